What follows belongs to an exercise in optimizing a design on an open flow for small area and a short achievable clock period; a production flow would make more cautious choices. RTL that was checked went through simulation tests only; none was proved equivalent to the original. Runs are listed by start time; runs that overlapped did not see each other's results, and the first one shown may already differ from the original design. The series may have gaps, and a smaller design here may also do less where the tests do not look. Only the layout flow was run in runs 1 to 10, 12, 14 and 18; the RTL was not checked for function there. Power is estimated from default activity; no workload was simulated.

===== flow/run.sh =====
#!/bin/bash
# synth_recipe.tcl (not shown) runs the flow's synth.tcl, then flattens the netlist and writes it again
# the make line also repeats each setting of config.mk as NAME=value (left out here)
make -C /OpenROAD-flow-scripts/flow DESIGN_CONFIG=/design/flow/config.mk WORK_HOME=/design/flow/orfs CLKGATE_MAP_FILE= SYNTH_SCRIPT=/design/flow/synth_recipe.tcl finish

===== flow/config.mk =====
export PLATFORM = sky130hd
export DESIGN_NAME = tinyalu
export DESIGN_NICKNAME = tinyalu
export VERILOG_FILES = /design/flow/design.v
export SDC_FILE = /design/flow/constraint.sdc
export NUM_CORES = 4
export LEC_CHECK = 0
export CAP_MARGIN = 20
export CORE_MARGIN = 2
export CORE_UTILIZATION = 40
export SLEW_MARGIN = 20

===== flow/constraint.sdc =====
create_clock -name core_clock -period 4.2 [get_ports {clk}]
set_input_delay 0.8400 -clock core_clock [delete_from_list [all_inputs] [get_ports {clk}]]
set_output_delay 0.8400 -clock core_clock [all_outputs]
set_load 0.01 [all_outputs]

===== flow/design.v =====
typedef enum logic [2:0] {OP_AND=3'h3, OP_ADD=3'h2, OP_XOR=3'h4, OP_MULT=3'h1, OP_NULL=3'h0} opcode;
`timescale 1 ns / 1 ps
module tinyalu (
	input  [7:0]  A,
	input  [7:0]  B,
	input  [2:0]  op,
	input         clk,
	input         reset_n,
	input         start,
	output        done,
	output [15:0] result
);
wire is_mult = (op == OP_MULT);
wire is_add  = (op == OP_ADD);
wire is_and  = (op == OP_AND);
wire is_xor  = (op == OP_XOR);
reg  [8:0] r_q;
reg        d_q;
wire       r_add = reset_n & is_add;
wire       r_and = reset_n & is_and;
wire       r_xor = reset_n & is_xor;
wire [8:0] sum   = A + B;
wire [8:0] r_d   = ({9{r_add}} & sum) | ({9{r_and}} & {1'b0, A & B}) | ({9{r_xor}} & {1'b0, A ^ B});
always @(posedge clk) begin
	if (!reset_n || is_add || is_and || is_xor)
		r_q <= r_d;
	d_q <= reset_n & start & (is_add | is_and | is_xor);
end
wire        en_m = start & is_mult;
reg  [7:0]  a_q, b_q;
reg  [15-1:0] s_q;
reg  [14-1:0] c_q;
reg  [15:0] m2_q, m_q;
reg  [2:0]  p_q;
reg         v_q;
reg         ci_q;
	wire pp0_0 = a_q[0] & b_q[0];
	wire pp0_1 = a_q[0] & b_q[1];
	wire pp0_2 = a_q[0] & b_q[2];
	wire pp0_3 = a_q[0] & b_q[3];
	wire pp0_4 = a_q[0] & b_q[4];
	wire pp0_5 = a_q[0] & b_q[5];
	wire pp0_6 = a_q[0] & b_q[6];
	wire pp0_7 = a_q[0] & b_q[7];
	wire pp1_0 = a_q[1] & b_q[0];
	wire pp1_1 = a_q[1] & b_q[1];
	wire pp1_2 = a_q[1] & b_q[2];
	wire pp1_3 = a_q[1] & b_q[3];
	wire pp1_4 = a_q[1] & b_q[4];
	wire pp1_5 = a_q[1] & b_q[5];
	wire pp1_6 = a_q[1] & b_q[6];
	wire pp1_7 = a_q[1] & b_q[7];
	wire pp2_0 = a_q[2] & b_q[0];
	wire pp2_1 = a_q[2] & b_q[1];
	wire pp2_2 = a_q[2] & b_q[2];
	wire pp2_3 = a_q[2] & b_q[3];
	wire pp2_4 = a_q[2] & b_q[4];
	wire pp2_5 = a_q[2] & b_q[5];
	wire pp2_6 = a_q[2] & b_q[6];
	wire pp2_7 = a_q[2] & b_q[7];
	wire pp3_0 = a_q[3] & b_q[0];
	wire pp3_1 = a_q[3] & b_q[1];
	wire pp3_2 = a_q[3] & b_q[2];
	wire pp3_3 = a_q[3] & b_q[3];
	wire pp3_4 = a_q[3] & b_q[4];
	wire pp3_5 = a_q[3] & b_q[5];
	wire pp3_6 = a_q[3] & b_q[6];
	wire pp3_7 = a_q[3] & b_q[7];
	wire pp4_0 = a_q[4] & b_q[0];
	wire pp4_1 = a_q[4] & b_q[1];
	wire pp4_2 = a_q[4] & b_q[2];
	wire pp4_3 = a_q[4] & b_q[3];
	wire pp4_4 = a_q[4] & b_q[4];
	wire pp4_5 = a_q[4] & b_q[5];
	wire pp4_6 = a_q[4] & b_q[6];
	wire pp4_7 = a_q[4] & b_q[7];
	wire pp5_0 = a_q[5] & b_q[0];
	wire pp5_1 = a_q[5] & b_q[1];
	wire pp5_2 = a_q[5] & b_q[2];
	wire pp5_3 = a_q[5] & b_q[3];
	wire pp5_4 = a_q[5] & b_q[4];
	wire pp5_5 = a_q[5] & b_q[5];
	wire pp5_6 = a_q[5] & b_q[6];
	wire pp5_7 = a_q[5] & b_q[7];
	wire pp6_0 = a_q[6] & b_q[0];
	wire pp6_1 = a_q[6] & b_q[1];
	wire pp6_2 = a_q[6] & b_q[2];
	wire pp6_3 = a_q[6] & b_q[3];
	wire pp6_4 = a_q[6] & b_q[4];
	wire pp6_5 = a_q[6] & b_q[5];
	wire pp6_6 = a_q[6] & b_q[6];
	wire pp6_7 = a_q[6] & b_q[7];
	wire pp7_0 = a_q[7] & b_q[0];
	wire pp7_1 = a_q[7] & b_q[1];
	wire pp7_2 = a_q[7] & b_q[2];
	wire pp7_3 = a_q[7] & b_q[3];
	wire pp7_4 = a_q[7] & b_q[4];
	wire pp7_5 = a_q[7] & b_q[5];
	wire pp7_6 = a_q[7] & b_q[6];
	wire pp7_7 = a_q[7] & b_q[7];
	wire hs1 = pp0_6 ^ pp1_5;
	wire hc2 = pp0_6 & pp1_5;
	wire fs3 = pp0_7 ^ pp1_6 ^ pp2_5;
	wire fc4 = (pp0_7 & pp1_6) | (pp0_7 & pp2_5) | (pp1_6 & pp2_5);
	wire hs5 = pp3_4 ^ pp4_3;
	wire hc6 = pp3_4 & pp4_3;
	wire fs7 = pp1_7 ^ pp2_6 ^ pp3_5;
	wire fc8 = (pp1_7 & pp2_6) | (pp1_7 & pp3_5) | (pp2_6 & pp3_5);
	wire hs9 = pp4_4 ^ pp5_3;
	wire hc10 = pp4_4 & pp5_3;
	wire fs11 = pp2_7 ^ pp3_6 ^ pp4_5;
	wire fc12 = (pp2_7 & pp3_6) | (pp2_7 & pp4_5) | (pp3_6 & pp4_5);
	wire hs13 = pp0_4 ^ pp1_3;
	wire hc14 = pp0_4 & pp1_3;
	wire fs15 = pp0_5 ^ pp1_4 ^ pp2_3;
	wire fc16 = (pp0_5 & pp1_4) | (pp0_5 & pp2_3) | (pp1_4 & pp2_3);
	wire hs17 = pp3_2 ^ pp4_1;
	wire hc18 = pp3_2 & pp4_1;
	wire fs19 = hs1 ^ pp2_4 ^ pp3_3;
	wire fc20 = (hs1 & pp2_4) | (hs1 & pp3_3) | (pp2_4 & pp3_3);
	wire fs21 = pp4_2 ^ pp5_1 ^ pp6_0;
	wire fc22 = (pp4_2 & pp5_1) | (pp4_2 & pp6_0) | (pp5_1 & pp6_0);
	wire fs23 = fs3 ^ hs5 ^ pp5_2;
	wire fc24 = (fs3 & hs5) | (fs3 & pp5_2) | (hs5 & pp5_2);
	wire fs25 = pp6_1 ^ pp7_0 ^ hc2;
	wire fc26 = (pp6_1 & pp7_0) | (pp6_1 & hc2) | (pp7_0 & hc2);
	wire fs27 = fs7 ^ hs9 ^ pp6_2;
	wire fc28 = (fs7 & hs9) | (fs7 & pp6_2) | (hs9 & pp6_2);
	wire fs29 = pp7_1 ^ fc4 ^ hc6;
	wire fc30 = (pp7_1 & fc4) | (pp7_1 & hc6) | (fc4 & hc6);
	wire fs31 = fs11 ^ pp5_4 ^ pp6_3;
	wire fc32 = (fs11 & pp5_4) | (fs11 & pp6_3) | (pp5_4 & pp6_3);
	wire fs33 = pp7_2 ^ fc8 ^ hc10;
	wire fc34 = (pp7_2 & fc8) | (pp7_2 & hc10) | (fc8 & hc10);
	wire fs35 = pp3_7 ^ pp4_6 ^ pp5_5;
	wire fc36 = (pp3_7 & pp4_6) | (pp3_7 & pp5_5) | (pp4_6 & pp5_5);
	wire fs37 = pp6_4 ^ pp7_3 ^ fc12;
	wire fc38 = (pp6_4 & pp7_3) | (pp6_4 & fc12) | (pp7_3 & fc12);
	wire fs39 = pp4_7 ^ pp5_6 ^ pp6_5;
	wire fc40 = (pp4_7 & pp5_6) | (pp4_7 & pp6_5) | (pp5_6 & pp6_5);
	wire hs41 = pp0_3 ^ pp1_2;
	wire hc42 = pp0_3 & pp1_2;
	wire fs43 = hs13 ^ pp2_2 ^ pp3_1;
	wire fc44 = (hs13 & pp2_2) | (hs13 & pp3_1) | (pp2_2 & pp3_1);
	wire fs45 = fs15 ^ hs17 ^ pp5_0;
	wire fc46 = (fs15 & hs17) | (fs15 & pp5_0) | (hs17 & pp5_0);
	wire fs47 = fs19 ^ fs21 ^ fc16;
	wire fc48 = (fs19 & fs21) | (fs19 & fc16) | (fs21 & fc16);
	wire fs49 = fs23 ^ fs25 ^ fc20;
	wire fc50 = (fs23 & fs25) | (fs23 & fc20) | (fs25 & fc20);
	wire fs51 = fs27 ^ fs29 ^ fc24;
	wire fc52 = (fs27 & fs29) | (fs27 & fc24) | (fs29 & fc24);
	wire fs53 = fs31 ^ fs33 ^ fc28;
	wire fc54 = (fs31 & fs33) | (fs31 & fc28) | (fs33 & fc28);
	wire fs55 = fs35 ^ fs37 ^ fc32;
	wire fc56 = (fs35 & fs37) | (fs35 & fc32) | (fs37 & fc32);
	wire fs57 = fs39 ^ pp7_4 ^ fc36;
	wire fc58 = (fs39 & pp7_4) | (fs39 & fc36) | (pp7_4 & fc36);
	wire fs59 = pp5_7 ^ pp6_6 ^ pp7_5;
	wire fc60 = (pp5_7 & pp6_6) | (pp5_7 & pp7_5) | (pp6_6 & pp7_5);
	wire hs61 = pp0_2 ^ pp1_1;
	wire hc62 = pp0_2 & pp1_1;
	wire fs63 = hs41 ^ pp2_1 ^ pp3_0;
	wire fc64 = (hs41 & pp2_1) | (hs41 & pp3_0) | (pp2_1 & pp3_0);
	wire fs65 = fs43 ^ pp4_0 ^ hc42;
	wire fc66 = (fs43 & pp4_0) | (fs43 & hc42) | (pp4_0 & hc42);
	wire fs67 = fs45 ^ hc14 ^ fc44;
	wire fc68 = (fs45 & hc14) | (fs45 & fc44) | (hc14 & fc44);
	wire fs69 = fs47 ^ hc18 ^ fc46;
	wire fc70 = (fs47 & hc18) | (fs47 & fc46) | (hc18 & fc46);
	wire fs71 = fs49 ^ fc22 ^ fc48;
	wire fc72 = (fs49 & fc22) | (fs49 & fc48) | (fc22 & fc48);
	wire fs73 = fs51 ^ fc26 ^ fc50;
	wire fc74 = (fs51 & fc26) | (fs51 & fc50) | (fc26 & fc50);
	wire fs75 = fs53 ^ fc30 ^ fc52;
	wire fc76 = (fs53 & fc30) | (fs53 & fc52) | (fc30 & fc52);
	wire fs77 = fs55 ^ fc34 ^ fc54;
	wire fc78 = (fs55 & fc34) | (fs55 & fc54) | (fc34 & fc54);
	wire fs79 = fs57 ^ fc38 ^ fc56;
	wire fc80 = (fs57 & fc38) | (fs57 & fc56) | (fc38 & fc56);
	wire fs81 = fs59 ^ fc40 ^ fc58;
	wire fc82 = (fs59 & fc40) | (fs59 & fc58) | (fc40 & fc58);
	wire fs83 = pp6_7 ^ pp7_6 ^ fc60;
	wire fc84 = (pp6_7 & pp7_6) | (pp6_7 & fc60) | (pp7_6 & fc60);
	wire [15-1:0] s_d = {pp7_7, fs83, fs81, fs79, fs77, fs75, fs73, fs71, fs69, fs67, fs65, fs63, hs61, pp0_1, pp0_0};
	wire [14-1:0] c_d = {fc84, fc82, fc80, fc78, fc76, fc74, fc72, fc70, fc68, fc66, fc64, hc62, pp2_0, pp1_0};
	wire ci_d = 1'b0;
	wire [15:0] prod = s_q + ({c_q, 1'b0} << (1 - 1)) + ({15'd0, ci_q} << 1);
always @(posedge clk) begin
	if (en_m) begin
		a_q  <= A;
		b_q  <= B;
		s_q  <= s_d;
		c_q  <= c_d;
		ci_q <= ci_d;
		m2_q <= prod;
		m_q  <= m2_q;
	end
end
always @(posedge clk) begin
	if (!reset_n) begin
		p_q <= 3'd0;
		v_q <= 1'b0;
	end else if (en_m) begin
		p_q <= {p_q[1] & p_q[0], p_q[1] ^ p_q[0], ~p_q[0] & ~p_q[2]};
		v_q <= v_q | (p_q == 3'd3);
	end
end
wire sel_m = is_mult & v_q;
assign done   = is_mult ? p_q[2] : d_q;
assign result = ({16{sel_m}} & m_q) | ({16{~is_mult}} & {7'd0, r_q});
endmodule

==> results of run 1 <==
==> report_power, final <==
group	switching, mW	internal, mW	leakage, nW
clock	0.322	0.490	0.145
combinational	0.139	0.117	1.50
sequential	0.0164	1.03	0.867
total	0.477	1.63	2.51
==> registers in the layout (all words and copies together) (netlist names) <==
signal  cells
m2_q       16
m_q        16
s_q        15
c_q        14
r_q         9
a_q         8
b_q         8
p_q         3
d_q         1
v_q         1
==> metrics by stage <==
stage | utilization (%) | cell area [µm²]
6_report | 47.8 | 6280
5_1_grt | 47.8 | 6280
4_1_cts | 47.8 | 6280
3_5_place_dp | 45.4 | 5960
3_3_place_gp | 45.4 | 5960
2_1_floorplan | - | 5340
==> path summary, 6_finish.rpt <==
kind | startpoint | endpoint | depth (start not counted)
min reg2reg | m2_q[7] | m_q[7] | 0
min | m2_q[7] | m_q[7] | 0
max reg2reg | a_q[2] | s_q[9] | 7
max | op[0] | result[0] | 6
==> final cells by class <==
cell class	instances	area, µm²
well taps	176	220
flip-flops and latches	91	2680
repair buffers	41	428
fillers	1211	6860
multi-input cells	307	2480
inverters	40	150
clock buffers	14	297
clock inverters	2	15.0
==> cell families (layout without fill, tap and decap cells) <==
| logic type | after synthesis | in the layout | synth area share [%] |
|---|---|---|---|
| XOR/XNOR | 11 | 11 | 1.81 |
| multiplexers | 1 | 1 | 0.211 |
| flip-flops | 91 | 91 | 50.3 |
| adder cells (fa/ha/maj) | 67 | 67 | 20.9 |
| AO/OA/AOI/OAI | 77 | 77 | 9.45 |
| AND/OR/NAND/NOR | 151 | 151 | 14.2 |
| buffers and inverters | 45 | 97 | 3.19 |
==> metal layers <==
layer	wire [µm]	vias to the layer above
li1	-	1653
met1	4730	1601
met2	4580	75
met3	323	20
met4	229	0
met5	0	-
==> placed cells by master (no fill, tap or decap), drive strengths merged, types with 14 or more instances in the layout <==
master | Yosys | layout
ha | 30 | 30
nand2 | 62 | 62
and2 | 41 | 41
clkbuf | 4 | 14
clkdlybuf4s50 | 0 | 38
a21oi | 24 | 24
fa | 37 | 37
edfxtp | 86 | 86
inv | 40 | 40
o21ai | 21 | 21
==> impl_metrics.csv, run 1 <==
group,metric,value,unit
status,status,"no timing/DRC/antenna violations",
clock_network,cts_buffers,9,
global_routing,met1_usage,19.8,%
cells_and_area,final_cells,671,
timing,fin_crit_sh,83.5,%
yosys,syn_avg_cell_area,12.0,µm²
floorplan,coreArea,0.0131,mm²
floorplan,die-area,0.0143,mm²
placed_design,place_ws,0.676,ns
routing,first_iter_violations,210,
critical_path,cp-end-kind,"output port",
global_routing,gr-usage-all-layers,14.9,%
timing,tightest_slew,0.618,ns
critical_path,crit_top_cell,"clkdlybuf4s50_1",
timing,whs,0.416,ns
global_routing,grt_max_degree,30,
timing,max_slew_margin,58.7,%
timing,setup_slack,0.694,ns
yosys,synthFlopType,"edfxtp_1",
critical_path,regToRegSetupSlack,1.03,ns
critical_path,cp_cell_sequence,"clkdlybuf4s50_1 > nor3b_2 > buf_4 > nand3_1 > nand2_1 > clkdlybuf4s50_1",
pwr,pwr_density_cell,336,mW/mm²
yosys,synth_commonest_cells,"edfxtp_1 (86), nand2_1 (62), and2_1 (41)",
critical_path,critPathSlowestCell,"clkdlybuf4s50_1",
clock_network,cts.clk_slew.worst_paths,0.06,ns
global_routing,grt_pass1_vias,3424,
timing,fin_worst_skew,0.0117,ns
routing,wl_per_cell,14.7,µm
pwr,power,2.11,mW
critical_path,slowest_delay,0.61,ns
global_routing,grt_overflow,0,
timing,finalSetupTns,0,ns
clock_network,cts-hold-fix-buffers,0,
worst_hold_path,hold_path.class,"reg2reg",
pwr,leakage,2.51,nW
floorplan,die_h,120,µm
floorplan,fp.dieW,120,µm
yosys,synth.cell_area,0.00534,mm²
routing,vias_per_cell,4.99,
clock_network,cts.path.max_buffers,2,
clock_network,cts-htree-levels,3,
clock_network,postCtsSetupBuffers,0,
yosys,syn-instance-count,443,
cells_and_area,syn2layout_area_growth,17.6,%
timing,fmax,285,MHz
placed_design,port-buffer-count,38,
critical_path,critical_path.top_delay_family,"buffers and inverters",
yosys,syn_nets,532,
yosys,synth.top_cell.area_share,48.4,%
yosys,synth-edff-count,86,
cells_and_area,diodes,0,
global_routing,grt_use_met3,2.76,%
timing,finalHoldViolCount,0,
run,cap_violations,0,
yosys,yosys_warnings,1,
yosys,synthMostInstantiatedCell,"edfxtp_1",
clock_network,cts.sinks,91,
yosys,synth-seq-cells,91,
yosys,yosysUniqueCellTypes,48,
yosys,synth_area_leaders,"edfxtp_1 (48%), fa_1 (14%), ha_1 (7.0%)",
critical_path,worstPathArrival,2.67,ns
pwr,vdd_drop_max,0.194,mV
routing,drc,0,
cells_and_area,finalNetCount,579,
critical_path,path_buf_inv,3,
placed_design,gp_congestion,0.852,
global_routing,grt.busiest_layer,"met2",
floorplan,initial_core_util,40.6,%
yosys,synth_async_sr_flop_share,0,%
clock_network,cts_root_buffer,"clkbuf_16",
global_routing,use_met2,24.1,%
routing,drt_wl_total,9860,µm
clock_network,cts_resized,0,
critical_path,critPathKind,"in2out",
global_routing,antenna_found_initial,0,
timing,setup_viol,0,
critical_path,crit_required,3.36,ns
critical_path,cp_max_fo,18,
timing,period_needed,3.51,ns
timing,rsz0062_at_grt,"false",
clock_network,cts_tree,"yes",
cells_and_area,drive_above_1_share,5.66,%
routing,drtAntennaViolNets,0,
placed_design,dp.cells,655,
clock_network,clock_latency,0.34,ns
yosys,synth_top_area_cell,"edfxtp_1",
routing,num_vias,3349,
critical_path,cp-start-kind,"input port",
yosys,yosysSeqAreaShare,50.3,%
routing,dr.pass1.iters,4,
floorplan,rows,42,
placed_design,post-dp-hpwl,7590,µm
floorplan,ios,39,
global_routing,grt_pass1_wl,16600,µm
timing,slew_violations,0,
==> run 2, diff against run 1 <==
--- a/flow/config.mk
+++ b/flow/config.mk
@@ -7,2 +7,3 @@
 export LEC_CHECK = 0
+export ABC_CLOCK_PERIOD_IN_PS = 3600
 export CAP_MARGIN = 20
@@ -10,2 +11,3 @@
 export CORE_UTILIZATION = 40
+export SETUP_SLACK_MARGIN = 1.6
 export SLEW_MARGIN = 20
==> run 2 against run 1 <==
Compared with the run above:
- via count is 2.1% higher
- die area is the same
- sequential power about the same
- sequential share of layout area down 1.7 points
- critical endpoint is now s_q[9]
- largest power group unchanged
- highest routed layer unchanged
==> impl_metrics.csv, run 2 <==
group,metric,value,unit
status,status,"no timing/DRC/antenna violations",
yosys,syn-instance-count,443,
timing,fin_crit_sh,70.0,%
timing,tightest_slew,0.615,ns
worst_hold_path,hp-start,"m2_q[8]",
floorplan,rows,42,
critical_path,cp-end-kind,"register",
cells_and_area,finalNetCount,598,
cells_and_area,mostFrequentLayoutCells,"edfxtp_1 (86), nand2_1 (54), and2_1 (37), inv_1 (36), fa_1 (29)",
clock_network,cts.sinks,91,
timing,fmax,340,MHz
yosys,synth_async_sr_flop_share,0,%
pwr,power,2.10,mW
pwr,leakage,2.66,nW
routing,first_iter_violations,228,
floorplan,coreArea,0.0131,mm²
critical_path,cp-start-kind,"register",
clock_network,cts_buffers,9,
critical_path,r2r_cells,7,
critical_path,worstPathArrival,3.02,ns
yosys,yosysSeqAreaShare,50.3,%
pwr,pwr_density_cell,321,mW/mm²
yosys,synth_top_area_cell,"edfxtp_1",
timing,setup_viol,0,
pwr,vdd_drop_max,0.207,mV
routing,dr.pass1.iters,4,
routing,drc,0,
yosys,syn_nets,532,
worst_hold_path,hold_end,"m_q[8]",
critical_path,r2r-end,"s_q[9]",
global_routing,grt_pass1_wl,17500,µm
timing,rsz0062_at_grt,"true",
critical_path,cp_max_fo,4,
critical_path,regToRegStartpoint,"a_q[2]",
yosys,yosys_warnings,1,
routing,wl_per_cell,15.0,µm
timing,slew_violations,0,
floorplan,die_h,120,µm
cells_and_area,layout.cells.most_common,"edfxtp_1",
timing,period_needed,2.94,ns
yosys,synth-seq-cells,91,
global_routing,grt_max_degree,30,
cells_and_area,diodes,0,
yosys,synth.cell_area,0.00534,mm²
critical_path,critPathKind,"reg2reg",
worst_hold_path,hold_path_depth,0,
global_routing,gr-usage-all-layers,15.8,%
yosys,yosysUniqueCellTypes,48,
timing,finalHoldViolCount,0,
clock_network,clock_latency,0.34,ns
yosys,synth.top_cell.area_share,48.4,%
placed_design,post-dp-hpwl,7650,µm
clock_network,cts.clk_slew.worst_paths,0.06,ns
yosys,syn_avg_cell_area,12.0,µm²
clock_network,cts.path.max_buffers,2,
clock_network,cts-htree-levels,3,
yosys,synth_commonest_cells,"edfxtp_1 (86), nand2_1 (62), and2_1 (41)",
floorplan,ios,39,
routing,num_vias,3420,
timing,finalSetupTns,0,ns
routing,drtAntennaViolNets,0,
global_routing,grt_pass1_vias,3549,
timing,max_slew_margin,58.9,%
run,cap_violations,0,
yosys,synth_area_leaders,"edfxtp_1 (48%), fa_1 (14%), ha_1 (7.0%)",
yosys,synthFlopType,"edfxtp_1",
timing,fin_worst_skew,0.00615,ns
yosys,synth-edff-count,86,
floorplan,die-area,0.0143,mm²
clock_network,cts_root_buffer,"clkbuf_16",
global_routing,grt_overflow,0,
cells_and_area,syn2layout_area_growth,22.6,%
cells_and_area,top_regs,"m2_q (16), m_q (16), s_q (15)",
placed_design,port-buffer-count,38,
placed_design,gp_congestion,0.839,
routing,vias_per_cell,4.96,
global_routing,antenna_found_initial,0,
clock_network,cts_tree,"yes",
cells_and_area,fillers,1189,
yosys,synthMostInstantiatedCell,"edfxtp_1",
cells_and_area,drive_above_1_share,19.8,%
critical_path,crit_required,4.27,ns
routing,drt_wl_total,10400,µm
floorplan,initial_core_util,40.6,%
floorplan,fp.dieW,120,µm
worst_hold_path,hold_path.class,"reg2reg",
critical_path,regToRegSetupSlack,1.26,ns
==> run 2: worst max path at each step <==
stage | startpoint | to | slack, ns
finish | a_q[2] | s_q[9] | 1.26
global route | b_q[5] | s_q[9] | 1.20
CTS | a_q[3] | s_q[9] | 1.27
detailed placement | op[0] | result[8] | 0.66
global placement | op[0] | result[2] | 0.73
floorplan | a_q[4] | s_q[9] | 1.37
==> run 2: metrics by stage <==
step	instances	hold WS (ns)	cell area (µm²)	worst slack [ns]	util (%)
after floorplan	443	0.400	5370	1.37	-
after global placement	655	0.400	5990	0.730	45.6
after detailed placement	655	0.405	5990	0.664	45.6
after CTS	690	0.419	6390	1.27	48.6
after global routing	690	0.422	6540	1.20	49.8
final	690	0.419	6540	1.26	49.8
==> run 2: layout make-up <==
class	instances	area, µm²	share of cell area, %
Sequential cell	91	2680	41.0
Clock buffer	9	225	3.44
Timing Repair Buffer	60	574	8.78
Clock inverter	7	68.8	1.05
Inverter	40	154	2.35
Multi-Input combinational cell	307	2620	40.0
Tap cell	176	220	3.37
==> run 2: what timing repair did <==
action | 4_1_cts | 5_1_grt
cloned | 3 | 0
gates resized for setup | 98 | 43
hold buffers | 0 | 0
pin swaps | 16 | 12
setup endpoints to repair | 109 | 29
buffers inserted | 16 | 0
endpoints found under the hold margin | 0 | 0
==> run 2: layer usage <==
metal | routed length [µm] | track usage, %
met1 | 4740 | 21.1
met2 | 4950 | 25.6
met3 | 423 | 2.95
met4 | 257 | 6.69
met5 | 0 | 0
==> run 2: logic make-up (layout without fill, tap and decap cells) <==
group | after synthesis | in the layout | share of synthesized area (%)
buf+inv | 45 | 116 | 3.19
flops | 91 | 91 | 50.3
xor+xnor | 11 | 11 | 1.81
fa+ha+maj | 67 | 67 | 20.9
mux | 1 | 1 | 0.211
simple gates | 151 | 151 | 14.2
compound gates | 77 | 77 | 9.45
==> run 2: power by group <==
part | total [mW] | internal [mW] | switching [mW]
combinational | 0.277 | 0.128 | 0.149
sequential | 1.04 | 1.03 | 0.0150
clock | 0.784 | 0.458 | 0.326
==> run 2: worst max-delay path, cell delays in order (launching register included) <==
cell and delay (ns):
edfxtp_1 0.50, and2_4 0.19, fa_1 0.48, inv_1 0.05, fa_1 0.49, inv_1 0.05, fa_1 0.49, fa_1 0.41
==> run 3, diff against run 2 <==
--- a/flow/config.mk
+++ b/flow/config.mk
@@ -7,3 +7,3 @@
 export LEC_CHECK = 0
-export ABC_CLOCK_PERIOD_IN_PS = 3600
+export ABC_CLOCK_PERIOD_IN_PS = 4000
 export CAP_MARGIN = 20
@@ -11,3 +11,3 @@
 export CORE_UTILIZATION = 40
-export SETUP_SLACK_MARGIN = 1.6
+export SETUP_SLACK_MARGIN = 1.2
 export SLEW_MARGIN = 20
==> run 3 against run 2 <==
Compared with the run above:
- worst hold slack lost 0.0010 ns
- die area is the same
- sequential cell count is the same
- final cell count shrank 0.58%
- largest cell class unchanged
- largest power group unchanged
- highest routed layer unchanged
==> impl_metrics.csv, run 3 <==
group,metric,value,unit
status,status,"no timing/DRC/antenna violations",
pwr,vdd_drop_max,0.184,mV
global_routing,grt_pass1_wl,17200,µm
floorplan,die-area,0.0143,mm²
critical_path,critPathKind,"reg2reg",
critical_path,worstPathArrival,3.19,ns
yosys,synth_area_leaders,"edfxtp_1 (48%), fa_1 (14%), ha_1 (7.0%)",
critical_path,cp_cell_sequence,"buf_6 > and2_4 > fa_2 > inv_2 > fa_1 > inv_2 > fa_2 > fa_1",
worst_hold_path,hold_path.class,"reg2reg",
pwr,pwr_density_cell,352,mW/mm²
placed_design,dp.cells,655,
timing,max_slew_margin,55.4,%
yosys,synth_xor_xnor_area_share,1.81,%
yosys,synth-seq-cells,91,
floorplan,initial_core_util,40.6,%
worst_hold_path,hold_path_depth,0,
yosys,syn_nets,532,
global_routing,grt_overflow,0,
worst_hold_path,hp-start,"m2_q[13]",
clock_network,cts.clk_slew.worst_paths,0.07,ns
yosys,synth.cell_area,0.00534,mm²
global_routing,antenna_found_initial,0,
cells_and_area,finalNetCount,594,
critical_path,r2r-end,"s_q[9]",
yosys,yosysUniqueCellTypes,48,
critical_path,cp-end-kind,"register",
placed_design,place_area,0.00597,mm²
critical_path,crit_required,4.28,ns
floorplan,rows,42,
yosys,syn-instance-count,443,
critical_path,crit_path_start,"a_q[2]",
pwr,leakage,2.68,nW
cells_and_area,top_regs,"m2_q (16), m_q (16), s_q (15)",
clock_network,cts.path.max_buffers,2,
yosys,yosysSeqAreaShare,50.3,%
timing,finalHoldViolCount,0,
clock_network,cts_tree,"yes",
yosys,synth_commonest_cells,"edfxtp_1 (86), nand2_1 (62), and2_1 (41)",
critical_path,critPathSlowestCell,"fa_2",
cells_and_area,final_cells,686,
clock_network,cts_root_buffer,"clkbuf_16",
yosys,synth_async_sr_flop_share,0,%
yosys,syn_avg_cell_area,12.0,µm²
cells_and_area,syn2layout_area_growth,21.3,%
yosys,muxShareOfSynthArea,0.211,%
global_routing,grt_max_degree,29,
floorplan,die_h,120,µm
routing,dr.pass1.iters,5,
critical_path,regToRegSetupSlack,1.08,ns
routing,drc,0,
cells_and_area,drive_above_1_share,11.4,%
clock_network,cts.sinks,91,
timing,fmax,321,MHz
cells_and_area,mostFrequentLayoutCells,"edfxtp_1 (86), nand2_1 (60), and2_1 (40), inv_1 (35), fa_1 (34)",
worst_hold_path,hold_end,"m_q[13]",
timing,whs,0.417,ns
clock_network,cts-htree-levels,3,
routing,vias_per_cell,5.01,
timing,setup_viol,0,
clock_network,clock_latency,0.34,ns
yosys,yosys_warnings,1,
timing,period_needed,3.12,ns
clock_network,cts_buffers,9,
floorplan,ios,39,
routing,wl_per_cell,14.9,µm
yosys,synth-edff-count,86,
critical_path,cp-start-kind,"register",
yosys,synth_top_area_cell,"edfxtp_1",
timing,rsz0062_at_grt,"true",
timing,fin_crit_sh,74.2,%
global_routing,gr-usage-all-layers,15.5,%
critical_path,regToRegStartpoint,"a_q[2]",
yosys,synth.top_cell.area_share,48.4,%
critical_path,cp_max_fo,6,
floorplan,fp.dieW,120,µm
cells_and_area,diodes,0,
cells_and_area,layout.cells.most_common,"edfxtp_1",
run,cap_violations,0,
yosys,synthFlopType,"edfxtp_1",
placed_design,post-dp-hpwl,7550,µm
timing,finalSetupTns,0,ns
floorplan,coreArea,0.0131,mm²
global_routing,grt_pass1_vias,3487,
yosys,synth_top_family_by_area,"adder cells",
routing,first_iter_violations,260,
clock_network,cts-hold-fix-buffers,0,
timing,fin_worst_skew,0.00997,ns
yosys,synthAdderAreaFrac,20.9,%
timing,tightest_slew,0.668,ns
routing,drtAntennaViolNets,0,
cells_and_area,finalInstanceArea,0.00647,mm²
placed_design,gp_congestion,0.846,
critical_path,r2r_cells,8,
routing,drt_wl_total,10200,µm
yosys,synthMostInstantiatedCell,"edfxtp_1",
routing,num_vias,3439,
pwr,power,2.28,mW
critical_path,slowest_delay,0.54,ns
yosys,synth_compound_area_share,9.45,%
yosys,yosys.area_share.simple,14.2,%
placed_design,port-buffer-count,38,
timing,slew_violations,0,
==> run 3: cell types whose count changed in the layout (fill, tap and decap cells not counted), sizes merged <==
cell           delta
clkdlybuf4s50     +4
dlymetal6s2s      -1
bufinv            +3
clkdlybuf4s15     -1
dlygate4sd2      +16
buf              -22
clkinv            -3
==> run 3: critical path: cells and delay by family (launching register included) <==
| kind | cells | cell delay (ns) |
|---|---|---|
| simple gates | 1 | 0.13 |
| fa+ha+maj | 4 | 1.98 |
| buf+inv | 3 | 0.25 |
| flops | 1 | 0.50 |
==> run 3: worst max-delay path by stage <==
stage                      endpoint  depth (start not counted)
after floorplan              s_q[9]                          7
after detailed placement  result[1]                          6
final                        s_q[9]                          8
after global placement    result[2]                          6
after global routing         s_q[9]                          8
after CTS                 result[1]                          7
==> run 3: kinds of logic after synthesis <==
| group | count (synthesis) |
|---|---|
| and+or+nand+nor | 151 |
| DFF | 91 |
| AOI/OAI and AO/OA | 77 |
| adders and majority gates | 67 |
| buffers and inverters | 45 |
| xor gates and xnor gates | 11 |
| muxes | 1 |
==> run 3: through the flow <==
step / util, % / setup slack [ns]
6_report: 49.3 / 1.08
3_5_place_dp: 45.4 / 0.708
5_1_grt: 49.3 / 0.965
3_3_place_gp: 45.4 / 0.760
4_1_cts: 48.9 / 1.05
2_1_floorplan: - / 1.20
==> run 3: layout make-up <==
type	instances	area (µm²)
fillers	1173	6660
flip-flops and latches	91	2680
multi-input cells	307	2520
repair buffers	56	531
clock buffers	9	225
well taps	176	220
inverters	40	154
clock inverters	7	140
==> run 3: where the power goes <==
part           internal [mW]  switching (mW)
logic                  0.119           0.143
registers               1.03          0.0178
clock network          0.640           0.334
==> run 3: routing by layer <==
layer / up-vias / global-route usage, % / part of all wire, %
li1: 1681 / - / -
met1: 1665 / 21.4 / 47
met2: 76 / 24.5 / 47
met3: 17 / 2.23 / 3.0
met4: 0 / 7.06 / 2.2
met5: - / 0 / 0
==> run 3: what timing repair did <==
| action | CTS | global route |
|---|---|---|
| pin swaps | 12 | 8 |
| setup buffers | 10 | 4 |
| gates resized for setup | 34 | 8 |
| endpoints found under the setup margin | 23 | 13 |
| cloned | 1 | 0 |
==> run 4, diff against run 3 <==
==> flow/flow/run.sh (new file) <==
#!/bin/bash
# Standard layout, except: ports buffered with buf_1, and full adders left to ABC
# (no extract_fa into sky130 fa/ha cells).
export BUFFER_PORTS_ARGS="-buffer_cell sky130_fd_sc_hd__buf_1"
export ADDER_MAP_FILE=
bash standard.sh > standard.log 2>&1
==> flow/standard.sh (new file) <==
#!/bin/bash
# synth_recipe.tcl (not shown) runs the flow's synth.tcl, then flattens the netlist and writes it again
# the make line also repeats each setting of config.mk as NAME=value (left out here)
make -C /OpenROAD-flow-scripts/flow DESIGN_CONFIG=/design/flow/config.mk WORK_HOME=/design/flow/orfs CLKGATE_MAP_FILE= SYNTH_SCRIPT=/design/flow/synth_recipe.tcl "${@:-finish}"
--- a/flow/config.mk
+++ b/flow/config.mk
@@ -7,3 +7,3 @@
 export LEC_CHECK = 0
-export ABC_CLOCK_PERIOD_IN_PS = 4000
+export ABC_CLOCK_PERIOD_IN_PS = 2600
 export CAP_MARGIN = 20
@@ -11,3 +11,3 @@
 export CORE_UTILIZATION = 40
-export SETUP_SLACK_MARGIN = 1.2
+export SETUP_SLACK_MARGIN = 1.6
 export SLEW_MARGIN = 20
removed: flow/run.sh
==> run 4 against run 3 <==
Compared with the run above:
- still clean on timing, DRC and antenna
- clock-buffer cell count is 2 higher
- critical path depth grew 2
- via count up 20%
- sequential cell count unchanged
- clock power down 19%
- final cell count is 17% higher
- non-clock buffer count is 15 higher
- wire length up 18%
- sequential share of layout area is 1.0 points lower
- global-route usage up 0.22 points
- final area grew 2.5%
- largest cell class is now multi-input combinational cells
- largest power group unchanged
- highest routed layer unchanged
==> impl_metrics.csv, run 4 <==
group,metric,value,unit
clock_network,cts-htree-levels,3,
yosys,yosys_warnings,1,
critical_path,critPathKind,"in2reg",
routing,vias_per_cell,5.15,
cells_and_area,final_cells,804,
critical_path,worstPathArrival,3.04,ns
yosys,syn_avg_cell_area,9.88,µm²
critical_path,slowest_delay,0.34,ns
yosys,synth.top_cell.area_share,46.7,%
global_routing,grt_max_degree,42,
yosys,synthFlopType,"edfxtp_1",
global_routing,gr-usage-all-layers,15.8,%
routing,drt_wl_total,12000,µm
timing,tightest_slew,0.845,ns
cells_and_area,fin_util,49.5,%
routing,first_iter_violations,424,
timing,period_needed,2.97,ns
floorplan,initial_core_util,41.3,%
yosys,synthMostInstantiatedCell,"nand2_1",
pwr,leakage,2.34,nW
pwr,power,2.16,mW
critical_path,cp-end-kind,"register",
cells_and_area,syn2layout_area_growth,19.9,%
routing,drtAntennaViolNets,0,
yosys,synth-edff-count,86,
global_routing,grt_pass1_wl,18200,µm
critical_path,crit_required,4.27,ns
timing,finalSetupTns,0,ns
pwr,pwr_density_cell,325,mW/mm²
floorplan,ios,39,
cells_and_area,finalNetCount,645,
run,cap_violations,0,
yosys,syn_nets,582,
timing,slew_violations,0,
cells_and_area,drive_above_1_share,15.4,%
yosys,synth_async_sr_flop_share,0,%
floorplan,coreArea,0.0134,mm²
timing,fin_worst_skew,0.00889,ns
placed_design,port-buffer-count,38,
critical_path,crit_top_cell,"maj3_2",
cells_and_area,layout.cells.most_common,"nand2_1",
floorplan,rows,42,
routing,dr.pass1.iters,4,
worst_hold_path,hold_path.class,"reg2reg",
timing,setup_viol,0,
clock_network,cts_buffers,9,
critical_path,cp-start-kind,"input port",
pwr,vdd_drop_max,0.187,mV
routing,drc,0,
clock_network,cts_tree,"yes",
cells_and_area,top_regs,"m2_q (16), m_q (16), s_q (15)",
global_routing,antenna_found_initial,0,
yosys,syn-instance-count,560,
cells_and_area,mostFrequentLayoutCells,"nand2_1 (106), edfxtp_1 (86), xnor2_1 (69), xor2_1 (37), nor2_1 (29)",
floorplan,die_h,122,µm
critical_path,critPathSlowestCell,"maj3_2",
status,status,"no timing/DRC/antenna violations",
critical_path,cp_max_fo,3,
timing,fmax,337,MHz
routing,wl_per_cell,14.9,µm
timing,finalHoldViolCount,0,
yosys,synth.cell_area,0.00553,mm²
yosys,synth_commonest_cells,"nand2_1 (109), edfxtp_1 (86), xnor2_1 (69)",
clock_network,clock_latency,0.34,ns
routing,num_vias,4137,
cells_and_area,finalInstanceArea,0.00664,mm²
yosys,yosysUniqueCellTypes,44,
global_routing,grt_overflow,0,
floorplan,fp.dieW,122,µm
timing,max_slew_margin,43.3,%
timing,fin_crit_sh,70.7,%
placed_design,place_area,0.00587,mm²
critical_path,cp_cell_sequence,"buf_8 > and2_4 > maj3_2 > maj3_2 > maj3_2 > maj3_2 > maj3_2 > o21bai_4 > nor2b_1 > o32ai_1",
placed_design,dp.cells,754,
yosys,yosysSeqAreaShare,48.5,%
cells_and_area,diodes,0,
global_routing,grt_pass1_vias,3727,
clock_network,cts.path.max_buffers,2,
placed_design,gp_congestion,0.820,
timing,rsz0062_at_grt,"true",
yosys,synth-seq-cells,91,
yosys,synth_top_area_cell,"edfxtp_1",
yosys,synth_area_leaders,"edfxtp_1 (47%), xnor2_1 (11%), nand2_1 (7.4%)",
floorplan,die-area,0.0148,mm²
clock_network,cts.sinks,91,
clock_network,cts.clk_slew.worst_paths,0.07,ns
clock_network,cts_root_buffer,"clkbuf_16",
placed_design,post-dp-hpwl,7990,µm
## run 4: per-layer routing
metal / vias to the layer above / global-route usage (%) / routed length (µm)
met5: - / 0 / 0
met4: 0 / 4.53 / 126
met3: 9 / 2.72 / 498
met2: 77 / 26.2 / 5810
met1: 1960 / 21.3 / 5560
li1: 2091 / - / -
## run 4: report_power, final
group | switching, mW | internal, mW
logic | 0.178 | 0.145
clock network | 0.346 | 0.444
registers | 0.0232 | 1.02
## run 4: cell families after synthesis
| family | count (synthesis) | synth area share (%) |
|---|---|---|
| buffers and inverters | 32 | 2.17 |
| AOI/OAI and AO/OA | 92 | 10.3 |
| DFF | 91 | 48.5 |
| adders and majority gates | 27 | 5.00 |
| and+or+nand+nor | 212 | 17.3 |
| xor gates and xnor gates | 106 | 16.8 |
## run 4: repair_timing
| action | 4_1_cts | 5_1_grt |
|---|---|---|
| hold buffers | 0 | 0 |
| setup endpoints to repair | 24 | 71 |
| pin swaps | 10 | 21 |
| cloned | 1 | 3 |
| resized for setup | 17 | 45 |
| setup buffers | 6 | 24 |
## run 4: cell type report
type | instances | area, µm²
repair buffers | 71 | 499
multi-input cells | 439 | 2890
repair inverters | 1 | 5.00
clock inverters | 5 | 42.5
well taps | 176 | 220
clock buffers | 11 | 254
flip-flops and latches | 91 | 2680
inverters | 10 | 41.3
fillers | 1236 | 6760
## run 4: path summary, 6_finish.rpt
path	start	slack, ns	endpoint	cells after the start
setup / recovery	A[0]	1.23	r_q[7]	10
hold reg to reg	s_q[0]	0.41	m2_q[0]	0
hold / removal	s_q[0]	0.41	m2_q[0]	0
setup reg to reg	s_q[1]	1.66	m2_q[14]	9
## run 4: per-stage QoR
step	hold WS, ns	setup WS, ns
after floorplan	0.400	0.999
after global placement	0.402	0.798
after detailed placement	0.405	0.737
after CTS	0.414	1.14
after global routing	0.418	1.15
final	0.411	1.23
## run 4: worst max-delay path: cells and delay by family
family / cells / cell delay (ns)
AO/OA/AOI/OAI: 2 / 0.22
adder cells (fa/ha/maj): 5 / 1.60
buffers and inverters: 1 / 0.10
AND/OR/NAND/NOR: 2 / 0.29
==> run 5, diff against run 4 <==
==> flow/run.sh (new file) <==
#!/bin/bash
# synth_recipe.tcl (not shown) runs the flow's synth.tcl, then flattens the netlist and writes it again
# the make line also repeats each setting of config.mk as NAME=value (left out here)
make -C /OpenROAD-flow-scripts/flow DESIGN_CONFIG=/design/flow/config.mk WORK_HOME=/design/flow/orfs CLKGATE_MAP_FILE= SYNTH_SCRIPT=/design/flow/synth_recipe.tcl finish
--- a/flow/config.mk
+++ b/flow/config.mk
@@ -7,3 +7,3 @@
 export LEC_CHECK = 0
-export ABC_CLOCK_PERIOD_IN_PS = 2600
+export ABC_CLOCK_PERIOD_IN_PS = 3000
 export CAP_MARGIN = 20
@@ -11,3 +11,4 @@
 export CORE_UTILIZATION = 40
-export SETUP_SLACK_MARGIN = 1.6
+export CTS_BUF_LIST = sky130_fd_sc_hd__clkbuf_8
+export SETUP_SLACK_MARGIN = 1.2
 export SLEW_MARGIN = 20
removed: flow/flow/run.sh
removed: flow/standard.sh
==> run 5 against run 4 <==
Compared with the run above:
- still clean
- combinational power is 19% lower
- sequential power hardly changed
- wire length is 15% lower
- non-clock buffer count is 13 lower
- clock skew is 0.0051 ns higher
- worst hold slack better by 0.013 ns
- critical path type is now reg2reg
- largest cell class is now registers
- largest power group unchanged
==> impl_metrics.csv, run 5 <==
group,metric,value,unit
status,status,"no timing/DRC/antenna violations",
yosys,yosysUniqueCellTypes,48,
yosys,synth_async_sr_flop_share,0,%
yosys,synth_commonest_cells,"edfxtp_1 (86), nand2_1 (62), and2_1 (41)",
routing,first_iter_violations,232,
yosys,synth-edff-count,86,
timing,fin_worst_skew,0.0140,ns
critical_path,critical_path.top_delay_family,"adder cells",
critical_path,cp-start-kind,"register",
yosys,synth.top_cell.area_share,48.4,%
critical_path,crit_required,4.29,ns
floorplan,coreArea,0.0131,mm²
timing,period_needed,3.14,ns
global_routing,gr-usage-all-layers,15.5,%
routing,wl_per_cell,14.9,µm
pwr,p_comb_share,12.8,%
timing,max_slew_margin,54.9,%
routing,dr.pass1.iters,4,
clock_network,cts.sinks,91,
placed_design,dp.cells,655,
routing,drt_wl_total,10200,µm
pwr,swShare,22.4,%
routing,drc,0,
clock_network,cts_root_buffer,"clkbuf_8",
cells_and_area,finalNetCount,596,
timing,fmax,318,MHz
clock_network,clock_latency,0.36,ns
floorplan,fp.dieW,120,µm
clock_network,cts_tree,"yes",
clock_network,cts_buffers,9,
cells_and_area,fillers,1184,
placed_design,port-buffer-count,38,
timing,finalHoldViolCount,0,
cells_and_area,drive_above_1_share,12.3,%
yosys,synthFlopType,"edfxtp_1",
floorplan,die_h,120,µm
placed_design,place_ws,0.708,ns
critical_path,critPathKind,"reg2reg",
clock_network,cts-hold-fix-buffers,0,
timing,fin_crit_sh,74.8,%
cells_and_area,final_cells,688,
pwr,vdd_drop_max,0.142,mV
pwr,leakage,2.64,nW
timing,setup_slack,1.06,ns
pwr,internal_power,1.60,mW
pwr,pwr_density_cell,322,mW/mm²
timing,tightest_slew,0.675,ns
cells_and_area,diodes,0,
critical_path,regToRegStartpoint,"a_q[2]",
critical_path,cp_max_fo,6,
yosys,synth.cell_area,0.00534,mm²
timing,slew_violations,0,
worst_hold_path,hp-start,"m2_q[15]",
floorplan,rows,42,
yosys,synth-seq-cells,91,
floorplan,die-area,0.0143,mm²
cells_and_area,seq_area,0.00268,mm²
critical_path,path_depth,8,
critical_path,r2r_cells,8,
yosys,synth_area_leaders,"edfxtp_1 (48%), fa_1 (14%), ha_1 (7.0%)",
placed_design,place_area,0.00597,mm²
cells_and_area,layout.cells.most_common,"edfxtp_1",
yosys,synthMostInstantiatedCell,"edfxtp_1",
global_routing,grt_max_degree,29,
clock_network,cts.path.max_buffers,2,
clock_network,cts.clk_slew.worst_paths,0.09,ns
pwr,clkPwrFrac,36.6,%
timing,setup_viol,0,
worst_hold_path,hold_path.class,"reg2reg",
timing,rsz0062_at_grt,"true",
placed_design,gp_congestion,0.846,
routing,num_vias,3430,
global_routing,grt_pass1_wl,17200,µm
yosys,yosysSeqAreaShare,50.3,%
yosys,syn_avg_cell_area,12.0,µm²
timing,whs,0.423,ns
cells_and_area,finalInstanceArea,0.00639,mm²
routing,vias_per_cell,4.99,
pwr,seq_power_share,50.6,%
routing,drtAntennaViolNets,0,
critical_path,cp-end-kind,"register",
global_routing,antenna_found_initial,0,
critical_path,crit_path_start,"a_q[2]",
global_routing,grt_pass1_vias,3453,
critical_path,slowest_delay,0.56,ns
yosys,syn-instance-count,443,
worst_hold_path,hold_path_depth,0,
placed_design,post-dp-hpwl,7550,µm
critical_path,worstPathArrival,3.24,ns
cells_and_area,mostFrequentLayoutCells,"edfxtp_1 (86), nand2_1 (59), and2_1 (40), inv_1 (34), fa_1 (33)",
critical_path,cp_cell_sequence,"buf_4 > and2_4 > fa_2 > inv_2 > fa_1 > inv_2 > fa_2 > fa_1",
critical_path,critPathSlowestCell,"fa_2",
pwr,net-switching-power,0.460,mW
clock_network,cts-htree-levels,3,
cells_and_area,syn2layout_area_growth,19.7,%
global_routing,grt_overflow,0,
cells_and_area,top_regs,"m2_q (16), m_q (16), s_q (15)",
yosys,syn_nets,532,
critical_path,path_buf_inv,3,
yosys,synth_top_area_cell,"edfxtp_1",
cells_and_area,multi_input_area,0.00253,mm²
floorplan,ios,39,
yosys,yosys_warnings,1,
floorplan,initial_core_util,40.6,%
timing,finalSetupTns,0,ns
run,cap_violations,0,
run 5: cell types whose count changed after synthesis, moves of 7 or more:
| cell | previous run | this run |
|---|---|---|
| and2_1 | 15 | 41 |
| maj3_1 | 22 | 0 |
| o21ai_1 | 12 | 1 |
| nor2_1 | 30 | 11 |
| clkbuf_1 | 22 | 4 |
| xnor2_1 | 69 | 7 |
| ha_1 | 0 | 30 |
| nor3_1 | 13 | 6 |
| xor2_1 | 37 | 4 |
| nand2_1 | 109 | 62 |
| inv_1 | 10 | 40 |
| fa_1 | 0 | 37 |
run 5: power groups by stage:
stage                     logic [mW]  registers, mW  clock network [mW]
after floorplan                0.164           1.05                   0
after global placement         0.248           1.06                   0
after detailed placement       0.256           1.06                   0
after CTS                      0.262           1.04               0.775
after global routing           0.306           1.04               0.807
final                          0.263           1.04               0.753
run 5: logic make-up after synthesis:
logic type / synth area share (%)
xor+xnor: 1.81
buf+inv: 3.19
flops: 50.3
mux: 0.211
simple gates: 14.2
fa+ha+maj: 20.9
compound gates: 9.45
run 5: repair_timing:
| action | 4_1_cts | 5_1_grt |
|---|---|---|
| setup buffers | 12 | 4 |
| endpoints found under the setup margin | 24 | 12 |
| resized for setup | 33 | 11 |
| pin swaps | 13 | 10 |
| gates cloned | 1 | 0 |
run 5: layer usage:
| layer | vias to the layer above | GRT usage [%] | wire [µm] |
|---|---|---|---|
| li1 | 1683 | - | - |
| met1 | 1669 | 21.5 | 4850 |
| met2 | 67 | 24.7 | 4870 |
| met3 | 11 | 2.52 | 375 |
| met4 | 0 | 5.74 | 125 |
| met5 | - | 0 | 0 |
run 5: worst paths after layout:
| check | end | slack (ns) |
|---|---|---|
| max | s_q[9] | 1.06 |
| min | m_q[15] | 0.42 |
| max reg2reg | s_q[9] | 1.06 |
| min reg2reg | m_q[15] | 0.42 |
run 5: final cells by class:
type	instances	area share [%]
clock buffer	9	1.94
clock inverter	7	2.19
inverter	40	2.41
multi-input combinational	307	39.5
sequential	91	42.0
tap	176	3.45
timing repair buffer	58	8.48
run 5: worst register-to-register path, stage by stage, from the launching register on:
cell and delay (ns):
edfxtp_1 0.50, buf_4 0.19, and2_4 0.13, fa_2 0.56
inv_2 0.04, fa_1 0.48, inv_2 0.04, fa_2 0.53
fa_1 0.41
run 5: metrics by stage:
| step | util [%] | power [mW] |
|---|---|---|
| 6_report | 48.6 | 2.06 |
| 5_1_grt | 48.6 | 2.16 |
| 4_1_cts | 48.2 | 2.08 |
| 3_5_place_dp | 45.4 | 1.32 |
| 3_3_place_gp | 45.4 | 1.31 |
| 2_1_floorplan | - | 1.22 |
==> run 6, diff against run 5 <==
==> flow/flow/run.sh (new file) <==
#!/bin/bash
# Standard layout, except: ports buffered with buf_1, and full adders left to ABC
# (no extract_fa into sky130 fa/ha cells).
export BUFFER_PORTS_ARGS="-buffer_cell sky130_fd_sc_hd__buf_1"
export ADDER_MAP_FILE=
bash standard.sh > standard.log 2>&1
==> flow/standard.sh (new file) <==
#!/bin/bash
# synth_recipe.tcl (not shown) runs the flow's synth.tcl, then flattens the netlist and writes it again
# the make line also repeats each setting of config.mk as NAME=value (left out here)
make -C /OpenROAD-flow-scripts/flow DESIGN_CONFIG=/design/flow/config.mk WORK_HOME=/design/flow/orfs CLKGATE_MAP_FILE= SYNTH_SCRIPT=/design/flow/synth_recipe.tcl "${@:-finish}"
--- a/flow/config.mk
+++ b/flow/config.mk
@@ -7,3 +7,3 @@
 export LEC_CHECK = 0
-export ABC_CLOCK_PERIOD_IN_PS = 3000
+export ABC_CLOCK_PERIOD_IN_PS = 2000
 export CAP_MARGIN = 20
@@ -12,3 +12,3 @@
 export CTS_BUF_LIST = sky130_fd_sc_hd__clkbuf_8
-export SETUP_SLACK_MARGIN = 1.2
+export SETUP_SLACK_MARGIN = 1.7
 export SLEW_MARGIN = 20
removed: flow/run.sh
==> run 6 against run 5 <==
Compared with the run above:
- still clean
- first-iteration DRC count rose by 27%
- clock-buffer cell count rose by 1
- wire length is 18% higher
- synthesized area increased by 3.7%
- register-to-register slack better by 0.57 ns
- largest cell class is now multi-input combinational cells
- highest routed layer unchanged
==> impl_metrics.csv, run 6 <==
group,metric,value,unit
routing,first_iter_violations,295,
pwr,p_comb_share,17.8,%
routing,drt_wl_total,12100,µm
global_routing,grt_pass1_vias,3868,
worst_hold_path,hold_path.class,"reg2reg",
timing,rsz0062_at_grt,"true",
yosys,synth_top_area_cell,"edfxtp_1",
routing,dr.pass1.iters,4,
pwr,pwr_density_cell,283,mW/mm²
floorplan,die-area,0.0148,mm²
timing,setup_slack,1.23,ns
pwr,vdd_drop_max,0.129,mV
placed_design,place_area,0.00587,mm²
routing,vias_per_cell,5.16,
floorplan,coreArea,0.0134,mm²
cells_and_area,finalInstanceArea,0.00681,mm²
global_routing,gr-usage-all-layers,16.3,%
yosys,syn_nets,582,
yosys,synth.cell_area,0.00553,mm²
timing,fin_worst_skew,0.0110,ns
timing,tightest_slew,0.845,ns
cells_and_area,drive_above_1_share,23.1,%
placed_design,place_ws,0.720,ns
yosys,synth.top_cell.area_share,46.7,%
placed_design,port-buffer-count,38,
yosys,synth_commonest_cells,"nand2_1 (109), edfxtp_1 (86), xnor2_1 (69)",
pwr,internal_power,1.41,mW
clock_network,cts.clk_slew.worst_paths,0.09,ns
clock_network,cts-hold-fix-buffers,0,
floorplan,rows,42,
global_routing,grt_max_degree,42,
yosys,syn_avg_cell_area,9.88,µm²
yosys,yosysSeqAreaShare,48.5,%
timing,finalSetupTns,0,ns
routing,highest_layer,"met4",
clock_network,cts_tree,"yes",
run,cap_violations,0,
timing,fin_crit_sh,70.6,%
placed_design,post-dp-hpwl,7960,µm
critical_path,crit_required,4.30,ns
cells_and_area,layout.cells.most_common,"nand2_1",
yosys,yosysUniqueCellTypes,44,
yosys,synthFlopType,"edfxtp_1",
pwr,net-switching-power,0.518,mW
yosys,synth_area_leaders,"edfxtp_1 (47%), xnor2_1 (11%), nand2_1 (7.4%)",
critical_path,worstPathArrival,3.07,ns
clock_network,cts-htree-levels,3,
critical_path,cp-end-kind,"register",
cells_and_area,mostFrequentLayoutCells,"nand2_1 (103), edfxtp_1 (86), xnor2_1 (67), buf_4 (47), xor2_1 (35)",
routing,route.met2.wl,5780,µm
routing,num_vias,4236,
floorplan,initial_core_util,41.3,%
pwr,seq_power_share,54.1,%
yosys,synth-seq-cells,91,
global_routing,grt_pass1_wl,19000,µm
cells_and_area,top_regs,"m2_q (16), m_q (16), s_q (15)",
pwr,leakage,2.43,nW
timing,period_needed,2.97,ns
yosys,yosys_warnings,1,
yosys,synth-edff-count,86,
floorplan,fp.dieW,122,µm
routing,drtAntennaViolNets,0,
timing,fmax,337,MHz
clock_network,cts.path.max_buffers,2,
critical_path,critPathKind,"in2reg",
routing,drc,0,
clock_network,cts_buffers,9,
cells_and_area,fillers,1218,
routing,met3_length,482,µm
pwr,clkPwrFrac,28.1,%
floorplan,die_h,122,µm
routing,drt-met1-wl,5660,µm
yosys,synthMostInstantiatedCell,"nand2_1",
yosys,synth_async_sr_flop_share,0,%
timing,whs,0.423,ns
cells_and_area,finalNetCount,662,
clock_network,cts.sinks,91,
timing,setup_viol,0,
status,status,"no timing/DRC/antenna violations",
clock_network,clock_latency,0.36,ns
yosys,syn-instance-count,560,
critical_path,cp_max_fo,3,
global_routing,antenna_found_initial,0,
clock_network,cts_root_buffer,"clkbuf_8",
timing,finalHoldViolCount,0,
cells_and_area,syn2layout_area_growth,23.1,%
pwr,swShare,26.9,%
timing,slew_violations,0,
global_routing,grt_overflow,0,
timing,max_slew_margin,43.4,%
placed_design,gp_congestion,0.820,
floorplan,ios,39,
critical_path,cp-start-kind,"input port",
routing,wl_per_cell,14.7,µm
cells_and_area,diodes,0,
==> run 6: cell types whose count changed after synthesis, moves of 7 or more <==
cell and change:
inv_1 -30, xnor2_1 +62, ha_1 -30, maj3_1 +22
xor2_1 +33, and2_1 -26, nand2_1 +47, fa_1 -37
clkbuf_1 +18, o21ai_1 +11, nor3_1 +7, nor2_1 +19
==> run 6: area by class of cell <==
cell class              count  area (µm²)  area share, %
repair buffers             87         633           9.29
inverters                  10        41.3          0.606
clock buffers              10         138           2.02
clock inverters             6        40.0          0.588
flip-flops and latches     91        2680           39.4
well taps                 176         220           3.23
repair inverters            1        5.00         0.0735
multi-input cells         440        3050           44.8
==> run 6: critical path, stage by stage <==
cell	delay, ns
buf_8	0.09
and2_4	0.15
maj3_2	0.30
maj3_2	0.31
maj3_2	0.32
maj3_2	0.31
maj3_2	0.34
o21bai_4	0.15
nor2b_4	0.16
o32ai_2	0.08
==> run 6: routing by layer <==
metal | vias up | global-route usage (%)
met3 | 12 | 2.53
li1 | 2133 | -
met4 | 0 | 5.17
met1 | 1994 | 22.2
met5 | - | 0
met2 | 97 | 26.9
==> run 6: through the flow <==
stage | instances | power, mW | utilization (%)
finish | 821 | 1.93 | 50.8
global route | 821 | 2.02 | 50.8
CTS | 794 | 1.92 | 48.2
detailed placement | 754 | 1.36 | 43.8
global placement | 754 | 1.35 | 43.8
floorplan | 560 | 1.28 | -
==> run 6: kinds of logic after synthesis <==
group,synth area share (%)
XOR/XNOR,16.8
AO/OA/AOI/OAI,10.3
AND/OR/NAND/NOR,17.3
flip-flops,48.5
buffers and inverters,2.17
adder cells (fa/ha/maj),5.00
==> run 6: power by group through the flow <==
| stage | clock network, mW | registers [mW] | logic [mW] |
|---|---|---|---|
| final | 0.542 | 1.04 | 0.343 |
| after global routing | 0.592 | 1.04 | 0.380 |
| after CTS | 0.558 | 1.04 | 0.318 |
| after detailed placement | 0 | 1.07 | 0.289 |
| after global placement | 0 | 1.07 | 0.280 |
| after floorplan | 0 | 1.05 | 0.233 |
==> run 6: repair_timing <==
| action | in CTS | in global routing |
|---|---|---|
| setup buffers | 21 | 26 |
| setup endpoints to repair | 68 | 70 |
| gates resized for setup | 66 | 29 |
| pin swaps | 35 | 32 |
| gates cloned | 3 | 1 |
==> run 6: path summary, 6_finish.rpt <==
check	start	to	slack, ns	cells past startpoint
setup reg to reg	c_q[0]	m2_q[14]	1.63	9
hold / removal	m2_q[11]	m_q[11]	0.42	0
hold reg to reg	m2_q[11]	m_q[11]	0.42	0
setup / recovery	A[0]	r_q[7]	1.23	10
==> run 7, diff against run 6 <==
--- a/flow/config.mk
+++ b/flow/config.mk
@@ -7,3 +7,3 @@
 export LEC_CHECK = 0
-export ABC_CLOCK_PERIOD_IN_PS = 2000
+export ABC_CLOCK_PERIOD_IN_PS = 2200
 export CAP_MARGIN = 20
@@ -12,3 +12,3 @@
 export CTS_BUF_LIST = sky130_fd_sc_hd__clkbuf_8
-export SETUP_SLACK_MARGIN = 1.7
+export SETUP_SLACK_MARGIN = 1.6
 export SLEW_MARGIN = 20
==> run 7 against run 6 <==
Compared with the run above:
- worst setup slack improved by 0.035 ns
- critical path type unchanged
- synthesized area did not move
- clock power rose by 11%
- worst hold slack got worse by 0.0097 ns
- combinational power fell by 6%
- sequential power barely moved
- final area fell by 3.7%
- register-to-register slack improved by 0.03 ns
- synthesized cell count did not move
- sequential share of layout area rose by 1.5 points
- largest power group unchanged
- power rose by 2.2%
- final cell count fell by 1.8%
==> impl_metrics.csv, run 7 <==
group,metric,value,unit
status,status,"no timing/DRC/antenna violations",
routing,vias_per_cell,5.19,
floorplan,coreArea,0.0134,mm²
pwr,clkPwrFrac,30.5,%
clock_network,cts.clk_slew.worst_paths,0.10,ns
cells_and_area,syn2layout_area_growth,18.5,%
timing,rsz0062_at_grt,"true",
yosys,synth-edff-count,86,
clock_network,clock_latency,0.37,ns
clock_network,cts_tree,"yes",
cells_and_area,top_regs,"m2_q (16), m_q (16), s_q (15)",
floorplan,rows,42,
yosys,yosys_warnings,1,
placed_design,port-buffer-count,38,
floorplan,fp.dieW,122,µm
yosys,synthFlopType,"edfxtp_1",
placed_design,dp.cells,754,
global_routing,antenna_found_initial,0,
critical_path,slowest_delay,0.34,ns
critical_path,cp_cell_sequence,"buf_8 > and2_4 > maj3_2 > maj3_2 > maj3_2 > maj3_2 > maj3_2 > o21bai_4 > nor2b_1 > o32ai_1",
routing,num_vias,4182,
cells_and_area,finalNetCount,647,
timing,period_needed,2.93,ns
critical_path,cp_max_fo,3,
clock_network,cts.path.max_buffers,2,
placed_design,post-dp-hpwl,7990,µm
critical_path,worstPathArrival,3.04,ns
clock_network,cts-htree-levels,3,
pwr,seq_power_share,53.1,%
clock_network,cts-hold-fix-buffers,0,
pwr,leakage,2.31,nW
floorplan,die-area,0.0148,mm²
yosys,syn_avg_cell_area,9.88,µm²
critical_path,crit_top_cell,"maj3_2",
yosys,yosysUniqueCellTypes,44,
yosys,synth_async_sr_flop_share,0,%
worst_hold_path,hold_path.class,"reg2reg",
yosys,synth-seq-cells,91,
yosys,synth_area_leaders,"edfxtp_1 (47%), xnor2_1 (11%), nand2_1 (7.4%)",
floorplan,initial_core_util,41.3,%
timing,fmax,341,MHz
yosys,yosysSeqAreaShare,48.5,%
critical_path,critPathKind,"in2reg",
cells_and_area,final_cells,806,
pwr,net-switching-power,0.522,mW
critical_path,cp-start-kind,"input port",
yosys,synth.top_cell.area_share,46.7,%
floorplan,die_h,122,µm
yosys,synthMostInstantiatedCell,"nand2_1",
yosys,syn-instance-count,560,
routing,drc,0,
routing,drt_wl_total,12000,µm
routing,wl_per_cell,14.9,µm
global_routing,grt_max_degree,42,
yosys,synth.cell_area,0.00553,mm²
routing,dr.pass1.iters,5,
clock_network,cts_buffers,9,
pwr,power,1.97,mW
global_routing,grt_pass1_wl,18200,µm
routing,drtAntennaViolNets,0,
timing,tightest_slew,0.820,ns
pwr,swShare,26.5,%
timing,finalHoldViolCount,0,
clock_network,cts_root_buffer,"clkbuf_8",
timing,slew_violations,0,
cells_and_area,fin_util,49.0,%
timing,setup_viol,0,
pwr,p_comb_share,16.4,%
timing,fin_worst_skew,0.0130,ns
critical_path,cp-end-kind,"register",
cells_and_area,diodes,0,
routing,first_iter_violations,403,
cells_and_area,layout.cells.most_common,"nand2_1",
pwr,internal_power,1.45,mW
cells_and_area,mostFrequentLayoutCells,"nand2_1 (106), edfxtp_1 (86), xnor2_1 (69), xor2_1 (37)",
timing,fin_crit_sh,69.8,%
yosys,synth_commonest_cells,"nand2_1 (109), edfxtp_1 (86), xnor2_1 (69)",
global_routing,grt_overflow,0,
critical_path,crit_required,4.31,ns
placed_design,gp_congestion,0.820,
pwr,pwr_density_cell,300,mW/mm²
global_routing,gr-usage-all-layers,15.8,%
yosys,synth_top_area_cell,"edfxtp_1",
global_routing,grt_pass1_vias,3758,
clock_network,cts.sinks,91,
timing,finalSetupTns,0,ns
floorplan,ios,39,
run,cap_violations,0,
pwr,vdd_drop_max,0.126,mV
critical_path,critPathSlowestCell,"maj3_2",
cells_and_area,drive_above_1_share,15.9,%
yosys,syn_nets,582,
timing,max_slew_margin,45.0,%
## run 7: final timing paths
| path | start | end | slack (ns) | depth (start not counted) |
|---|---|---|---|---|
| setup / recovery | A[0] | r_q[7] | 1.27 | 10 |
| hold / removal | m2_q[11] | m_q[11] | 0.41 | 0 |
| setup reg to reg | s_q[3] | m2_q[14] | 1.66 | 9 |
| hold reg to reg | m2_q[11] | m_q[11] | 0.41 | 0 |
## run 7: power groups by stage
| stage | Combinational, mW | Clock, mW | Sequential (mW) |
|---|---|---|---|
| finish | 0.324 | 0.600 | 1.05 |
| detailed placement | 0.288 | 0 | 1.07 |
| global placement | 0.279 | 0 | 1.07 |
| CTS | 0.300 | 0.619 | 1.05 |
| global route | 0.361 | 0.652 | 1.05 |
| floorplan | 0.233 | 0 | 1.05 |
## run 7: logic make-up (layout without fill, tap and decap cells)
logic type	count (synthesis)	after routing	share of synthesized area, %
flip-flops	91	91	48.5
XOR/XNOR	106	106	16.8
adder cells (fa/ha/maj)	27	27	5.00
AND/OR/NAND/NOR	212	214	17.3
AO/OA/AOI/OAI	92	92	10.3
buffers and inverters	32	100	2.17
## run 7: final cells by class
| type | instances | area (µm²) |
|---|---|---|
| clock buffer | 9 | 124 |
| timing repair buffer | 73 | 514 |
| timing repair inverter | 1 | 5.00 |
| tap | 176 | 220 |
| clock inverter | 7 | 76.3 |
| multi-input combinational | 439 | 2900 |
| sequential | 91 | 2680 |
| fill | 1254 | 6840 |
| inverter | 10 | 41.3 |
## run 7: per-stage QoR
stage               cell area [µm²]  hold WS, ns  setup WS [ns]
detailed placement             5870        0.405          0.737
global placement               5870        0.402          0.798
CTS                            6210        0.415           1.17
global route                   6560        0.421           1.20
floorplan                      5570        0.400          0.999
finish                         6560        0.413           1.27
## run 7: worst max-delay path: cells and delay by family
family          cells  cell delay [ns]
fa+ha+maj           5             1.60
simple gates        2             0.29
compound gates      2             0.22
buf+inv             1             0.10
## run 7: repair_timing
action / CTS / global route
pin swaps: 10 / 23
endpoints found under the hold margin: 0 / 0
resized for setup: 17 / 47
gates cloned: 1 / 3
buffers inserted: 6 / 26
setup endpoints to repair: 24 / 70
## run 7: routing by layer
metal / global-route usage [%] / part of all wire (%)
met1: 21.1 / 46
met2: 26.4 / 48
met3: 2.76 / 4.3
met4: 4.67 / 1.4
met5: 0 / 0
==> run 8, diff against run 7 <==
--- a/flow/config.mk
+++ b/flow/config.mk
@@ -7,3 +7,3 @@
 export LEC_CHECK = 0
-export ABC_CLOCK_PERIOD_IN_PS = 2200
+export ABC_CLOCK_PERIOD_IN_PS = 1200
 export CAP_MARGIN = 20
@@ -12,3 +12,3 @@
 export CTS_BUF_LIST = sky130_fd_sc_hd__clkbuf_8
-export SETUP_SLACK_MARGIN = 1.6
+export SETUP_SLACK_MARGIN = 1.7
 export SLEW_MARGIN = 20
==> run 8 against run 7 <==
Compared with the run above:
- still clean
- sequential share of layout area shrank 1.5 points
- maximum frequency shrank 1.2%
- synthesized area is the same
- critical path type unchanged
==> impl_metrics.csv, run 8 <==
group,metric,value,unit
critical_path,worstPathArrival,3.07,ns
yosys,syn_avg_cell_area,9.88,µm²
floorplan,ios,39,
clock_network,cts.clk_slew.worst_paths,0.09,ns
yosys,synth_top_area_cell,"edfxtp_1",
worst_hold_path,hold_path.class,"reg2reg",
routing,dr.pass1.iters,4,
yosys,synth.top_cell.area_share,46.7,%
cells_and_area,seq_area,0.00268,mm²
critical_path,crit_required,4.30,ns
placed_design,port-buffer-count,38,
global_routing,grt_max_degree,42,
critical_path,cp_max_fo,3,
cells_and_area,syn2layout_area_growth,23.1,%
placed_design,place_area,0.00587,mm²
yosys,yosysUniqueCellTypes,44,
floorplan,fp.dieW,122,µm
clock_network,clock_latency,0.36,ns
yosys,yosysSeqAreaShare,48.5,%
yosys,syn-instance-count,560,
cells_and_area,drive_above_1_share,23.1,%
floorplan,die_h,122,µm
floorplan,rows,42,
timing,setup_viol,0,
yosys,yosys_warnings,1,
yosys,synth.cell_area,0.00553,mm²
global_routing,gr-usage-all-layers,16.3,%
cells_and_area,finalNetCount,662,
routing,drtAntennaViolNets,0,
routing,first_iter_violations,295,
routing,wl_per_cell,14.7,µm
timing,tightest_slew,0.845,ns
timing,slew_violations,0,
yosys,synthMostInstantiatedCell,"nand2_1",
cells_and_area,final_cells,821,
cells_and_area,mostFrequentLayoutCells,"nand2_1 (103), edfxtp_1 (86), xnor2_1 (67), buf_4 (47), xor2_1 (35)",
routing,vias_per_cell,5.16,
global_routing,grt_overflow,0,
timing,period_needed,2.97,ns
timing,max_slew_margin,43.4,%
placed_design,dp.cells,754,
cells_and_area,fillers,1218,
cells_and_area,layout.cells.most_common,"nand2_1",
critical_path,cp_cell_sequence,"buf_8 > and2_4 > maj3_2 > maj3_2 > maj3_2 > maj3_2 > maj3_2 > o21bai_4 > nor2b_4 > o32ai_2",
placed_design,post-dp-hpwl,7960,µm
cells_and_area,top_regs,"m2_q (16), m_q (16), s_q (15)",
clock_network,cts-htree-levels,3,
status,status,"no timing/DRC/antenna violations",
yosys,synth-seq-cells,91,
routing,drc,0,
floorplan,die-area,0.0148,mm²
floorplan,coreArea,0.0134,mm²
clock_network,cts_tree,"yes",
global_routing,antenna_found_initial,0,
placed_design,gp_congestion,0.820,
pwr,leakage,2.43,nW
timing,rsz0062_at_grt,"true",
cells_and_area,finalInstanceArea,0.00681,mm²
yosys,synth-edff-count,86,
routing,num_vias,4236,
yosys,syn_nets,582,
run,cap_violations,0,
critical_path,critPathSlowestCell,"maj3_2",
timing,finalSetupTns,0,ns
pwr,pwr_density_cell,283,mW/mm²
global_routing,grt_pass1_wl,19000,µm
timing,fin_crit_sh,70.6,%
timing,fin_worst_skew,0.0110,ns
clock_network,cts_buffers,9,
critical_path,critPathKind,"in2reg",
yosys,synth_area_leaders,"edfxtp_1 (47%), xnor2_1 (11%), nand2_1 (7.4%)",
timing,finalHoldViolCount,0,
global_routing,grt_pass1_vias,3868,
critical_path,cp-start-kind,"input port",
cells_and_area,diodes,0,
yosys,synth_async_sr_flop_share,0,%
critical_path,crit_top_cell,"maj3_2",
critical_path,slowest_delay,0.34,ns
floorplan,initial_core_util,41.3,%
routing,drt_wl_total,12100,µm
pwr,vdd_drop_max,0.129,mV
yosys,synthFlopType,"edfxtp_1",
cells_and_area,multi_input_area,0.00305,mm²
timing,fmax,337,MHz
clock_network,cts.path.max_buffers,2,
yosys,synth_commonest_cells,"nand2_1 (109), edfxtp_1 (86), xnor2_1 (69)",
clock_network,cts_root_buffer,"clkbuf_8",
clock_network,cts.sinks,91,
critical_path,cp-end-kind,"register",
==> run 8: worst paths after layout <==
path / slack [ns] / startpoint / cells past startpoint / endpoint
worst max-delay path: 1.23 / A[0] / 10 / r_q[7]
worst min-delay path: 0.42 / m2_q[11] / 0 / m_q[11]
worst max register to register: 1.63 / c_q[0] / 9 / m2_q[14]
worst min register to register: 0.42 / m2_q[11] / 0 / m_q[11]
==> run 8: metrics by stage <==
stage                     hold slack (ns)  utilization (%)  setup WS (ns)  total power [mW]
after CTS                           0.423             48.2           1.16              1.92
after global routing                0.433             50.8           1.20              2.02
final                               0.423             50.8           1.23              1.93
after floorplan                     0.400                -          0.999              1.28
after global placement              0.401             43.8          0.798              1.35
after detailed placement            0.405             43.8          0.720              1.36
==> run 8: cell families after synthesis <==
| family | after synthesis | synth area share, % |
|---|---|---|
| AO/OA/AOI/OAI | 92 | 10.3 |
| flip-flops | 91 | 48.5 |
| AND/OR/NAND/NOR | 212 | 17.3 |
| adder cells (fa/ha/maj) | 27 | 5.00 |
| XOR/XNOR | 106 | 16.8 |
| buffers and inverters | 32 | 2.17 |
==> run 8: area by class of cell <==
class | instances | share of cell area, %
inverters | 10 | 0.606
repair inverters | 1 | 0.0735
repair buffers | 87 | 9.29
clock inverters | 6 | 0.588
clock buffers | 10 | 2.02
well taps | 176 | 3.23
flip-flops and latches | 91 | 39.4
multi-input cells | 440 | 44.8
==> run 8: layer usage <==
metal / vias to the layer above / share of wire (%) / track usage, %
met4: 0 / 1.3 / 5.17
met2: 97 / 48 / 26.9
li1: 2133 / - / -
met1: 1994 / 47 / 22.2
met3: 12 / 4.0 / 2.53
met5: - / 0 / 0
==> run 8: critical path: cells and delay by family <==
| kind | cells | cell delay (ns) |
|---|---|---|
| AOI/OAI and AO/OA | 2 | 0.23 |
| and+or+nand+nor | 2 | 0.31 |
| adders and majority gates | 5 | 1.58 |
| buffers and inverters | 1 | 0.09 |
==> run 8: report_power, final <==
group / leakage [nW] / switching, mW / internal (mW) / total [mW]
clock network: 0.0861 / 0.312 / 0.230 / 0.542
registers: 0.868 / 0.0198 / 1.02 / 1.04
logic: 1.47 / 0.187 / 0.156 / 0.343
total: 2.43 / 0.518 / 1.41 / 1.93
==> run 8: what timing repair did <==
item | CTS | global route
pin swaps | 35 | 32
gates cloned | 3 | 1
setup endpoints to repair | 68 | 70
hold buffers | 0 | 0
setup buffers | 21 | 26
resized for setup | 66 | 29
==> run 9, diff against run 8 <==
--- a/flow/config.mk
+++ b/flow/config.mk
@@ -7,3 +7,3 @@
 export LEC_CHECK = 0
-export ABC_CLOCK_PERIOD_IN_PS = 1200
+export ABC_CLOCK_PERIOD_IN_PS = 1500
 export CAP_MARGIN = 20
==> run 9 against run 8 <==
Compared with the run above:
- worst setup slack unchanged
- clock-buffer cell count unchanged
- final cell count unchanged
- wire length unchanged
- via count unchanged
- die area unchanged
- largest power group unchanged
==> impl_metrics.csv, run 9 <==
group,metric,value,unit
status,status,"no timing/DRC/antenna violations",
yosys,syn-instance-count,560,
cells_and_area,finalNetCount,662,
yosys,synthFlopType,"edfxtp_1",
clock_network,cts.path.max_buffers,2,
global_routing,grt_max_degree,42,
placed_design,gp_congestion,0.820,
yosys,synth.cell_area,0.00553,mm²
timing,fin_worst_skew,0.0110,ns
global_routing,grt_overflow,0,
global_routing,grt_pass1_wl,19000,µm
critical_path,critical_path.top_delay_family,"adder cells",
global_routing,grt_pass1_vias,3868,
clock_network,cts.clk_slew.worst_paths,0.09,ns
routing,first_iter_violations,295,
floorplan,initial_core_util,41.3,%
critical_path,slowest_delay,0.34,ns
yosys,synthAdderAreaFrac,5.00,%
floorplan,die-area,0.0148,mm²
critical_path,cp_max_fo,3,
cells_and_area,final_cells,821,
yosys,syn_nets,582,
yosys,synth.top_cell.area_share,46.7,%
routing,dr.pass1.iters,4,
yosys,synth_commonest_cells,"nand2_1 (109), edfxtp_1 (86), xnor2_1 (69)",
routing,num_vias,4236,
timing,period_needed,2.97,ns
yosys,synth_top_area_cell,"edfxtp_1",
pwr,net-switching-power,0.518,mW
timing,setup_slack,1.23,ns
yosys,synthMostInstantiatedCell,"nand2_1",
worst_hold_path,hold_path.class,"reg2reg",
cells_and_area,multi_input_area,0.00305,mm²
routing,drc,0,
critical_path,cp-end-kind,"register",
timing,finalSetupTns,0,ns
pwr,vdd_drop_max,0.129,mV
yosys,yosys_warnings,1,
yosys,yosysUniqueCellTypes,44,
cells_and_area,top_regs,"m2_q (16), m_q (16), s_q (15)",
critical_path,critPathSlowestCell,"maj3_2",
critical_path,worstPathArrival,3.07,ns
cells_and_area,fillers,1218,
routing,vias_per_cell,5.16,
placed_design,place_ws,0.720,ns
yosys,synth_top_family_by_area,"simple AND/OR/NAND/NOR gates",
timing,slew_violations,0,
pwr,internal_power,1.41,mW
yosys,synth_area_leaders,"edfxtp_1 (47%), xnor2_1 (11%), nand2_1 (7.4%)",
routing,drt_wl_total,12100,µm
global_routing,antenna_found_initial,0,
floorplan,fp.dieW,122,µm
routing,drtAntennaViolNets,0,
pwr,swShare,26.9,%
timing,tightest_slew,0.845,ns
cells_and_area,diodes,0,
yosys,synth_compound_area_share,10.3,%
critical_path,path_buf_inv,1,
timing,fin_crit_sh,70.6,%
floorplan,coreArea,0.0134,mm²
global_routing,gr-usage-all-layers,16.3,%
yosys,yosys.area_share.simple,17.3,%
yosys,synth-edff-count,86,
placed_design,port-buffer-count,38,
yosys,muxShareOfSynthArea,0,%
yosys,synth_xor_xnor_area_share,16.8,%
clock_network,cts_root_buffer,"clkbuf_8",
clock_network,cts.sinks,91,
placed_design,post-dp-hpwl,7960,µm
yosys,syn_avg_cell_area,9.88,µm²
yosys,synth_async_sr_flop_share,0,%
timing,max_slew_margin,43.4,%
pwr,p_comb_share,17.8,%
clock_network,cts-hold-fix-buffers,0,
routing,wl_per_cell,14.7,µm
cells_and_area,drive_above_1_share,23.1,%
critical_path,crit_required,4.30,ns
yosys,yosysSeqAreaShare,48.5,%
clock_network,clock_latency,0.36,ns
clock_network,cts_tree,"yes",
critical_path,crit_top_cell,"maj3_2",
critical_path,cp-start-kind,"input port",
floorplan,rows,42,
cells_and_area,layout.cells.most_common,"nand2_1",
clock_network,cts_buffers,9,
floorplan,die_h,122,µm
pwr,seq_power_share,54.1,%
timing,fmax,337,MHz
placed_design,dp.cells,754,
cells_and_area,syn2layout_area_growth,23.1,%
critical_path,cp_cell_sequence,"buf_8 > and2_4 > maj3_2 > maj3_2 > maj3_2 > maj3_2 > maj3_2 > o21bai_4 > nor2b_4 > o32ai_2",
pwr,clkPwrFrac,28.1,%
timing,finalHoldViolCount,0,
pwr,pwr_density_cell,283,mW/mm²
run,cap_violations,0,
floorplan,ios,39,
critical_path,critPathKind,"in2reg",
cells_and_area,seq_area,0.00268,mm²
cells_and_area,mostFrequentLayoutCells,"nand2_1 (103), edfxtp_1 (86), xnor2_1 (67), buf_4 (47), xor2_1 (35)",
yosys,synth-seq-cells,91,
pwr,leakage,2.43,nW
timing,rsz0062_at_grt,"true",
timing,setup_viol,0,
clock_network,cts-htree-levels,3,
[run 9: cell counts after synthesis]
Identical to the previous run, type by type.
[run 9: layout make-up]
type	count	area share, %
Multi-Input combinational cell	440	44.8
Sequential cell	91	39.4
Timing Repair Buffer	87	9.29
Tap cell	176	3.23
Clock buffer	10	2.02
Inverter	10	0.606
Clock inverter	6	0.588
Timing Repair inverter	1	0.0735
[run 9: through the flow]
step	util, %	hold WS, ns	instance area [µm²]	power [mW]
3_5_place_dp	43.8	0.405	5870	1.36
6_report	50.8	0.423	6810	1.93
3_3_place_gp	43.8	0.401	5870	1.35
2_1_floorplan	-	0.400	5570	1.28
5_1_grt	50.8	0.433	6810	2.02
4_1_cts	48.2	0.423	6460	1.92
[run 9: per-layer routing]
metal	track usage [%]	part of all wire (%)
met5	0	0
met4	5.17	1.3
met1	22.2	47
met2	26.9	48
met3	2.53	4.0
[run 9: kinds of logic after synthesis]
logic type	count (synthesis)
XOR/XNOR	106
adder cells (fa/ha/maj)	27
AO/OA/AOI/OAI	92
flip-flops	91
AND/OR/NAND/NOR	212
buffers and inverters	32
[run 9: power groups by stage]
stage	Combinational [mW]	Sequential, mW	Clock [mW]
floorplan	0.233	1.05	0
global placement	0.280	1.07	0
detailed placement	0.289	1.07	0
CTS	0.318	1.04	0.558
global route	0.380	1.04	0.592
finish	0.343	1.04	0.542
[run 9: final timing paths]
kind / depth (start not counted) / end / start / slack, ns
worst max-delay path: 10 / r_q[7] / A[0] / 1.23
worst min-delay path: 0 / m_q[11] / m2_q[11] / 0.42
worst max register to register: 9 / m2_q[14] / c_q[0] / 1.63
worst min register to register: 0 / m_q[11] / m2_q[11] / 0.42
[run 9: what timing repair did]
item | 4_1_cts | 5_1_grt
endpoints found under the setup margin | 68 | 70
pin swaps | 35 | 32
gates resized for setup | 66 | 29
gates cloned | 3 | 1
setup buffers | 21 | 26
==> run 10, diff against run 9 <==
--- a/flow/design.v
+++ b/flow/design.v
@@ -21,3 +21,4 @@
 wire       r_xor = reset_n & is_xor;
-wire [8:0] sum   = A + B;
+wire [8:0] sum;
+alu_add u_add (.A(A), .B(B), .sum(sum));
 wire [8:0] r_d   = ({9{r_add}} & sum) | ({9{r_and}} & {1'b0, A & B}) | ({9{r_xor}} & {1'b0, A ^ B});
@@ -36,2 +37,46 @@
 reg         ci_q;
+wire [15-1:0] s_d;
+wire [14-1:0] c_d;
+wire            ci_d;
+wire [15:0]     prod;
+mul_cs u_mul (.a_q(a_q), .b_q(b_q), .s_d(s_d), .c_d(c_d), .ci_d(ci_d));
+cpa u_cpa (.s_q(s_q), .c_q(c_q), .ci_q(ci_q), .prod(prod));
+always @(posedge clk) begin
+	if (en_m) begin
+		a_q  <= A;
+		b_q  <= B;
+		s_q  <= s_d;
+		c_q  <= c_d;
+		ci_q <= ci_d;
+		m2_q <= prod;
+		m_q  <= m2_q;
+	end
+end
+always @(posedge clk) begin
+	if (!reset_n) begin
+		p_q <= 3'd0;
+		v_q <= 1'b0;
+	end else if (en_m) begin
+		p_q <= {p_q[1] & p_q[0], p_q[1] ^ p_q[0], ~p_q[0] & ~p_q[2]};
+		v_q <= v_q | (p_q == 3'd3);
+	end
+end
+wire sel_m = is_mult & v_q;
+assign done   = is_mult ? p_q[2] : d_q;
+assign result = ({16{sel_m}} & m_q) | ({16{~is_mult}} & {7'd0, r_q});
+endmodule
+module alu_add (
+	input  [7:0] A,
+	input  [7:0] B,
+	output [8:0] sum
+);
+assign sum = A + B;
+endmodule
+module mul_cs (
+	input  [7:0]        a_q,
+	input  [7:0]        b_q,
+	output [15-1:0]   s_d,
+	output [14-1:0]   c_d,
+	output              ci_d
+);
 	wire pp0_0 = a_q[0] & b_q[0];
@@ -184,29 +229,13 @@
 	wire fc84 = (pp6_7 & pp7_6) | (pp6_7 & fc60) | (pp7_6 & fc60);
-	wire [15-1:0] s_d = {pp7_7, fs83, fs81, fs79, fs77, fs75, fs73, fs71, fs69, fs67, fs65, fs63, hs61, pp0_1, pp0_0};
-	wire [14-1:0] c_d = {fc84, fc82, fc80, fc78, fc76, fc74, fc72, fc70, fc68, fc66, fc64, hc62, pp2_0, pp1_0};
-	wire ci_d = 1'b0;
-	wire [15:0] prod = s_q + ({c_q, 1'b0} << (1 - 1)) + ({15'd0, ci_q} << 1);
-always @(posedge clk) begin
-	if (en_m) begin
-		a_q  <= A;
-		b_q  <= B;
-		s_q  <= s_d;
-		c_q  <= c_d;
-		ci_q <= ci_d;
-		m2_q <= prod;
-		m_q  <= m2_q;
-	end
-end
-always @(posedge clk) begin
-	if (!reset_n) begin
-		p_q <= 3'd0;
-		v_q <= 1'b0;
-	end else if (en_m) begin
-		p_q <= {p_q[1] & p_q[0], p_q[1] ^ p_q[0], ~p_q[0] & ~p_q[2]};
-		v_q <= v_q | (p_q == 3'd3);
-	end
-end
-wire sel_m = is_mult & v_q;
-assign done   = is_mult ? p_q[2] : d_q;
-assign result = ({16{sel_m}} & m_q) | ({16{~is_mult}} & {7'd0, r_q});
-endmodule
+	assign s_d = {pp7_7, fs83, fs81, fs79, fs77, fs75, fs73, fs71, fs69, fs67, fs65, fs63, hs61, pp0_1, pp0_0};
+	assign c_d = {fc84, fc82, fc80, fc78, fc76, fc74, fc72, fc70, fc68, fc66, fc64, hc62, pp2_0, pp1_0};
+	assign ci_d = 1'b0;
+endmodule
+module cpa (
+	input  [15-1:0] s_q,
+	input  [14-1:0] c_q,
+	input             ci_q,
+	output [15:0]     prod
+);
+assign prod = s_q + ({c_q, 1'b0} << (1 - 1)) + ({15'd0, ci_q} << 1);
+endmodule
--- a/flow/config.mk
+++ b/flow/config.mk
@@ -7,3 +7,2 @@
 export LEC_CHECK = 0
-export ABC_CLOCK_PERIOD_IN_PS = 1500
 export CAP_MARGIN = 20
@@ -14 +13,2 @@
 export SLEW_MARGIN = 20
+export SYNTH_HIERARCHICAL = 1
==> run 10 against run 9 <==
Compared with the run above:
- global-route usage down 1.6 points
- clock power is 19% higher
- via count grew 8.5%
- maximum frequency up 7.3%
- die area up 17%
- worst setup slack better by 0.20 ns
- sequential share of layout area shrank 1.7 points
- wire length increased by 7.4%
- register-to-register slack better by 0.06 ns
- first-iteration DRC count is 15% higher
- worst hold slack better by 0.0013 ns
- utilization down 5.5 points
- critical path type is now in2out
- highest routed layer unchanged
==> impl_metrics.csv, run 10 <==
group,metric,value,unit
status,status,"no timing/DRC/antenna violations",
global_routing,antenna_found_initial,0,
yosys,synthFlopType,"edfxtp_1",
clock_network,cts-htree-levels,3,
placed_design,gp_congestion,0.785,
routing,wl_per_cell,14.5,µm
floorplan,die_h,131,µm
routing,vias_per_cell,5.15,
floorplan,coreArea,0.0159,mm²
pwr,pwr_density_cell,289,mW/mm²
yosys,yosys_warnings,7,
cells_and_area,mostFrequentLayoutCells,"nand2_1 (90), xnor2_1 (87), edfxtp_1 (87), buf_4 (40), o21ai_0 (35)",
timing,setup_viol,0,
yosys,syn-instance-count,639,
critical_path,critPathKind,"in2out",
pwr,net-switching-power,0.570,mW
cells_and_area,drive_above_1_share,17.6,%
timing,period_needed,2.77,ns
cells_and_area,finalNetCount,693,
critical_path,cp_max_fo,4,
pwr,seq_power_share,50.8,%
yosys,synth-edff-count,87,
routing,first_iter_violations,339,
yosys,synth.cell_area,0.00649,mm²
pwr,clkPwrFrac,31.0,%
critical_path,crit_path_start,"op[2]",
pwr,swShare,27.5,%
routing,drtAntennaViolNets,0,
clock_network,cts.path.max_buffers,2,
critical_path,regToRegStartpoint,"b_q[7]",
clock_network,cts.sinks,92,
clock_network,clock_latency,0.37,ns
worst_hold_path,hold_path.class,"reg2reg",
clock_network,cts-hold-fix-buffers,0,
critical_path,cp-end-kind,"output port",
cells_and_area,final_cells,892,
pwr,vdd_drop_max,0.145,mV
timing,rsz0062_at_grt,"true",
floorplan,rows,46,
yosys,synthMostInstantiatedCell,"xnor2_1",
global_routing,grt_overflow,0,
pwr,leakage,2.57,nW
routing,drt_wl_total,13000,µm
yosys,synth_commonest_cells,"xnor2_1 (92), nand2_1 (90), edfxtp_1 (87)",
timing,finalSetupTns,0,ns
clock_network,cts_root_buffer,"clkbuf_8",
yosys,synth_top_area_cell,"edfxtp_1",
timing,slew_violations,0,
critical_path,regToRegSetupSlack,1.69,ns
pwr,p_comb_share,18.2,%
cells_and_area,layout.cells.most_common,"nand2_1",
floorplan,die-area,0.0173,mm²
yosys,syn_avg_cell_area,10.2,µm²
global_routing,grt_pass1_wl,20700,µm
critical_path,r2r_cells,8,
critical_path,worstPathArrival,1.93,ns
cells_and_area,top_regs,"m2_q (16), m_q (16), s_q (15)",
global_routing,grt_pass1_vias,4239,
clock_network,cts_tree,"yes",
global_routing,gr-usage-all-layers,14.8,%
cells_and_area,syn2layout_area_growth,10.8,%
yosys,synth_async_sr_flop_share,0,%
clock_network,cts_buffers,9,
critical_path,cp-start-kind,"input port",
timing,max_slew_margin,33.7,%
floorplan,fp.dieW,131,µm
clock_network,cts.clk_slew.worst_paths,0.09,ns
placed_design,port-buffer-count,38,
placed_design,post-dp-hpwl,8710,µm
timing,fin_crit_sh,65.8,%
critical_path,crit_required,3.36,ns
yosys,synth_area_leaders,"edfxtp_1 (40%), xnor2_1 (12%), nand2_1 (5.2%)",
cells_and_area,fin_util,45.3,%
floorplan,initial_core_util,40.9,%
yosys,synth.top_cell.area_share,40.2,%
yosys,yosysUniqueCellTypes,68,
timing,finalHoldViolCount,0,
pwr,internal_power,1.51,mW
timing,fmax,362,MHz
yosys,yosysSeqAreaShare,41.8,%
timing,tightest_slew,0.994,ns
floorplan,ios,39,
critical_path,r2r-end,"c_q[10]",
yosys,synth-seq-cells,92,
routing,num_vias,4596,
routing,drc,0,
placed_design,dp.cells,833,
yosys,syn_nets,661,
routing,dr.pass1.iters,5,
cells_and_area,diodes,0,
critical_path,crit_path_end,"done",
timing,fin_worst_skew,0.0123,ns
global_routing,grt_max_degree,84,
run,cap_violations,0,
cells_and_area,fillers,1479,
==> run 10: area by class of cell <==
cell class	instances	area (µm²)	share of cell area, %
clock buffers	9	124	1.72
well taps	216	270	3.76
inverters	11	41.3	0.574
clock inverters	7	87.6	1.22
multi-input cells	475	3410	47.3
flip-flops and latches	92	2710	37.7
repair buffers	82	553	7.69
==> run 10: routing by layer <==
| metal | GRT usage, % | vias to the layer above | part of all wire [%] |
|---|---|---|---|
| met5 | 0 | - | 0 |
| met2 | 24.4 | 104 | 49 |
| met1 | 18.9 | 2161 | 45 |
| met3 | 2.16 | 31 | 3.3 |
| met4 | 7.31 | 0 | 3.0 |
| li1 | - | 2300 | - |
==> run 10: cell families after synthesis <==
family / count (synthesis) / share of synthesized area [%]
AO/OA/AOI/OAI: 128 / 13.6
XOR/XNOR: 126 / 18.1
adder cells (fa/ha/maj): 32 / 5.07
buffers and inverters: 72 / 7.27
flip-flops: 92 / 41.8
multiplexers: 4 / 0.694
other: 1 / 0.0578
AND/OR/NAND/NOR: 184 / 13.4
==> run 10: timing repair <==
| item | 4_1_cts | 5_1_grt |
|---|---|---|
| resized for setup | 30 | 18 |
| setup buffers | 28 | 15 |
| endpoints found under the setup margin | 23 | 24 |
| pin swaps | 7 | 14 |
==> run 10: how the worst min path moves through the flow <==
stage / depth (start not counted) / startpoint / slack (ns) / to
2_1_floorplan: 0 / m2_q[0] / 0.40 / m_q[0]
3_5_place_dp: 0 / m2_q[0] / 0.40 / m_q[0]
4_1_cts: 0 / m2_q[15] / 0.42 / m_q[15]
3_3_place_gp: 0 / m2_q[15] / 0.40 / m_q[15]
6_report: 0 / m2_q[15] / 0.42 / m_q[15]
5_1_grt: 0 / m2_q[14] / 0.43 / m_q[14]
==> run 10: power by group through the flow <==
stage	clock network (mW)	logic (mW)	registers [mW]
global route	0.692	0.414	1.06
floorplan	0	0.328	1.06
CTS	0.665	0.354	1.06
global placement	0	0.316	1.08
finish	0.643	0.379	1.06
detailed placement	0	0.326	1.09
==> run 10: worst max-delay path, stage by stage <==
cell	delay, ns
buf_8	0.10
or3b_4	0.44
buf_6	0.14
mux2_4	0.28
clkbuf_2	0.13
==> run 10: per-module statistics from Yosys (local to each module, per instance) <==
module / copies in the design / flip-flops and latches
tinyalu: 1 / 92
cpa: 1 / 0
mul_cs: 1 / 0
alu_add: 1 / 0
==> run 10: metrics by stage <==
stage | instance area, µm² | total power, mW | hold WS [ns] | worst slack [ns]
floorplan | 6500 | 1.39 | 0.400 | 1.67
global placement | 6500 | 1.40 | 0.400 | 1.18
detailed placement | 6500 | 1.41 | 0.405 | 1.14
CTS | 6990 | 2.08 | 0.422 | 1.41
global route | 7190 | 2.16 | 0.434 | 1.41
finish | 7190 | 2.08 | 0.424 | 1.43
==> run 11, diff against run 10 <==
--- a/flow/design.v
+++ b/flow/design.v
@@ -37,46 +37,2 @@
 reg         ci_q;
-wire [15-1:0] s_d;
-wire [14-1:0] c_d;
-wire            ci_d;
-wire [15:0]     prod;
-mul_cs u_mul (.a_q(a_q), .b_q(b_q), .s_d(s_d), .c_d(c_d), .ci_d(ci_d));
-cpa u_cpa (.s_q(s_q), .c_q(c_q), .ci_q(ci_q), .prod(prod));
-always @(posedge clk) begin
-	if (en_m) begin
-		a_q  <= A;
-		b_q  <= B;
-		s_q  <= s_d;
-		c_q  <= c_d;
-		ci_q <= ci_d;
-		m2_q <= prod;
-		m_q  <= m2_q;
-	end
-end
-always @(posedge clk) begin
-	if (!reset_n) begin
-		p_q <= 3'd0;
-		v_q <= 1'b0;
-	end else if (en_m) begin
-		p_q <= {p_q[1] & p_q[0], p_q[1] ^ p_q[0], ~p_q[0] & ~p_q[2]};
-		v_q <= v_q | (p_q == 3'd3);
-	end
-end
-wire sel_m = is_mult & v_q;
-assign done   = is_mult ? p_q[2] : d_q;
-assign result = ({16{sel_m}} & m_q) | ({16{~is_mult}} & {7'd0, r_q});
-endmodule
-module alu_add (
-	input  [7:0] A,
-	input  [7:0] B,
-	output [8:0] sum
-);
-assign sum = A + B;
-endmodule
-module mul_cs (
-	input  [7:0]        a_q,
-	input  [7:0]        b_q,
-	output [15-1:0]   s_d,
-	output [14-1:0]   c_d,
-	output              ci_d
-);
 	wire pp0_0 = a_q[0] & b_q[0];
@@ -229,13 +185,36 @@
 	wire fc84 = (pp6_7 & pp7_6) | (pp6_7 & fc60) | (pp7_6 & fc60);
-	assign s_d = {pp7_7, fs83, fs81, fs79, fs77, fs75, fs73, fs71, fs69, fs67, fs65, fs63, hs61, pp0_1, pp0_0};
-	assign c_d = {fc84, fc82, fc80, fc78, fc76, fc74, fc72, fc70, fc68, fc66, fc64, hc62, pp2_0, pp1_0};
-	assign ci_d = 1'b0;
+	wire [15-1:0] s_d = {pp7_7, fs83, fs81, fs79, fs77, fs75, fs73, fs71, fs69, fs67, fs65, fs63, hs61, pp0_1, pp0_0};
+	wire [14-1:0] c_d = {fc84, fc82, fc80, fc78, fc76, fc74, fc72, fc70, fc68, fc66, fc64, hc62, pp2_0, pp1_0};
+	wire ci_d = 1'b0;
+	wire [15:0] prod = s_q + ({c_q, 1'b0} << (1 - 1)) + ({15'd0, ci_q} << 1);
+always @(posedge clk) begin
+	if (en_m) begin
+		a_q  <= A;
+		b_q  <= B;
+		s_q  <= s_d;
+		c_q  <= c_d;
+		ci_q <= ci_d;
+		m2_q <= prod;
+		m_q  <= m2_q;
+	end
+end
+always @(posedge clk) begin
+	if (!reset_n) begin
+		p_q <= 3'd0;
+		v_q <= 1'b0;
+	end else if (en_m) begin
+		p_q <= {p_q[1] & p_q[0], p_q[1] ^ p_q[0], ~p_q[0] & ~p_q[2]};
+		v_q <= v_q | (p_q == 3'd3);
+	end
+end
+wire sel_m = is_mult & v_q;
+assign done   = is_mult ? p_q[2] : d_q;
+assign result = ({16{sel_m}} & m_q) | ({16{~is_mult}} & {7'd0, r_q});
 endmodule
-module cpa (
-	input  [15-1:0] s_q,
-	input  [14-1:0] c_q,
-	input             ci_q,
-	output [15:0]     prod
+module alu_add (
+	input  [7:0] A,
+	input  [7:0] B,
+	output [8:0] sum
 );
-assign prod = s_q + ({c_q, 1'b0} << (1 - 1)) + ({15'd0, ci_q} << 1);
+assign sum = A + B;
 endmodule
==> run 11 against run 10 <==
Compared with the run above:
- power shrank 4.2%
- final cell count shrank 9.1%
- sequential power is essentially flat
- synthesized cell count shrank 11%
==> impl_metrics.csv, run 11 <==
group,metric,value,unit
cells_and_area,finalNetCount,644,
routing,drt_wl_total,11700,µm
global_routing,gr-usage-all-layers,14.2,%
yosys,synth-edff-count,86,
critical_path,cp_max_fo,5,
placed_design,port-buffer-count,38,
critical_path,cp-start-kind,"input port",
routing,first_iter_violations,388,
yosys,synth_top_area_cell,"edfxtp_1",
yosys,yosysUniqueCellTypes,59,
floorplan,die_h,125,µm
yosys,syn_nets,590,
critical_path,crit_required,3.36,ns
routing,dr.pass1.iters,5,
global_routing,grt_max_degree,31,
global_routing,antenna_found_initial,0,
yosys,synth_area_leaders,"edfxtp_1 (44%), xnor2_1 (10%), nand2_1 (7.0%)",
placed_design,post-dp-hpwl,8070,µm
cells_and_area,finalInstanceArea,0.00665,mm²
critical_path,critPathKind,"in2out",
routing,drtAntennaViolNets,0,
cells_and_area,syn2layout_area_growth,13.2,%
floorplan,die-area,0.0157,mm²
timing,fin_worst_skew,0.0130,ns
floorplan,initial_core_util,40.7,%
timing,setup_slack,1.66,ns
pwr,leakage,2.44,nW
yosys,synth_commonest_cells,"nand2_1 (109), edfxtp_1 (86), xnor2_1 (67)",
yosys,syn-instance-count,568,
cells_and_area,diodes,0,
routing,wl_per_cell,14.4,µm
worst_hold_path,hold_path.class,"reg2reg",
placed_design,gp_congestion,0.828,
timing,finalSetupTns,0,ns
yosys,synth_async_sr_flop_share,0,%
cells_and_area,layout.cells.most_common,"nand2_1",
yosys,yosysSeqAreaShare,45.7,%
timing,rsz0062_at_grt,"true",
cells_and_area,drive_above_1_share,15.9,%
clock_network,clock_latency,0.35,ns
yosys,synth.top_cell.area_share,44.0,%
yosys,synth.cell_area,0.00587,mm²
critical_path,worstPathArrival,1.70,ns
clock_network,cts.path.max_buffers,2,
global_routing,grt_pass1_wl,18200,µm
critical_path,cp-end-kind,"output port",
routing,vias_per_cell,5.17,
yosys,yosys_warnings,7,
timing,fin_crit_sh,60.4,%
cells_and_area,fillers,1407,
clock_network,cts_buffers,9,
timing,tightest_slew,0.952,ns
floorplan,fp.dieW,125,µm
yosys,synthMostInstantiatedCell,"nand2_1",
pwr,power,1.99,mW
status,status,"no timing/DRC/antenna violations",
clock_network,cts.clk_slew.worst_paths,0.09,ns
yosys,synthFlopType,"edfxtp_1",
cells_and_area,mostFrequentLayoutCells,"nand2_1 (107), edfxtp_1 (86), xnor2_1 (67), xor2_1 (43), nor2_1 (31)",
run,cap_violations,0,
cells_and_area,top_regs,"m2_q (16), m_q (16), s_q (15)",
timing,finalHoldViolCount,0,
timing,period_needed,2.54,ns
floorplan,coreArea,0.0144,mm²
timing,slew_violations,0,
routing,num_vias,4194,
yosys,synth-seq-cells,91,
floorplan,ios,39,
floorplan,rows,44,
clock_network,cts-htree-levels,3,
placed_design,place_ws,1.54,ns
global_routing,grt_overflow,0,
yosys,syn_avg_cell_area,10.3,µm²
placed_design,place_area,0.00611,mm²
clock_network,cts_tree,"yes",
clock_network,cts.sinks,91,
clock_network,cts_root_buffer,"clkbuf_8",
timing,setup_viol,0,
clock_network,cts-hold-fix-buffers,0,
pwr,pwr_density_cell,299,mW/mm²
pwr,vdd_drop_max,0.172,mV
timing,max_slew_margin,36.0,%
routing,drc,0,
timing,fmax,394,MHz
global_routing,grt_pass1_vias,3815,
[run 11: changes by cell type in the layout (fill, tap and decap cells not counted), moves of 5 or more]
cell / delta
and3_1: +5
and2_1: -9
o21ai_0: -24
xor2_1: +15
a22o_1: -8
xnor2_1: -20
buf_4: -12
nand2_1: +17
[run 11: critical path: stages]
cell	delay (ns)
buf_8	0.10
nor2_4	0.20
and2_4	0.24
nand3_1	0.10
nand2_1	0.09
buf_2	0.12
[run 11: per-layer routing]
layer  global-route usage (%)  share of wire, %
met5                        0                 0
met4                     4.05               1.7
met3                     2.65               4.3
met2                     24.2                48
met1                     18.5                46
[run 11: power breakdown]
part,internal [mW],total [mW],switching (mW)
Clock,0.305,0.594,0.290
Combinational,0.161,0.351,0.190
Sequential,1.02,1.04,0.0212
Total,1.49,1.99,0.501
[run 11: final timing paths]
path	startpoint	endpoint	slack, ns	depth (start not counted)
setup / recovery	op[1]	result[1]	1.66	6
hold / removal	s_q[0]	m2_q[0]	0.42	0
setup reg to reg	b_q[6]	s_q[10]	1.69	7
hold reg to reg	s_q[0]	m2_q[0]	0.42	0
[run 11: layout make-up]
class | count | area, µm² | share of cell area [%]
multi-input combinational | 448 | 3100 | 46.7
sequential | 91 | 2680 | 40.4
timing repair buffer | 66 | 399 | 6.00
tap | 184 | 230 | 3.46
clock buffer | 11 | 151 | 2.28
clock inverter | 5 | 53.8 | 0.809
inverter | 6 | 26.3 | 0.395
[run 11: through the flow]
stage | util, % | cells | hold slack [ns]
6_report | 46.1 | 811 | 0.422
5_1_grt | 46.1 | 811 | 0.423
4_1_cts | 44.7 | 797 | 0.425
3_5_place_dp | 42.4 | 766 | 0.405
3_3_place_gp | 42.4 | 766 | 0.401
2_1_floorplan | - | 568 | 0.400
[run 11: logic make-up (layout without fill, tap and decap cells)]
logic type / after synthesis / in the layout / share of synthesized area, %
XOR/XNOR: 119 / 119 / 19.9
adder cells (fa/ha/maj): 29 / 29 / 5.07
flip-flops: 91 / 91 / 45.7
AND/OR/NAND/NOR: 208 / 211 / 15.9
buffers and inverters: 32 / 88 / 3.28
AO/OA/AOI/OAI: 89 / 89 / 10.2
[run 11: timing repair]
item,CTS,global route
gates resized for setup,2,55
pin swaps,0,17
buffers inserted,15,11
gates cloned,0,3
endpoints found under the setup margin,24,25
[run 11: per-module statistics from Yosys, one instance, submodules excluded]
| module | flip-flops and latches | area, µm² | cells inside | times used |
|---|---|---|---|---|
| tinyalu | 91 | 5500 | 513 | 1 |
| alu_add | 0 | 370 | 55 | 1 |
==> run 12, diff against run 11 <==
--- a/flow/design.v
+++ b/flow/design.v
@@ -32,3 +32,3 @@
 reg  [15-1:0] s_q;
-reg  [14-1:0] c_q;
+reg  [7-1:0] c_q;
 reg  [15:0] m2_q, m_q;
@@ -185,6 +185,20 @@
 	wire fc84 = (pp6_7 & pp7_6) | (pp6_7 & fc60) | (pp7_6 & fc60);
-	wire [15-1:0] s_d = {pp7_7, fs83, fs81, fs79, fs77, fs75, fs73, fs71, fs69, fs67, fs65, fs63, hs61, pp0_1, pp0_0};
-	wire [14-1:0] c_d = {fc84, fc82, fc80, fc78, fc76, fc74, fc72, fc70, fc68, fc66, fc64, hc62, pp2_0, pp1_0};
-	wire ci_d = 1'b0;
-	wire [15:0] prod = s_q + ({c_q, 1'b0} << (1 - 1)) + ({15'd0, ci_q} << 1);
+	wire hs85 = pp0_1 ^ pp1_0;
+	wire hc86 = pp0_1 & pp1_0;
+	wire fs87 = hs61 ^ pp2_0 ^ hc86;
+	wire fc88 = (hs61 & pp2_0) | (hs61 & hc86) | (pp2_0 & hc86);
+	wire fs89 = fs63 ^ hc62 ^ fc88;
+	wire fc90 = (fs63 & hc62) | (fs63 & fc88) | (hc62 & fc88);
+	wire fs91 = fs65 ^ fc64 ^ fc90;
+	wire fc92 = (fs65 & fc64) | (fs65 & fc90) | (fc64 & fc90);
+	wire fs93 = fs67 ^ fc66 ^ fc92;
+	wire fc94 = (fs67 & fc66) | (fs67 & fc92) | (fc66 & fc92);
+	wire fs95 = fs69 ^ fc68 ^ fc94;
+	wire fc96 = (fs69 & fc68) | (fs69 & fc94) | (fc68 & fc94);
+	wire fs97 = fs71 ^ fc70 ^ fc96;
+	wire fc98 = (fs71 & fc70) | (fs71 & fc96) | (fc70 & fc96);
+	wire [15-1:0] s_d = {pp7_7, fs83, fs81, fs79, fs77, fs75, fs73, fs97, fs95, fs93, fs91, fs89, fs87, hs85, pp0_0};
+	wire [7-1:0] c_d = {fc84, fc82, fc80, fc78, fc76, fc74, fc72};
+	wire ci_d = fc98;
+	wire [15:0] prod = s_q + ({c_q, 1'b0} << (8 - 1)) + ({15'd0, ci_q} << 8);
 always @(posedge clk) begin
==> run 12 against run 11 <==
Compared with the run above:
- critical endpoint is now s_q[7]
- still clean on timing, DRC and antenna
- clock-buffer cell count did not move
- sequential power shrank 6%
- sequential cell count shrank 6
- register-to-register slack got worse by 0.40 ns
==> impl_metrics.csv, run 12 <==
group,metric,value,unit
status,status,"no timing/DRC/antenna violations",
placed_design,place_area,0.00588,mm²
timing,fin_worst_skew,0.0125,ns
routing,drt_wl_total,14100,µm
timing,period_needed,2.91,ns
placed_design,port-buffer-count,38,
timing,slew_violations,0,
routing,wl_per_cell,16.3,µm
timing,fmax,344,MHz
critical_path,slowest_delay,0.52,ns
yosys,synth-edff-count,80,
global_routing,antenna_found_initial,0,
critical_path,cp-start-kind,"register",
global_routing,grt_max_degree,38,
routing,first_iter_violations,420,
cells_and_area,finalInstanceArea,0.00717,mm²
placed_design,gp_congestion,0.878,
timing,tightest_slew,0.787,ns
yosys,yosysSeqAreaShare,45.0,%
clock_network,cts_buffers,9,
global_routing,grt_overflow,0,
cells_and_area,layout.cells.most_common,"nand2_1",
pwr,leakage,2.74,nW
yosys,synth_top_area_cell,"edfxtp_1",
clock_network,cts.sinks,85,
clock_network,cts-htree-levels,3,
floorplan,fp.dieW,122,µm
cells_and_area,fin_util,52.2,%
cells_and_area,diodes,0,
critical_path,r2r-end,"s_q[7]",
routing,num_vias,4659,
critical_path,worstPathArrival,3.12,ns
cells_and_area,drive_above_1_share,29.7,%
critical_path,critical_path.top_delay_family,"compound AO/OA/AOI/OAI gates",
floorplan,ios,39,
routing,route.met2.wl,7070,µm
global_routing,grt_pass1_vias,4294,
timing,finalSetupTns,0,ns
timing,setup_viol,0,
critical_path,path_buf_inv,2,
critical_path,regToRegSetupSlack,1.29,ns
cells_and_area,mostFrequentLayoutCells,"nand2_1 (112), edfxtp_1 (80), buf_4 (63), xnor2_1 (59), xor2_1 (36)",
yosys,synth.top_cell.area_share,43.2,%
floorplan,coreArea,0.0137,mm²
critical_path,regToRegStartpoint,"a_q[0]",
critical_path,cp_cell_sequence,"buf_4 > buf_4 > nand2_1 > a21o_1 > a31oi_2 > o32ai_2 > o211ai_1 > a21o_1 > or4b_1 > nand4b_1 > xor2_1",
clock_network,cts_tree,"yes",
worst_hold_path,hold_path.class,"reg2reg",
cells_and_area,seq_area,0.00250,mm²
floorplan,initial_core_util,40.6,%
cells_and_area,top_regs,"m2_q (16), m_q (16), s_q (15)",
placed_design,dp.cells,770,
yosys,yosysUniqueCellTypes,52,
critical_path,critPathSlowestCell,"or4b_1",
pwr,power,2.15,mW
timing,max_slew_margin,47.3,%
cells_and_area,finalNetCount,700,
yosys,syn_nets,601,
cells_and_area,syn2layout_area_growth,28.8,%
routing,highest_layer,"met4",
timing,rsz0062_at_grt,"true",
timing,finalHoldViolCount,0,
yosys,synth.cell_area,0.00556,mm²
yosys,synthFlopType,"edfxtp_1",
cells_and_area,multi_input_area,0.00332,mm²
critical_path,crit_required,4.41,ns
critical_path,cp-end-kind,"register",
critical_path,cp_max_fo,5,
cells_and_area,fillers,1230,
global_routing,grt_pass1_wl,21200,µm
run,cap_violations,0,
placed_design,post-dp-hpwl,8530,µm
yosys,synth_area_leaders,"edfxtp_1 (43%), xnor2_1 (11%), nand2_1 (8.8%)",
routing,met3_length,524,µm
yosys,synthMostInstantiatedCell,"nand2_1",
floorplan,die_h,122,µm
clock_network,clock_latency,0.37,ns
floorplan,die-area,0.0149,mm²
pwr,pwr_density_cell,300,mW/mm²
routing,drc,0,
clock_network,cts_root_buffer,"clkbuf_8",
routing,drt-met1-wl,6040,µm
critical_path,r2r_cells,11,
routing,drtAntennaViolNets,0,
clock_network,cts.clk_slew.worst_paths,0.09,ns
yosys,synth_async_sr_flop_share,0,%
pwr,vdd_drop_max,0.141,mV
yosys,syn-instance-count,579,
clock_network,cts-hold-fix-buffers,0,
worst_hold_path,hp-start,"m2_q[1]",
floorplan,rows,43,
critical_path,critPathKind,"reg2reg",
yosys,synth-seq-cells,85,
worst_hold_path,hold_end,"m_q[1]",
yosys,syn_avg_cell_area,9.61,µm²
clock_network,cts.path.max_buffers,2,
worst_hold_path,hold_path_depth,0,
yosys,yosys_warnings,7,
timing,fin_crit_sh,69.3,%
yosys,synth_commonest_cells,"nand2_1 (130), edfxtp_1 (80), xnor2_1 (72)",
cells_and_area,final_cells,863,
routing,dr.pass1.iters,7,
global_routing,gr-usage-all-layers,18.3,%
routing,vias_per_cell,5.40,
## run 12: layer usage
layer  GRT usage [%]  vias to the layer above
li1                -                     2225
met1            22.6                     2246
met2            31.8                      140
met3            2.62                       48
met4            8.26                        0
met5               0                        -
## run 12: power breakdown
group	internal (mW)	leakage (nW)	switching, mW
Sequential	0.959	0.805	0.0161
Clock	0.368	0.116	0.298
Combinational	0.236	1.81	0.274
Total	1.56	2.74	0.588
## run 12: worst register-to-register path, stage by stage, from the launching register on
cell and delay (ns):
edfxtp_1 0.51, buf_4 0.21, buf_4 0.13, nand2_1 0.08, a21o_1 0.15, a31oi_2 0.14
o32ai_2 0.29, o211ai_1 0.12, a21o_1 0.26, or4b_1 0.52, nand4b_1 0.13, xor2_1 0.19
## run 12: cell families (layout without fill, tap and decap cells)
group                      after synthesis  after routing  share of synthesized area [%]
and+or+nand+nor                        228            231                           18.0
xor gates and xnor gates               114            114                           18.4
AOI/OAI and AO/OA                       83             83                           10.5
buffers and inverters                   41            142                           2.90
adders and majority gates               28             28                           5.22
DFF                                     85             85                           45.0
## run 12: metrics by stage
step,hold WS (ns),setup slack (ns)
2_1_floorplan,0.400,1.37
3_3_place_gp,0.401,1.33
3_5_place_dp,0.406,1.23
4_1_cts,0.421,1.38
5_1_grt,0.423,1.19
6_report,0.423,1.29
## run 12: per-module statistics from Yosys, one instance, submodules excluded
module   flops+latches  times used  area (µm²)
tinyalu             85           1        5190
alu_add              0           1         370
## run 12: how the worst max path moves through the flow
stage	startpoint	end	slack [ns]	cells after the start
6_report	a_q[0]	s_q[7]	1.29	11
3_5_place_dp	a_q[2]	s_q[7]	1.23	8
4_1_cts	s_q[8]	m2_q[15]	1.38	7
5_1_grt	a_q[0]	s_q[7]	1.19	11
2_1_floorplan	s_q[8]	m2_q[15]	1.37	7
3_3_place_gp	s_q[8]	m2_q[15]	1.33	7
## run 12: timing repair
item / 4_1_cts / 5_1_grt
pin swaps: 20 / 41
buffers inserted: 57 / 16
cloned: 3 / 1
gates resized for setup: 38 / 93
setup endpoints to repair: 28 / 69
## run 12: area by class of cell
type,instances,share of cell area (%)
sequential,85,34.9
timing repair buffer,112,11.5
multi-input combinational,456,46.3
clock buffer,11,2.11
timing repair inverter,1,0.0698
inverter,13,0.733
tap,180,3.14
clock inverter,5,1.13
==> run 13, diff against run 12 <==
--- a/flow/design.v
+++ b/flow/design.v
@@ -32,3 +32,3 @@
 reg  [15-1:0] s_q;
-reg  [7-1:0] c_q;
+reg  [14-1:0] c_q;
 reg  [15:0] m2_q, m_q;
@@ -185,20 +185,6 @@
 	wire fc84 = (pp6_7 & pp7_6) | (pp6_7 & fc60) | (pp7_6 & fc60);
-	wire hs85 = pp0_1 ^ pp1_0;
-	wire hc86 = pp0_1 & pp1_0;
-	wire fs87 = hs61 ^ pp2_0 ^ hc86;
-	wire fc88 = (hs61 & pp2_0) | (hs61 & hc86) | (pp2_0 & hc86);
-	wire fs89 = fs63 ^ hc62 ^ fc88;
-	wire fc90 = (fs63 & hc62) | (fs63 & fc88) | (hc62 & fc88);
-	wire fs91 = fs65 ^ fc64 ^ fc90;
-	wire fc92 = (fs65 & fc64) | (fs65 & fc90) | (fc64 & fc90);
-	wire fs93 = fs67 ^ fc66 ^ fc92;
-	wire fc94 = (fs67 & fc66) | (fs67 & fc92) | (fc66 & fc92);
-	wire fs95 = fs69 ^ fc68 ^ fc94;
-	wire fc96 = (fs69 & fc68) | (fs69 & fc94) | (fc68 & fc94);
-	wire fs97 = fs71 ^ fc70 ^ fc96;
-	wire fc98 = (fs71 & fc70) | (fs71 & fc96) | (fc70 & fc96);
-	wire [15-1:0] s_d = {pp7_7, fs83, fs81, fs79, fs77, fs75, fs73, fs97, fs95, fs93, fs91, fs89, fs87, hs85, pp0_0};
-	wire [7-1:0] c_d = {fc84, fc82, fc80, fc78, fc76, fc74, fc72};
-	wire ci_d = fc98;
-	wire [15:0] prod = s_q + ({c_q, 1'b0} << (8 - 1)) + ({15'd0, ci_q} << 8);
+	wire [15-1:0] s_d = {pp7_7, fs83, fs81, fs79, fs77, fs75, fs73, fs71, fs69, fs67, fs65, fs63, hs61, pp0_1, pp0_0};
+	wire [14-1:0] c_d = {fc84, fc82, fc80, fc78, fc76, fc74, fc72, fc70, fc68, fc66, fc64, hc62, pp2_0, pp1_0};
+	wire ci_d = 1'b0;
+	wire [15:0] prod = s_q + ({c_q, 1'b0} << (1 - 1)) + ({15'd0, ci_q} << 1);
 always @(posedge clk) begin
--- a/flow/config.mk
+++ b/flow/config.mk
@@ -9,4 +9,5 @@
 export CORE_MARGIN = 2
-export CORE_UTILIZATION = 40
+export CORE_UTILIZATION = 60
 export CTS_BUF_LIST = sky130_fd_sc_hd__clkbuf_8
+export PLACE_DENSITY = 0.75
 export SETUP_SLACK_MARGIN = 1.7
==> run 13 against run 12 <==
Compared with the run above:
- still clean
- worst setup slack improved by 0.36 ns
- via count fell by 9.7%
- sequential power rose by 7%
- maximum frequency rose by 14%
- largest power group unchanged
- highest routed layer unchanged
==> impl_metrics.csv, run 13 <==
group,metric,value,unit
floorplan,coreArea,0.00964,mm²
routing,drtAntennaViolNets,0,
timing,finalHoldViolCount,0,
yosys,syn-instance-count,568,
global_routing,gr-usage-all-layers,22.2,%
yosys,synthMostInstantiatedCell,"nand2_1",
global_routing,grt_overflow,0,
yosys,synth_compound_area_share,10.2,%
timing,fin_crit_sh,60.8,%
routing,num_vias,4205,
critical_path,crit_required,4.29,ns
cells_and_area,mostFrequentLayoutCells,"nand2_1 (106), edfxtp_1 (86), xnor2_1 (67), xor2_1 (43), nor2_1 (31)",
yosys,synth_top_family_by_area,"XOR/XNOR gates",
timing,tightest_slew,1.06,ns
clock_network,cts-htree-levels,3,
global_routing,antenna_found_initial,0,
timing,slew_violations,0,
critical_path,cp_max_fo,5,
cells_and_area,fin_util,67.8,%
floorplan,fp.dieW,103,µm
global_routing,grt_pass1_wl,17900,µm
yosys,synth.cell_area,0.00587,mm²
routing,drt_wl_total,11400,µm
critical_path,regToRegSetupSlack,1.65,ns
floorplan,initial_core_util,60.9,%
cells_and_area,fillers,758,
timing,fmax,391,MHz
cells_and_area,drive_above_1_share,16.0,%
clock_network,clock_latency,0.35,ns
timing,max_slew_margin,28.6,%
timing,rsz0062_at_grt,"true",
timing,setup_viol,0,
floorplan,rows,36,
routing,wl_per_cell,15.2,µm
cells_and_area,diodes,0,
yosys,synth_top_area_cell,"edfxtp_1",
pwr,leakage,2.39,nW
routing,drc,0,
cells_and_area,syn2layout_area_growth,11.3,%
global_routing,grt_max_degree,52,
placed_design,dp.cells,714,
timing,whs,0.422,ns
yosys,synth_xor_xnor_area_share,19.9,%
yosys,synth_commonest_cells,"nand2_1 (109), edfxtp_1 (86), xnor2_1 (67)",
yosys,yosysUniqueCellTypes,59,
placed_design,place_ws,1.44,ns
placed_design,gp_congestion,0.864,
clock_network,cts_root_buffer,"clkbuf_8",
cells_and_area,layout.cells.most_common,"nand2_1",
yosys,muxShareOfSynthArea,0,%
pwr,pwr_density_cell,288,mW/mm²
cells_and_area,top_regs,"m2_q (16), m_q (16), s_q (15)",
cells_and_area,final_cells,751,
clock_network,cts_tree,"yes",
yosys,synth_area_leaders,"edfxtp_1 (44%), xnor2_1 (10%), nand2_1 (7.0%)",
yosys,syn_nets,590,
yosys,yosys_warnings,7,
status,status,"no timing/DRC/antenna violations",
timing,finalSetupTns,0,ns
yosys,synthAdderAreaFrac,5.07,%
critical_path,worstPathArrival,2.65,ns
yosys,yosys.area_share.simple,15.9,%
placed_design,port-buffer-count,38,
pwr,vdd_drop_max,0.152,mV
critical_path,critPathKind,"reg2reg",
timing,fin_worst_skew,0.0124,ns
worst_hold_path,hold_path.class,"reg2reg",
clock_network,cts_buffers,9,
clock_network,cts.clk_slew.worst_paths,0.08,ns
placed_design,post-dp-hpwl,7950,µm
yosys,synth_async_sr_flop_share,0,%
cells_and_area,finalNetCount,635,
floorplan,die_h,103,µm
routing,dr.pass1.iters,5,
clock_network,cts.path.max_buffers,2,
yosys,synth.top_cell.area_share,44.0,%
clock_network,cts-hold-fix-buffers,0,
routing,vias_per_cell,5.60,
global_routing,grt_pass1_vias,3814,
floorplan,die-area,0.0106,mm²
timing,period_needed,2.55,ns
yosys,synth-edff-count,86,
critical_path,cp-start-kind,"register",
yosys,yosysSeqAreaShare,45.7,%
clock_network,cts.sinks,91,
routing,first_iter_violations,156,
floorplan,ios,39,
timing,setup_slack,1.65,ns
critical_path,cp-end-kind,"register",
yosys,synthFlopType,"edfxtp_1",
yosys,syn_avg_cell_area,10.3,µm²
yosys,synth-seq-cells,91,
run,cap_violations,0,
run 13: cell types whose count changed after synthesis, moves of 4 or more:
| cell | previous run | this run |
|---|---|---|
| inv_1 | 13 | 6 |
| edfxtp_1 | 80 | 86 |
| nand2_1 | 130 | 109 |
| buf_6 | 0 | 7 |
| a21oi_1 | 17 | 25 |
| clkbuf_1 | 18 | 13 |
| and2_2 | 0 | 5 |
| xor2_1 | 40 | 44 |
| xnor2_1 | 72 | 67 |
| nand3_1 | 17 | 13 |
run 13: critical path: stages (launching register included):
cell and delay, ns:
edfxtp_1 0.45, and2_2 0.22, xor3_1 0.37, maj3_2 0.38, maj3_2 0.35, a221oi_2 0.28
o21ai_1 0.11, xor2_1 0.14
run 13: final timing paths:
check            end  cells past startpoint    start
max          s_q[10]                      7   a_q[3]
min           m_q[7]                      0  m2_q[7]
max reg2reg  s_q[10]                      7   a_q[3]
min reg2reg   m_q[7]                      0  m2_q[7]
run 13: power breakdown:
part / internal [mW] / switching [mW]
combinational: 0.162 / 0.188
sequential: 1.02 / 0.0206
clock: 0.208 / 0.278
total: 1.39 / 0.487
run 13: cells by family (layout without fill, tap and decap cells):
group / Yosys count / count (layout)
DFF: 91 / 91
AOI/OAI and AO/OA: 89 / 89
buffers and inverters: 32 / 79
xor gates and xnor gates: 119 / 119
and+or+nand+nor: 208 / 211
adders and majority gates: 29 / 29
run 13: modules after synthesis, one instance, submodules excluded:
| module | cells | times used |
|---|---|---|
| tinyalu | 513 | 1 |
| alu_add | 55 | 1 |
run 13: metrics by stage:
step / instance area (µm²) / total power, mW
finish: 6540 / 1.88
global route: 6540 / 1.97
CTS: 6350 / 1.88
detailed placement: 6050 / 1.39
global placement: 6050 / 1.37
floorplan: 5900 / 1.32
run 13: area by class of cell:
type	instances	area, µm²	area share [%]
tap	133	166	2.55
inverter	6	26.3	0.402
multi-input combinational	448	3130	47.8
clock buffer	9	124	1.90
clock inverter	7	40.0	0.613
sequential	91	2680	41.0
timing repair buffer	57	370	5.67
run 13: routing by layer:
metal | vias to the layer above | routed length [µm] | track usage (%)
met2 | 117 | 5830 | 39.1
met3 | 22 | 515 | 4.00
met1 | 1970 | 4820 | 27.3
li1 | 2096 | - | -
met5 | - | 0 | 0
met4 | 0 | 262 | 8.30
run 13: repair_timing:
item | in CTS | in global routing
resized for setup | 9 | 56
pin swaps | 0 | 18
setup buffers | 13 | 5
endpoints found under the setup margin | 25 | 26
gates cloned | 2 | 1
==> run 14, diff against run 13 <==
--- a/flow/design.v
+++ b/flow/design.v
@@ -21,5 +21,4 @@
 wire       r_xor = reset_n & is_xor;
-wire [8:0] sum;
-alu_add u_add (.A(A), .B(B), .sum(sum));
-wire [8:0] r_d   = ({9{r_add}} & sum) | ({9{r_and}} & {1'b0, A & B}) | ({9{r_xor}} & {1'b0, A ^ B});
+wire [8:0] r_d;
+alu u_alu (.A(A), .B(B), .r_add(r_add), .r_and(r_and), .r_xor(r_xor), .r_d(r_d));
 always @(posedge clk) begin
@@ -213,8 +212,12 @@
 endmodule
-module alu_add (
+module alu (
 	input  [7:0] A,
 	input  [7:0] B,
-	output [8:0] sum
+	input        r_add,
+	input        r_and,
+	input        r_xor,
+	output [8:0] r_d
 );
-assign sum = A + B;
+wire [8:0] sum = A + B;
+assign r_d = ({9{r_add}} & sum) | ({9{r_and}} & {1'b0, A & B}) | ({9{r_xor}} & {1'b0, A ^ B});
 endmodule
--- a/flow/config.mk
+++ b/flow/config.mk
@@ -9,5 +9,4 @@
 export CORE_MARGIN = 2
-export CORE_UTILIZATION = 60
+export CORE_UTILIZATION = 40
 export CTS_BUF_LIST = sky130_fd_sc_hd__clkbuf_8
-export PLACE_DENSITY = 0.75
 export SETUP_SLACK_MARGIN = 1.7
==> run 14 against run 13 <==
Compared with the run above:
- still clean on timing, DRC and antenna
- worst hold slack better by 0.0014 ns
- global-route usage shrank 6.1 points
- wire length up 5.8%
- clock power up 33%
- register-to-register slack better by 0.03 ns
- sequential cell count is the same
- worst setup slack got worse by 0.029 ns
- clock-buffer cell count unchanged
- utilization fell by 19 points
- first-iteration DRC count rose to 2.6 times the previous value
- via count is 0.33% lower
- combinational power is 1% higher
- largest power group unchanged
==> impl_metrics.csv, run 14 <==
group,metric,value,unit
pwr,net-switching-power,0.518,mW
timing,slew_violations,0,
cells_and_area,diodes,0,
placed_design,post-dp-hpwl,8150,µm
yosys,synth_top_family_by_area,"XOR/XNOR gates",
placed_design,port-buffer-count,38,
routing,num_vias,4191,
yosys,synth.cell_area,0.00570,mm²
placed_design,place_area,0.00601,mm²
yosys,muxShareOfSynthArea,0,%
yosys,yosys.area_share.simple,16.4,%
floorplan,ios,39,
clock_network,cts_root_buffer,"clkbuf_8",
routing,wl_per_cell,15.0,µm
yosys,syn-instance-count,551,
routing,highest_layer,"met4",
global_routing,grt_pass1_vias,3881,
cells_and_area,top_regs,"m2_q (16), m_q (16), s_q (15)",
floorplan,die_h,123,µm
cells_and_area,fillers,1295,
cells_and_area,syn2layout_area_growth,18.2,%
clock_network,clock_latency,0.37,ns
yosys,synth_top_area_cell,"edfxtp_1",
clock_network,cts_buffers,9,
cells_and_area,finalNetCount,641,
critical_path,cp-start-kind,"input port",
floorplan,fp.dieW,123,µm
yosys,synthMostInstantiatedCell,"nand2_1",
run,cap_violations,0,
timing,setup_viol,0,
yosys,synth_async_sr_flop_share,0,%
critical_path,worstPathArrival,1.74,ns
pwr,power,2.04,mW
pwr,p_comb_share,17.3,%
global_routing,antenna_found_initial,0,
pwr,clkPwrFrac,31.8,%
routing,dr.pass1.iters,5,
routing,first_iter_violations,398,
pwr,seq_power_share,50.9,%
routing,drt_wl_total,12100,µm
yosys,synth-edff-count,86,
status,status,"no timing/DRC/antenna violations",
global_routing,grt_pass1_wl,18800,µm
critical_path,cp_cell_sequence,"buf_8 > nor3b_4 > buf_6 > clkbuf_16 > nand3_2 > nand2_1 > buf_2",
clock_network,cts.clk_slew.worst_paths,0.10,ns
cells_and_area,mostFrequentLayoutCells,"nand2_1 (97), edfxtp_1 (86), xnor2_1 (54), nor2_1 (32), buf_4 (31)",
cells_and_area,layout.cells.most_common,"nand2_1",
routing,route.met2.wl,5800,µm
critical_path,crit_required,3.36,ns
timing,tightest_slew,0.877,ns
clock_network,cts_tree,"yes",
critical_path,cp-end-kind,"output port",
timing,finalHoldViolCount,0,
worst_hold_path,hold_path.class,"reg2reg",
yosys,synth_compound_area_share,11.3,%
critical_path,critPathKind,"in2out",
yosys,synthAdderAreaFrac,4.96,%
clock_network,cts.sinks,91,
yosys,synth_xor_xnor_area_share,17.6,%
critical_path,critical_path.top_delay_family,"buffers and inverters",
timing,rsz0062_at_grt,"true",
yosys,synthFlopType,"edfxtp_1",
clock_network,cts-hold-fix-buffers,0,
global_routing,grt_max_degree,52,
pwr,swShare,25.4,%
yosys,yosys_warnings,7,
clock_network,cts-htree-levels,3,
yosys,yosysSeqAreaShare,47.0,%
timing,fin_crit_sh,61.5,%
timing,period_needed,2.58,ns
floorplan,initial_core_util,41.1,%
floorplan,rows,43,
cells_and_area,drive_above_1_share,19.1,%
timing,finalSetupTns,0,ns
global_routing,grt_overflow,0,
yosys,yosysUniqueCellTypes,58,
yosys,syn_avg_cell_area,10.4,µm²
critical_path,path_buf_inv,4,
yosys,synth_area_leaders,"edfxtp_1 (45%), xnor2_1 (8.8%), nand2_1 (6.6%)",
timing,fmax,387,MHz
pwr,pwr_density_cell,303,mW/mm²
critical_path,slowest_delay,0.23,ns
critical_path,cp_max_fo,4,
global_routing,gr-usage-all-layers,16.1,%
pwr,internal_power,1.52,mW
clock_network,cts.path.max_buffers,2,
placed_design,gp_congestion,0.821,
pwr,vdd_drop_max,0.133,mV
routing,vias_per_cell,5.21,
yosys,synth-seq-cells,91,
yosys,synth.top_cell.area_share,45.3,%
critical_path,critPathSlowestCell,"nor3b_4",
yosys,synth_commonest_cells,"nand2_1 (100), edfxtp_1 (86), xnor2_1 (57)",
timing,max_slew_margin,41.3,%
timing,fin_worst_skew,0.0181,ns
routing,drc,0,
floorplan,coreArea,0.0139,mm²
pwr,leakage,2.51,nW
floorplan,die-area,0.0152,mm²
routing,met3_length,326,µm
cells_and_area,finalInstanceArea,0.00674,mm²
routing,drt-met1-wl,5640,µm
yosys,syn_nets,573,
routing,drtAntennaViolNets,0,
-- run 14: changes by cell type in the layout (fill, tap and decap cells not counted), sizes merged, moves of 5 or more --
| cell | before | now |
|---|---|---|
| xnor2 | 68 | 60 |
| nand3 | 13 | 20 |
| buf | 53 | 75 |
| a32oi | 8 | 0 |
| o21ai | 14 | 21 |
| xor2 | 45 | 27 |
| and2 | 21 | 15 |
| a21oi | 25 | 30 |
| nand2 | 109 | 102 |
| inv | 8 | 14 |
-- run 14: path summary, 6_finish.rpt --
path / startpoint / cells after the start / slack (ns) / endpoint
max: op[1] / 7 / 1.62 / result[2]
min: s_q[0] / 0 / 0.42 / m2_q[0]
max reg2reg: a_q[1] / 6 / 1.68 / c_q[9]
min reg2reg: s_q[0] / 0 / 0.42 / m2_q[0]
-- run 14: cells by family after synthesis --
family                   after synthesis
flip-flops                            91
AND/OR/NAND/NOR                      206
adder cells (fa/ha/maj)               28
buffers and inverters                 32
AO/OA/AOI/OAI                         98
XOR/XNOR                              96
-- run 14: layer usage --
layer	global-route usage, %	vias to the layer above
li1	-	2091
met1	21.5	1998
met2	25.7	78
met3	2.86	24
met4	6.82	0
met5	0	-
-- run 14: layout make-up --
| class | count | area (µm²) | share of cell area [%] |
|---|---|---|---|
| multi-input combinational | 428 | 3000 | 44.5 |
| sequential | 91 | 2680 | 39.8 |
| timing repair buffer | 77 | 571 | 8.46 |
| tap | 180 | 225 | 3.34 |
| clock buffer | 9 | 124 | 1.84 |
| clock inverter | 7 | 92.6 | 1.37 |
| inverter | 12 | 48.8 | 0.724 |
-- run 14: per-stage QoR --
step / setup slack [ns] / utilization, % / hold WS (ns) / cells
floorplan: 1.54 / - / 0.400 / 551
global placement: 1.17 / 43.3 / 0.402 / 751
detailed placement: 1.08 / 43.3 / 0.406 / 751
CTS: 1.63 / 46.5 / 0.427 / 793
global route: 1.57 / 48.6 / 0.431 / 804
finish: 1.62 / 48.6 / 0.423 / 804
-- run 14: Yosys stat by module, one instance, submodules excluded --
module / copies in the design / cells inside / cell area, µm² / flops+latches
tinyalu: 1 / 471 / 5200 / 91
alu: 1 / 80 / 499 / 0
-- run 14: timing repair --
item | in CTS | in global routing
cloned | 0 | 3
gates resized for setup | 6 | 69
setup endpoints to repair | 73 | 25
pin swaps | 1 | 21
buffers inserted | 26 | 8
-- run 14: power groups by stage --
stage	clock (mW)	sequential [mW]	combinational (mW)
finish	0.649	1.04	0.354
floorplan	0	1.05	0.242
CTS	0.659	1.04	0.327
detailed placement	0	1.07	0.301
global route	0.695	1.04	0.390
global placement	0	1.07	0.295
==> run 15, diff against run 14 <==
--- a/flow/design.v
+++ b/flow/design.v
@@ -21,4 +21,5 @@
 wire       r_xor = reset_n & is_xor;
-wire [8:0] r_d;
-alu u_alu (.A(A), .B(B), .r_add(r_add), .r_and(r_and), .r_xor(r_xor), .r_d(r_d));
+wire [8:0] sum;
+alu_add u_add (.A(A), .B(B), .sum(sum));
+wire [8:0] r_d   = ({9{r_add}} & sum) | ({9{r_and}} & {1'b0, A & B}) | ({9{r_xor}} & {1'b0, A ^ B});
 always @(posedge clk) begin
@@ -212,12 +213,8 @@
 endmodule
-module alu (
+module alu_add (
 	input  [7:0] A,
 	input  [7:0] B,
-	input        r_add,
-	input        r_and,
-	input        r_xor,
-	output [8:0] r_d
+	output [8:0] sum
 );
-wire [8:0] sum = A + B;
-assign r_d = ({9{r_add}} & sum) | ({9{r_and}} & {1'b0, A & B}) | ({9{r_xor}} & {1'b0, A ^ B});
+assign sum = A + B;
 endmodule
--- a/flow/config.mk
+++ b/flow/config.mk
@@ -7,2 +7,3 @@
 export LEC_CHECK = 0
+export ABC_AREA = 1
 export CAP_MARGIN = 20
==> run 15 against run 14 <==
Compared with the run above:
- still clean
- synthesized cell count rose by 52%
- worst setup slack better by 0.065 ns
- combinational power down 17%
- global-route usage decreased by 0.71 points
- sequential cell count did not move
- die area up 9.5%
==> impl_metrics.csv, run 15 <==
group,metric,value,unit
yosys,syn_avg_cell_area,7.46,µm²
cells_and_area,diodes,0,
run,cap_violations,0,
global_routing,grt_overflow,0,
yosys,synthAdderAreaFrac,0,%
yosys,synth_async_sr_flop_share,0,%
timing,finalSetupTns,0,ns
clock_network,cts-htree-levels,3,
floorplan,fp.dieW,129,µm
clock_network,cts.sinks,91,
global_routing,grt_pass1_wl,20600,µm
global_routing,antenna_found_initial,0,
routing,wl_per_cell,11.1,µm
critical_path,critPathSlowestCell,"nor3_4",
cells_and_area,multi_input_area,0.00306,mm²
critical_path,r2r_cells,16,
critical_path,worstPathArrival,1.68,ns
timing,tightest_slew,0.618,ns
clock_network,cts_buffers,9,
yosys,yosysUniqueCellTypes,40,
yosys,synthFlopType,"edfxtp_1",
cells_and_area,seq_area,0.00268,mm²
cells_and_area,drive_above_1_share,15.0,%
critical_path,crit_path_start,"op[2]",
yosys,synth-seq-cells,91,
critical_path,path_depth,7,
yosys,synth.cell_area,0.00626,mm²
yosys,synth-edff-count,86,
clock_network,cts_root_buffer,"clkbuf_8",
timing,setup_slack,1.68,ns
critical_path,path_buf_inv,4,
yosys,yosys_warnings,7,
cells_and_area,fin_util,45.2,%
critical_path,crit_required,3.36,ns
global_routing,gr-usage-all-layers,15.4,%
timing,fin_crit_sh,60.0,%
global_routing,grt_pass1_vias,4542,
timing,fmax,397,MHz
yosys,yosys.area_share.simple,37.0,%
timing,finalHoldViolCount,0,
critical_path,cp_max_fo,8,
pwr,vdd_drop_max,0.155,mV
clock_network,cts.clk_slew.worst_paths,0.08,ns
yosys,synth_xor_xnor_area_share,5.75,%
timing,max_slew_margin,58.6,%
cells_and_area,top_regs,"m2_q (16), m_q (16), s_q (15)",
routing,first_iter_violations,365,
critical_path,crit_top_cell,"buf_6",
timing,setup_viol,0,
pwr,leakage,3.40,nW
critical_path,critical_path.top_delay_family,"buffers and inverters",
floorplan,coreArea,0.0153,mm²
placed_design,place_area,0.00656,mm²
critical_path,cp-end-kind,"output port",
cells_and_area,syn2layout_area_growth,10.1,%
yosys,synth.top_cell.area_share,41.2,%
routing,num_vias,5071,
yosys,yosysSeqAreaShare,42.8,%
critical_path,cp_cell_sequence,"buf_8 > nor3_4 > buf_6 > buf_6 > nand3_1 > nand2_1 > buf_2",
critical_path,regToRegSetupSlack,2.06,ns
timing,rsz0062_at_grt,"true",
timing,fin_worst_skew,0.00937,ns
clock_network,cts.path.max_buffers,2,
yosys,syn-instance-count,840,
critical_path,regToRegStartpoint,"b_q[6]",
routing,drtAntennaViolNets,0,
yosys,muxShareOfSynthArea,0,%
floorplan,rows,45,
clock_network,clock_latency,0.35,ns
routing,vias_per_cell,4.63,
placed_design,gp_congestion,0.789,
critical_path,cp-start-kind,"input port",
yosys,synth_top_area_cell,"edfxtp_1",
pwr,power,1.92,mW
critical_path,crit_path_end,"result[6]",
yosys,synth_compound_area_share,5.45,%
global_routing,grt_max_degree,32,
placed_design,post-dp-hpwl,9640,µm
status,status,"no timing/DRC/antenna violations",
routing,dr.pass1.iters,5,
yosys,synth_top_family_by_area,"simple AND/OR/NAND/NOR gates",
placed_design,place_ws,1.25,ns
cells_and_area,layout.cells.most_common,"nand2_1",
cells_and_area,fillers,1585,
critical_path,r2r-end,"s_q[8]",
clock_network,cts_tree,"yes",
yosys,syn_nets,862,
critical_path,critPathKind,"in2out",
routing,drc,0,
floorplan,ios,39,
placed_design,port-buffer-count,38,
timing,period_needed,2.52,ns
cells_and_area,finalNetCount,902,
pwr,pwr_density_cell,278,mW/mm²
floorplan,die_h,129,µm
worst_hold_path,hold_path.class,"reg2reg",
floorplan,die-area,0.0167,mm²
floorplan,initial_core_util,41.0,%
yosys,synthMostInstantiatedCell,"nand2_1",
timing,slew_violations,0,
critical_path,slowest_delay,0.21,ns
yosys,synth_area_leaders,"edfxtp_1 (41%), nand2_1 (19%), inv_1 (5.9%)",
routing,drt_wl_total,12200,µm
cells_and_area,mostFrequentLayoutCells,"nand2_1 (319), inv_1 (97), edfxtp_1 (86), nand3_1 (61), nor2_1 (60)",
cells_and_area,finalInstanceArea,0.00690,mm²
yosys,synth_commonest_cells,"nand2_1 (321), inv_1 (98), edfxtp_1 (86)",
-- run 15: stage by stage --
step	instances	hold WS [ns]
global route	1096	0.427
global placement	1072	0.401
CTS	1095	0.423
detailed placement	1072	0.405
finish	1096	0.421
floorplan	840	0.400
-- run 15: area by class of cell --
| class | instances | share of cell area (%) |
|---|---|---|
| sequential | 91 | 38.9 |
| clock inverter | 5 | 0.762 |
| clock buffer | 11 | 2.19 |
| multi-input combinational | 618 | 44.3 |
| tap | 211 | 3.83 |
| inverter | 113 | 6.19 |
| timing repair buffer | 47 | 3.85 |
-- run 15: power by group --
part / total, mW / internal (mW) / switching, mW / leakage, nW
registers: 1.04 / 1.02 / 0.0208 / 0.864
clock network: 0.584 / 0.305 / 0.278 / 0.111
logic: 0.295 / 0.108 / 0.187 / 2.43
-- run 15: layer usage --
| layer | share of wire (%) | wire length, µm | vias up | GRT usage, % |
|---|---|---|---|---|
| met2 | 44 | 5370 | 82 | 25.3 |
| li1 | - | - | 2749 | - |
| met3 | 3.4 | 414 | 16 | 2.23 |
| met1 | 51 | 6250 | 2224 | 21.3 |
| met5 | 0 | 0 | - | 0 |
| met4 | 1.2 | 147 | 0 | 4.09 |
-- run 15: worst min path at each step --
stage | startpoint | endpoint | slack, ns | cells past startpoint
floorplan | s_q[0] | m2_q[0] | 0.40 | 0
global placement | m2_q[12] | m_q[12] | 0.40 | 0
detailed placement | m2_q[13] | m_q[13] | 0.40 | 0
CTS | m2_q[13] | m_q[13] | 0.42 | 0
global route | m2_q[13] | m_q[13] | 0.43 | 0
finish | m2_q[13] | m_q[13] | 0.42 | 0
-- run 15: timing repair --
action,4_1_cts,5_1_grt
setup endpoints to repair,78,76
hold endpoints to repair,0,0
gates cloned,0,1
hold buffers,0,0
gates resized for setup,17,19
setup buffers,7,0
pin swaps,2,5
-- run 15: cells by family after synthesis --
logic type | Yosys count
buf+inv | 132
xor+xnor | 39
simple gates | 522
compound gates | 56
flops | 91
-- run 15: Yosys stat by module, one instance, submodules excluded --
module | times used | flops+latches | area (µm²) | cells
tinyalu | 1 | 91 | 5820 | 751
alu_add | 1 | 0 | 445 | 89
==> run 16, diff against run 15 <==
--- a/flow/config.mk
+++ b/flow/config.mk
@@ -7,3 +7,2 @@
 export LEC_CHECK = 0
-export ABC_AREA = 1
 export CAP_MARGIN = 20
@@ -12,3 +11,3 @@
 export CTS_BUF_LIST = sky130_fd_sc_hd__clkbuf_8
-export SETUP_SLACK_MARGIN = 1.7
+export SETUP_SLACK_MARGIN = 1.5
 export SLEW_MARGIN = 20
==> run 16 against run 15 <==
Compared with the run above:
- die area down 6.0%
- final cell count down 27%
- sequential cell count unchanged
- first-iteration DRC count down 0.82%
- wire length down 10%
- register-to-register slack worse by 0.47 ns
- via count down 19%
- global-route usage down 1.6 points
- combinational power up 11%
- critical path type is now reg2reg
- worst setup slack worse by 0.093 ns
- power up 3.0%
==> impl_metrics.csv, run 16 <==
group,metric,value,unit
cells_and_area,seq_area,0.00268,mm²
routing,drtAntennaViolNets,0,
clock_network,clock_latency,0.35,ns
clock_network,cts.sinks,91,
routing,vias_per_cell,5.14,
clock_network,cts_tree,"yes",
worst_hold_path,hp-start,"m2_q[3]",
status,status,"no timing/DRC/antenna violations",
yosys,syn_nets,590,
yosys,synth_async_sr_flop_share,0,%
cells_and_area,syn2layout_area_growth,9.48,%
cells_and_area,final_cells,796,
clock_network,cts.path.max_buffers,2,
yosys,synth_area_leaders,"edfxtp_1 (44%), xnor2_1 (10%), nand2_1 (7.0%)",
yosys,synth_commonest_cells,"nand2_1 (109), edfxtp_1 (86), xnor2_1 (67)",
critical_path,critPathKind,"reg2reg",
critical_path,cp-end-kind,"register",
floorplan,fp.dieW,125,µm
routing,num_vias,4089,
timing,fin_worst_skew,0.0138,ns
clock_network,cts-htree-levels,3,
timing,rsz0062_at_grt,"false",
yosys,synth.top_cell.area_share,44.0,%
yosys,syn-instance-count,568,
yosys,yosysSeqAreaShare,45.7,%
timing,slew_violations,0,
critical_path,crit_required,4.30,ns
worst_hold_path,hold_path_depth,0,
cells_and_area,diodes,0,
cells_and_area,drive_above_1_share,9.15,%
critical_path,r2r-end,"s_q[10]",
yosys,yosysUniqueCellTypes,59,
placed_design,place_area,0.00611,mm²
cells_and_area,mostFrequentLayoutCells,"nand2_1 (108), edfxtp_1 (86), xnor2_1 (67), xor2_1 (43), buf_1 (38)",
timing,finalSetupTns,0,ns
routing,wl_per_cell,13.8,µm
floorplan,coreArea,0.0144,mm²
cells_and_area,fillers,1411,
yosys,synth.cell_area,0.00587,mm²
yosys,synthMostInstantiatedCell,"nand2_1",
global_routing,antenna_found_initial,0,
timing,fin_crit_sh,62.2,%
yosys,yosys_warnings,7,
placed_design,dp.cells,766,
yosys,synth-edff-count,86,
worst_hold_path,hold_path.class,"reg2reg",
timing,period_needed,2.61,ns
critical_path,regToRegStartpoint,"a_q[4]",
critical_path,cp-start-kind,"register",
clock_network,cts_root_buffer,"clkbuf_8",
yosys,synth_top_area_cell,"edfxtp_1",
global_routing,grt_max_degree,31,
run,cap_violations,0,
cells_and_area,finalInstanceArea,0.00643,mm²
placed_design,port-buffer-count,38,
floorplan,die_h,125,µm
pwr,pwr_density_cell,307,mW/mm²
clock_network,cts-hold-fix-buffers,0,
pwr,power,1.97,mW
global_routing,grt_pass1_vias,3665,
global_routing,grt_overflow,0,
floorplan,rows,44,
global_routing,grt_pass1_wl,17600,µm
yosys,syn_avg_cell_area,10.3,µm²
critical_path,r2r_cells,7,
pwr,leakage,2.29,nW
global_routing,gr-usage-all-layers,13.7,%
placed_design,gp_congestion,0.828,
timing,setup_viol,0,
clock_network,cts_buffers,9,
floorplan,ios,39,
critical_path,regToRegSetupSlack,1.59,ns
routing,dr.pass1.iters,4,
routing,first_iter_violations,362,
timing,max_slew_margin,36.0,%
placed_design,post-dp-hpwl,8070,µm
floorplan,initial_core_util,40.7,%
cells_and_area,finalNetCount,629,
pwr,vdd_drop_max,0.174,mV
yosys,synthFlopType,"edfxtp_1",
critical_path,worstPathArrival,2.71,ns
routing,drt_wl_total,11000,µm
critical_path,cp_max_fo,10,
yosys,synth-seq-cells,91,
timing,finalHoldViolCount,0,
timing,tightest_slew,0.953,ns
routing,drc,0,
timing,fmax,383,MHz
clock_network,cts.clk_slew.worst_paths,0.09,ns
floorplan,die-area,0.0157,mm²
cells_and_area,top_regs,"m2_q (16), m_q (16), s_q (15)",
worst_hold_path,hold_end,"m_q[3]",
cells_and_area,layout.cells.most_common,"nand2_1",
cells_and_area,multi_input_area,0.00302,mm²
run 16: changes by cell type after synthesis, sizes merged, moves of 18 or more:
cell,change
nand2,-243
inv,-107
and2,+18
maj3,+29
nand3,-61
nor2,-40
xnor2,+58
run 16: worst max path at each step:
stage | from | end | depth (start not counted) | slack, ns
finish | a_q[4] | s_q[10] | 7 | 1.59
global route | a_q[4] | c_q[10] | 7 | 1.49
CTS | a_q[3] | s_q[10] | 7 | 1.53
detailed placement | a_q[3] | s_q[10] | 7 | 1.54
global placement | a_q[3] | s_q[10] | 7 | 1.56
floorplan | op[2] | p_q[1] | 8 | 1.46
run 16: cell type report:
cell class	count	share of cell area (%)
timing repair buffer	54	4.09
multi-input combinational	445	47.0
clock inverter	5	0.837
sequential	91	41.7
clock buffer	11	2.35
inverter	6	0.409
tap	184	3.58
run 16: logic make-up after synthesis:
group	synth area share, %
flops	45.7
fa+ha+maj	5.07
xor+xnor	19.9
buf+inv	3.28
compound gates	10.2
simple gates	15.9
run 16: report_power, final:
group	internal, mW	switching [mW]	leakage [nW]
Combinational	0.148	0.180	1.31
Sequential	1.02	0.0243	0.868
Clock	0.305	0.292	0.108
run 16: timing repair:
| action | in CTS | in global routing |
|---|---|---|
| endpoints found under the hold margin | 0 | 0 |
| setup buffers | 0 | 14 |
| gates resized for setup | 0 | 1 |
| setup endpoints to repair | 0 | 3 |
run 16: modules after synthesis (local to each module, per instance):
module / cells / copies in the design / flops+latches
alu_add: 55 / 1 / 0
tinyalu: 513 / 1 / 91
run 16: through the flow:
stage | util, % | hold slack (ns) | worst slack [ns]
after global routing | 44.6 | 0.423 | 1.49
after detailed placement | 42.4 | 0.405 | 1.54
after floorplan | - | 0.400 | 1.46
after CTS | 43.8 | 0.425 | 1.53
after global placement | 42.4 | 0.401 | 1.56
final | 44.6 | 0.420 | 1.59
run 16: critical path: stages, from the launching register on:
cell and delay [ns]:
edfxtp_1 0.63, nand2_1 0.17, xor3_1 0.49, xnor2_4 0.23
maj3_2 0.33, a221oi_1 0.25, o21ai_1 0.11, xor2_1 0.15
run 16: layer usage:
metal / vias up / track usage [%] / routed length, µm
met4: 0 / 3.92 / 179
met5: - / 0 / 0
li1: 2082 / - / -
met2: 74 / 22.8 / 5090
met3: 15 / 2.35 / 412
met1: 1918 / 18.6 / 5270
==> run 17, diff against run 16 <==
==> flow/flow/run.sh (replaced) <==
#!/bin/bash
# Layout flow: the standard flow (standard.sh, ORFS) with these changes only:
#  - the ports are buffered with sky130_fd_sc_hd__buf_1 (BUFFER_PORTS_ARGS);
#  - synthesis does not extract full/half adders into fa/ha cells (ADDER_MAP_FILE
#    empty), so ABC maps the adders;
#  - ABC maps module alu_add with ORFS's speed script and the rest of the design
#    with flow/abc_area_d.script (delay-oriented mapping with area recovery).
# Synthesis is otherwise the standard flow's own script (synth_recipe.tcl: synth -nofsm -noshare,
# flatten, rename), so the registers are the standard synthesis's.
set -euo pipefail
W=$PWD
F=$W/flow
python3 $F/patch_synth.py "$FLOW_HOME/scripts/synth.tcl" $W/synth_my.tcl > patch.log 2>&1
sed "s#^source \$::env(SCRIPTS_DIR)/synth.tcl#source $W/synth_my.tcl#" synth_recipe.tcl > synth_recipe_my.tcl
grep -q "^source $W/synth_my.tcl" synth_recipe_my.tcl
sed "s#SYNTH_SCRIPT=[^ ]*synth_recipe.tcl#SYNTH_SCRIPT=$W/synth_recipe_my.tcl#" standard.sh > standard_my.sh
grep -q "SYNTH_SCRIPT=$W/synth_recipe_my.tcl" standard_my.sh
export BUFFER_PORTS_ARGS="-buffer_cell sky130_fd_sc_hd__buf_1"
export ADDER_MAP_FILE=
export MY_ABC_SCRIPT=$F/abc_area_d.script
export MY_ABC_SPEED_MODULES=alu_add
bash standard_my.sh > standard.log 2>&1
==> flow/flow/abc_area_d.script (new file) <==
strash
&get -n
&fraig -x
&put
scorr
dc2
dretime
strash
&get -n
&dch -f
&nf {D}
&put
buffer -c
topo
stime -c
upsize -c {D}
dnsize -c {D}
==> flow/flow/patch_synth.py (new file) <==
#!/usr/bin/env python3
"""Write a copy of ORFS's synth.tcl (argv[1]) to argv[2] in which the ABC mapping
step maps the modules in MY_ABC_SPEED_MODULES with ORFS's own script and the rest
with the script MY_ABC_SCRIPT. Nothing else in synthesis changes."""
import sys
src = open(sys.argv[1]).read()
old = "  log_cmd abc {*}$abc_args\n"
new = """  if { [info exists ::env(MY_ABC_SPEED_MODULES)] } {
    foreach m $::env(MY_ABC_SPEED_MODULES) { log_cmd abc {*}$abc_args $m }
  }
  log_cmd abc {*}[lreplace $abc_args 1 1 $::env(MY_ABC_SCRIPT)]
"""
assert src.count(old) == 1, "abc call not found in synth.tcl"
open(sys.argv[2], "w").write(src.replace(old, new))
--- a/flow/config.mk
+++ b/flow/config.mk
@@ -11,3 +11,3 @@
 export CTS_BUF_LIST = sky130_fd_sc_hd__clkbuf_8
-export SETUP_SLACK_MARGIN = 1.5
+export SETUP_SLACK_MARGIN = 1.7
 export SLEW_MARGIN = 20
==> run 17 against run 16 <==
Compared with the run above:
- largest power group unchanged
- power is 0.74% higher
- non-clock buffer count is 12 higher
- sequential power hardly changed
- sequential cell count stayed put
- worst hold slack better by 0.0038 ns
- first-iteration DRC count is 33% lower
- critical endpoint is now result[7]
- highest routed layer unchanged
- clock-buffer cell count is 2 lower
- largest cell class unchanged
==> impl_metrics.csv, run 17 <==
group,metric,value,unit
timing,max_slew_margin,38.2,%
critical_path,crit_required,3.36,ns
floorplan,die_h,122,µm
cells_and_area,finalNetCount,610,
placed_design,port-buffer-count,38,
critical_path,worstPathArrival,1.63,ns
timing,fin_crit_sh,58.9,%
yosys,syn-instance-count,532,
yosys,synth.top_cell.area_share,46.7,%
global_routing,grt_max_degree,78,
clock_network,cts_buffers,9,
routing,drtAntennaViolNets,0,
critical_path,cp_max_fo,5,
pwr,p_comb_share,15.8,%
critical_path,regToRegStartpoint,"b_q[7]",
global_routing,grt_pass1_vias,3500,
yosys,synth_commonest_cells,"edfxtp_1 (86), nand2_1 (80), nor2_1 (61)",
placed_design,post-dp-hpwl,7430,µm
floorplan,die-area,0.0148,mm²
critical_path,r2r_cells,10,
clock_network,cts-htree-levels,3,
yosys,syn_nets,554,
clock_network,cts.sinks,91,
worst_hold_path,hold_path.class,"reg2reg",
yosys,synth-seq-cells,91,
routing,vias_per_cell,5.12,
critical_path,critPathKind,"in2out",
pwr,net-switching-power,0.488,mW
routing,wl_per_cell,13.9,µm
clock_network,cts_root_buffer,"clkbuf_8",
pwr,internal_power,1.50,mW
cells_and_area,syn2layout_area_growth,16.3,%
clock_network,cts.path.max_buffers,2,
critical_path,critPathSlowestCell,"and3_4",
routing,dr.pass1.iters,4,
worst_hold_path,hold_end,"m_q[6]",
worst_hold_path,hold_path_depth,0,
floorplan,fp.dieW,122,µm
worst_hold_path,hp-start,"m2_q[6]",
cells_and_area,top_regs,"m2_q (16), m_q (16), s_q (15)",
yosys,synthFlopType,"edfxtp_1",
critical_path,path_buf_inv,2,
critical_path,cp-start-kind,"input port",
placed_design,gp_congestion,0.817,
cells_and_area,layout.cells.most_common,"edfxtp_1",
run,cap_violations,0,
timing,fmax,404,MHz
yosys,synth-edff-count,86,
floorplan,ios,39,
yosys,synth_top_area_cell,"edfxtp_1",
yosys,yosysSeqAreaShare,48.5,%
pwr,leakage,2.37,nW
cells_and_area,diodes,0,
timing,finalSetupTns,0,ns
global_routing,grt_pass1_wl,16900,µm
floorplan,coreArea,0.0133,mm²
yosys,synth.cell_area,0.00553,mm²
pwr,power,1.99,mW
clock_network,cts_tree,"yes",
cells_and_area,fillers,1205,
timing,slew_violations,0,
timing,setup_viol,0,
pwr,seq_power_share,52.5,%
pwr,swShare,24.6,%
yosys,yosys_warnings,7,
global_routing,grt_overflow,0,
routing,first_iter_violations,243,
timing,tightest_slew,0.927,ns
routing,drt_wl_total,10700,µm
clock_network,cts.clk_slew.worst_paths,0.08,ns
yosys,yosysUniqueCellTypes,65,
pwr,pwr_density_cell,309,mW/mm²
critical_path,regToRegSetupSlack,1.74,ns
timing,period_needed,2.47,ns
clock_network,clock_latency,0.36,ns
pwr,clkPwrFrac,31.8,%
critical_path,slowest_delay,0.25,ns
timing,finalHoldViolCount,0,
cells_and_area,mostFrequentLayoutCells,"edfxtp_1 (86), nand2_1 (75), nor2_1 (58), xnor2_1 (58), buf_4 (27)",
timing,fin_worst_skew,0.0148,ns
critical_path,r2r-end,"s_q[8]",
global_routing,antenna_found_initial,0,
clock_network,cts-hold-fix-buffers,0,
routing,drc,0,
critical_path,cp_cell_sequence,"buf_8 > nor2_4 > and3_4 > a22o_1 > buf_2",
yosys,syn_avg_cell_area,10.4,µm²
pwr,vdd_drop_max,0.175,mV
critical_path,cp-end-kind,"output port",
floorplan,rows,42,
global_routing,gr-usage-all-layers,14.7,%
status,status,"no timing/DRC/antenna violations",
yosys,synth_async_sr_flop_share,0,%
yosys,synth_area_leaders,"edfxtp_1 (47%), xnor2_1 (9.5%), nand2_1 (5.4%)",
timing,rsz0062_at_grt,"true",
critical_path,critical_path.top_delay_family,"simple AND/OR/NAND/NOR gates",
yosys,synthMostInstantiatedCell,"edfxtp_1",
floorplan,initial_core_util,41.4,%
routing,num_vias,3936,
cells_and_area,drive_above_1_share,18.2,%
-- run 17: cell types whose count changed in the layout (fill, tap and decap cells not counted), moves of 13 or more --
| cell | delta |
|---|---|
| nand2_1 | -33 |
| nor2_1 | +27 |
| buf_1 | -19 |
| xor2_1 | -19 |
| a22o_1 | +14 |
| maj3_1 | -13 |
-- run 17: worst max-delay path by stage --
stage | from | end | slack, ns | depth (start not counted)
6_report | op[2] | result[7] | 1.73 | 5
5_1_grt | b_q[7] | s_q[8] | 1.59 | 10
4_1_cts | op[1] | result[15] | 1.67 | 5
3_5_place_dp | A[1] | r_q[6] | 1.50 | 8
3_3_place_gp | op[2] | result[1] | 1.59 | 5
2_1_floorplan | op[2] | a_q[0] | 1.51 | 5
-- run 17: cells by family (layout without fill, tap and decap cells) --
logic type               after synthesis  after routing  synth area share (%)
AND/OR/NAND/NOR                      198            200                  16.2
AO/OA/AOI/OAI                        109            109                  14.5
XOR/XNOR                              91             91                  15.8
flip-flops                            91             91                  48.5
buffers and inverters                 30             89                  2.53
adder cells (fa/ha/maj)               13             13                  2.44
-- run 17: power by group through the flow --
| stage | Combinational (mW) | Sequential (mW) | Clock [mW] |
|---|---|---|---|
| 3_5_place_dp | 0.285 | 1.07 | 0 |
| 6_report | 0.313 | 1.04 | 0.632 |
| 2_1_floorplan | 0.236 | 1.05 | 0 |
| 4_1_cts | 0.293 | 1.04 | 0.650 |
| 5_1_grt | 0.350 | 1.05 | 0.689 |
| 3_3_place_gp | 0.278 | 1.07 | 0 |
-- run 17: worst register-to-register path: cells and delay by family, from the launching register on --
kind / cells / cell delay, ns
compound gates: 2 / 0.46
xor+xnor: 6 / 0.95
flops: 1 / 0.54
simple gates: 2 / 0.27
-- run 17: per-stage QoR --
step | instances | util [%] | worst slack [ns] | hold WS (ns) | instance area, µm²
2_1_floorplan | 532 | - | 1.51 | 0.400 | 5560
3_3_place_gp | 724 | 43.5 | 1.59 | 0.403 | 5810
3_5_place_dp | 724 | 43.5 | 1.50 | 0.405 | 5810
4_1_cts | 746 | 45.9 | 1.67 | 0.425 | 6120
5_1_grt | 769 | 48.2 | 1.59 | 0.430 | 6430
6_report | 769 | 48.2 | 1.73 | 0.423 | 6430
-- run 17: modules after synthesis (local to each module, per instance) --
module,copies in the design,area [µm²],cells
tinyalu,1,5160,477
alu_add,1,370,55
-- run 17: timing repair --
item,in CTS,in global routing
pin swaps,1,29
gates cloned,1,1
setup endpoints to repair,16,29
resized for setup,15,48
setup buffers,5,22
-- run 17: layout make-up --
class / instances / area, µm² / share of cell area (%)
Multi-Input combinational cell: 413 / 2870 / 44.6
Sequential cell: 91 / 2680 / 41.7
Timing Repair Buffer: 66 / 415 / 6.46
Tap cell: 176 / 220 / 3.42
Clock buffer: 9 / 124 / 1.93
Clock inverter: 7 / 92.6 / 1.44
Inverter: 7 / 30.0 / 0.467
-- run 17: routing by layer --
| layer | wire length (µm) | vias up | track usage [%] |
|---|---|---|---|
| li1 | - | 2029 | - |
| met1 | 5220 | 1805 | 20.2 |
| met2 | 4920 | 88 | 23.7 |
| met3 | 364 | 14 | 2.39 |
| met4 | 168 | 0 | 5.39 |
| met5 | 0 | - | 0 |
==> run 18, diff against run 17 <==
--- a/flow/design.v
+++ b/flow/design.v
@@ -32,3 +32,3 @@
 reg  [15-1:0] s_q;
-reg  [14-1:0] c_q;
+reg  [9-1:0] c_q;
 reg  [15:0] m2_q, m_q;
@@ -185,6 +185,16 @@
 	wire fc84 = (pp6_7 & pp7_6) | (pp6_7 & fc60) | (pp7_6 & fc60);
-	wire [15-1:0] s_d = {pp7_7, fs83, fs81, fs79, fs77, fs75, fs73, fs71, fs69, fs67, fs65, fs63, hs61, pp0_1, pp0_0};
-	wire [14-1:0] c_d = {fc84, fc82, fc80, fc78, fc76, fc74, fc72, fc70, fc68, fc66, fc64, hc62, pp2_0, pp1_0};
-	wire ci_d = 1'b0;
-	wire [15:0] prod = s_q + ({c_q, 1'b0} << (1 - 1)) + ({15'd0, ci_q} << 1);
+	wire hs85 = pp0_1 ^ pp1_0;
+	wire hc86 = pp0_1 & pp1_0;
+	wire fs87 = hs61 ^ pp2_0 ^ hc86;
+	wire fc88 = (hs61 & pp2_0) | (hs61 & hc86) | (pp2_0 & hc86);
+	wire fs89 = fs63 ^ hc62 ^ fc88;
+	wire fc90 = (fs63 & hc62) | (fs63 & fc88) | (hc62 & fc88);
+	wire fs91 = fs65 ^ fc64 ^ fc90;
+	wire fc92 = (fs65 & fc64) | (fs65 & fc90) | (fc64 & fc90);
+	wire fs93 = fs67 ^ fc66 ^ fc92;
+	wire fc94 = (fs67 & fc66) | (fs67 & fc92) | (fc66 & fc92);
+	wire [15-1:0] s_d = {pp7_7, fs83, fs81, fs79, fs77, fs75, fs73, fs71, fs69, fs93, fs91, fs89, fs87, hs85, pp0_0};
+	wire [9-1:0] c_d = {fc84, fc82, fc80, fc78, fc76, fc74, fc72, fc70, fc68};
+	wire ci_d = fc94;
+	wire [15:0] prod = s_q + ({c_q, 1'b0} << (6 - 1)) + ({15'd0, ci_q} << 6);
 always @(posedge clk) begin
==> run 18 against run 17 <==
Compared with the run above:
- still clean on timing, DRC and antenna
- worst hold slack worse by 0.0023 ns
- synthesized area down 2.1%
- global-route usage up 1.3 points
- non-clock buffer count up 15
- die area down 2.1%
- critical path type unchanged
- critical endpoint is now result[0]
- largest power group unchanged
==> impl_metrics.csv, run 18 <==
group,metric,value,unit
status,status,"no timing/DRC/antenna violations",
floorplan,fp.dieW,120,µm
floorplan,die-area,0.0145,mm²
yosys,syn-instance-count,518,
critical_path,regToRegStartpoint,"b_q[7]",
yosys,synthMostInstantiatedCell,"edfxtp_1",
timing,fmax,391,MHz
timing,rsz0062_at_grt,"true",
cells_and_area,fillers,1237,
timing,finalHoldViolCount,0,
critical_path,cp_max_fo,4,
clock_network,clock_latency,0.35,ns
pwr,leakage,2.45,nW
placed_design,port-buffer-count,38,
routing,drtAntennaViolNets,0,
worst_hold_path,hold_path_depth,0,
routing,dr.pass1.iters,4,
yosys,synthFlopType,"edfxtp_1",
global_routing,grt_pass1_vias,3773,
yosys,synth_commonest_cells,"edfxtp_1 (82), nand2_1 (74), xnor2_1 (54)",
placed_design,dp.cells,712,
critical_path,cp_cell_sequence,"buf_8 > nor2_4 > buf_12 > and3_4 > a22o_1 > buf_2",
cells_and_area,top_regs,"m2_q (16), m_q (16), s_q (15)",
clock_network,cts_root_buffer,"clkbuf_8",
timing,max_slew_margin,42.2,%
global_routing,grt_max_degree,44,
floorplan,rows,42,
critical_path,worstPathArrival,1.72,ns
pwr,power,1.87,mW
global_routing,grt_pass1_wl,18300,µm
cells_and_area,finalInstanceArea,0.00643,mm²
yosys,yosysUniqueCellTypes,57,
placed_design,gp_congestion,0.831,
timing,period_needed,2.56,ns
cells_and_area,fin_util,48.6,%
critical_path,critPathKind,"in2out",
floorplan,ios,39,
critical_path,regToRegSetupSlack,1.70,ns
yosys,synth-edff-count,82,
yosys,syn_avg_cell_area,10.4,µm²
critical_path,critical_path.top_delay_family,"simple AND/OR/NAND/NOR gates",
cells_and_area,seq_area,0.00256,mm²
clock_network,cts_buffers,9,
cells_and_area,finalNetCount,613,
timing,finalSetupTns,0,ns
yosys,yosysSeqAreaShare,47.3,%
critical_path,path_buf_inv,3,
clock_network,cts-htree-levels,3,
yosys,synth_async_sr_flop_share,0,%
cells_and_area,multi_input_area,0.00292,mm²
timing,tightest_slew,0.863,ns
placed_design,place_ws,1.35,ns
cells_and_area,diodes,0,
worst_hold_path,hold_end,"m2_q[2]",
timing,slew_violations,0,
routing,vias_per_cell,5.20,
timing,setup_slack,1.64,ns
yosys,synth_top_area_cell,"edfxtp_1",
placed_design,post-dp-hpwl,7810,µm
clock_network,cts.sinks,87,
worst_hold_path,hp-start,"s_q[2]",
routing,drt_wl_total,11400,µm
global_routing,gr-usage-all-layers,16.0,%
routing,num_vias,4017,
critical_path,critPathSlowestCell,"and3_4",
critical_path,crit_required,3.36,ns
yosys,synth_area_leaders,"edfxtp_1 (45%), xnor2_1 (8.7%), nand2_1 (5.1%)",
cells_and_area,layout.cells.most_common,"edfxtp_1",
yosys,syn_nets,540,
floorplan,die_h,120,µm
global_routing,grt_overflow,0,
timing,whs,0.421,ns
yosys,synth.top_cell.area_share,45.5,%
placed_design,place_area,0.00569,mm²
cells_and_area,drive_above_1_share,22.8,%
yosys,synth.cell_area,0.00541,mm²
floorplan,coreArea,0.0132,mm²
routing,drc,0,
yosys,yosys_warnings,7,
timing,setup_viol,0,
cells_and_area,final_cells,772,
clock_network,cts_tree,"yes",
critical_path,r2r-end,"c_q[2]",
critical_path,r2r_cells,7,
critical_path,cp-start-kind,"input port",
pwr,pwr_density_cell,291,mW/mm²
timing,fin_crit_sh,60.8,%
yosys,synth-seq-cells,87,
critical_path,slowest_delay,0.21,ns
routing,wl_per_cell,14.8,µm
cells_and_area,syn2layout_area_growth,18.9,%
pwr,vdd_drop_max,0.134,mV
clock_network,cts.clk_slew.worst_paths,0.09,ns
critical_path,cp-end-kind,"output port",
timing,fin_worst_skew,0.00742,ns
cells_and_area,mostFrequentLayoutCells,"edfxtp_1 (82), nand2_1 (69), xnor2_1 (54), buf_4 (34), nor2_1 (31)",
clock_network,cts.path.max_buffers,2,
worst_hold_path,hold_path.class,"reg2reg",
floorplan,initial_core_util,40.9,%
run,cap_violations,0,
routing,first_iter_violations,292,
global_routing,antenna_found_initial,0,
## run 18: cells by family after synthesis
kind of cell / synth area share, %
adders and majority gates: 3.54
and+or+nand+nor: 15.8
DFF: 47.3
buffers and inverters: 2.75
xor gates and xnor gates: 16.6
AOI/OAI and AO/OA: 14.0
## run 18: per-module statistics from Yosys, one instance, submodules excluded
module | area, µm² | flip-flops and latches | copies in the design | cells inside
tinyalu | 5040 | 87 | 1 | 463
alu_add | 370 | 0 | 1 | 55
## run 18: how the worst max path moves through the flow
stage | from | endpoint | depth (start not counted)
floorplan | op[2] | a_q[0] | 5
global placement | op[2] | c_q[7] | 6
global route | op[2] | result[0] | 6
CTS | op[2] | result[1] | 5
finish | op[2] | result[0] | 6
detailed placement | op[2] | m2_q[15] | 6
## run 18: area by class of cell
type                       instances  share of cell area (%)
multi-input combinational        403                    45.4
sequential                        87                    39.8
timing repair buffer              81                    7.97
tap                              176                    3.42
clock buffer                       9                    1.92
clock inverter                     7                   0.894
inverter                           8                   0.525
timing repair inverter             1                  0.0778
## run 18: per-layer routing
layer / wire, µm / up-vias / share of wire (%) / GRT usage (%)
li1: - / 2018 / - / -
met1: 5090 / 1911 / 44 / 21.1
met2: 5720 / 75 / 50 / 26.4
met3: 475 / 13 / 4.2 / 2.83
met4: 149 / 0 / 1.3 / 6.03
met5: 0 / - / 0 / 0
## run 18: repair_timing
action | CTS | global route
hold buffers | 0 | 0
buffers inserted | 30 | 11
pin swaps | 3 | 32
resized for setup | 15 | 72
setup endpoints to repair | 24 | 65
cloned | 0 | 3
## run 18: power by group
group	switching, mW	internal [mW]	total (mW)
Combinational	0.189	0.167	0.355
Clock	0.300	0.222	0.522
Sequential	0.0139	0.979	0.993
Total	0.503	1.37	1.87
==> run 19, diff against run 18 <==
--- a/flow/design.v
+++ b/flow/design.v
@@ -32,3 +32,3 @@
 reg  [15-1:0] s_q;
-reg  [9-1:0] c_q;
+reg  [14-1:0] c_q;
 reg  [15:0] m2_q, m_q;
@@ -185,16 +185,6 @@
 	wire fc84 = (pp6_7 & pp7_6) | (pp6_7 & fc60) | (pp7_6 & fc60);
-	wire hs85 = pp0_1 ^ pp1_0;
-	wire hc86 = pp0_1 & pp1_0;
-	wire fs87 = hs61 ^ pp2_0 ^ hc86;
-	wire fc88 = (hs61 & pp2_0) | (hs61 & hc86) | (pp2_0 & hc86);
-	wire fs89 = fs63 ^ hc62 ^ fc88;
-	wire fc90 = (fs63 & hc62) | (fs63 & fc88) | (hc62 & fc88);
-	wire fs91 = fs65 ^ fc64 ^ fc90;
-	wire fc92 = (fs65 & fc64) | (fs65 & fc90) | (fc64 & fc90);
-	wire fs93 = fs67 ^ fc66 ^ fc92;
-	wire fc94 = (fs67 & fc66) | (fs67 & fc92) | (fc66 & fc92);
-	wire [15-1:0] s_d = {pp7_7, fs83, fs81, fs79, fs77, fs75, fs73, fs71, fs69, fs93, fs91, fs89, fs87, hs85, pp0_0};
-	wire [9-1:0] c_d = {fc84, fc82, fc80, fc78, fc76, fc74, fc72, fc70, fc68};
-	wire ci_d = fc94;
-	wire [15:0] prod = s_q + ({c_q, 1'b0} << (6 - 1)) + ({15'd0, ci_q} << 6);
+	wire [15-1:0] s_d = {pp7_7, fs83, fs81, fs79, fs77, fs75, fs73, fs71, fs69, fs67, fs65, fs63, hs61, pp0_1, pp0_0};
+	wire [14-1:0] c_d = {fc84, fc82, fc80, fc78, fc76, fc74, fc72, fc70, fc68, fc66, fc64, hc62, pp2_0, pp1_0};
+	wire ci_d = 1'b0;
+	wire [15:0] prod = s_q + ({c_q, 1'b0} << (1 - 1)) + ({15'd0, ci_q} << 1);
 always @(posedge clk) begin
--- a/flow/flow/run.sh
+++ b/flow/flow/run.sh
@@ -21,2 +21,3 @@
 export MY_ABC_SPEED_MODULES=alu_add
+export RECOVER_POWER=100
 bash standard_my.sh > standard.log 2>&1
==> run 19 against run 18 <==
Compared with the run above:
- now fails the layout checks on max-capacitance violations, max-slew violations
- critical path depth stayed put
- die area grew 2.1%
- worst hold slack better by 0.0027 ns
- sequential cell count increased by 4
- non-clock buffer count decreased by 15
- final cell count down 0.39%
- register-to-register slack got worse by 0.34 ns
- largest power group unchanged
- highest routed layer unchanged
==> impl_metrics.csv, run 19 <==
group,metric,value,unit
placed_design,gp_congestion,0.817,
yosys,synth_top_area_cell,"edfxtp_1",
routing,first_iter_violations,255,
timing,period_needed,3.06,ns
clock_network,cts.sinks,91,
cells_and_area,fillers,1242,
timing,setup_viol,0,
cells_and_area,mostFrequentLayoutCells,"edfxtp_1 (86), nand2_1 (76), xnor2_1 (60), nor2_1 (59), clkbuf_1 (33)",
floorplan,fp.dieW,122,µm
yosys,syn_nets,554,
global_routing,grt_max_degree,78,
cells_and_area,seq_area,0.00268,mm²
clock_network,cts-htree-levels,3,
critical_path,critPathSlowestCell,"clkbuf_2",
critical_path,cp-end-kind,"register",
critical_path,critical_path.top_delay_family,"buffers and inverters",
pwr,pwr_density_cell,316,mW/mm²
clock_network,cts_root_buffer,"clkbuf_8",
routing,dr.pass1.iters,4,
timing,tightest_slew,1.81,ns
cells_and_area,diodes,0,
critical_path,path_buf_inv,4,
yosys,syn_avg_cell_area,10.4,µm²
global_routing,gr-usage-all-layers,14.7,%
cells_and_area,top_regs,"m2_q (16), m_q (16), s_q (15)",
clock_network,cts-hold-fix-buffers,0,
timing,fin_crit_sh,72.8,%
timing,fin_worst_skew,0.0149,ns
timing,rsz0062_at_grt,"true",
critical_path,cp-start-kind,"input port",
clock_network,cts.path.max_buffers,2,
clock_network,clock_latency,0.36,ns
floorplan,die-area,0.0148,mm²
cells_and_area,multi_input_area,0.00273,mm²
placed_design,port-buffer-count,38,
critical_path,cp_max_fo,77,
floorplan,rows,42,
floorplan,initial_core_util,41.4,%
yosys,yosys_warnings,7,
yosys,synth.cell_area,0.00553,mm²
placed_design,post-dp-hpwl,7430,µm
pwr,power,1.97,mW
yosys,synth_commonest_cells,"edfxtp_1 (86), nand2_1 (80), nor2_1 (61)",
clock_network,cts.clk_slew.worst_paths,0.08,ns
clock_network,cts_tree,"yes",
global_routing,antenna_found_initial,0,
cells_and_area,finalNetCount,610,
global_routing,grt_pass1_wl,16900,µm
timing,finalHoldViolCount,0,
pwr,vdd_drop_max,0.175,mV
critical_path,crit_top_cell,"clkbuf_1",
timing,max_slew_margin,-20.9,%
yosys,syn-instance-count,532,
yosys,synthFlopType,"edfxtp_1",
routing,wl_per_cell,13.9,µm
routing,drtAntennaViolNets,0,
yosys,synth.top_cell.area_share,46.7,%
critical_path,worstPathArrival,3.02,ns
yosys,synth_area_leaders,"edfxtp_1 (47%), xnor2_1 (9.5%), nand2_1 (5.4%)",
cells_and_area,layout.cells.most_common,"edfxtp_1",
yosys,yosysSeqAreaShare,48.5,%
run,cap_violations,1,
cells_and_area,syn2layout_area_growth,12.9,%
yosys,synth-seq-cells,91,
yosys,synthMostInstantiatedCell,"edfxtp_1",
yosys,yosysUniqueCellTypes,65,
status,status,"complete, but fails checks",
clock_network,cts_buffers,9,
yosys,synth-edff-count,86,
floorplan,coreArea,0.0133,mm²
global_routing,grt_pass1_vias,3500,
routing,drc,0,
floorplan,ios,39,
global_routing,grt_overflow,0,
timing,fmax,327,MHz
critical_path,critPathKind,"in2reg",
yosys,synth_async_sr_flop_share,0,%
cells_and_area,drive_above_1_share,12.1,%
routing,num_vias,3936,
floorplan,die_h,122,µm
status,violations,"max-capacitance violations, max-slew violations",
timing,slew_violations,78,
routing,vias_per_cell,5.12,
worst_hold_path,hold_path.class,"reg2reg",
timing,finalSetupTns,0,ns
critical_path,slowest_delay,1.29,ns
critical_path,crit_required,4.16,ns
routing,drt_wl_total,10700,µm
timing,whs,0.424,ns
pwr,leakage,2.26,nW
critical_path,cp_cell_sequence,"clkbuf_1 > and2_0 > clkbuf_1 > nand2_4 > clkinvlp_2 > clkbuf_2",
-- run 19: routing by layer --
metal	track usage, %	routed length, µm	vias to the layer above
li1	-	-	2031
met1	20.2	5290	1800
met2	23.7	4880	92
met3	2.39	390	13
met4	5.39	160	0
met5	0	0	-
-- run 19: power by group --
group	internal, mW	switching [mW]	total [mW]
sequential	1.02	0.0204	1.04
combinational	0.135	0.165	0.300
clock	0.334	0.298	0.632
total	1.49	0.484	1.97
-- run 19: per-stage QoR --
step	setup slack [ns]	instances	area, µm²	util (%)
global route	0.923	769	6240	46.8
detailed placement	1.50	724	5810	43.5
global placement	1.59	724	5810	43.5
finish	1.14	769	6240	46.8
floorplan	1.51	532	5560	-
CTS	1.67	746	6120	45.9
-- run 19: worst reg2reg max path: stages (launching register included) --
cell      delay [ns]
edfxtp_1        0.42
nor2_1          0.11
o21ai_0         0.13
maj3_1          0.41
a211oi_1        0.31
nor3_1          0.13
o221ai_1        0.43
a211oi_1        0.19
o221ai_1        0.18
a31oi_1         0.13
xnor2_1         0.14
-- run 19: per-module statistics from Yosys, one instance, submodules excluded --
module,times used,cell area (µm²),flip-flops and latches,cells inside
tinyalu,1,5160,91,477
alu_add,1,370,0,55
-- run 19: final timing paths --
path | startpoint | endpoint | slack, ns | depth (start not counted)
max | op[0] | b_q[3] | 1.14 | 6
min | m2_q[12] | m_q[12] | 0.42 | 0
min reg2reg | m2_q[12] | m_q[12] | 0.42 | 0
max reg2reg | c_q[1] | m2_q[14] | 1.36 | 10
-- run 19: kinds of logic after synthesis --
family	Yosys count	share of synthesized area, %
buffers and inverters	30	2.53
DFF	91	48.5
and+or+nand+nor	198	16.2
adders and majority gates	13	2.44
AOI/OAI and AO/OA	109	14.5
xor gates and xnor gates	91	15.8
-- run 19: timing repair --
action                     CTS  global route
cloned                       1             1
setup endpoints to repair   16            29
pin swaps                    1            29
gates resized for setup     15            48
setup buffers                5            22
-- run 19: final cells by class --
| type | instances | area share [%] |
|---|---|---|
| Clock buffer | 9 | 1.98 |
| Clock inverter | 7 | 1.48 |
| Inverter | 7 | 0.441 |
| Multi-Input combinational cell | 413 | 43.6 |
| Sequential cell | 91 | 43.0 |
| Tap cell | 176 | 3.53 |
| Timing Repair Buffer | 66 | 5.97 |
==> run 20, diff against run 19 <==
--- a/flow/flow/run.sh
+++ b/flow/flow/run.sh
@@ -21,3 +21,4 @@
 export MY_ABC_SPEED_MODULES=alu_add
-export RECOVER_POWER=100
+# clock tree: CTS with clkbuf_8 and without dummy loads
+export CTS_ARGS="-sink_clustering_enable -repair_clock_nets -buf_list sky130_fd_sc_hd__clkbuf_8 -dont_use_dummy_load"
 bash standard_my.sh > standard.log 2>&1
==> run 20 against run 19 <==
Compared with the run above:
- now clean on timing, DRC and antenna
- register-to-register slack improved by 0.38 ns
- first-iteration DRC count fell by 15%
- wire length fell by 0.52%
- sequential share of layout area fell by 0.81 points
- largest cell class unchanged
- maximum frequency rose by 23%
- die area did not move
- highest routed layer unchanged
- critical path type is now in2out
==> impl_metrics.csv, run 20 <==
group,metric,value,unit
timing,fmax,403,MHz
placed_design,place_ws,1.50,ns
pwr,clkPwrFrac,24.7,%
cells_and_area,syn2layout_area_growth,15.1,%
clock_network,cts_tree,"yes",
cells_and_area,drive_above_1_share,17.8,%
global_routing,grt_max_degree,78,
timing,finalHoldViolCount,0,
timing,setup_slack,1.72,ns
critical_path,critical_path.top_delay_family,"simple AND/OR/NAND/NOR gates",
timing,fin_crit_sh,59.0,%
floorplan,rows,42,
clock_network,clock_latency,0.36,ns
critical_path,r2r_cells,11,
cells_and_area,top_regs,"m2_q (16), m_q (16), s_q (15)",
yosys,synth_commonest_cells,"edfxtp_1 (86), nand2_1 (80), nor2_1 (61)",
floorplan,ios,39,
critical_path,regToRegSetupSlack,1.74,ns
yosys,yosysUniqueCellTypes,65,
yosys,yosys_warnings,7,
routing,drt_wl_total,10700,µm
pwr,p_comb_share,17.4,%
pwr,vdd_drop_max,0.135,mV
yosys,synthMostInstantiatedCell,"edfxtp_1",
clock_network,cts_buffers,9,
status,status,"no timing/DRC/antenna violations",
critical_path,critPathKind,"in2out",
timing,max_slew_margin,37.6,%
routing,vias_per_cell,5.13,
routing,drtAntennaViolNets,0,
cells_and_area,mostFrequentLayoutCells,"edfxtp_1 (86), nand2_1 (75), xnor2_1 (59), nor2_1 (58), buf_4 (30)",
yosys,synth_top_area_cell,"edfxtp_1",
yosys,syn_avg_cell_area,10.4,µm²
critical_path,cp_max_fo,5,
pwr,net-switching-power,0.444,mW
routing,wl_per_cell,13.9,µm
placed_design,port-buffer-count,38,
yosys,synth_async_sr_flop_share,0,%
cells_and_area,diodes,0,
clock_network,cts.clk_slew.worst_paths,0.08,ns
critical_path,cp-start-kind,"input port",
yosys,synth.cell_area,0.00553,mm²
clock_network,cts_root_buffer,"clkbuf_8",
global_routing,gr-usage-all-layers,14.7,%
global_routing,grt_use_met3,2.53,%
yosys,syn-instance-count,532,
critical_path,crit_required,3.36,ns
pwr,seq_power_share,57.8,%
placed_design,gp_congestion,0.817,
timing,period_needed,2.48,ns
timing,slew_violations,0,
routing,dr.pass1.iters,5,
global_routing,grt_pass1_vias,3467,
critical_path,critPathSlowestCell,"and3_4",
floorplan,die_h,122,µm
timing,setup_viol,0,
floorplan,initial_core_util,41.4,%
timing,tightest_slew,0.936,ns
pwr,pwr_density_cell,283,mW/mm²
cells_and_area,finalNetCount,614,
placed_design,post-dp-hpwl,7430,µm
critical_path,path_buf_inv,2,
yosys,synth.top_cell.area_share,46.7,%
routing,first_iter_violations,216,
floorplan,fp.dieW,122,µm
global_routing,grt_pass1_wl,16800,µm
floorplan,die-area,0.0148,mm²
yosys,yosysSeqAreaShare,48.5,%
routing,drc,0,
pwr,leakage,2.34,nW
critical_path,path_depth,5,
routing,num_vias,3931,
critical_path,slowest_delay,0.25,ns
cells_and_area,layout.cells.most_common,"edfxtp_1",
global_routing,use_met2,23.5,%
yosys,synthFlopType,"edfxtp_1",
global_routing,grt.busiest_layer,"met2",
critical_path,worstPathArrival,1.64,ns
yosys,syn_nets,554,
global_routing,antenna_found_initial,0,
clock_network,cts-htree-levels,3,
yosys,synth-seq-cells,91,
timing,rsz0062_at_grt,"true",
worst_hold_path,hold_path.class,"reg2reg",
pwr,internal_power,1.36,mW
run,cap_violations,0,
critical_path,cp_cell_sequence,"buf_8 > nor2_4 > and3_4 > a22o_1 > buf_2",
clock_network,cts.path.max_buffers,2,
clock_network,cts.sinks,91,
timing,fin_worst_skew,0.0282,ns
worst_hold_path,hold_path_depth,0,
pwr,swShare,24.6,%
global_routing,grt_overflow,0,
floorplan,coreArea,0.0133,mm²
critical_path,cp-end-kind,"output port",
timing,finalSetupTns,0,ns
global_routing,met1_usage,20.2,%
yosys,synth-edff-count,86,
yosys,synth_area_leaders,"edfxtp_1 (47%), xnor2_1 (9.5%), nand2_1 (5.4%)",
==> run 20: cell type report <==
type                       count  area (µm²)
fill                        1206        6980
multi-input combinational    413        2860
sequential                    91        2680
timing repair buffer          70         449
tap                          176         220
clock buffer                   9         124
inverter                       7        30.0
==> run 20: logic make-up after synthesis <==
kind of cell	after synthesis	synth area share [%]
AOI/OAI and AO/OA	109	14.5
DFF	91	48.5
buffers and inverters	30	2.53
xor gates and xnor gates	91	15.8
and+or+nand+nor	198	16.2
adders and majority gates	13	2.44
==> run 20: timing repair <==
action,CTS,global route
endpoints found under the setup margin,16,29
pin swaps,1,29
resized for setup,14,49
hold buffers,0,0
setup buffers,5,26
gates cloned,1,1
==> run 20: through the flow <==
step                      hold slack, ns  cell area (µm²)  power [mW]  instances  util (%)
after floorplan                    0.400             5560        1.28        532         -
after global placement             0.403             5810        1.34        724      43.5
after detailed placement           0.405             5810        1.35        724      43.5
after CTS                          0.423             6030        1.80        739      45.1
after global routing               0.430             6360        1.90        766      47.7
final                              0.422             6360        1.80        766      47.7
==> run 20: modules after synthesis, one instance, submodules excluded <==
module / flip-flops and latches / cells / area [µm²] / copies in the design
tinyalu: 91 / 477 / 5160 / 1
alu_add: 0 / 55 / 370 / 1
==> run 20: power groups by stage <==
stage                     clock network [mW]  logic (mW)  registers [mW]
final                                  0.446       0.314            1.04
after global routing                   0.502       0.351            1.04
after CTS                              0.464       0.293            1.04
after detailed placement                   0       0.285            1.07
after global placement                     0       0.278            1.07
after floorplan                            0       0.236            1.05
==> run 20: final timing paths <==
check / start / to
min: m2_q[6] / m_q[6]
max reg2reg: b_q[7] / s_q[8]
min reg2reg: m2_q[6] / m_q[6]
max: op[2] / result[7]
==> run 20: routing by layer <==
layer	wire length, µm	vias up
met3	564	9
li1	-	2029
met5	0	-
met2	4970	88
met1	4970	1805
met4	160	0
==> run 21, diff against run 20 <==
--- a/flow/config.mk
+++ b/flow/config.mk
@@ -11,3 +11,3 @@
 export CTS_BUF_LIST = sky130_fd_sc_hd__clkbuf_8
-export SETUP_SLACK_MARGIN = 1.7
+export SETUP_SLACK_MARGIN = 1.6
 export SLEW_MARGIN = 20
==> run 21 against run 20 <==
Compared with the run above:
- still clean
- global-route usage is 0.21 points lower
- final area down 3.5%
- non-clock buffer count fell by 9
- critical endpoint unchanged
==> impl_metrics.csv, run 21 <==
group,metric,value,unit
status,status,"no timing/DRC/antenna violations",
clock_network,cts_root_buffer,"clkbuf_8",
critical_path,cp_cell_sequence,"buf_1 > nor2_4 > and3_4 > a22o_1 > buf_1",
placed_design,post-dp-hpwl,7430,µm
floorplan,coreArea,0.0133,mm²
floorplan,fp.dieW,122,µm
timing,fin_crit_sh,59.8,%
critical_path,worstPathArrival,1.67,ns
yosys,synth.cell_area,0.00553,mm²
cells_and_area,final_cells,755,
routing,drt_wl_total,10400,µm
pwr,vdd_drop_max,0.134,mV
yosys,synth_commonest_cells,"edfxtp_1 (86), nand2_1 (80), nor2_1 (61)",
run,cap_violations,0,
routing,vias_per_cell,5.12,
routing,drtAntennaViolNets,0,
cells_and_area,syn2layout_area_growth,11.0,%
yosys,synth-edff-count,86,
clock_network,cts-htree-levels,3,
timing,fmax,398,MHz
routing,drc,0,
cells_and_area,layout.cells.most_common,"edfxtp_1",
timing,period_needed,2.51,ns
placed_design,port-buffer-count,38,
timing,rsz0062_at_grt,"true",
routing,wl_per_cell,13.7,µm
yosys,syn-instance-count,532,
critical_path,regToRegStartpoint,"a_q[1]",
global_routing,grt_pass1_vias,3476,
yosys,synthMostInstantiatedCell,"edfxtp_1",
pwr,pwr_density_cell,291,mW/mm²
clock_network,cts_buffers,9,
cells_and_area,finalNetCount,603,
floorplan,initial_core_util,41.4,%
worst_hold_path,hp-start,"m2_q[1]",
global_routing,gr-usage-all-layers,14.5,%
critical_path,cp_max_fo,9,
routing,num_vias,3867,
placed_design,place_ws,1.50,ns
clock_network,cts.path.max_buffers,2,
global_routing,grt_max_degree,78,
floorplan,rows,42,
worst_hold_path,hold_path.class,"reg2reg",
cells_and_area,top_regs,"m2_q (16), m_q (16), s_q (15)",
floorplan,ios,39,
clock_network,clock_latency,0.36,ns
yosys,syn_avg_cell_area,10.4,µm²
placed_design,dp.cells,724,
pwr,power,1.79,mW
timing,setup_viol,0,
yosys,synth.top_cell.area_share,46.7,%
worst_hold_path,hold_end,"m_q[1]",
worst_hold_path,hold_path_depth,0,
routing,first_iter_violations,219,
yosys,synth-seq-cells,91,
cells_and_area,mostFrequentLayoutCells,"edfxtp_1 (86), nand2_1 (77), xnor2_1 (60), nor2_1 (58), buf_1 (38)",
global_routing,grt_pass1_wl,16700,µm
yosys,syn_nets,554,
pwr,leakage,2.20,nW
critical_path,r2r-end,"s_q[8]",
critical_path,r2r_cells,10,
cells_and_area,drive_above_1_share,11.4,%
yosys,yosys_warnings,7,
critical_path,critPathKind,"in2out",
critical_path,cp-start-kind,"input port",
yosys,yosysSeqAreaShare,48.5,%
critical_path,regToRegSetupSlack,1.73,ns
global_routing,grt_overflow,0,
critical_path,crit_top_cell,"buf_1",
yosys,synth_top_area_cell,"edfxtp_1",
timing,finalSetupTns,0,ns
routing,dr.pass1.iters,5,
placed_design,gp_congestion,0.817,
timing,setup_slack,1.69,ns
critical_path,crit_required,3.36,ns
clock_network,cts-hold-fix-buffers,0,
timing,tightest_slew,0.938,ns
timing,finalHoldViolCount,0,
clock_network,cts_tree,"yes",
yosys,synth_area_leaders,"edfxtp_1 (47%), xnor2_1 (9.5%), nand2_1 (5.4%)",
clock_network,cts.sinks,91,
critical_path,cp-end-kind,"output port",
cells_and_area,diodes,0,
yosys,synth_async_sr_flop_share,0,%
floorplan,die-area,0.0148,mm²
timing,max_slew_margin,37.5,%
timing,slew_violations,0,
yosys,synthFlopType,"edfxtp_1",
cells_and_area,fillers,1235,
timing,fin_worst_skew,0.0287,ns
critical_path,critPathSlowestCell,"and3_4",
floorplan,die_h,122,µm
yosys,yosysUniqueCellTypes,65,
clock_network,cts.clk_slew.worst_paths,0.07,ns
global_routing,antenna_found_initial,0,
critical_path,slowest_delay,0.26,ns
run 21: cell types whose count changed in the layout (fill, tap and decap cells not counted), sizes merged:
cell and change:
clkbuf -4, buf -5, and3 -1, and2 -1
run 21: Yosys stat by module (local to each module, per instance):
module   times used  cells  flops+latches
tinyalu           1    477             91
alu_add           1     55              0
run 21: worst max path at each step:
stage	start	end	slack [ns]
floorplan	op[2]	a_q[0]	1.51
global placement	op[2]	result[1]	1.59
detailed placement	A[1]	r_q[6]	1.50
CTS	op[2]	result[1]	1.61
global route	a_q[1]	s_q[8]	1.57
finish	op[2]	result[7]	1.69
run 21: repair_timing:
action | in CTS | in global routing
cloned | 0 | 0
setup buffers | 0 | 22
gates resized for setup | 3 | 8
endpoints found under the hold margin | 0 | 0
pin swaps | 0 | 6
setup endpoints to repair | 11 | 19
run 21: layout make-up:
class	count	area, µm²	area share, %
Multi-Input combinational cell	411	2770	45.1
Timing Repair Buffer	61	313	5.09
Sequential cell	91	2680	43.7
Tap cell	176	220	3.59
Clock buffer	9	124	2.02
Inverter	7	30.0	0.489
run 21: critical path: cells and delay by family:
kind	cells	cell delay (ns)
AOI/OAI and AO/OA	1	0.15
and+or+nand+nor	2	0.41
buffers and inverters	2	0.27
run 21: stage by stage:
stage                     instance area, µm²  hold slack (ns)  util (%)
after floorplan                         5560            0.400         -
after global routing                    6140            0.430      46.0
final                                   6140            0.422      46.0
after detailed placement                5810            0.405      43.5
after global placement                  5810            0.403      43.5
after CTS                               5950            0.423      44.6
run 21: cells by family after synthesis:
| group | count (synthesis) | synth area share, % |
|---|---|---|
| AO/OA/AOI/OAI | 109 | 14.5 |
| AND/OR/NAND/NOR | 198 | 16.2 |
| flip-flops | 91 | 48.5 |
| buffers and inverters | 30 | 2.53 |
| adder cells (fa/ha/maj) | 13 | 2.44 |
| XOR/XNOR | 91 | 15.8 |
run 21: power by group:
group | internal, mW | leakage (nW) | switching, mW
clock network | 0.192 | 0.0647 | 0.255
registers | 1.02 | 0.864 | 0.0217
logic | 0.135 | 1.28 | 0.164
total | 1.35 | 2.20 | 0.441
run 21: per-layer routing:
layer / share of wire [%] / vias up / GRT usage [%]
li1: - / 2003 / -
met1: 49 / 1778 / 20.0
met2: 45 / 71 / 23.0
met3: 4.3 / 15 / 2.53
met4: 2.2 / 0 / 5.17
met5: 0 / - / 0
==> run 22, diff against run 21 <==
--- a/flow/config.mk
+++ b/flow/config.mk
@@ -11,3 +11,3 @@
 export CTS_BUF_LIST = sky130_fd_sc_hd__clkbuf_8
-export SETUP_SLACK_MARGIN = 1.6
+export SETUP_SLACK_MARGIN = 1.8
 export SLEW_MARGIN = 20
==> run 22 against run 21 <==
Compared with the run above:
- worst hold slack hardly changed
- final cell count is 1.3% higher
- clock power hardly changed
- final area is 5.6% higher
- first-iteration DRC count is 5.9% lower
- worst setup slack better by 0.038 ns
- combinational power is about 10% higher
- sequential power hardly changed
- global-route usage is 0.70 points higher
- utilization is 2.6 points higher
- critical endpoint unchanged
==> impl_metrics.csv, run 22 <==
group,metric,value,unit
floorplan,fp.dieW,122,µm
critical_path,critPathSlowestCell,"and3_4",
routing,drc,0,
cells_and_area,mostFrequentLayoutCells,"edfxtp_1 (86), nand2_1 (73), nor2_1 (57), xnor2_1 (56), buf_4 (28)",
yosys,synth_top_area_cell,"edfxtp_1",
global_routing,grt_max_degree,78,
yosys,synth_compound_area_share,14.5,%
global_routing,use_met2,24.6,%
routing,first_iter_violations,206,
timing,setup_slack,1.72,ns
cells_and_area,final_cells,765,
cells_and_area,fillers,1193,
clock_network,cts_tree,"yes",
global_routing,grt_use_met3,2.53,%
floorplan,rows,42,
floorplan,die_h,122,µm
cells_and_area,finalNetCount,613,
routing,drtAntennaViolNets,0,
critical_path,path_buf_inv,2,
timing,fin_crit_sh,58.9,%
critical_path,worstPathArrival,1.64,ns
critical_path,critPathKind,"in2out",
placed_design,dp.cells,724,
pwr,vdd_drop_max,0.134,mV
yosys,muxShareOfSynthArea,0,%
critical_path,critical_path.top_delay_family,"simple AND/OR/NAND/NOR gates",
yosys,synth_xor_xnor_area_share,15.8,%
timing,setup_viol,0,
timing,slew_violations,0,
floorplan,ios,39,
critical_path,crit_required,3.36,ns
cells_and_area,multi_input_area,0.00295,mm²
yosys,synthFlopType,"edfxtp_1",
pwr,power,1.82,mW
routing,drt_wl_total,11000,µm
yosys,synthMostInstantiatedCell,"edfxtp_1",
critical_path,cp_cell_sequence,"buf_8 > nor2_4 > and3_4 > a22o_1 > buf_2",
timing,finalSetupTns,0,ns
global_routing,grt_pass1_wl,17300,µm
cells_and_area,drive_above_1_share,22.2,%
yosys,synth_async_sr_flop_share,0,%
critical_path,regToRegStartpoint,"b_q[7]",
cells_and_area,diodes,0,
global_routing,grt_overflow,0,
yosys,synthAdderAreaFrac,2.44,%
yosys,syn_nets,554,
routing,wl_per_cell,14.3,µm
run,cap_violations,0,
global_routing,grt_pass1_vias,3613,
clock_network,cts.path.max_buffers,2,
yosys,synth.cell_area,0.00553,mm²
yosys,synth_commonest_cells,"edfxtp_1 (86), nand2_1 (80), nor2_1 (61)",
clock_network,cts.sinks,91,
yosys,yosys_warnings,7,
yosys,yosysUniqueCellTypes,65,
yosys,yosys.area_share.simple,16.2,%
yosys,synth-seq-cells,91,
routing,vias_per_cell,5.17,
yosys,synth-edff-count,86,
yosys,yosysSeqAreaShare,48.5,%
yosys,synth_top_family_by_area,"simple AND/OR/NAND/NOR gates",
timing,whs,0.422,ns
worst_hold_path,hp-start,"m2_q[6]",
global_routing,gr-usage-all-layers,15.2,%
yosys,syn-instance-count,532,
placed_design,post-dp-hpwl,7430,µm
routing,dr.pass1.iters,5,
clock_network,cts_root_buffer,"clkbuf_8",
placed_design,gp_congestion,0.817,
worst_hold_path,hold_path.class,"reg2reg",
timing,rsz0062_at_grt,"true",
global_routing,met1_usage,20.3,%
placed_design,place_ws,1.50,ns
clock_network,cts_buffers,9,
cells_and_area,syn2layout_area_growth,17.3,%
global_routing,grt.busiest_layer,"met2",
pwr,leakage,2.39,nW
timing,tightest_slew,0.828,ns
placed_design,port-buffer-count,38,
floorplan,die-area,0.0148,mm²
timing,max_slew_margin,44.6,%
floorplan,initial_core_util,41.4,%
routing,num_vias,3957,
yosys,syn_avg_cell_area,10.4,µm²
critical_path,slowest_delay,0.25,ns
yosys,synth_area_leaders,"edfxtp_1 (47%), xnor2_1 (9.5%), nand2_1 (5.4%)",
floorplan,coreArea,0.0133,mm²
clock_network,clock_latency,0.36,ns
yosys,synth.top_cell.area_share,46.7,%
pwr,pwr_density_cell,281,mW/mm²
timing,fin_worst_skew,0.0293,ns
critical_path,crit_path_start,"op[2]",
global_routing,antenna_found_initial,0,
critical_path,cp_max_fo,5,
clock_network,cts.clk_slew.worst_paths,0.08,ns
cells_and_area,layout.cells.most_common,"edfxtp_1",
status,status,"no timing/DRC/antenna violations",
clock_network,cts-htree-levels,3,
timing,period_needed,2.48,ns
critical_path,cp-start-kind,"input port",
timing,finalHoldViolCount,0,
critical_path,cp-end-kind,"output port",
timing,fmax,404,MHz
cells_and_area,top_regs,"m2_q (16), m_q (16), s_q (15)",
cells_and_area,seq_area,0.00268,mm²
run 22: cell types whose count changed in the layout (fill, tap and decap cells not counted), sizes merged:
cell | before | now
clkbuf | 10 | 16
buf | 60 | 62
and2 | 16 | 17
and3 | 14 | 15
run 22: worst register-to-register path: stages (launching register included):
cell      delay [ns]
edfxtp_1        0.52
a22oi_2         0.25
o21ba_4         0.20
xnor2_4         0.14
xnor2_2         0.15
xnor2_1         0.13
and2_1          0.15
nor2_1          0.12
xor2_1          0.23
xor2_1          0.20
xnor2_1         0.08
run 22: layout make-up:
| cell class | instances | share of cell area [%] |
|---|---|---|
| Multi-Input combinational cell | 413 | 45.5 |
| Inverter | 7 | 0.463 |
| Timing Repair Buffer | 69 | 7.37 |
| Clock buffer | 9 | 1.91 |
| Tap cell | 176 | 3.40 |
| Sequential cell | 91 | 41.4 |
run 22: cell families (layout without fill, tap and decap cells):
| logic type | after synthesis | in the layout |
|---|---|---|
| compound gates | 109 | 109 |
| buf+inv | 30 | 85 |
| fa+ha+maj | 13 | 13 |
| xor+xnor | 91 | 91 |
| simple gates | 198 | 200 |
| flops | 91 | 91 |
run 22: per-module statistics from Yosys, one instance, submodules excluded:
module / area (µm²) / cells inside / copies in the design
alu_add: 370 / 55 / 1
tinyalu: 5160 / 477 / 1
run 22: final timing paths:
path,end,slack (ns),cells past startpoint
worst max-delay path,result[7],1.72,5
worst max register to register,s_q[8],1.78,10
worst min-delay path,m_q[6],0.42,0
worst min register to register,m_q[6],0.42,0
run 22: per-layer routing:
metal	routed length [µm]	up-vias
met5	0	-
met2	5020	118
li1	-	2022
met4	286	0
met3	491	18
met1	5170	1799
run 22: what timing repair did:
item,in CTS,in global routing
hold buffers,0,0
gates cloned,2,0
pin swaps,18,33
endpoints found under the setup margin,28,56
resized for setup,43,45
setup buffers,23,7
run 22: per-stage QoR:
step / area [µm²] / util [%]
2_1_floorplan: 5560 / -
3_3_place_gp: 5810 / 43.5
3_5_place_dp: 5810 / 43.5
4_1_cts: 6230 / 46.7
5_1_grt: 6480 / 48.6
6_report: 6480 / 48.6
run 22: power by group:
| group | switching [mW] | internal (mW) |
|---|---|---|
| logic | 0.176 | 0.153 |
| clock network | 0.256 | 0.192 |
| registers | 0.0202 | 1.02 |
==> run 23, diff against run 22 <==
==> flow/flow/abc_area_d.script (replaced) <==
strash
&get -n
&fraig -x
&put
scorr
dc2
dretime
strash
&get -n
&dch -f
&nf {D}
&put
--- a/flow/config.mk
+++ b/flow/config.mk
@@ -11,3 +11,3 @@
 export CTS_BUF_LIST = sky130_fd_sc_hd__clkbuf_8
-export SETUP_SLACK_MARGIN = 1.8
+export SETUP_SLACK_MARGIN = 1.7
 export SLEW_MARGIN = 20
==> run 23 against run 22 <==
Compared with the run above:
- first-iteration DRC count up 72%
- non-clock buffer count rose by 4
- worst hold slack about the same
- maximum frequency fell by 0.83%
- still clean on timing, DRC and antenna
- die area shrank 3.5%
- largest power group unchanged
- global-route usage fell by 0.070 points
- sequential power about the same
- critical path depth did not move
- utilization is 0.24 points lower
==> impl_metrics.csv, run 23 <==
group,metric,value,unit
status,status,"no timing/DRC/antenna violations",
routing,drtAntennaViolNets,0,
yosys,synth-seq-cells,91,
cells_and_area,fin_util,48.3,%
timing,setup_slack,1.70,ns
critical_path,regToRegSetupSlack,1.75,ns
global_routing,grt_overflow,0,
clock_network,cts-hold-fix-buffers,0,
critical_path,crit_required,3.36,ns
cells_and_area,fillers,1192,
routing,drt_wl_total,11100,µm
floorplan,coreArea,0.0131,mm²
pwr,swShare,24.6,%
global_routing,grt_pass1_vias,3430,
critical_path,cp_max_fo,5,
cells_and_area,finalNetCount,617,
yosys,synth_top_area_cell,"edfxtp_1",
floorplan,die_h,119,µm
pwr,pwr_density_cell,284,mW/mm²
yosys,syn_avg_cell_area,10.4,µm²
yosys,synth-edff-count,86,
cells_and_area,diodes,0,
yosys,synthMostInstantiatedCell,"edfxtp_1",
timing,finalHoldViolCount,0,
clock_network,cts_buffers,9,
cells_and_area,syn2layout_area_growth,19.2,%
floorplan,ios,39,
timing,fin_crit_sh,59.4,%
worst_hold_path,hold_path.class,"reg2reg",
yosys,syn-instance-count,512,
yosys,synth.cell_area,0.00533,mm²
timing,rsz0062_at_grt,"true",
yosys,yosysSeqAreaShare,50.3,%
yosys,synthFlopType,"edfxtp_1",
cells_and_area,layout.cells.most_common,"edfxtp_1",
run,cap_violations,0,
clock_network,cts.path.max_buffers,2,
critical_path,regToRegStartpoint,"a_q[0]",
placed_design,port-buffer-count,38,
clock_network,cts.clk_slew.worst_paths,0.08,ns
global_routing,grt_pass1_wl,17000,µm
placed_design,gp_congestion,0.830,
worst_hold_path,hp-start,"m2_q[14]",
pwr,clkPwrFrac,24.7,%
yosys,synth_async_sr_flop_share,0,%
cells_and_area,final_cells,769,
routing,num_vias,4058,
timing,setup_viol,0,
timing,tightest_slew,0.827,ns
pwr,vdd_drop_max,0.122,mV
cells_and_area,mostFrequentLayoutCells,"edfxtp_1 (86), nand2_1 (78), xnor2_1 (59), nor2_1 (58), buf_4 (31)",
critical_path,worstPathArrival,1.66,ns
yosys,yosysUniqueCellTypes,47,
critical_path,cp-end-kind,"output port",
placed_design,dp.cells,723,
pwr,leakage,2.32,nW
worst_hold_path,hold_path_depth,0,
timing,slew_violations,0,
floorplan,die-area,0.0143,mm²
critical_path,critPathKind,"in2out",
floorplan,fp.dieW,119,µm
yosys,synth_commonest_cells,"edfxtp_1 (86), nand2_1 (82), xnor2_1 (62)",
pwr,internal_power,1.36,mW
yosys,synth.top_cell.area_share,48.5,%
clock_network,cts-htree-levels,3,
timing,period_needed,2.50,ns
worst_hold_path,hold_end,"m_q[14]",
routing,first_iter_violations,354,
pwr,p_comb_share,17.5,%
global_routing,grt_max_degree,78,
placed_design,place_ws,1.42,ns
placed_design,post-dp-hpwl,7260,µm
yosys,yosys_warnings,7,
routing,vias_per_cell,5.28,
global_routing,antenna_found_initial,0,
critical_path,r2r-end,"s_q[7]",
cells_and_area,drive_above_1_share,17.9,%
yosys,syn_nets,534,
floorplan,initial_core_util,40.6,%
clock_network,clock_latency,0.35,ns
routing,wl_per_cell,14.4,µm
timing,fmax,401,MHz
clock_network,cts.sinks,91,
global_routing,gr-usage-all-layers,15.1,%
yosys,synth_area_leaders,"edfxtp_1 (48%), xnor2_1 (10%), nand2_1 (5.8%)",
timing,max_slew_margin,44.7,%
clock_network,cts_root_buffer,"clkbuf_8",
clock_network,cts_tree,"yes",
timing,fin_worst_skew,0.0216,ns
routing,drc,0,
pwr,seq_power_share,57.8,%
pwr,net-switching-power,0.443,mW
cells_and_area,top_regs,"m2_q (16), m_q (16), s_q (15)",
timing,finalSetupTns,0,ns
critical_path,cp-start-kind,"input port",
critical_path,r2r_cells,10,
pwr,power,1.80,mW
routing,dr.pass1.iters,5,
floorplan,rows,42,
run 23: per-stage QoR:
stage | hold WS [ns] | cell area (µm²)
global route | 0.431 | 6350
global placement | 0.403 | 5690
CTS | 0.424 | 5990
floorplan | 0.400 | 5340
detailed placement | 0.405 | 5690
finish | 0.421 | 6350
run 23: critical path, stage by stage:
cell and delay (ns):
buf_4 0.13, nor2_4 0.16, and3_4 0.25, a22o_1 0.14, buf_2 0.13
run 23: power by group through the flow:
| stage | combinational, mW | sequential [mW] | clock (mW) |
|---|---|---|---|
| after floorplan | 0.213 | 1.06 | 0 |
| after global placement | 0.269 | 1.06 | 0 |
| after detailed placement | 0.274 | 1.06 | 0 |
| after CTS | 0.290 | 1.04 | 0.466 |
| after global routing | 0.349 | 1.04 | 0.498 |
| final | 0.315 | 1.04 | 0.446 |
run 23: area by class of cell:
class / count / area, µm² / share of cell area (%)
tap: 176 / 220 / 3.47
sequential: 91 / 2680 / 42.2
multi-input combinational: 413 / 2830 / 44.5
inverter: 7 / 31.3 / 0.493
clock buffer: 9 / 124 / 1.95
timing repair buffer: 73 / 465 / 7.33
run 23: worst max-delay path by stage:
stage                      start          to
after CTS                  op[1]  result[14]
after detailed placement  c_q[0]    m2_q[15]
after global placement    c_q[0]    m2_q[15]
after global routing      b_q[6]     c_q[11]
final                      op[1]   result[8]
after floorplan           s_q[2]    m2_q[15]
run 23: logic make-up (layout without fill, tap and decap cells):
family                     after synthesis  in the layout  synth area share [%]
adders and majority gates               13             13                  2.46
and+or+nand+nor                        198            200                  16.5
xor gates and xnor gates                91             91                  15.5
buffers and inverters                   10             89                 0.728
AOI/OAI and AO/OA                      109            109                  14.5
DFF                                     91             91                  50.3
run 23: what timing repair did:
action,4_1_cts,5_1_grt
resized for setup,23,65
cloned,1,1
setup endpoints to repair,28,31
pin swaps,6,33
buffers inserted,13,22
run 23: routing by layer:
metal	vias to the layer above	GRT usage (%)	share of wire (%)
met5	-	0	0
li1	2024	-	-
met4	0	5.22	1.6
met2	122	23.6	48
met3	15	2.68	5.0
met1	1897	21.2	46
run 23: modules after synthesis, one instance, submodules excluded:
module / times used / cells / flip-flops and latches / area, µm²
tinyalu: 1 / 457 / 91 / 4960
alu_add: 1 / 55 / 0 / 370
==> run 24, diff against run 23 <==
==> flow/flow/abc_area_d.script (replaced) <==
strash
&get -n
&fraig -x
&put
scorr
dc2
dretime
strash
&get -n
&dch -f
&nf {D}
&put
buffer -c
topo
stime -c
upsize -c {D}
dnsize -c {D}
--- a/flow/config.mk
+++ b/flow/config.mk
@@ -11,3 +11,3 @@
 export CTS_BUF_LIST = sky130_fd_sc_hd__clkbuf_8
-export SETUP_SLACK_MARGIN = 1.7
+export SETUP_SLACK_MARGIN = 1.5
 export SLEW_MARGIN = 20
==> run 24 against run 23 <==
Compared with the run above:
- die area rose by 3.6%
- final area fell by 5.4%
- still clean on timing, DRC and antenna
- critical path type unchanged
- sequential power barely moved
- critical path depth did not move
- largest power group unchanged
==> impl_metrics.csv, run 24 <==
group,metric,value,unit
timing,slew_violations,0,
pwr,pwr_density_cell,298,mW/mm²
timing,fin_crit_sh,61.9,%
pwr,power,1.79,mW
clock_network,cts-htree-levels,3,
floorplan,fp.dieW,122,µm
critical_path,cp_max_fo,10,
timing,max_slew_margin,38.5,%
routing,wl_per_cell,13.8,µm
yosys,synth_area_leaders,"edfxtp_1 (47%), xnor2_1 (9.5%), nand2_1 (5.4%)",
clock_network,cts.clk_slew.worst_paths,0.08,ns
timing,period_needed,2.60,ns
routing,drc,0,
global_routing,met1_usage,19.9,%
critical_path,r2r_cells,9,
critical_path,critPathKind,"in2out",
timing,tightest_slew,0.922,ns
yosys,synth.top_cell.area_share,46.7,%
routing,drt_wl_total,10200,µm
clock_network,cts-hold-fix-buffers,0,
floorplan,rows,42,
critical_path,r2r-end,"c_q[8]",
routing,num_vias,3788,
yosys,synthMostInstantiatedCell,"edfxtp_1",
floorplan,initial_core_util,41.4,%
cells_and_area,syn2layout_area_growth,8.60,%
global_routing,antenna_found_initial,0,
critical_path,crit_required,3.36,ns
yosys,yosysSeqAreaShare,48.5,%
yosys,yosysUniqueCellTypes,65,
yosys,yosys_warnings,7,
timing,setup_viol,0,
timing,rsz0062_at_grt,"false",
routing,vias_per_cell,5.13,
global_routing,grt_pass1_vias,3453,
critical_path,crit_path_end,"result[7]",
yosys,synth.cell_area,0.00553,mm²
global_routing,grt_pass1_wl,16700,µm
global_routing,grt.busiest_layer,"met2",
cells_and_area,drive_above_1_share,7.99,%
yosys,syn_nets,554,
run,cap_violations,0,
critical_path,cp-end-kind,"output port",
critical_path,crit_path_start,"op[2]",
pwr,leakage,2.13,nW
yosys,synth-edff-count,86,
placed_design,port-buffer-count,38,
yosys,synth_commonest_cells,"edfxtp_1 (86), nand2_1 (80), nor2_1 (61)",
critical_path,regToRegStartpoint,"b_q[7]",
floorplan,die_h,122,µm
yosys,syn_avg_cell_area,10.4,µm²
clock_network,cts_tree,"yes",
yosys,synth_top_area_cell,"edfxtp_1",
placed_design,gp_congestion,0.822,
yosys,synth_async_sr_flop_share,0,%
clock_network,clock_latency,0.36,ns
global_routing,gr-usage-all-layers,14.5,%
cells_and_area,final_cells,739,
routing,drtAntennaViolNets,0,
routing,first_iter_violations,243,
clock_network,cts_root_buffer,"clkbuf_8",
floorplan,ios,39,
timing,fin_worst_skew,0.0190,ns
global_routing,use_met2,23.0,%
critical_path,regToRegSetupSlack,1.67,ns
timing,finalSetupTns,0,ns
floorplan,coreArea,0.0133,mm²
timing,finalHoldViolCount,0,
cells_and_area,top_regs,"m2_q (16), m_q (16), s_q (15)",
yosys,synthFlopType,"edfxtp_1",
floorplan,die-area,0.0148,mm²
critical_path,cp-start-kind,"input port",
pwr,vdd_drop_max,0.128,mV
timing,fmax,384,MHz
clock_network,cts.path.max_buffers,2,
placed_design,dp.cells,724,
cells_and_area,finalNetCount,587,
yosys,syn-instance-count,532,
status,status,"no timing/DRC/antenna violations",
cells_and_area,mostFrequentLayoutCells,"edfxtp_1 (86), nand2_1 (79), xnor2_1 (60), nor2_1 (59), buf_1 (38)",
worst_hold_path,hold_path.class,"reg2reg",
global_routing,grt_overflow,0,
clock_network,cts_buffers,9,
critical_path,worstPathArrival,1.76,ns
cells_and_area,diodes,0,
cells_and_area,layout.cells.most_common,"edfxtp_1",
global_routing,grt_use_met3,3.51,%
global_routing,grt_max_degree,78,
placed_design,post-dp-hpwl,7450,µm
yosys,synth-seq-cells,91,
clock_network,cts.sinks,91,
routing,dr.pass1.iters,4,
-- run 24: changes by cell type after synthesis, sizes merged --
cell,before,now
buf,2,12
clkbuf,1,11
clkinv,7,1
inv,0,6
-- run 24: cell families after synthesis --
group                      Yosys count  share of synthesized area [%]
adders and majority gates           13                           2.44
DFF                                 91                           48.5
and+or+nand+nor                    198                           16.2
buffers and inverters               30                           2.53
AOI/OAI and AO/OA                  109                           14.5
xor gates and xnor gates            91                           15.8
-- run 24: worst max-delay path: stages --
cell     delay (ns)
buf_1          0.12
nor2_4         0.13
nand2_1        0.22
a22o_1         0.31
buf_1          0.13
-- run 24: final cells by class --
type,count,area (µm²)
fill,1254,7340
multi-input combinational,411,2750
sequential,91,2680
tap,176,220
timing repair buffer,45,195
clock buffer,9,124
inverter,7,30.0
-- run 24: report_power, final --
part	switching, mW	internal (mW)
Sequential	0.0233	1.02
Clock	0.263	0.192
Combinational	0.159	0.129
-- run 24: worst min-delay path by stage --
stage | from | end | slack [ns] | cells past startpoint
3_3_place_gp | m2_q[7] | m_q[7] | 0.40 | 0
5_1_grt | m2_q[7] | m_q[7] | 0.41 | 0
4_1_cts | m2_q[7] | m_q[7] | 0.41 | 0
3_5_place_dp | m2_q[14] | m_q[14] | 0.40 | 0
6_report | m2_q[7] | m_q[7] | 0.42 | 0
2_1_floorplan | s_q[0] | m2_q[0] | 0.40 | 0
-- run 24: through the flow --
stage / util [%] / setup slack (ns) / area (µm²) / hold slack (ns)
final: 45.0 / 1.60 / 6010 / 0.420
after global routing: 45.0 / 1.50 / 6010 / 0.414
after CTS: 44.4 / 1.52 / 5930 / 0.415
after detailed placement: 43.5 / 1.52 / 5810 / 0.405
after global placement: 43.5 / 1.59 / 5810 / 0.402
after floorplan: - / 1.51 / 5560 / 0.400
-- run 24: metal layers --
metal  wire [µm]  vias to the layer above
met4         123                        0
met2        4440                       74
met3         605                        9
li1            -                     1964
met5           0                        -
met1        5000                     1741
-- run 24: Yosys stat by module (local to each module, per instance) --
| module | cell area [µm²] | times used | flops+latches | cells inside |
|---|---|---|---|---|
| alu_add | 370 | 1 | 0 | 55 |
| tinyalu | 5160 | 1 | 91 | 477 |
-- run 24: what timing repair did --
action,4_1_cts,5_1_grt
endpoints found under the hold margin,0,0
endpoints found under the setup margin,0,15
setup buffers,0,6
resized for setup,0,5
==> run 25, diff against run 24 <==
--- a/flow/config.mk
+++ b/flow/config.mk
@@ -11,3 +11,3 @@
 export CTS_BUF_LIST = sky130_fd_sc_hd__clkbuf_8
-export SETUP_SLACK_MARGIN = 1.5
+export SETUP_SLACK_MARGIN = 1.4
 export SLEW_MARGIN = 20
==> run 25 against run 24 <==
Compared with the run above:
- global-route usage grew 0.19 points
- maximum frequency down 2.5%
- synthesized cell count stayed put
- clock-buffer cell count unchanged
- worst setup slack worse by 0.067 ns
- non-clock buffer count fell by 4
- synthesized area unchanged
- highest routed layer unchanged
- sequential power about the same
- combinational power down 1%
- clock skew down 0.0060 ns
- power down 0.60%
- wire length is 0.70% higher
==> impl_metrics.csv, run 25 <==
group,metric,value,unit
yosys,synthMostInstantiatedCell,"edfxtp_1",
placed_design,gp_congestion,0.776,
routing,drt-met1-wl,5050,µm
clock_network,cts_root_buffer,"clkbuf_8",
cells_and_area,fillers,1289,
timing,max_slew_margin,64.8,%
pwr,vdd_drop_max,0.117,mV
global_routing,grt_max_degree,31,
timing,setup_viol,0,
routing,dr.pass1.iters,4,
pwr,net-switching-power,0.437,mW
yosys,yosys_warnings,7,
cells_and_area,diodes,0,
timing,finalHoldViolCount,0,
critical_path,critPathSlowestCell,"and3_1",
timing,setup_slack,1.53,ns
routing,route.met2.wl,4700,µm
critical_path,cp-end-kind,"output port",
worst_hold_path,hp-start,"m2_q[12]",
pwr,clkPwrFrac,25.2,%
floorplan,coreArea,0.0133,mm²
status,status,"no timing/DRC/antenna violations",
placed_design,port-buffer-count,38,
placed_design,post-dp-hpwl,7810,µm
yosys,synth.cell_area,0.00553,mm²
timing,finalSetupTns,0,ns
yosys,syn_nets,554,
cells_and_area,drive_above_1_share,6.44,%
critical_path,crit_required,3.36,ns
timing,fmax,375,MHz
critical_path,regToRegSetupSlack,1.60,ns
timing,period_needed,2.67,ns
critical_path,crit_path_start,"op[2]",
timing,fin_worst_skew,0.0129,ns
global_routing,grt_pass1_wl,16800,µm
floorplan,rows,42,
clock_network,cts_tree,"yes",
yosys,synth_area_leaders,"edfxtp_1 (47%), xnor2_1 (9.5%), nand2_1 (5.4%)",
floorplan,die-area,0.0148,mm²
critical_path,regToRegStartpoint,"s_q[2]",
clock_network,cts_buffers,9,
placed_design,place_area,0.00581,mm²
routing,drtAntennaViolNets,0,
yosys,synth-edff-count,86,
clock_network,cts.path.max_buffers,2,
routing,first_iter_violations,237,
global_routing,grt_overflow,0,
yosys,syn_avg_cell_area,10.4,µm²
critical_path,slowest_delay,0.38,ns
cells_and_area,finalNetCount,583,
floorplan,initial_core_util,41.4,%
pwr,seq_power_share,58.8,%
routing,met3_length,392,µm
yosys,synth-seq-cells,91,
floorplan,ios,39,
routing,drc,0,
yosys,synth_commonest_cells,"edfxtp_1 (86), nand2_1 (80), nor2_1 (61)",
global_routing,gr-usage-all-layers,14.7,%
floorplan,die_h,122,µm
worst_hold_path,hold_path.class,"reg2reg",
critical_path,path_depth,5,
routing,wl_per_cell,13.9,µm
yosys,syn-instance-count,532,
critical_path,cp_max_fo,9,
clock_network,cts.clk_slew.worst_paths,0.07,ns
critical_path,critPathKind,"in2out",
critical_path,cp-start-kind,"input port",
critical_path,path_buf_inv,2,
cells_and_area,seq_area,0.00268,mm²
critical_path,critical_path.top_delay_family,"simple AND/OR/NAND/NOR gates",
yosys,yosysSeqAreaShare,48.5,%
yosys,yosysUniqueCellTypes,65,
critical_path,crit_top_cell,"buf_1",
pwr,pwr_density_cell,299,mW/mm²
global_routing,antenna_found_initial,0,
floorplan,fp.dieW,122,µm
timing,tightest_slew,0.522,ns
critical_path,cp_cell_sequence,"buf_1 > nor2_1 > and3_1 > a22o_1 > buf_1",
placed_design,place_ws,1.45,ns
cells_and_area,fin_util,44.5,%
yosys,synth_async_sr_flop_share,0,%
pwr,internal_power,1.34,mW
clock_network,cts-htree-levels,3,
placed_design,dp.cells,726,
yosys,synthFlopType,"edfxtp_1",
critical_path,r2r_cells,10,
timing,slew_violations,0,
cells_and_area,top_regs,"m2_q (16), m_q (16), s_q (15)",
yosys,synth.top_cell.area_share,46.7,%
routing,vias_per_cell,5.15,
critical_path,worstPathArrival,1.83,ns
clock_network,cts.sinks,91,
routing,drt_wl_total,10200,µm
worst_hold_path,hold_path_depth,0,
yosys,synth_top_area_cell,"edfxtp_1",
cells_and_area,finalInstanceArea,0.00594,mm²
timing,fin_crit_sh,63.5,%
cells_and_area,multi_input_area,0.00272,mm²
cells_and_area,syn2layout_area_growth,7.40,%
cells_and_area,layout.cells.most_common,"edfxtp_1",
cells_and_area,mostFrequentLayoutCells,"edfxtp_1 (86), nand2_1 (79), nor2_1 (61), xnor2_1 (60), buf_1 (38)",
timing,rsz0062_at_grt,"false",
routing,highest_layer,"met4",
run,cap_violations,0,
clock_network,clock_latency,0.35,ns
pwr,p_comb_share,16.0,%
pwr,swShare,24.6,%
global_routing,grt_pass1_vias,3458,
routing,num_vias,3787,
cells_and_area,final_cells,735,
pwr,leakage,2.09,nW
run 25: cell counts after synthesis:
No cell type changed its count.
run 25: logic make-up (layout without fill, tap and decap cells):
| logic type | Yosys count | count (layout) | synth area share, % |
|---|---|---|---|
| flops | 91 | 91 | 48.5 |
| buf+inv | 30 | 57 | 2.53 |
| compound gates | 109 | 109 | 14.5 |
| fa+ha+maj | 13 | 13 | 2.44 |
| simple gates | 198 | 198 | 16.2 |
| xor+xnor | 91 | 91 | 15.8 |
run 25: area by class of cell:
type / instances / share of cell area, %
clock buffers: 9 / 2.09
flip-flops and latches: 91 / 45.2
inverters: 7 / 0.506
well taps: 176 / 3.71
multi-input cells: 411 / 45.8
repair buffers: 41 / 2.78
run 25: per-module statistics from Yosys, one instance, submodules excluded:
| module | cells | flip-flops and latches |
|---|---|---|
| alu_add | 55 | 0 |
| tinyalu | 477 | 91 |
run 25: path summary, 6_finish.rpt:
kind,to
min,m_q[12]
max reg2reg,m2_q[15]
min reg2reg,m_q[12]
max,result[7]
run 25: timing repair:
action / CTS / global route
setup buffers: 0 / 0
resized for setup: 0 / 1
hold buffers: 0 / 0
endpoints found under the setup margin: 0 / 2
run 25: worst reg2reg max path, stage by stage (launching register included):
cell	delay [ns]
edfxtp_1	0.43
nor2_1	0.16
o21ai_2	0.08
maj3_4	0.36
a211oi_4	0.31
nor3_4	0.08
o221ai_2	0.26
a21oi_2	0.12
o221ai_1	0.23
a311o_1	0.20
a31oi_1	0.09
run 25: power groups by stage:
| stage | Clock, mW | Sequential (mW) | Combinational (mW) |
|---|---|---|---|
| after floorplan | 0 | 1.05 | 0.234 |
| after global placement | 0 | 1.06 | 0.279 |
| after detailed placement | 0 | 1.07 | 0.286 |
| after CTS | 0.465 | 1.05 | 0.287 |
| after global routing | 0.502 | 1.05 | 0.318 |
| final | 0.448 | 1.05 | 0.284 |
run 25: metrics by stage:
stage / total power [mW] / hold slack (ns)
final: 1.78 / 0.420
after detailed placement: 1.35 / 0.405
after CTS: 1.80 / 0.421
after floorplan: 1.28 / 0.400
after global placement: 1.34 / 0.401
after global routing: 1.87 / 0.428
run 25: metal layers:
metal,vias to the layer above,global-route usage [%]
met5,-,0
met4,0,4.96
met3,6,2.53
met2,81,23.2
met1,1747,20.6
li1,1953,-
==> run 26, diff against run 25 <==
--- a/flow/flow/run.sh
+++ b/flow/flow/run.sh
@@ -5,2 +5,3 @@
 #    empty), so ABC maps the adders;
+#  - CTS without dummy loads (CTS_ARGS);
 #  - ABC maps module alu_add with ORFS's speed script and the rest of the design
--- a/flow/config.mk
+++ b/flow/config.mk
@@ -11,3 +11,3 @@
 export CTS_BUF_LIST = sky130_fd_sc_hd__clkbuf_8
-export SETUP_SLACK_MARGIN = 1.4
+export SETUP_SLACK_MARGIN = 1.6
 export SLEW_MARGIN = 20
==> run 26 against run 25 <==
Compared with the run above:
- sequential power barely moved
- synthesized cell count did not move
- global-route usage fell by 0.24 points
- via count rose by 2.1%
- utilization rose by 1.5 points
- still clean
- final area rose by 3.4%
==> impl_metrics.csv, run 26 <==
group,metric,value,unit
status,status,"no timing/DRC/antenna violations",
clock_network,cts-htree-levels,3,
global_routing,antenna_found_initial,0,
routing,dr.pass1.iters,5,
timing,slew_violations,0,
timing,finalSetupTns,0,ns
critical_path,cp_max_fo,9,
yosys,yosysSeqAreaShare,48.5,%
clock_network,cts.sinks,91,
placed_design,place_area,0.00581,mm²
pwr,pwr_density_cell,291,mW/mm²
floorplan,rows,42,
pwr,net-switching-power,0.441,mW
yosys,synth.top_cell.area_share,46.7,%
pwr,clkPwrFrac,25.0,%
clock_network,cts_root_buffer,"clkbuf_8",
routing,drtAntennaViolNets,0,
floorplan,coreArea,0.0133,mm²
routing,num_vias,3867,
timing,rsz0062_at_grt,"true",
yosys,yosys_warnings,7,
routing,met3_length,448,µm
routing,first_iter_violations,219,
floorplan,die-area,0.0148,mm²
floorplan,initial_core_util,41.4,%
critical_path,cp-start-kind,"input port",
worst_hold_path,hold_path.class,"reg2reg",
yosys,synth-edff-count,86,
clock_network,cts.path.max_buffers,2,
routing,route.met2.wl,4640,µm
placed_design,gp_congestion,0.817,
floorplan,ios,39,
yosys,synth.cell_area,0.00553,mm²
yosys,synth_top_area_cell,"edfxtp_1",
cells_and_area,finalNetCount,603,
timing,setup_viol,0,
cells_and_area,syn2layout_area_growth,11.0,%
critical_path,cp-end-kind,"output port",
pwr,leakage,2.20,nW
clock_network,cts_buffers,9,
timing,tightest_slew,0.938,ns
yosys,syn_nets,554,
routing,vias_per_cell,5.12,
timing,fin_worst_skew,0.0287,ns
critical_path,crit_required,3.36,ns
cells_and_area,mostFrequentLayoutCells,"edfxtp_1 (86), nand2_1 (77), xnor2_1 (60), nor2_1 (58), buf_1 (38)",
yosys,syn_avg_cell_area,10.4,µm²
cells_and_area,top_regs,"m2_q (16), m_q (16), s_q (15)",
routing,highest_layer,"met4",
critical_path,worstPathArrival,1.67,ns
yosys,synthFlopType,"edfxtp_1",
clock_network,cts.clk_slew.worst_paths,0.07,ns
pwr,internal_power,1.35,mW
run,cap_violations,0,
global_routing,grt_pass1_wl,16700,µm
global_routing,gr-usage-all-layers,14.5,%
clock_network,clock_latency,0.36,ns
critical_path,regToRegSetupSlack,1.73,ns
yosys,yosysUniqueCellTypes,65,
pwr,swShare,24.7,%
routing,drt-met1-wl,5050,µm
timing,fin_crit_sh,59.8,%
yosys,synth_area_leaders,"edfxtp_1 (47%), xnor2_1 (9.5%), nand2_1 (5.4%)",
placed_design,port-buffer-count,38,
timing,fmax,398,MHz
cells_and_area,layout.cells.most_common,"edfxtp_1",
routing,drt_wl_total,10400,µm
timing,max_slew_margin,37.5,%
pwr,seq_power_share,58.3,%
yosys,synth-seq-cells,91,
cells_and_area,drive_above_1_share,11.4,%
floorplan,die_h,122,µm
routing,wl_per_cell,13.7,µm
critical_path,critPathKind,"in2out",
timing,period_needed,2.51,ns
cells_and_area,fillers,1235,
cells_and_area,diodes,0,
clock_network,cts-hold-fix-buffers,0,
placed_design,post-dp-hpwl,7430,µm
cells_and_area,finalInstanceArea,0.00614,mm²
yosys,synthMostInstantiatedCell,"edfxtp_1",
yosys,syn-instance-count,532,
clock_network,cts_tree,"yes",
global_routing,grt_overflow,0,
pwr,p_comb_share,16.7,%
global_routing,grt_max_degree,78,
yosys,synth_async_sr_flop_share,0,%
pwr,vdd_drop_max,0.134,mV
timing,finalHoldViolCount,0,
global_routing,grt_pass1_vias,3476,
floorplan,fp.dieW,122,µm
yosys,synth_commonest_cells,"edfxtp_1 (86), nand2_1 (80), nor2_1 (61)",
routing,drc,0,
## run 26: cell counts after synthesis
Identical to the previous run, type by type.
## run 26: worst max-delay path, stage by stage
cell and delay [ns]:
buf_1 0.12, nor2_4 0.15, and3_4 0.26, a22o_1 0.15, buf_1 0.15
## run 26: timing repair
item                                   CTS  global route
setup buffers                            0            22
resized for setup                        3             8
setup endpoints to repair               11            19
pin swaps                                0             6
endpoints found under the hold margin    0             0
## run 26: power groups by stage
stage	Combinational, mW	Clock (mW)	Sequential (mW)
floorplan	0.236	0	1.05
global placement	0.278	0	1.07
global route	0.335	0.500	1.05
detailed placement	0.285	0	1.07
CTS	0.286	0.464	1.05
finish	0.299	0.447	1.04
## run 26: worst paths after layout
kind | startpoint | endpoint | cells after the start
max | op[2] | result[7] | 5
min | m2_q[1] | m_q[1] | 0
max reg2reg | a_q[1] | s_q[8] | 10
min reg2reg | m2_q[1] | m_q[1] | 0
## run 26: kinds of logic (layout without fill, tap and decap cells)
family | after synthesis | count (layout) | synth area share, %
DFF | 91 | 91 | 48.5
adders and majority gates | 13 | 13 | 2.44
buffers and inverters | 30 | 77 | 2.53
and+or+nand+nor | 198 | 198 | 16.2
xor gates and xnor gates | 91 | 91 | 15.8
AOI/OAI and AO/OA | 109 | 109 | 14.5
## run 26: routing by layer
layer | track usage (%) | vias up
li1 | - | 2003
met1 | 20.0 | 1778
met2 | 23.0 | 71
met3 | 2.53 | 15
met4 | 5.17 | 0
met5 | 0 | -
## run 26: cell type report
type | count | area [µm²] | area share, %
tap | 176 | 220 | 3.59
multi-input combinational | 411 | 2770 | 45.1
timing repair buffer | 61 | 313 | 5.09
clock buffer | 9 | 124 | 2.02
sequential | 91 | 2680 | 43.7
inverter | 7 | 30.0 | 0.489
## run 26: modules after synthesis (local to each module, per instance)
module | times used | area [µm²] | flip-flops and latches
alu_add | 1 | 370 | 0
tinyalu | 1 | 5160 | 91
## run 26: metrics by stage
stage / hold slack (ns) / utilization, % / cells / power, mW / setup slack, ns
2_1_floorplan: 0.400 / - / 532 / 1.28 / 1.51
4_1_cts: 0.423 / 44.6 / 733 / 1.80 / 1.61
3_5_place_dp: 0.405 / 43.5 / 724 / 1.35 / 1.50
3_3_place_gp: 0.403 / 43.5 / 724 / 1.34 / 1.59
5_1_grt: 0.430 / 46.0 / 755 / 1.88 / 1.57
6_report: 0.422 / 46.0 / 755 / 1.79 / 1.69
==> run 27, diff against run 26 <==
--- a/flow/flow/run.sh
+++ b/flow/flow/run.sh
@@ -5,3 +5,2 @@
 #    empty), so ABC maps the adders;
-#  - CTS without dummy loads (CTS_ARGS);
 #  - ABC maps module alu_add with ORFS's speed script and the rest of the design
@@ -23,3 +22,3 @@
 # clock tree: CTS with clkbuf_8 and without dummy loads
-export CTS_ARGS="-sink_clustering_enable -repair_clock_nets -buf_list sky130_fd_sc_hd__clkbuf_8 -dont_use_dummy_load"
+export CTS_ARGS="-sink_clustering_enable -repair_clock_nets -buf_list {sky130_fd_sc_hd__clkbuf_4 sky130_fd_sc_hd__clkbuf_8} -dont_use_dummy_load"
 bash standard_my.sh > standard.log 2>&1
==> run 27 against run 26 <==
Compared with the run above:
- still clean on timing, DRC and antenna
- maximum frequency did not move
- combinational power about the same
- utilization stayed put
- final cell count did not move
- wire length unchanged
- synthesized area is the same
- clock-buffer cell count unchanged
- critical path type unchanged
- critical endpoint unchanged
- highest routed layer unchanged
==> impl_metrics.csv, run 27 <==
group,metric,value,unit
status,status,"no timing/DRC/antenna violations",
cells_and_area,finalInstanceArea,0.00614,mm²
critical_path,crit_path_start,"op[2]",
pwr,internal_power,1.35,mW
yosys,synth_xor_xnor_area_share,15.8,%
global_routing,grt_max_degree,78,
yosys,synth_async_sr_flop_share,0,%
routing,first_iter_violations,219,
routing,num_vias,3867,
yosys,synthFlopType,"edfxtp_1",
pwr,clkPwrFrac,25.0,%
cells_and_area,finalNetCount,603,
yosys,synth_area_leaders,"edfxtp_1 (47%), xnor2_1 (9.5%), nand2_1 (5.4%)",
yosys,yosysUniqueCellTypes,65,
routing,wl_per_cell,13.7,µm
placed_design,place_ws,1.50,ns
critical_path,r2r-end,"s_q[8]",
global_routing,grt_overflow,0,
timing,fin_crit_sh,59.8,%
clock_network,cts_tree,"yes",
clock_network,cts-htree-levels,3,
timing,setup_slack,1.69,ns
global_routing,grt_pass1_vias,3476,
yosys,yosysSeqAreaShare,48.5,%
global_routing,met1_usage,20.0,%
critical_path,cp-end-kind,"output port",
floorplan,rows,42,
yosys,synth-seq-cells,91,
yosys,yosys_warnings,7,
yosys,synth-edff-count,86,
floorplan,coreArea,0.0133,mm²
yosys,muxShareOfSynthArea,0,%
critical_path,regToRegSetupSlack,1.73,ns
critical_path,worstPathArrival,1.67,ns
routing,dr.pass1.iters,5,
critical_path,regToRegStartpoint,"a_q[1]",
global_routing,antenna_found_initial,0,
timing,fmax,398,MHz
placed_design,place_area,0.00581,mm²
cells_and_area,final_cells,755,
cells_and_area,diodes,0,
clock_network,cts.sinks,91,
cells_and_area,top_regs,"m2_q (16), m_q (16), s_q (15)",
yosys,synth_top_area_cell,"edfxtp_1",
yosys,yosys.area_share.simple,16.2,%
clock_network,cts.path.max_buffers,2,
clock_network,cts_root_buffer,"clkbuf_8",
timing,fin_worst_skew,0.0287,ns
clock_network,cts.clk_slew.worst_paths,0.07,ns
critical_path,crit_path_end,"result[7]",
timing,finalHoldViolCount,0,
worst_hold_path,hold_path.class,"reg2reg",
pwr,swShare,24.7,%
yosys,synthAdderAreaFrac,2.44,%
placed_design,port-buffer-count,38,
placed_design,dp.cells,724,
critical_path,r2r_cells,10,
cells_and_area,fillers,1235,
routing,drtAntennaViolNets,0,
yosys,syn_avg_cell_area,10.4,µm²
routing,vias_per_cell,5.12,
floorplan,die-area,0.0148,mm²
floorplan,die_h,122,µm
pwr,p_comb_share,16.7,%
global_routing,grt_use_met3,2.53,%
floorplan,ios,39,
pwr,leakage,2.20,nW
clock_network,clock_latency,0.36,ns
timing,rsz0062_at_grt,"true",
floorplan,initial_core_util,41.4,%
timing,whs,0.422,ns
global_routing,gr-usage-all-layers,14.5,%
timing,setup_viol,0,
pwr,pwr_density_cell,291,mW/mm²
yosys,syn-instance-count,532,
yosys,synth_top_family_by_area,"simple AND/OR/NAND/NOR gates",
worst_hold_path,hp-start,"m2_q[1]",
placed_design,post-dp-hpwl,7430,µm
yosys,syn_nets,554,
timing,max_slew_margin,37.5,%
cells_and_area,mostFrequentLayoutCells,"edfxtp_1 (86), nand2_1 (77), xnor2_1 (60), nor2_1 (58), buf_1 (38)",
timing,slew_violations,0,
yosys,synth.cell_area,0.00553,mm²
pwr,seq_power_share,58.3,%
pwr,net-switching-power,0.441,mW
critical_path,cp-start-kind,"input port",
critical_path,crit_required,3.36,ns
clock_network,cts_buffers,9,
global_routing,grt.busiest_layer,"met2",
global_routing,grt_pass1_wl,16700,µm
global_routing,use_met2,23.0,%
critical_path,cp_max_fo,9,
placed_design,gp_congestion,0.817,
yosys,synthMostInstantiatedCell,"edfxtp_1",
cells_and_area,drive_above_1_share,11.4,%
pwr,vdd_drop_max,0.134,mV
critical_path,critPathKind,"in2out",
yosys,synth_commonest_cells,"edfxtp_1 (86), nand2_1 (80), nor2_1 (61)",
run,cap_violations,0,
yosys,synth_compound_area_share,14.5,%
routing,drc,0,
timing,period_needed,2.51,ns
cells_and_area,layout.cells.most_common,"edfxtp_1",
floorplan,fp.dieW,122,µm
yosys,synth.top_cell.area_share,46.7,%
timing,finalSetupTns,0,ns
cells_and_area,syn2layout_area_growth,11.0,%
timing,tightest_slew,0.938,ns
routing,drt_wl_total,10400,µm
## run 27: cell counts after synthesis
No cell type changed its count.
## run 27: worst min path at each step
| stage | slack [ns] | to | cells past startpoint |
|---|---|---|---|
| 2_1_floorplan | 0.40 | m2_q[0] | 0 |
| 3_3_place_gp | 0.40 | m_q[7] | 0 |
| 3_5_place_dp | 0.40 | m_q[12] | 0 |
| 4_1_cts | 0.42 | m_q[6] | 0 |
| 5_1_grt | 0.43 | m_q[6] | 0 |
| 6_report | 0.42 | m_q[1] | 0 |
## run 27: per-stage QoR
step / total power, mW / util [%]
2_1_floorplan: 1.28 / -
3_3_place_gp: 1.34 / 43.5
3_5_place_dp: 1.35 / 43.5
4_1_cts: 1.80 / 44.6
5_1_grt: 1.88 / 46.0
6_report: 1.79 / 46.0
## run 27: per-module statistics from Yosys (local to each module, per instance)
module	cell area, µm²	cells	flip-flops and latches	times used
alu_add	370	55	0	1
tinyalu	5160	477	91	1
## run 27: power by group through the flow
stage | Sequential, mW | Clock (mW) | Combinational, mW
2_1_floorplan | 1.05 | 0 | 0.236
3_3_place_gp | 1.07 | 0 | 0.278
3_5_place_dp | 1.07 | 0 | 0.285
4_1_cts | 1.05 | 0.464 | 0.286
5_1_grt | 1.05 | 0.500 | 0.335
6_report | 1.04 | 0.447 | 0.299
## run 27: final cells by class
type	instances	area, µm²	share of cell area (%)
inverter	7	30.0	0.489
timing repair buffer	61	313	5.09
clock buffer	9	124	2.02
tap	176	220	3.59
multi-input combinational	411	2770	45.1
sequential	91	2680	43.7
## run 27: worst max-delay path, cell delays in order
cell,delay (ns)
buf_1,0.12
nor2_4,0.15
and3_4,0.26
a22o_1,0.15
buf_1,0.15
## run 27: per-layer routing
| metal | part of all wire (%) | up-vias |
|---|---|---|
| li1 | - | 2003 |
| met1 | 49 | 1778 |
| met2 | 45 | 71 |
| met3 | 4.3 | 15 |
| met4 | 2.2 | 0 |
| met5 | 0 | - |
## run 27: kinds of logic after synthesis
group                      count (synthesis)
and+or+nand+nor                          198
AOI/OAI and AO/OA                        109
xor gates and xnor gates                  91
DFF                                       91
buffers and inverters                     30
adders and majority gates                 13
## run 27: repair_timing
action,CTS,global route
hold endpoints to repair,0,0
hold buffers,0,0
pin swaps,0,6
gates resized for setup,3,8
setup buffers,0,22
cloned,0,0
endpoints found under the setup margin,11,19
==> run 28, diff against run 27 <==
--- a/flow/flow/run.sh
+++ b/flow/flow/run.sh
@@ -22,3 +22,3 @@
 # clock tree: CTS with clkbuf_8 and without dummy loads
-export CTS_ARGS="-sink_clustering_enable -repair_clock_nets -buf_list {sky130_fd_sc_hd__clkbuf_4 sky130_fd_sc_hd__clkbuf_8} -dont_use_dummy_load"
+export CTS_ARGS="-sink_clustering_enable -repair_clock_nets -buf_list sky130_fd_sc_hd__clkbuf_8 -dont_use_dummy_load"
 bash standard_my.sh > standard.log 2>&1
--- a/flow/config.mk
+++ b/flow/config.mk
@@ -9,4 +9,5 @@
 export CORE_MARGIN = 2
-export CORE_UTILIZATION = 40
+export CORE_UTILIZATION = 55
 export CTS_BUF_LIST = sky130_fd_sc_hd__clkbuf_8
+export PLACE_DENSITY = 0.7
 export SETUP_SLACK_MARGIN = 1.6
==> run 28 against run 27 <==
Compared with the run above:
- synthesized cell count did not move
- die area down 26%
- maximum frequency is 0.43% higher
- sequential cell count unchanged
- wire length decreased by 2.9%
- critical path depth stayed put
- first-iteration DRC count fell by 8.7%
- worst hold slack got worse by 0.0044 ns
- largest power group unchanged
- highest routed layer unchanged
==> impl_metrics.csv, run 28 <==
group,metric,value,unit
yosys,synth_area_leaders,"edfxtp_1 (47%), xnor2_1 (9.5%), nand2_1 (5.4%)",
placed_design,post-dp-hpwl,7090,µm
clock_network,cts_tree,"yes",
floorplan,die-area,0.0109,mm²
floorplan,ios,39,
routing,drt_wl_total,10100,µm
run,cap_violations,0,
pwr,leakage,2.24,nW
yosys,yosysSeqAreaShare,48.5,%
pwr,vdd_drop_max,0.132,mV
timing,fmax,400,MHz
global_routing,grt_pass1_wl,15800,µm
cells_and_area,finalInstanceArea,0.00615,mm²
routing,highest_layer,"met4",
routing,first_iter_violations,200,
clock_network,cts-htree-levels,3,
yosys,synth.top_cell.area_share,46.7,%
timing,finalHoldViolCount,0,
timing,rsz0062_at_grt,"false",
pwr,internal_power,1.35,mW
clock_network,cts.path.max_buffers,2,
placed_design,port-buffer-count,38,
yosys,yosysUniqueCellTypes,65,
worst_hold_path,hold_path.class,"reg2reg",
pwr,net-switching-power,0.438,mW
cells_and_area,syn2layout_area_growth,11.3,%
critical_path,worstPathArrival,1.66,ns
status,status,"no timing/DRC/antenna violations",
yosys,synth_commonest_cells,"edfxtp_1 (86), nand2_1 (80), nor2_1 (61)",
routing,route.met2.wl,4740,µm
yosys,syn-instance-count,532,
placed_design,place_area,0.00575,mm²
cells_and_area,finalNetCount,611,
yosys,synth_top_area_cell,"edfxtp_1",
pwr,seq_power_share,58.2,%
clock_network,cts.clk_slew.worst_paths,0.08,ns
routing,drt-met1-wl,4730,µm
clock_network,cts.sinks,91,
yosys,synthMostInstantiatedCell,"edfxtp_1",
timing,max_slew_margin,38.6,%
routing,met3_length,392,µm
global_routing,grt_pass1_vias,3397,
floorplan,rows,36,
critical_path,cp-end-kind,"output port",
global_routing,grt_overflow,0,
floorplan,die_h,104,µm
yosys,synth_async_sr_flop_share,0,%
routing,dr.pass1.iters,5,
cells_and_area,layout.cells.most_common,"edfxtp_1",
clock_network,cts_buffers,9,
routing,drc,0,
critical_path,cp-start-kind,"input port",
routing,drtAntennaViolNets,0,
cells_and_area,fillers,806,
critical_path,critPathKind,"in2out",
clock_network,clock_latency,0.36,ns
timing,fin_worst_skew,0.0203,ns
cells_and_area,drive_above_1_share,12.9,%
timing,setup_viol,0,
timing,slew_violations,0,
yosys,synth.cell_area,0.00553,mm²
cells_and_area,mostFrequentLayoutCells,"edfxtp_1 (86), nand2_1 (76), xnor2_1 (60), nor2_1 (58), buf_1 (38)",
floorplan,fp.dieW,104,µm
placed_design,gp_congestion,0.807,
critical_path,cp_max_fo,9,
yosys,syn_nets,554,
routing,num_vias,3973,
pwr,pwr_density_cell,291,mW/mm²
yosys,synthFlopType,"edfxtp_1",
routing,wl_per_cell,14.0,µm
timing,fin_crit_sh,59.6,%
cells_and_area,top_regs,"m2_q (16), m_q (16), s_q (15)",
timing,period_needed,2.50,ns
floorplan,coreArea,0.00977,mm²
pwr,swShare,24.5,%
pwr,p_comb_share,16.9,%
floorplan,initial_core_util,56.6,%
yosys,synth-edff-count,86,
yosys,synth-seq-cells,91,
timing,tightest_slew,0.921,ns
global_routing,grt_max_degree,78,
pwr,clkPwrFrac,24.9,%
cells_and_area,diodes,0,
timing,finalSetupTns,0,ns
cells_and_area,multi_input_area,0.00278,mm²
global_routing,antenna_found_initial,0,
clock_network,cts_root_buffer,"clkbuf_8",
cells_and_area,seq_area,0.00268,mm²
yosys,syn_avg_cell_area,10.4,µm²
critical_path,crit_required,3.36,ns
clock_network,cts-hold-fix-buffers,0,
routing,vias_per_cell,5.52,
yosys,yosys_warnings,7,
global_routing,gr-usage-all-layers,18.3,%
## run 28: cell counts after synthesis
Identical to the previous run, type by type.
## run 28: kinds of logic after synthesis
group / after synthesis / synth area share, %
fa+ha+maj: 13 / 2.44
flops: 91 / 48.5
buf+inv: 30 / 2.53
compound gates: 109 / 14.5
xor+xnor: 91 / 15.8
simple gates: 198 / 16.2
## run 28: area by class of cell
cell class / count / share of cell area, %
clock buffers: 9 / 2.01
inverters: 7 / 0.488
multi-input cells: 411 / 45.2
flip-flops and latches: 91 / 43.6
well taps: 133 / 2.70
repair buffers: 69 / 5.98
## run 28: power by group through the flow
stage / sequential [mW] / combinational (mW) / clock, mW
2_1_floorplan: 1.05 / 0.236 / 0
3_3_place_gp: 1.06 / 0.275 / 0
3_5_place_dp: 1.06 / 0.284 / 0
4_1_cts: 1.04 / 0.285 / 0.459
5_1_grt: 1.04 / 0.336 / 0.491
6_report: 1.04 / 0.303 / 0.446
## run 28: layer usage
layer | vias to the layer above | track usage [%]
met3 | 17 | 3.26
met1 | 1837 | 25.5
li1 | 2015 | -
met5 | - | 0
met4 | 0 | 7.05
met2 | 104 | 28.7
## run 28: timing repair
| item | CTS | global route |
|---|---|---|
| endpoints found under the setup margin | 12 | 18 |
| gates resized for setup | 2 | 11 |
| pin swaps | 0 | 7 |
| setup buffers | 0 | 30 |
## run 28: through the flow
stage | cells | total power, mW | hold slack (ns) | setup WS [ns] | utilization, %
finish | 720 | 1.79 | 0.418 | 1.70 | 63.0
global route | 720 | 1.87 | 0.422 | 1.56 | 63.0
CTS | 690 | 1.79 | 0.417 | 1.61 | 60.2
detailed placement | 681 | 1.35 | 0.405 | 1.53 | 58.9
global placement | 681 | 1.34 | 0.402 | 1.60 | 58.9
floorplan | 532 | 1.28 | 0.400 | 1.51 | -
## run 28: per-module statistics from Yosys (local to each module, per instance)
module / flops+latches / cell area, µm²
alu_add: 0 / 370
tinyalu: 91 / 5160
## run 28: critical path, stage by stage
cell and delay [ns]:
buf_1 0.13, nor2_4 0.15, and3_4 0.26, a22o_1 0.13, buf_1 0.15
## run 28: worst paths after layout
kind,start,to,slack (ns),cells after the start
worst max-delay path,op[2],result[2],1.70,5
worst min-delay path,m2_q[9],m_q[9],0.42,0
worst max register to register,b_q[7],c_q[9],1.74,10
worst min register to register,m2_q[9],m_q[9],0.42,0
==> run 29, diff against run 28 <==
--- a/flow/config.mk
+++ b/flow/config.mk
@@ -9,6 +9,5 @@
 export CORE_MARGIN = 2
-export CORE_UTILIZATION = 55
+export CORE_UTILIZATION = 40
 export CTS_BUF_LIST = sky130_fd_sc_hd__clkbuf_8
-export PLACE_DENSITY = 0.7
-export SETUP_SLACK_MARGIN = 1.6
+export SETUP_SLACK_MARGIN = 1.65
 export SLEW_MARGIN = 20
==> run 29 against run 28 <==
Compared with the run above:
- worst setup slack lost 0.011 ns
- power grew 0.47%
- sequential power is essentially flat
- via count shrank 1.7%
- final area grew 1.4%
- highest routed layer unchanged
- synthesized cell count is the same
- worst hold slack gained 0.0034 ns
- critical path depth is the same
- global-route usage shrank 3.8 points
- largest power group unchanged
- wire length grew 4.7%
==> impl_metrics.csv, run 29 <==
group,metric,value,unit
critical_path,cp_max_fo,5,
worst_hold_path,hold_path.class,"reg2reg",
cells_and_area,top_regs,"m2_q (16), m_q (16), s_q (15)",
yosys,synth-seq-cells,91,
critical_path,cp_cell_sequence,"clkbuf_2 > nor2_4 > and2_2 > and3_1 > buf_1",
timing,period_needed,2.51,ns
run,cap_violations,0,
clock_network,cts_root_buffer,"clkbuf_8",
critical_path,critPathKind,"in2out",
pwr,p_comb_share,17.1,%
critical_path,path_buf_inv,2,
cells_and_area,layout.cells.most_common,"edfxtp_1",
status,status,"no timing/DRC/antenna violations",
yosys,synth_async_sr_flop_share,0,%
routing,drtAntennaViolNets,0,
timing,fin_crit_sh,59.9,%
yosys,yosysUniqueCellTypes,65,
yosys,synthMostInstantiatedCell,"edfxtp_1",
critical_path,crit_required,3.36,ns
critical_path,cp-end-kind,"output port",
routing,first_iter_violations,242,
cells_and_area,fin_util,46.7,%
yosys,yosys_warnings,7,
clock_network,cts.clk_slew.worst_paths,0.07,ns
pwr,pwr_density_cell,288,mW/mm²
cells_and_area,final_cells,759,
placed_design,port-buffer-count,38,
timing,tightest_slew,0.926,ns
routing,drc,0,
timing,fin_worst_skew,0.0289,ns
clock_network,cts.path.max_buffers,2,
critical_path,critPathSlowestCell,"and2_2",
floorplan,initial_core_util,41.4,%
clock_network,cts-hold-fix-buffers,0,
yosys,syn-instance-count,532,
cells_and_area,drive_above_1_share,15.1,%
pwr,clkPwrFrac,24.8,%
yosys,yosysSeqAreaShare,48.5,%
timing,max_slew_margin,38.3,%
pwr,power,1.80,mW
critical_path,critical_path.top_delay_family,"simple AND/OR/NAND/NOR gates",
yosys,syn_nets,554,
global_routing,grt_pass1_vias,3467,
floorplan,rows,42,
floorplan,fp.dieW,122,µm
placed_design,post-dp-hpwl,7430,µm
cells_and_area,syn2layout_area_growth,12.8,%
placed_design,dp.cells,724,
placed_design,gp_congestion,0.817,
clock_network,cts-htree-levels,3,
routing,num_vias,3906,
global_routing,grt_overflow,0,
clock_network,cts_buffers,9,
critical_path,cp-start-kind,"input port",
pwr,net-switching-power,0.444,mW
yosys,synth-edff-count,86,
timing,rsz0062_at_grt,"true",
critical_path,slowest_delay,0.22,ns
routing,vias_per_cell,5.15,
pwr,seq_power_share,58.0,%
floorplan,coreArea,0.0133,mm²
routing,wl_per_cell,13.9,µm
routing,drt_wl_total,10500,µm
pwr,swShare,24.7,%
timing,finalHoldViolCount,0,
global_routing,antenna_found_initial,0,
yosys,synth_area_leaders,"edfxtp_1 (47%), xnor2_1 (9.5%), nand2_1 (5.4%)",
floorplan,die-area,0.0148,mm²
yosys,syn_avg_cell_area,10.4,µm²
pwr,internal_power,1.35,mW
timing,whs,0.421,ns
clock_network,cts_tree,"yes",
floorplan,ios,39,
cells_and_area,mostFrequentLayoutCells,"edfxtp_1 (86), nand2_1 (75), xnor2_1 (59), nor2_1 (58), buf_1 (25)",
routing,dr.pass1.iters,4,
yosys,synth.top_cell.area_share,46.7,%
cells_and_area,diodes,0,
timing,slew_violations,0,
clock_network,clock_latency,0.36,ns
yosys,synth_commonest_cells,"edfxtp_1 (86), nand2_1 (80), nor2_1 (61)",
timing,fmax,398,MHz
timing,finalSetupTns,0,ns
clock_network,cts.sinks,91,
global_routing,gr-usage-all-layers,14.6,%
global_routing,grt_max_degree,78,
global_routing,grt_pass1_wl,16800,µm
pwr,vdd_drop_max,0.134,mV
floorplan,die_h,122,µm
timing,setup_viol,0,
cells_and_area,finalNetCount,607,
yosys,synth_top_area_cell,"edfxtp_1",
yosys,synth.cell_area,0.00553,mm²
critical_path,worstPathArrival,1.67,ns
yosys,synthFlopType,"edfxtp_1",
pwr,leakage,2.28,nW
==> run 29: modules after synthesis (local to each module, per instance) <==
module	flops+latches	cells inside	cell area, µm²	copies in the design
alu_add	0	55	370	1
tinyalu	91	477	5160	1
==> run 29: logic make-up (layout without fill, tap and decap cells) <==
group                    count (synthesis)  in the layout  synth area share [%]
buffers and inverters                   30             79                  2.53
adder cells (fa/ha/maj)                 13             13                  2.44
AO/OA/AOI/OAI                          109            109                  14.5
AND/OR/NAND/NOR                        198            200                  16.2
XOR/XNOR                                91             91                  15.8
flip-flops                              91             91                  48.5
==> run 29: stage by stage <==
| stage | cell area (µm²) | setup WS (ns) |
|---|---|---|
| final | 6240 | 1.69 |
| after detailed placement | 5810 | 1.50 |
| after floorplan | 5560 | 1.51 |
| after CTS | 5990 | 1.66 |
| after global routing | 6240 | 1.61 |
| after global placement | 5810 | 1.59 |
==> run 29: worst register-to-register path, delay by kind of cell, from the launching register on <==
kind | cells | cell delay, ns
DFF | 1 | 0.52
AOI/OAI and AO/OA | 2 | 0.46
and+or+nand+nor | 2 | 0.27
xor gates and xnor gates | 6 | 0.95
==> run 29: timing repair <==
action,CTS,global route
gates cloned,0,2
buffers inserted,3,21
resized for setup,6,28
endpoints found under the setup margin,15,25
pin swaps,0,21
==> run 29: layer usage <==
layer	routed length (µm)	track usage (%)	share of wire (%)
met1	4940	20.1	47
met3	596	2.53	5.7
met5	0	0	0
met2	4840	23.3	46
met4	161	5.17	1.5
==> run 29: power by group through the flow <==
stage / logic, mW / registers [mW] / clock network (mW)
final: 0.308 / 1.04 / 0.447
after global routing: 0.345 / 1.05 / 0.501
after CTS: 0.289 / 1.05 / 0.464
after detailed placement: 0.285 / 1.07 / 0
after global placement: 0.278 / 1.07 / 0
after floorplan: 0.236 / 1.05 / 0
==> run 29: worst paths after layout <==
kind | start | endpoint | slack, ns | cells past startpoint
min | m2_q[6] | m_q[6] | 0.42 | 0
min reg2reg | m2_q[6] | m_q[6] | 0.42 | 0
max | op[1] | result[10] | 1.69 | 5
max reg2reg | b_q[7] | s_q[8] | 1.75 | 10
==> run 29: layout make-up <==
type,instances,area [µm²]
fill,1222,7110
timing repair buffer,63,344
multi-input combinational,413,2840
clock buffer,9,124
tap,176,220
sequential,91,2680
inverter,7,30.0
==> run 30, diff against run 29 <==
--- a/flow/config.mk
+++ b/flow/config.mk
@@ -11,3 +11,3 @@
 export CTS_BUF_LIST = sky130_fd_sc_hd__clkbuf_8
-export SETUP_SLACK_MARGIN = 1.65
+export SETUP_SLACK_MARGIN = 1.55
 export SLEW_MARGIN = 20
==> run 30 against run 29 <==
Compared with the run above:
- wire length down 1.5%
- first-iteration DRC count is 4.5% higher
- clock-buffer cell count stayed put
- clock power about the same
- sequential power is essentially flat
- maximum frequency about the same
- non-clock buffer count fell by 8
- critical path depth stayed put
- still clean on timing, DRC and antenna
- sequential cell count unchanged
- combinational power fell by 4%
- via count down 0.36%
- synthesized cell count did not move
==> impl_metrics.csv, run 30 <==
group,metric,value,unit
status,status,"no timing/DRC/antenna violations",
cells_and_area,mostFrequentLayoutCells,"edfxtp_1 (86), nand2_1 (78), xnor2_1 (60), nor2_1 (58), buf_1 (38)",
routing,wl_per_cell,13.9,µm
pwr,seq_power_share,58.5,%
yosys,synth_area_leaders,"edfxtp_1 (47%), xnor2_1 (9.5%), nand2_1 (5.4%)",
timing,period_needed,2.51,ns
timing,tightest_slew,0.949,ns
critical_path,cp_max_fo,9,
routing,dr.pass1.iters,5,
timing,max_slew_margin,36.7,%
pwr,leakage,2.17,nW
timing,setup_viol,0,
clock_network,cts-htree-levels,3,
floorplan,coreArea,0.0133,mm²
critical_path,cp-end-kind,"output port",
routing,drc,0,
routing,drtAntennaViolNets,0,
critical_path,worstPathArrival,1.67,ns
yosys,yosys_warnings,7,
pwr,internal_power,1.35,mW
global_routing,grt_pass1_wl,16600,µm
yosys,synth-seq-cells,91,
critical_path,critPathKind,"in2out",
critical_path,cp_cell_sequence,"buf_1 > nor2_4 > and3_4 > a22o_1 > buf_1",
cells_and_area,drive_above_1_share,10.1,%
placed_design,dp.cells,724,
yosys,yosysUniqueCellTypes,65,
routing,first_iter_violations,253,
floorplan,ios,39,
clock_network,cts_tree,"yes",
clock_network,cts.path.max_buffers,2,
critical_path,critPathSlowestCell,"and3_4",
routing,drt_wl_total,10400,µm
yosys,syn-instance-count,532,
cells_and_area,diodes,0,
clock_network,cts_root_buffer,"clkbuf_8",
cells_and_area,layout.cells.most_common,"edfxtp_1",
timing,fmax,398,MHz
global_routing,gr-usage-all-layers,14.4,%
timing,slew_violations,0,
placed_design,place_area,0.00581,mm²
run,cap_violations,0,
yosys,yosysSeqAreaShare,48.5,%
floorplan,rows,42,
timing,whs,0.421,ns
floorplan,die-area,0.0148,mm²
pwr,clkPwrFrac,25.0,%
clock_network,clock_latency,0.36,ns
cells_and_area,finalNetCount,597,
timing,finalSetupTns,0,ns
critical_path,crit_top_cell,"buf_1",
clock_network,cts.sinks,91,
pwr,swShare,24.6,%
cells_and_area,fin_util,45.6,%
yosys,synth_top_area_cell,"edfxtp_1",
yosys,synth.cell_area,0.00553,mm²
critical_path,cp-start-kind,"input port",
global_routing,antenna_found_initial,0,
timing,fin_crit_sh,59.9,%
yosys,syn_avg_cell_area,10.4,µm²
critical_path,crit_path_start,"op[2]",
global_routing,grt_max_degree,78,
cells_and_area,finalInstanceArea,0.00609,mm²
floorplan,die_h,122,µm
pwr,vdd_drop_max,0.133,mV
worst_hold_path,hp-start,"m2_q[6]",
floorplan,fp.dieW,122,µm
pwr,net-switching-power,0.440,mW
timing,rsz0062_at_grt,"false",
yosys,synth_commonest_cells,"edfxtp_1 (86), nand2_1 (80), nor2_1 (61)",
critical_path,slowest_delay,0.26,ns
routing,vias_per_cell,5.20,
floorplan,initial_core_util,41.4,%
routing,num_vias,3892,
yosys,synth_async_sr_flop_share,0,%
pwr,pwr_density_cell,293,mW/mm²
cells_and_area,top_regs,"m2_q (16), m_q (16), s_q (15)",
yosys,synthMostInstantiatedCell,"edfxtp_1",
critical_path,crit_required,3.36,ns
critical_path,critical_path.top_delay_family,"simple AND/OR/NAND/NOR gates",
placed_design,gp_congestion,0.817,
global_routing,grt_overflow,0,
cells_and_area,syn2layout_area_growth,10.2,%
pwr,p_comb_share,16.6,%
timing,finalHoldViolCount,0,
clock_network,cts_buffers,9,
clock_network,cts-hold-fix-buffers,0,
worst_hold_path,hold_path.class,"reg2reg",
yosys,synth.top_cell.area_share,46.7,%
placed_design,post-dp-hpwl,7430,µm
timing,fin_worst_skew,0.0282,ns
cells_and_area,final_cells,749,
yosys,synth-edff-count,86,
yosys,syn_nets,554,
clock_network,cts.clk_slew.worst_paths,0.07,ns
global_routing,grt_pass1_vias,3465,
critical_path,path_buf_inv,2,
yosys,synthFlopType,"edfxtp_1",
placed_design,port-buffer-count,38,
critical_path,regToRegStartpoint,"s_q[2]",
[run 30: cell counts after synthesis]
Identical to the previous run, type by type.
[run 30: modules after synthesis, one instance, submodules excluded]
module | flops+latches | cells inside
tinyalu | 91 | 477
alu_add | 0 | 55
[run 30: power groups by stage]
stage	clock network [mW]	registers [mW]	logic [mW]
after global routing	0.500	1.05	0.331
after floorplan	0	1.05	0.236
final	0.446	1.04	0.296
after detailed placement	0	1.07	0.285
after CTS	0.464	1.05	0.286
after global placement	0	1.07	0.278
[run 30: metal layers]
metal  track usage, %  up-vias  wire length (µm)
li1                 -     1993                 -
met1             20.0     1785              5150
met2             22.7      103              4600
met3             2.53       11               436
met4             5.17        0               185
met5                0        -                 0
[run 30: worst paths after layout]
check | endpoint | slack, ns | depth (start not counted)
worst min register to register | m_q[6] | 0.42 | 0
worst max register to register | m2_q[15] | 1.69 | 10
worst min-delay path | m_q[6] | 0.42 | 0
worst max-delay path | result[7] | 1.69 | 5
[run 30: repair_timing]
action	4_1_cts	5_1_grt
pin swaps	0	0
buffers inserted	0	16
endpoints found under the setup margin	1	18
resized for setup	1	8
[run 30: cells by family (layout without fill, tap and decap cells)]
| group | after synthesis | count (layout) | synth area share [%] |
|---|---|---|---|
| buffers and inverters | 30 | 71 | 2.53 |
| XOR/XNOR | 91 | 91 | 15.8 |
| adder cells (fa/ha/maj) | 13 | 13 | 2.44 |
| AND/OR/NAND/NOR | 198 | 198 | 16.2 |
| flip-flops | 91 | 91 | 48.5 |
| AO/OA/AOI/OAI | 109 | 109 | 14.5 |
[run 30: area by class of cell]
cell class                 count  area [µm²]
fill                        1241        7260
multi-input combinational    411        2770
sequential                    91        2680
timing repair buffer          55         268
tap                          176         220
clock buffer                   9         124
inverter                       7        30.0
[run 30: through the flow]
stage / setup WS, ns / power (mW)
floorplan: 1.51 / 1.28
global placement: 1.59 / 1.34
detailed placement: 1.50 / 1.35
CTS: 1.55 / 1.80
global route: 1.53 / 1.88
finish: 1.69 / 1.79
==> run 31, diff against run 30 <==
--- a/flow/flow/run.sh
+++ b/flow/flow/run.sh
@@ -5,2 +5,3 @@
 #    empty), so ABC maps the adders;
+#  - CTS without dummy loads (CTS_ARGS);
 #  - ABC maps module alu_add with ORFS's speed script and the rest of the design
==> run 31 against run 30 <==
Compared with the run above:
- still clean on timing, DRC and antenna
- maximum frequency stayed put
- first-iteration DRC count stayed put
- clock skew stayed put
- clock power hardly changed
- sequential share of layout area stayed put
- critical endpoint unchanged
- largest power group unchanged
==> impl_metrics.csv, run 31 <==
group,metric,value,unit
critical_path,critPathKind,"in2out",
cells_and_area,finalInstanceArea,0.00609,mm²
timing,max_slew_margin,36.7,%
cells_and_area,mostFrequentLayoutCells,"edfxtp_1 (86), nand2_1 (78), xnor2_1 (60), nor2_1 (58), buf_1 (38)",
floorplan,die-area,0.0148,mm²
yosys,synth-edff-count,86,
placed_design,post-dp-hpwl,7430,µm
cells_and_area,top_regs,"m2_q (16), m_q (16), s_q (15)",
yosys,synthFlopType,"edfxtp_1",
critical_path,crit_path_start,"op[2]",
floorplan,fp.dieW,122,µm
critical_path,r2r-end,"m2_q[15]",
yosys,synth-seq-cells,91,
clock_network,cts_buffers,9,
critical_path,r2r_cells,10,
cells_and_area,syn2layout_area_growth,10.2,%
yosys,synthMostInstantiatedCell,"edfxtp_1",
yosys,synth.top_cell.area_share,46.7,%
clock_network,cts.path.max_buffers,2,
yosys,syn-instance-count,532,
routing,vias_per_cell,5.20,
routing,wl_per_cell,13.9,µm
clock_network,cts-hold-fix-buffers,0,
clock_network,cts_root_buffer,"clkbuf_8",
placed_design,port-buffer-count,38,
timing,fin_crit_sh,59.9,%
timing,fin_worst_skew,0.0282,ns
timing,slew_violations,0,
critical_path,regToRegSetupSlack,1.69,ns
timing,period_needed,2.51,ns
floorplan,ios,39,
critical_path,cp_max_fo,9,
cells_and_area,drive_above_1_share,10.1,%
run,cap_violations,0,
routing,drt_wl_total,10400,µm
cells_and_area,layout.cells.most_common,"edfxtp_1",
clock_network,clock_latency,0.36,ns
cells_and_area,fin_util,45.6,%
cells_and_area,diodes,0,
clock_network,cts_tree,"yes",
placed_design,place_area,0.00581,mm²
routing,drc,0,
global_routing,gr-usage-all-layers,14.4,%
placed_design,gp_congestion,0.817,
routing,dr.pass1.iters,5,
floorplan,coreArea,0.0133,mm²
critical_path,regToRegStartpoint,"s_q[2]",
clock_network,cts-htree-levels,3,
yosys,synth_async_sr_flop_share,0,%
global_routing,grt_pass1_vias,3465,
timing,fmax,398,MHz
timing,setup_viol,0,
critical_path,cp-start-kind,"input port",
routing,drtAntennaViolNets,0,
critical_path,crit_required,3.36,ns
yosys,synth_area_leaders,"edfxtp_1 (47%), xnor2_1 (9.5%), nand2_1 (5.4%)",
routing,num_vias,3892,
timing,rsz0062_at_grt,"false",
timing,finalSetupTns,0,ns
yosys,yosysSeqAreaShare,48.5,%
worst_hold_path,hold_end,"m_q[6]",
yosys,syn_avg_cell_area,10.4,µm²
pwr,power,1.79,mW
worst_hold_path,hp-start,"m2_q[6]",
critical_path,worstPathArrival,1.67,ns
yosys,synth_top_area_cell,"edfxtp_1",
routing,first_iter_violations,253,
global_routing,grt_max_degree,78,
global_routing,grt_pass1_wl,16600,µm
pwr,leakage,2.17,nW
status,status,"no timing/DRC/antenna violations",
yosys,synth_commonest_cells,"edfxtp_1 (86), nand2_1 (80), nor2_1 (61)",
floorplan,die_h,122,µm
cells_and_area,fillers,1241,
yosys,syn_nets,554,
cells_and_area,finalNetCount,597,
floorplan,rows,42,
floorplan,initial_core_util,41.4,%
clock_network,cts.clk_slew.worst_paths,0.07,ns
timing,tightest_slew,0.949,ns
timing,whs,0.421,ns
global_routing,antenna_found_initial,0,
yosys,yosysUniqueCellTypes,65,
critical_path,cp-end-kind,"output port",
pwr,vdd_drop_max,0.133,mV
global_routing,grt_overflow,0,
worst_hold_path,hold_path.class,"reg2reg",
worst_hold_path,hold_path_depth,0,
clock_network,cts.sinks,91,
yosys,yosys_warnings,7,
yosys,synth.cell_area,0.00553,mm²
pwr,pwr_density_cell,293,mW/mm²
timing,finalHoldViolCount,0,
## run 31: cell counts after synthesis
Identical to the previous run, type by type.
## run 31: area by class of cell
class / count / area (µm²) / area share [%]
Clock buffer: 9 / 124 / 2.03
Timing Repair Buffer: 55 / 268 / 4.40
Inverter: 7 / 30.0 / 0.493
Sequential cell: 91 / 2680 / 44.0
Multi-Input combinational cell: 411 / 2770 / 45.4
Tap cell: 176 / 220 / 3.61
## run 31: metal layers
| metal | track usage (%) | up-vias | share of wire (%) |
|---|---|---|---|
| met2 | 22.7 | 103 | 44 |
| met3 | 2.53 | 11 | 4.2 |
| met1 | 20.0 | 1785 | 50 |
| met4 | 5.17 | 0 | 1.8 |
| met5 | 0 | - | 0 |
| li1 | - | 1993 | - |
## run 31: metrics by stage
stage,std cells,setup WS [ns]
final,749,1.69
after CTS,733,1.55
after global placement,724,1.59
after detailed placement,724,1.50
after floorplan,532,1.51
after global routing,749,1.53
## run 31: per-module statistics from Yosys (local to each module, per instance)
module / cells / cell area (µm²) / flip-flops and latches / copies in the design
tinyalu: 477 / 5160 / 91 / 1
alu_add: 55 / 370 / 0 / 1
## run 31: worst max-delay path, stage by stage
cell and delay (ns):
buf_1 0.12, nor2_4 0.15, and3_4 0.26, a22o_1 0.15
buf_1 0.15
## run 31: worst max path at each step
stage	end	slack, ns	cells after the start
after floorplan	a_q[0]	1.51	5
after global placement	result[1]	1.59	5
after detailed placement	r_q[6]	1.50	8
after CTS	result[1]	1.55	5
after global routing	c_q[9]	1.53	10
final	result[7]	1.69	5
## run 31: report_power, final
group	internal (mW)	switching (mW)	leakage, nW	total (mW)
Sequential	1.02	0.0222	0.864	1.04
Clock	0.192	0.254	0.0647	0.446
Combinational	0.132	0.163	1.24	0.296
## run 31: what timing repair did
action / CTS / global route
resized for setup: 1 / 8
cloned: 0 / 0
setup buffers: 0 / 16
setup endpoints to repair: 1 / 18
## run 31: logic make-up after synthesis
logic type / share of synthesized area, %
and+or+nand+nor: 16.2
AOI/OAI and AO/OA: 14.5
xor gates and xnor gates: 15.8
DFF: 48.5
buffers and inverters: 2.53
adders and majority gates: 2.44

[static timing again, ports no longer ideal]
Ports are ideal in the flow. The routed layouts listed here were re-timed in OpenROAD. Step 1 assumes that a clkbuf_16 drives the clock port and a buf_2 every other input. Step 2, shift: input delay + t, output delay - t, t = (earliest + latest rising clock arrival at the registers) / 2. This alone moves slack from input paths to output paths. a / b / c = no drivers / after step 1 / after step 2; a / b = the first two.
run	t (ns)	slack for setup (ns)	worst register clock-pin slew, ns	worst slew at a driven data input, ns
run 1	0.378	0.694 / 0.669 / 0.669	0.07 / 0.07	0.04
run 2	0.376	1.260 / 1.260 / 1.260	0.06 / 0.06	0.05
run 3	0.377	1.083 / 1.083 / 0.983	0.07 / 0.07	0.04
run 4	0.373	1.229 / 1.231 / 0.857	0.07 / 0.07	0.06
run 5	0.386	1.057 / 1.057 / 0.993	0.09 / 0.09	0.03
run 6	0.394	1.234 / 1.231 / 0.837	0.09 / 0.09	0.05
run 7	0.397	1.268 / 1.266 / 0.870	0.10 / 0.10	0.06
run 8	0.394	1.234 / 1.231 / 0.837	0.09 / 0.09	0.05
run 9	0.394	1.234 / 1.231 / 0.837	0.09 / 0.09	0.05
run 10	0.407	1.434 / 1.391 / 1.391	0.10 / 0.10	0.06
run 11	0.377	1.664 / 1.626 / 1.405	0.09 / 0.09	0.05
run 12	0.398	1.290 / 1.290 / 1.290	0.09 / 0.09	0.05
run 13	0.370	1.646 / 1.646 / 1.558	0.09 / 0.09	0.05
run 14	0.397	1.616 / 1.573 / 1.461	0.10 / 0.10	0.06
run 15	0.377	1.681 / 1.636 / 1.636	0.09 / 0.09	0.06
run 16	0.378	1.588 / 1.588 / 1.578	0.09 / 0.09	0.03
run 17	0.390	1.725 / 1.686 / 1.502	0.09 / 0.09	0.05
run 18	0.375	1.645 / 1.601 / 1.428	0.09 / 0.09	0.06
run 19	0.388	1.141 / 1.149 / 0.761	0.09 / 0.09	0.05
run 20	0.383	1.720 / 1.680 / 1.474	0.08 / 0.08	0.05
run 21	0.383	1.686 / 1.664 / 1.495	0.09 / 0.09	0.03
run 22	0.381	1.725 / 1.685 / 1.530	0.09 / 0.09	0.05
run 23	0.374	1.704 / 1.677 / 1.448	0.09 / 0.09	0.04
run 24	0.379	1.599 / 1.578 / 1.475	0.08 / 0.08	0.05
run 25	0.377	1.531 / 1.510 / 1.466	0.08 / 0.08	0.04
run 26	0.383	1.686 / 1.664 / 1.495	0.09 / 0.09	0.03
run 27	0.383	1.686 / 1.664 / 1.495	0.09 / 0.09	0.03
run 28	0.380	1.697 / 1.678 / 1.552	0.08 / 0.08	0.03
run 29	0.382	1.686 / 1.664 / 1.449	0.08 / 0.08	0.03
run 30	0.381	1.686 / 1.663 / 1.478	0.08 / 0.08	0.03
run 31	0.381	1.686 / 1.663 / 1.478	0.08 / 0.08	0.03
For run 7, which loses most, drivers alone change the setup slack by -0.002 ns; drivers and shift together by -0.398 ns.
